From an optimization exercise on the open Yosys and OpenROAD flow, aimed at small area; shortcuts taken in it are not production practice. RTL that was checked went through simulation tests only; none was proved equivalent to the original. Order is by start time. A run may have started before the one above it ended, and the first run may already hold edits. Not every run is shown, and edits may drop behaviour that the tests do not exercise. The RTL of runs 19 and 22 was laid out without a check of its function.

<file path="design/flow/config.mk">
export PLATFORM = sky130hd
export DESIGN_NAME = uart_transmitter
export DESIGN_NICKNAME = uart_transmitter
export VERILOG_FILES = /design/flow/design.v
export SDC_FILE = /design/flow/constraint.sdc
export NUM_CORES = 4
export LEC_CHECK = 0
export CAP_MARGIN = 20
export CORE_MARGIN = 2
export CORE_UTILIZATION = 40
export SLEW_MARGIN = 20
</file>
<file path="design/flow/constraint.sdc">
create_clock -name core_clock -period 10.0 [get_ports {clock_i}]
set_input_delay 2.0000 -clock core_clock [delete_from_list [all_inputs] [get_ports {clock_i}]]
set_output_delay 2.0000 -clock core_clock [all_outputs]
set_load 0.01 [all_outputs]
</file>
<file path="design/flow/run.sh">
#!/bin/bash
# synth_recipe.tcl (not shown) runs the flow's synth.tcl, then flattens the netlist and writes it again
# the make line also repeats each setting of config.mk as NAME=value (left out here)
make -C /OpenROAD-flow-scripts/flow DESIGN_CONFIG=/design/flow/config.mk WORK_HOME=/design/flow/orfs CLKGATE_MAP_FILE= SYNTH_SCRIPT=/design/flow/synth_recipe.tcl finish
</file>
<file path="design/flow/design.v">
module fifo_buffer
(
	input clock, reset_n,
	input write_enable, read_enable,
	input [7:0] data_in,
	input [5:0] full_thres,
	output [7:0] data_out,
	output empty, full
);
wire wr_en_mem, rd_en_mem;
reg [4:0] write_ptr, read_ptr;
reg [5:0] fifo_cnt;
reg [7:0] memory [0:31];
assign	wr_en_mem = write_enable & ~full;
assign	rd_en_mem = read_enable & ~empty;
assign	full = fifo_cnt == full_thres;
assign	empty = fifo_cnt == 0;
always@(posedge clock) begin
	if(reset_n == 0)
		fifo_cnt <= 0;
	else begin
		if((wr_en_mem == 0) & (rd_en_mem == 1))
			fifo_cnt <= fifo_cnt - 1;
		if((wr_en_mem == 1) & (rd_en_mem == 0))
			fifo_cnt <= fifo_cnt + 1;
	end
	if(reset_n == 0)
		write_ptr <= 0;
	else
		if(wr_en_mem == 1)
			write_ptr <= write_ptr + 1;
		else
			write_ptr <= write_ptr;
	if(reset_n == 0)
		read_ptr <= 0;
	else
		if(rd_en_mem == 1)
			read_ptr <= read_ptr + 1;
		else
			read_ptr <= read_ptr;
end
always@(posedge clock) begin
	if(wr_en_mem)
		memory[write_ptr] <= data_in;
end
assign data_out = memory[read_ptr];
endmodule
module tx_baud_gen
(
	input clock, reset_n,
	input[1:0] baudrate_select,
	output reg tx_baud
);
reg [6:0]num;
always@(posedge clock) begin
	if(reset_n == 0)
		num <= 0;
	else
		num <= num + 1;
end
always@(*) begin
	case(baudrate_select)
		0: tx_baud = (4'b1111 == num[3:0]) ? 1 : 0;
		1: tx_baud = (5'b11111 == num[4:0]) ? 1 : 0;
		2: tx_baud = (6'b111111 == num[5:0]) ? 1 : 0;
		3: tx_baud = (7'b1111111 == num[6:0]) ? 1 : 0;
		default: tx_baud = 0;
	endcase
end
endmodule
module uart_tx
(
	input clock, reset_n,
	input tx_start, tx_baud,
	input [7:0] data_in,
	output tx_done,
	output reg tx
);
localparam STATE_IDLE =	2'b00;
localparam STATE_START = 2'b01;
localparam STATE_DATA = 2'b10;
localparam STATE_STOP = 2'b11;
reg [8:0] buffer_in;
reg [1:0] state, state_next;
reg [3:0] bit_counter;
always@(posedge clock) begin
	if(reset_n == 0)
		state <= STATE_IDLE;
	else
		state <= state_next;
end
always@(*) begin
	state_next = state;
	case(state)
		STATE_IDLE: begin
			if(tx_start == 1 & tx_baud == 1)
				state_next = STATE_START;
		end
		STATE_START: begin
			if(tx_baud == 1)
				state_next = STATE_DATA;
		end
		STATE_DATA: begin
			if(bit_counter == 4'b1000 & tx_baud == 1)
				state_next = STATE_STOP;
		end
		STATE_STOP: begin
			if(tx_baud == 1 & tx_start == 1)
				state_next = STATE_IDLE;
			else if(tx_baud == 1)
				state_next = STATE_IDLE;
		end
		default: state_next = STATE_IDLE;
	endcase
end
always@(posedge clock) begin
	if(reset_n == 0)
		buffer_in <= 0;
	else
		if(state == STATE_IDLE & tx_start == 1)
			buffer_in <= {^data_in, data_in};
		else
			if(state == STATE_DATA & tx_baud == 1)
				buffer_in <= buffer_in >> 1;
			else
				buffer_in <= buffer_in;
end
always@(posedge clock)begin
	if(reset_n == 0)
		bit_counter <= 0;
	else begin
		if(tx_baud == 1)
			bit_counter <= bit_counter + 1;
		if(state != STATE_DATA & tx_baud == 1)
			bit_counter <= 0;
	end
end
always@(*) begin
	if(state == STATE_START)
		tx = 0;
	else
		if(state == STATE_IDLE || state == STATE_STOP)
			tx = 1;
		else
			tx = buffer_in[0];
end
assign tx_done = (state == STATE_STOP & tx_baud == 1);
endmodule
module uart_transmitter
(
	input [7:0] data_i,
	input data_write_i, clock_i, reset_n_i,
	input [5:0] data_buffer_full_thres_i,
	input [1:0] baudrate_select_i,
	output data_buffer_full_o,
	output uart_tx_o
);
wire empty;
wire fifo_read;
wire [7:0] data;
wire tx_baud;
fifo_buffer FIFO
(
	.clock(clock_i),
	.reset_n(reset_n_i),
	.full_thres(data_buffer_full_thres_i),
	.write_enable(data_write_i),
	.read_enable(fifo_read),
	.data_in(data_i),
	.data_out(data),
	.full(data_buffer_full_o),
	.empty(empty)
);
tx_baud_gen TX_BAUD_GEN
(
	.clock(clock_i),
	.reset_n(reset_n_i),
	.baudrate_select(baudrate_select_i),
	.tx_baud(tx_baud)
);
uart_tx UART_TX
(
	.clock(clock_i),
	.reset_n(reset_n_i),
	.tx_start(~empty),
	.tx_baud(tx_baud),
	.data_in(data),
	.tx_done(fifo_read),
	.tx(uart_tx_o)
);
endmodule
</file>
==> out/qor_table.md, run 1 <==
| Group | Parameter | Value |
|---|---|---|
| status | Run status | finished clean |
| timing | Max Clock Skew | 0.0154 ns |
| synthesis | Number of instances in the synthesized netlist | 731 |
| synthesis | Number of flip-flops and latches in the synthesized netlist | 299 |
| critical path | Class of the most critical setup path | in2out |
| synthesis | Synthesized area per cell | 16.8 sq um |
| critical path | Critical path startpoint category | input port |
| cts | H-tree levels | 2 |
| floorplan | DIE WIDTH | 179 um |
| cts | PostCTS Resize Cnt | 0 |
| layout | Relative area change from synthesis to final layout | 13.7% |
| synthesis | Number of enable-type register cells in the synthesized netlist | 256 |
| timing | Pin slew with the least headroom to its limit | 0.897 ns |
| detailed routing | Post-route DRC violation count | 0 |
| detailed routing | Vias post-DR | 6373 |
| global routing | All-layer global routing usage | 0.162 |
| global routing | Wire length of the first global-routing pass | 38.4 mm |
| placement | Final HPWL DP | 15.8 mm |
| cts | Total of hold buffers inserted after clock tree synthesis | 0 |
| synthesis | Most used flip-flop cell after synthesis | edfxtp_1 |
| floorplan | Num ports | 21 |
| layout | Commonest cells after routing, fill and taps aside | 256 x edfxtp_1, 73 x nor2_1, 56 x mux4_2 |
| floorplan | Effective utilization at floorplan | 0.404 |
| synthesis | Sequential fraction of the synthesis area | 0.695 |
| critical path | Kind of end point of the critical path | primary output |
| placement | IO Port Bufs | 20 |
| cts | TritonCTS Buffers | 34 |
| layout | Most common cell after layout, fill and taps aside | edfxtp_1 |
| cts | TritonCTS Sinks | 299 |
| synthesis | Synthesis warning total | 3 |
| hold path | Hold crit path type | reg2reg |
| run | Max Cap Viol | 0 |
| layout | Antenna diode count | 0 |
| timing | Max-slew headroom | 0.390 |
| detailed routing | Total Routed Length | 25.5 mm |
| layout | Net count of the finished layout | 795 |
| timing | Final setup vio count | 0 |
| cts | Post-CTS setup buffer count | 0 |
| detailed routing | Average routed wire per standard cell | 21.7 um |
| critical path | Endpoint required time on the critical path | 8.00 ns |
| cts | CTS tree | yes |
| timing | Hold violation total from the final report | 0 |
| floorplan | Placeable core region | 30400 sq um |
| detailed routing | Via-per-instance ratio | 5.42 |
| timing | Max frequency | 181 MHz |
| global routing | Global-route congestion overflow total | 0 |
| synthesis | Number of distinct library cells after synthesis | 54 |
| detailed routing | Antenna Violating Nets Remaining | 0 |
| critical path | Maximum fanout along the worst path | 2 |
| detailed routing | Detailed-router iteration count before antenna repair | 5 |
| cts | Clock input transition at the sequential cells of the worst setup and hold paths | 0.05 ns |
| detailed routing | First DRT Iteration DRCs | 470 |
| cts | Later-pin clock latency in the skew report | 0.51 ns |
| synthesis | Number of nets produced by synthesis | 770 |
| synthesis | Cell area after synthesis | 12300 sq um |
| timing | RSZ-0062 raised after global routing | no |
| placement | Post-DP Area | 12800 sq um |
| floorplan | Count of standard-cell rows | 64 |
| floorplan | Height of the die | 179 um |
| critical path | Data arrival, critical path | 3.53 ns |
| critical path | Crit. Startpoint | data_buffer_full_thres_i[3] |
| global routing | Antenna violations before repair | 0 |
| timing | Shortest clock period the worst path allows after layout | 5.53 ns |
| hold path | Start point of the worst hold path | TX_BAUD_GEN.num[0]$_SDFF_PN0_ |
| timing | Final Max Slew Viols | 0 |
| timing | Final clock period utilization by the worst path | 0.553 |
| cts | Max Root-Sink Buffers | 3 |
| timing | Setup TNS | 0 ns |
| global routing | Via count of the first global-routing pass | 6500 |
| layout | Share of post-route cells with drive strength above 1 | 0.182 |
| floorplan | Die footprint | 32200 sq um |
| global routing | Pin count of the biggest net entering global routing | 73 |
| cts | Root Buffer Master | clkbuf_16 |
| placement | Routability congestion estimate | 0.804 |
| critical path | Startpoint of the worst-slack reg-to-reg timing path | TX_BAUD_GEN.num[0]$_SDFF_PN0_ |
| layout | Design area | 14000 sq um |
| synthesis | Async set-reset flop share out of synthesis | 0 |
## layer usage
metal / wire length, um / vias to the layer above / GRT usage
li1: - / 2883 / -
met1: 11200 / 3257 / 0.217
met2: 12400 / 180 / 0.267
met3: 1270 / 53 / 0.0276
met4: 678 / 0 / 0.0575
met5: 0 / - / 0
## through the flow
step	utilization	hold WS, ns	worst slack, ns	cells
2_1_floorplan	-	0.418	5.31	731
3_3_place_gp	0.420	0.428	4.42	1114
3_5_place_dp	0.420	0.465	4.18	1115
4_1_cts	0.459	0.473	4.44	1174
5_1_grt	0.460	0.501	4.28	1175
6_report	0.460	0.467	4.47	1175
## synth_stat cells, drive strengths merged, types with 3 or more instances
| cell type | n | area, sq um |
|---|---|---|
| buf | 18 | 161 |
| and3 | 10 | 62.6 |
| o21ai | 3 | 15.0 |
| mux4 | 56 | 1260 |
| o21bai | 10 | 75.1 |
| mux2i | 19 | 194 |
| and2 | 11 | 68.8 |
| nand3 | 15 | 75.1 |
| a221oi | 9 | 129 |
| xor2 | 14 | 123 |
| ha | 19 | 238 |
| xnor2 | 14 | 123 |
| nand2 | 39 | 146 |
| edfxtp | 256 | 7690 |
| a21boi | 8 | 60.1 |
| inv | 17 | 63.8 |
| a22oi | 8 | 60.1 |
| nand4 | 4 | 25.0 |
| or3 | 3 | 18.8 |
| a21oi | 15 | 75.1 |
| nor2 | 74 | 285 |
| dfxtp | 43 | 861 |
| a311oi | 8 | 70.1 |
| clkbuf | 18 | 75.1 |
| a31oi | 16 | 150 |
## layout make-up
cell class                      instances  area (sq um)
Sequential cell                       299          8560
Clock buffer                           49          1000
Timing Repair Buffer                   25           243
Inverter                               18          67.6
Tap cell                              396           495
Multi-Input combinational cell        378          3450
Fill cell                            2572         16400
Clock inverter                         10           175
## kinds of logic (layout without fill, tap and decap cells)
kind of cell,count (synthesis),in the layout,synth area share
flops,299,299,0.695
simple gates,171,171,0.0647
compound gates,83,83,0.0556
mux,76,76,0.119
buf+inv,54,102,0.0247
xor+xnor,28,28,0.0199
fa+ha+maj,20,20,0.0210
## sequential cells by signal, indices dropped and copies added, names as in the netlist, named ones only
signal / count
UART_TX.buffer_in: 9
TX_BAUD_GEN.num: 7
FIFO.memory: 256
UART_TX.state: 2
FIFO.fifo_cnt: 6
FIFO.read_ptr: 5
FIFO.write_ptr: 5
UART_TX.bit_counter: 4
## worst max-delay path, cell delays in order
cell and delay (ns):
clkdlybuf4s50_1 0.42, xor2_1 0.15, nor4_1 0.26, nand3_1 0.12, inv_1 0.06, clkdlybuf4s50_1 0.52
## worst paths after layout
check | endpoint | slack, ns | depth (start not counted)
worst max-delay path | data_buffer_full_o | 4.47 | 6
worst min-delay path | TX_BAUD_GEN.num[0]$_SDFF_PN0_ | 0.47 | 1
worst max register to register | FIFO.fifo_cnt[5]$_SDFFE_PN0P_ | 5.69 | 17
worst min register to register | TX_BAUD_GEN.num[0]$_SDFF_PN0_ | 0.47 | 1
Power of run 1 is not shown: the default activity estimate is doubtful for this run.
==> inputs of run 2 (changes only) <==
==> design/flow/design.v (replaced) <==
module fifo_buffer
(
	input clock, reset_n,
	input write_enable, read_enable,
	input [7:0] data_in,
	input [5:0] full_thres,
	output [7:0] tap_data,
	output head_at_tap,
	output empty, full
);
reg [5:0] fifo_cnt;
reg [4:0] wpos, rpos;
reg [255:0] ring;
wire wr = write_enable & ~full;
wire rd = read_enable & ~empty;
assign full  = fifo_cnt == full_thres;
assign empty = fifo_cnt == 0;
wire [4:0] wpos_e = empty ? 5'd0 : wpos;
always @(posedge clock) begin
	if (reset_n == 0)
		fifo_cnt <= 0;
	else if (wr & ~rd)
		fifo_cnt <= fifo_cnt + 1;
	else if (rd & ~wr)
		fifo_cnt <= fifo_cnt - 1;
	wpos <= wpos_e + 5'd1 + {4'd0, wr};
	rpos <= empty ? 5'd0 : rpos + 5'd1 + {4'd0, rd};
end
genvar i;
generate
	for (i = 0; i < 32; i = i + 1) begin : g_ring
		wire sel = wr & (wpos_e == i);
		wire [7:0] din = (i % 2) ? data_in : ~data_in;
		always @(posedge clock)
			ring[8*i +: 8] <= ~(sel ? din : ring[8*((i+31)%32) +: 8]);
	end
endgenerate
assign tap_data = ring[7:0];
assign head_at_tap = rpos == 5'd0;
endmodule
module tx_baud_gen
(
	input clock, reset_n,
	input [1:0] baudrate_select,
	output tx_baud
);
reg [6:0] num;
always @(posedge clock) begin
	if (reset_n == 0)
		num <= 0;
	else
		num <= num + 1;
end
assign tx_baud = &num[3:0] &
                 (num[4] | (baudrate_select == 2'd0)) &
                 (num[5] | ~baudrate_select[1]) &
                 (num[6] | (baudrate_select != 2'd3));
endmodule
module uart_tx
(
	input clock, reset_n,
	input tx_start, tx_baud,
	input [7:0] data_in,
	input data_valid,
	output tx_done,
	output tx
);
localparam STATE_IDLE  = 2'b00;
localparam STATE_START = 2'b01;
localparam STATE_DATA  = 2'b10;
localparam STATE_STOP  = 2'b11;
reg [1:0] state;
reg [8:0] sh;
reg par;
wire in_data = state == STATE_DATA;
wire last = sh[8:1] == 0;
always @(posedge clock) begin
	if (reset_n == 0)
		state <= STATE_IDLE;
	else if (tx_baud)
		case (state)
			STATE_IDLE:  if (tx_start) state <= STATE_START;
			STATE_START: state <= STATE_DATA;
			STATE_DATA:  if (last) state <= STATE_STOP;
			STATE_STOP:  state <= STATE_IDLE;
		endcase
end
always @(posedge clock) begin
	if (~in_data) begin
		if (data_valid)
			sh <= {1'b1, data_in};
	end else if (tx_baud)
		sh <= {1'b0, sh[8:1]};
	if (~in_data)
		par <= 1'b0;
	else if (tx_baud)
		par <= par ^ sh[0];
end
assign tx = (state == STATE_START) ? 1'b0 :
            in_data ? (last ? par : sh[0]) : 1'b1;
assign tx_done = (state == STATE_STOP) & tx_baud;
endmodule
module uart_transmitter
(
	input [7:0] data_i,
	input data_write_i, clock_i, reset_n_i,
	input [5:0] data_buffer_full_thres_i,
	input [1:0] baudrate_select_i,
	output data_buffer_full_o,
	output uart_tx_o
);
wire empty;
wire fifo_read;
wire [7:0] data;
wire head_at_tap;
wire tx_baud;
fifo_buffer FIFO
(
	.clock(clock_i),
	.reset_n(reset_n_i),
	.full_thres(data_buffer_full_thres_i),
	.write_enable(data_write_i),
	.read_enable(fifo_read),
	.data_in(data_i),
	.tap_data(data),
	.head_at_tap(head_at_tap),
	.full(data_buffer_full_o),
	.empty(empty)
);
tx_baud_gen TX_BAUD_GEN
(
	.clock(clock_i),
	.reset_n(reset_n_i),
	.baudrate_select(baudrate_select_i),
	.tx_baud(tx_baud)
);
uart_tx UART_TX
(
	.clock(clock_i),
	.reset_n(reset_n_i),
	.tx_start(~empty),
	.tx_baud(tx_baud),
	.data_in(data),
	.data_valid(head_at_tap),
	.tx_done(fifo_read),
	.tx(uart_tx_o)
);
endmodule
==> out/qor_table.md, run 2 <==
| Group | Parameter | Value |
|---|---|---|
| cts | Root Buffer Master | clkbuf_16 |
| synthesis | Most repeated cell in the gate-level netlist after synthesis | dfxtp_1 |
| global routing | Global-route congestion overflow total | 0 |
| synthesis | Number of distinct library cells after synthesis | 47 |
| cts | Post-CTS setup buffer count | 0 |
| synthesis | Most used flip-flop cell after synthesis | dfxtp_1 |
| global routing | Wire length of the first global-routing pass | 33.6 mm |
| detailed routing | Total Routed Length | 20.6 mm |
| critical path | Kind of end point of the critical path | primary output |
| synthesis | Number of nets produced by synthesis | 841 |
| synthesis | Number of enable-type register cells in the synthesized netlist | 9 |
| synthesis | Sequential fraction of the synthesis area | 0.571 |
| synthesis | Number of instances in the synthesized netlist | 805 |
| layout | Antenna diode count | 0 |
| floorplan | Placeable core region | 25300 sq um |
| hold path | Number of cells traversed by the worst hold path | 1 |
| global routing | Met2 global-route usage | 0.261 |
| global routing | Pin count of the biggest net entering global routing | 22 |
| cts | PostCTS Resize Cnt | 0 |
| global routing | Most crowded layer after global routing | met2 |
| layout | Share of post-route cells with drive strength above 1 | 0.118 |
| synthesis | Number of flip-flops and latches in the synthesized netlist | 291 |
| floorplan | Die footprint | 27200 sq um |
| placement | IO Port Bufs | 20 |
| placement | Routability congestion estimate | 0.744 |
| timing | Pin slew with the least headroom to its limit | 1.10 ns |
| global routing | Antenna violations before repair | 0 |
| layout | Commonest cells after routing, fill and taps aside | 282 x dfxtp_1, 258 x mux2i_1, 30 x clkbuf_16 |
| hold path | Hold crit path type | reg2reg |
| layout | Register bank with the most flops | FIFO.ring |
| global routing | Via count of the first global-routing pass | 5789 |
| global routing | GR met3 Demand/Resource | 0.0269 |
| detailed routing | Vias post-DR | 5728 |
| synthesis | Synthesis warning total | 3 |
| detailed routing | Detailed-router iteration count before antenna repair | 4 |
| timing | Final setup vio count | 0 |
| timing | Shortest clock period the worst path allows after layout | 5.84 ns |
| cts | Later-pin clock latency in the skew report | 0.53 ns |
| timing | Max-slew headroom | 0.265 |
| synthesis | Cell area after synthesis | 10400 sq um |
| cts | TritonCTS Buffers | 29 |
| floorplan | Effective utilization at floorplan | 0.409 |
| global routing | Met1 usage in global routing | 0.222 |
| layout | Registers with the most flip-flops | FIFO.ring (256), UART_TX.sh (9), TX_BAUD_GEN.num (7) |
| critical path | Class of the most critical setup path | in2out |
| layout | Fillers | 2284 |
| detailed routing | Antenna Violating Nets Remaining | 0 |
| critical path | Length in cells of the worst reg-to-reg path | 13 |
| timing | Hold violation total from the final report | 0 |
| critical path | Reg2reg setup slack | 6.87 ns |
| hold path | Start point of the worst hold path | FIFO.ring[134]$_DFF_P_ |
| cts | Max Root-Sink Buffers | 3 |
| run | Max Cap Viol | 0 |
| timing | Final Max Slew Viols | 0 |
| layout | Most common cell after layout, fill and taps aside | dfxtp_1 |
| cts | H-tree levels | 1 |
| timing | RSZ-0062 raised after global routing | no |
| synthesis | Portion of synthesized cell area occupied by the leading cell type | 0.545 |
| layout | Largest register FFs | 256 |
| cts | TritonCTS Sinks | 291 |
| critical path | Maximum fanout along the worst path | 5 |
| detailed routing | First DRT Iteration DRCs | 214 |
| detailed routing | Via-per-instance ratio | 4.91 |
| layout | Net count of the finished layout | 853 |
| synthesis | Most area-consuming cells after synthesis | dfxtp_1 54%, mux2i_1 25%, nor3_4 3.0% |
| synthesis | Cell type with the highest aggregate area in the netlist | dfxtp_1 |
| timing | Setup TNS | 0 ns |
| floorplan | Num ports | 21 |
| timing | Max frequency | 171 MHz |
| critical path | Data arrival, critical path | 3.84 ns |
| cts | Total of hold buffers inserted after clock tree synthesis | 0 |
| cts | Clock input transition at the sequential cells of the worst setup and hold paths | 0.06 ns |
| critical path | Startpoint of the worst-slack reg-to-reg timing path | TX_BAUD_GEN.num[0]$_SDFF_PN0_ |
| detailed routing | Average routed wire per standard cell | 17.7 um |
| synthesis | Synthesized area per cell | 12.9 sq um |
| placement | Final HPWL DP | 12.4 mm |
| synthesis | Most numerous cell types in the synthesized netlist | 282 x dfxtp_1, 258 x mux2i_1, 32 x clkbuf_1 |
| critical path | Critical path startpoint category | input port |
| cts | CTS tree | yes |
| synthesis | Async set-reset flop share out of synthesis | 0 |
| layout | Relative area change from synthesis to final layout | 13.7% |
| critical path | Capture instance of the worst register-to-register path | FIFO.fifo_cnt[5]$_SDFFE_PN0P_ |
| critical path | Crit. Startpoint | data_buffer_full_thres_i[4] |
| status | Run status | finished clean |
| timing | Max Clock Skew | 0.0134 ns |
| detailed routing | Post-route DRC violation count | 0 |
| floorplan | Count of standard-cell rows | 58 |
| timing | Final clock period utilization by the worst path | 0.584 |
| floorplan | DIE WIDTH | 165 um |
| global routing | All-layer global routing usage | 0.160 |
| floorplan | Height of the die | 165 um |
| critical path | Endpoint required time on the critical path | 8.00 ns |
| hold path | Hold path endpoint | FIFO.ring[142]$_DFF_P_ |
==> run 2: per-layer routing <==
layer  part of all wire  vias up  wire, um
li1                   -     2837         -
met1               0.49     2793     10200
met2               0.46       71      9400
met3              0.037       27       768
met4              0.015        0       304
met5                  0        -         0
==> run 2: through the flow <==
stage	util	std cells	worst slack (ns)	area (sq um)	hold WS [ns]
after detailed placement	0.428	1116	4.16	10800	0.392
final	0.465	1166	4.16	11800	0.397
after floorplan	-	805	5.15	10400	0.387
after CTS	0.465	1166	4.15	11800	0.399
after global routing	0.465	1166	4.06	11800	0.405
after global placement	0.428	1116	4.19	10800	0.388
==> run 2: logic make-up (layout without fill, tap and decap cells) <==
logic type / after synthesis / count (layout) / share of synthesized area
flip-flops: 291 / 291 / 0.571
AND/OR/NAND/NOR: 119 / 119 / 0.0893
buffers and inverters: 70 / 101 / 0.0286
AO/OA/AOI/OAI: 23 / 23 / 0.0161
multiplexers: 266 / 266 / 0.258
adder cells (fa/ha/maj): 17 / 17 / 0.0212
XOR/XNOR: 19 / 19 / 0.0161
==> run 2: worst max-delay path by stage <==
stage               slack (ns)                 end  cells past startpoint
CTS                       4.15  data_buffer_full_o                      6
detailed placement        4.16  data_buffer_full_o                      6
finish                    4.16  data_buffer_full_o                      6
global route              4.06  data_buffer_full_o                      6
floorplan                 5.15  data_buffer_full_o                      5
global placement          4.19  data_buffer_full_o                      6
==> run 2: final cells by class <==
| class | instances | area, sq um | share of cell area |
|---|---|---|---|
| clock buffers | 38 | 841 | 0.0713 |
| clock inverters | 12 | 114 | 0.00966 |
| inverters | 23 | 86.3 | 0.00733 |
| multi-input cells | 444 | 4160 | 0.353 |
| flip-flops and latches | 291 | 5920 | 0.502 |
| well taps | 330 | 413 | 0.0350 |
| repair buffers | 28 | 260 | 0.0221 |
==> run 2: worst max-delay path, stage by stage <==
cell and delay (ns):
clkdlybuf4s50_1 0.48, xnor2_1 0.12, nand4_1 0.22, or2_2 0.41, inv_1 0.08, clkdlybuf4s50_1 0.53
Power of run 2 is not shown: the default activity estimate is doubtful for this run.
==> inputs of run 3 (changes only) <==
--- a/design/flow/design.v
+++ b/design/flow/design.v
@@ -12,4 +12,6 @@
 reg [4:0] wpos, rpos;
 reg [255:0] ring;
+reg [7:0] data_d;
+reg staged;
 wire wr = write_enable & ~full;
 wire rd = read_enable & ~empty;
@@ -17,4 +19,6 @@
 assign empty = fifo_cnt == 0;
 wire [4:0] wpos_e = empty ? 5'd0 : wpos;
+wire ins = wpos_e[0] ? staged : wr;
+wire [7:0] bus = wpos_e[0] ? data_d : data_in;
 always @(posedge clock) begin
 	if (reset_n == 0)
@@ -26,12 +30,19 @@
 	wpos <= wpos_e + 5'd1 + {4'd0, wr};
 	rpos <= empty ? 5'd0 : rpos + 5'd1 + {4'd0, rd};
+	data_d <= data_in;
+	staged <= wr & wpos_e[0];
 end
 genvar i;
 generate
 	for (i = 0; i < 32; i = i + 1) begin : g_ring
-		wire sel = wr & (wpos_e == i);
-		wire [7:0] din = (i % 2) ? data_in : ~data_in;
-		always @(posedge clock)
-			ring[8*i +: 8] <= ~(sel ? din : ring[8*((i+31)%32) +: 8]);
+		if (i % 2 == 0) begin : g_even
+			wire sel = ins & (wpos_e[4:1] == i / 2);
+			wire [7:0] din = ((i / 2) % 2) ? bus : ~bus;
+			always @(posedge clock)
+				ring[8*i +: 8] <= ~(sel ? din : ring[8*((i+31)%32) +: 8]);
+		end else begin : g_odd
+			always @(posedge clock)
+				ring[8*i +: 8] <= ring[8*(i-1) +: 8];
+		end
 	end
 endgenerate
==> out/qor_table.md, run 3 <==
| Group | Parameter | Value |
|---|---|---|
| status | Run status | finished clean |
| detailed routing | Total Routed Length | 16.7 mm |
| synthesis | Share of synthesized cell area in full adder, half adder and majority cells | 0.0245 |
| critical path | Critical path startpoint category | input port |
| layout | Most common cell after layout, fill and taps aside | dfxtp_1 |
| detailed routing | Via-per-instance ratio | 4.76 |
| synthesis | Most used flip-flop cell after synthesis | dfxtp_1 |
| critical path | Kind of end point of the critical path | primary output |
| global routing | Global-route congestion overflow total | 0 |
| synthesis | Number of distinct library cells after synthesis | 43 |
| layout | Commonest cells after routing, fill and taps aside | 291 x dfxtp_1, 139 x mux2i_1, 31 x nand2_1 |
| floorplan | Count of standard-cell rows | 54 |
| synthesis | Number of instances in the synthesized netlist | 649 |
| cts | Max Root-Sink Buffers | 3 |
| layout | Relative area change from synthesis to final layout | 17.3% |
| synthesis | Fraction of the mapped netlist area in compound gates | 0.0432 |
| floorplan | DIE WIDTH | 154 um |
| timing | Max frequency | 175 MHz |
| synthesis | Most area-consuming cells after synthesis | dfxtp_1 65%, mux2i_1 15%, edfxtp_1 3.0% |
| timing | Final setup vio count | 0 |
| critical path | Startpoint of the worst-slack reg-to-reg timing path | FIFO.fifo_cnt[1]$_SDFFE_PN0P_ |
| synthesis | Share of the synthesized netlist area taken by xor and xnor gates | 0.0195 |
| timing | Max-slew headroom | 0.274 |
| critical path | Capture instance of the worst register-to-register path | FIFO.fifo_cnt[5]$_SDFFE_PN0P_ |
| detailed routing | Detailed-router iteration count before antenna repair | 4 |
| global routing | All-layer global routing usage | 0.146 |
| critical path | Maximum fanout along the worst path | 2 |
| synthesis | Most numerous cell types in the synthesized netlist | 291 x dfxtp_1, 139 x mux2i_1, 31 x nand2_1 |
| placement | IO Port Bufs | 20 |
| run | Max Cap Viol | 0 |
| detailed routing | Vias post-DR | 4749 |
| timing | Pin slew with the least headroom to its limit | 1.09 ns |
| floorplan | Placeable core region | 22000 sq um |
| critical path | Length in cells of the worst reg-to-reg path | 10 |
| critical path | Endpoint required time on the critical path | 8.00 ns |
| critical path | Data arrival, critical path | 3.70 ns |
| synthesis | Most repeated cell in the gate-level netlist after synthesis | dfxtp_1 |
| synthesis | Portion of synthesized cell area occupied by the leading cell type | 0.649 |
| global routing | Wire length of the first global-routing pass | 27.1 mm |
| global routing | Pin count of the biggest net entering global routing | 19 |
| cts | TritonCTS Buffers | 29 |
| layout | Largest register FFs | 256 |
| detailed routing | Average routed wire per standard cell | 16.8 um |
| critical path | Crit. Startpoint | data_buffer_full_thres_i[0] |
| timing | Final clock period utilization by the worst path | 0.570 |
| placement | Final HPWL DP | 10.3 mm |
| layout | Register area | 6100 sq um |
| timing | RSZ-0062 raised after global routing | no |
| cts | PostCTS Resize Cnt | 0 |
| detailed routing | First DRT Iteration DRCs | 181 |
| cts | CTS tree | yes |
| synthesis | Number of nets produced by synthesis | 685 |
| detailed routing | Antenna Violating Nets Remaining | 0 |
| synthesis | Largest family of logic cells by synthesized area | multiplexers |
| synthesis | Synthesis warning total | 3 |
| timing | Setup TNS | 0 ns |
| timing | Hold violation total from the final report | 0 |
| cts | TritonCTS Sinks | 300 |
| hold path | Hold crit path type | reg2reg |
| timing | Max Clock Skew | 0.0159 ns |
| cts | H-tree levels | 1 |
| global routing | Via count of the first global-routing pass | 5009 |
| critical path | Critical path capture point | data_buffer_full_o |
| cts | Clock input transition at the sequential cells of the worst setup and hold paths | 0.06 ns |
| timing | Final Max Slew Viols | 0 |
| layout | Registers with the most flip-flops | FIFO.ring (256), UART_TX.sh (9), FIFO.data_d (8) |
| synthesis | Synthesized area per cell | 13.8 sq um |
| floorplan | Effective utilization at floorplan | 0.409 |
| layout | Antenna diode count | 0 |
| synthesis | Cell area after synthesis | 8980 sq um |
| critical path | Reg2reg setup slack | 6.27 ns |
| synthesis | Number of flip-flops and latches in the synthesized netlist | 300 |
| placement | Routability congestion estimate | 0.787 |
| cts | Root Buffer Master | clkbuf_16 |
| synthesis | Async set-reset flop share out of synthesis | 0 |
| synthesis | Cell type with the highest aggregate area in the netlist | dfxtp_1 |
| detailed routing | Post-route DRC violation count | 0 |
| synthesis | Area fraction in and, or, nand and nor cells after synthesis | 0.0464 |
| synthesis | Sequential fraction of the synthesis area | 0.679 |
| global routing | Antenna violations before repair | 0 |
| layout | Net count of the finished layout | 730 |
| cts | Post-CTS setup buffer count | 0 |
| layout | Area of combinational cells with multiple inputs | 2770 sq um |
| layout | Share of post-route cells with drive strength above 1 | 0.124 |
| synthesis | Portion of netlist area occupied by mux cells | 0.175 |
| floorplan | Height of the die | 154 um |
| cts | Later-pin clock latency in the skew report | 0.54 ns |
| timing | Shortest clock period the worst path allows after layout | 5.70 ns |
| floorplan | Die footprint | 23700 sq um |
| floorplan | Num ports | 21 |
| cts | Total of hold buffers inserted after clock tree synthesis | 0 |
| layout | Register bank with the most flops | FIFO.ring |
| layout | Fillers | 1821 |
| synthesis | Number of enable-type register cells in the synthesized netlist | 9 |
| critical path | Class of the most critical setup path | in2out |
run 3: cells by family (layout without fill, tap and decap cells):
family                     count (synthesis)  after routing
AOI/OAI and AO/OA                         45             45
muxes                                    155            155
xor gates and xnor gates                  20             20
buffers and inverters                     28             96
DFF                                      300            300
adders and majority gates                 17             17
and+or+nand+nor                           84             84
run 3: metal layers:
metal | vias up | global-route usage | part of all wire
li1 | 2345 | - | -
met1 | 2306 | 0.198 | 0.48
met2 | 64 | 0.238 | 0.46
met3 | 34 | 0.0276 | 0.038
met4 | 0 | 0.0423 | 0.020
met5 | - | 0 | 0
run 3: cell type report:
cell class              count  share of cell area
clock buffers              34              0.0717
clock inverters            20              0.0241
inverters                  18             0.00642
multi-input cells         321               0.263
well taps                 280              0.0333
repair buffers             24              0.0222
flip-flops and latches    300               0.579
run 3: worst min-delay path by stage:
stage | start | end | slack, ns | cells after the start
2_1_floorplan | FIFO.ring[96]$_DFF_P_ | FIFO.ring[104]$_DFF_P_ | 0.31 | 0
3_3_place_gp | FIFO.ring[134]$_DFF_P_ | FIFO.ring[142]$_DFF_P_ | 0.31 | 0
3_5_place_dp | FIFO.ring[197]$_DFF_P_ | FIFO.ring[205]$_DFF_P_ | 0.31 | 0
4_1_cts | FIFO.ring[20]$_DFF_P_ | FIFO.ring[28]$_DFF_P_ | 0.31 | 0
5_1_grt | FIFO.ring[20]$_DFF_P_ | FIFO.ring[28]$_DFF_P_ | 0.32 | 0
6_report | FIFO.ring[20]$_DFF_P_ | FIFO.ring[28]$_DFF_P_ | 0.31 | 0
run 3: per-stage QoR:
| step | util | cell area [sq um] | hold WS [ns] | setup WS, ns | std cells |
|---|---|---|---|---|---|
| floorplan | - | 8980 | 0.310 | 5.30 | 649 |
| global placement | 0.433 | 9510 | 0.311 | 4.32 | 942 |
| detailed placement | 0.433 | 9510 | 0.312 | 4.29 | 942 |
| CTS | 0.479 | 10500 | 0.312 | 4.29 | 996 |
| global route | 0.479 | 10500 | 0.323 | 4.21 | 997 |
| finish | 0.479 | 10500 | 0.311 | 4.30 | 997 |
run 3: worst max-delay path, stage by stage:
cell and delay, ns:
clkdlybuf4s50_1 0.47, xnor2_1 0.11, nand2_1 0.11, or3_1 0.41, inv_1 0.07, clkdlybuf4s50_1 0.54
Power of run 3 is not shown: the default activity estimate is doubtful for this run.
==> inputs of run 4 (changes only) <==
--- a/design/flow/config.mk
+++ b/design/flow/config.mk
@@ -9,3 +9,4 @@
 export CORE_MARGIN = 2
 export CORE_UTILIZATION = 40
+export CTS_BUF_LIST = sky130_fd_sc_hd__clkbuf_4
 export SLEW_MARGIN = 20
==> out/qor_table.md, run 4 <==
| Group | Parameter | Value |
|---|---|---|
| status | Run status | finished clean |
| synthesis | Number of distinct library cells after synthesis | 43 |
| placement | Setup slack after placement | 4.29 ns |
| run | Max Cap Viol | 0 |
| critical path | Number of buffer and inverter instances along the worst setup path | 3 |
| cts | CTS tree | yes |
| global routing | Via count of the first global-routing pass | 5393 |
| detailed routing | First DRT Iteration DRCs | 192 |
| cts | Total of hold buffers inserted after clock tree synthesis | 0 |
| synthesis | Async set-reset flop share out of synthesis | 0 |
| global routing | Wire length of the first global-routing pass | 28.0 mm |
| synthesis | Largest family of logic cells by synthesized area | multiplexers |
| detailed routing | Detailed-router iteration count before antenna repair | 4 |
| placement | IO Port Bufs | 20 |
| layout | Largest register FFs | 256 |
| global routing | Global-route congestion overflow total | 0 |
| placement | Cells after DPL | 942 |
| synthesis | Synthesized area per cell | 13.8 sq um |
| detailed routing | Antenna Violating Nets Remaining | 0 |
| critical path | Maximum fanout along the worst path | 2 |
| cts | PostCTS Resize Cnt | 0 |
| cts | Later-pin clock latency in the skew report | 0.66 ns |
| detailed routing | Total Routed Length | 17.4 mm |
| synthesis | Fraction of the mapped netlist area in compound gates | 0.0432 |
| synthesis | Cell area after synthesis | 8980 sq um |
| detailed routing | Vias post-DR | 5040 |
| timing | Final Max Slew Viols | 0 |
| floorplan | Effective utilization at floorplan | 0.409 |
| synthesis | Most numerous cell types in the synthesized netlist | 291 x dfxtp_1, 139 x mux2i_1, 31 x nand2_1 |
| critical path | Kind of end point of the critical path | primary output |
| timing | Final clock period utilization by the worst path | 0.570 |
| timing | Shortest clock period the worst path allows after layout | 5.70 ns |
| cts | Clock input transition at the sequential cells of the worst setup and hold paths | 0.06 ns |
| synthesis | Cell type with the highest aggregate area in the netlist | dfxtp_1 |
| timing | Hold violation total from the final report | 0 |
| synthesis | Number of instances in the synthesized netlist | 649 |
| timing | Setup ws final | 4.30 ns |
| synthesis | Share of synthesized cell area in full adder, half adder and majority cells | 0.0245 |
| synthesis | Area fraction in and, or, nand and nor cells after synthesis | 0.0464 |
| layout | Most common cell after layout, fill and taps aside | dfxtp_1 |
| detailed routing | Via-per-instance ratio | 4.71 |
| floorplan | DIE WIDTH | 154 um |
| timing | Max Clock Skew | 0.0304 ns |
| hold path | Hold crit path type | reg2reg |
| timing | Final setup vio count | 0 |
| layout | Registers with the most flip-flops | FIFO.ring (256), UART_TX.sh (9), FIFO.data_d (8) |
| cts | H-tree levels | 3 |
| synthesis | Number of enable-type register cells in the synthesized netlist | 9 |
| floorplan | Die footprint | 23700 sq um |
| synthesis | Sequential fraction of the synthesis area | 0.679 |
| cts | Root Buffer Master | clkbuf_4 |
| placement | Final HPWL DP | 10.3 mm |
| global routing | Antenna violations before repair | 1 |
| synthesis | Number of flip-flops and latches in the synthesized netlist | 300 |
| detailed routing | Average routed wire per standard cell | 16.2 um |
| floorplan | Count of standard-cell rows | 54 |
| cts | TritonCTS Sinks | 300 |
| synthesis | Portion of netlist area occupied by mux cells | 0.175 |
| cts | Post-CTS setup buffer count | 0 |
| critical path | Standard cell with the maximum stage delay on the critical path | clkdlybuf4s50_1 |
| cts | Max Root-Sink Buffers | 3 |
| layout | Register bank with the most flops | FIFO.ring |
| global routing | Pin count of the biggest net entering global routing | 19 |
| placement | Routability congestion estimate | 0.787 |
| critical path | List of cells traversed by the critical path | clkdlybuf4s50_1 -> xnor2_1 -> nand2_1 -> or3_1 -> inv_1 -> clkdlybuf4s50_1 |
| critical path | Largest incremental delay on the critical path | 0.54 ns |
| layout | Share of post-route cells with drive strength above 1 | 0.190 |
| layout | Commonest cells after routing, fill and taps aside | 291 x dfxtp_1, 139 x mux2i_1, 107 x clkbuf_4 |
| synthesis | Portion of synthesized cell area occupied by the leading cell type | 0.649 |
| global routing | All-layer global routing usage | 0.153 |
| critical path | Class of the most critical setup path | in2out |
| synthesis | Most repeated cell in the gate-level netlist after synthesis | dfxtp_1 |
| cts | TritonCTS Buffers | 74 |
| critical path | Cell mode on critical path | clkdlybuf4s50_1 |
| timing | Max-slew headroom | 0.265 |
| critical path | Data arrival, critical path | 3.70 ns |
| critical path | Cell family with most CP delay | buffers and inverters |
| synthesis | Most used flip-flop cell after synthesis | dfxtp_1 |
| timing | Pin slew with the least headroom to its limit | 1.10 ns |
| synthesis | Most area-consuming cells after synthesis | dfxtp_1 65%, mux2i_1 15%, edfxtp_1 3.0% |
| floorplan | Height of the die | 154 um |
| timing | RSZ-0062 raised after global routing | no |
| layout | Relative area change from synthesis to final layout | 16.5% |
| critical path | Endpoint required time on the critical path | 8.00 ns |
| floorplan | Placeable core region | 22000 sq um |
| floorplan | Num ports | 21 |
| synthesis | Synthesis warning total | 3 |
| layout | Fin cells | 1070 |
| layout | Net count of the finished layout | 775 |
| timing | Setup TNS | 0 ns |
| synthesis | Number of nets produced by synthesis | 685 |
| detailed routing | Post-route DRC violation count | 0 |
| synthesis | Share of the synthesized netlist area taken by xor and xnor gates | 0.0195 |
| critical path | Critical path startpoint category | input port |
| timing | Max frequency | 175 MHz |
==> run 4: cell counts after synthesis <==
Identical to the previous run, type by type.
==> run 4: worst paths after layout <==
kind | start | end | slack, ns | cells after the start
worst min register to register | FIFO.ring[128]$_DFF_P_ | FIFO.ring[136]$_DFF_P_ | 0.30 | 0
worst max-delay path | data_buffer_full_thres_i[0] | data_buffer_full_o | 4.30 | 6
worst max register to register | FIFO.fifo_cnt[1]$_SDFFE_PN0P_ | FIFO.fifo_cnt[5]$_SDFFE_PN0P_ | 6.21 | 10
worst min-delay path | FIFO.ring[128]$_DFF_P_ | FIFO.ring[136]$_DFF_P_ | 0.30 | 0
==> run 4: cell families (layout without fill, tap and decap cells) <==
kind of cell,Yosys count,count (layout)
flip-flops,300,300
multiplexers,155,155
AND/OR/NAND/NOR,84,84
AO/OA/AOI/OAI,45,45
buffers and inverters,28,167
XOR/XNOR,20,20
adder cells (fa/ha/maj),17,17
other,0,2
==> run 4: cell type report <==
type                       count  area (sq um)
antenna                        2          5.00
clock buffer                 107           803
clock inverter                18           128
fill                        1890         11500
inverter                      18          67.6
multi-input combinational    321          2770
sequential                   300          6100
tap                          280           350
timing repair buffer          24           234
==> run 4: routing by layer <==
metal | global-route usage | vias up | share of wire
met5 | 0 | - | 0
met4 | 0.0717 | 0 | 0.021
met3 | 0.0479 | 34 | 0.049
met2 | 0.239 | 91 | 0.46
met1 | 0.195 | 2443 | 0.47
li1 | - | 2472 | -
==> run 4: worst reg2reg max path, delay by kind of cell, from the launching register on <==
family	cells	cell delay (ns)
flops	1	0.37
simple gates	5	1.83
buf+inv	1	0.17
compound gates	1	0.40
fa+ha+maj	2	0.72
mux	1	0.22
==> run 4: metrics by stage <==
| step | hold WS (ns) | util | instance area (sq um) |
|---|---|---|---|
| after floorplan | 0.310 | - | 8980 |
| after global placement | 0.311 | 0.433 | 9510 |
| after detailed placement | 0.312 | 0.433 | 9510 |
| after CTS | 0.283 | 0.475 | 10400 |
| after global routing | 0.289 | 0.476 | 10500 |
| final | 0.303 | 0.476 | 10500 |
Power of run 4 is not shown: the default activity estimate is doubtful for this run.
==> inputs of run 5 (changes only) <==
--- a/design/flow/config.mk
+++ b/design/flow/config.mk
@@ -8,5 +8,6 @@
 export CAP_MARGIN = 20
 export CORE_MARGIN = 2
-export CORE_UTILIZATION = 40
-export CTS_BUF_LIST = sky130_fd_sc_hd__clkbuf_4
+export CORE_UTILIZATION = 65
+export CTS_BUF_LIST = sky130_fd_sc_hd__clkbuf_2
+export PLACE_DENSITY = 0.75
 export SLEW_MARGIN = 20
==> out/qor_table.md, run 5 <==
| Group | Parameter | Value |
|---|---|---|
| synthesis | Most used flip-flop cell after synthesis | dfxtp_1 |
| synthesis | Number of instances in the synthesized netlist | 649 |
| layout | Largest register FFs | 256 |
| cts | H-tree levels | 3 |
| timing | Final setup vio count | 0 |
| synthesis | Synthesis warning total | 3 |
| cts | Total of hold buffers inserted after clock tree synthesis | 0 |
| synthesis | Share of the synthesized netlist area taken by xor and xnor gates | 0.0195 |
| critical path | Critical path startpoint category | input port |
| layout | Register bank with the most flops | FIFO.ring |
| timing | Hold violation total from the final report | 0 |
| timing | Final Max Slew Viols | 0 |
| critical path | Crit. Startpoint | data_buffer_full_thres_i[5] |
| layout | Area of combinational cells with multiple inputs | 2770 sq um |
| timing | Max Clock Skew | 0.0426 ns |
| synthesis | Portion of synthesized cell area occupied by the leading cell type | 0.649 |
| timing | Max-slew headroom | 0.263 |
| detailed routing | Average routed wire per standard cell | 17.5 um |
| cts | Max Root-Sink Buffers | 3 |
| run | Max Cap Viol | 0 |
| timing | Final clock period utilization by the worst path | 0.570 |
| cts | PostCTS Resize Cnt | 0 |
| detailed routing | Total Routed Length | 16.8 mm |
| global routing | Via count of the first global-routing pass | 5152 |
| synthesis | Portion of netlist area occupied by mux cells | 0.175 |
| placement | Routability congestion estimate | 0.846 |
| cts | Post-CTS setup buffer count | 0 |
| floorplan | DIE WIDTH | 122 um |
| cts | CTS tree | yes |
| hold path | Hold crit path type | reg2reg |
| synthesis | Synthesized area per cell | 13.8 sq um |
| detailed routing | Antenna Violating Nets Remaining | 0 |
| cts | Root Buffer Master | clkbuf_2 |
| detailed routing | Post-route DRC violation count | 0 |
| critical path | Data arrival, critical path | 3.70 ns |
| layout | Net count of the finished layout | 771 |
| global routing | Pin count of the biggest net entering global routing | 20 |
| global routing | GR met3 Demand/Resource | 0.0625 |
| synthesis | Async set-reset flop share out of synthesis | 0 |
| synthesis | Share of synthesized cell area in full adder, half adder and majority cells | 0.0245 |
| layout | Commonest cells after routing, fill and taps aside | 291 x dfxtp_1, 139 x mux2i_1, 101 x clkbuf_2 |
| floorplan | Die footprint | 14800 sq um |
| critical path | Startpoint of the worst-slack reg-to-reg timing path | FIFO.fifo_cnt[0]$_SDFFE_PN0P_ |
| layout | Registers with the most flip-flops | FIFO.ring (256), UART_TX.sh (9), FIFO.data_d (8) |
| critical path | Endpoint required time on the critical path | 8.00 ns |
| floorplan | Placeable core region | 13300 sq um |
| placement | IO Port Bufs | 20 |
| floorplan | Height of the die | 122 um |
| placement | Final HPWL DP | 10.1 mm |
| synthesis | Cell area after synthesis | 8980 sq um |
| timing | Max frequency | 176 MHz |
| cts | Clock input transition at the sequential cells of the worst setup and hold paths | 0.11 ns |
| timing | Setup TNS | 0 ns |
| layout | Most common cell after layout, fill and taps aside | dfxtp_1 |
| critical path | Class of the most critical setup path | in2out |
| synthesis | Number of nets produced by synthesis | 685 |
| timing | Pin slew with the least headroom to its limit | 1.11 ns |
| global routing | Antenna violations before repair | 1 |
| global routing | Most crowded layer after global routing | met2 |
| layout | Fillers | 912 |
| layout | Share of post-route cells with drive strength above 1 | 0.184 |
| synthesis | Largest family of logic cells by synthesized area | multiplexers |
| synthesis | Fraction of the mapped netlist area in compound gates | 0.0432 |
| floorplan | Num ports | 21 |
| critical path | Maximum fanout along the worst path | 2 |
| cts | TritonCTS Buffers | 70 |
| cts | TritonCTS Sinks | 300 |
| detailed routing | First DRT Iteration DRCs | 272 |
| layout | Register area | 6100 sq um |
| status | Run status | finished clean |
| synthesis | Most area-consuming cells after synthesis | dfxtp_1 65%, mux2i_1 15%, edfxtp_1 3.0% |
| global routing | All-layer global routing usage | 0.245 |
| global routing | Global-route congestion overflow total | 0 |
| synthesis | Area fraction in and, or, nand and nor cells after synthesis | 0.0464 |
| global routing | Met1 usage in global routing | 0.331 |
| timing | RSZ-0062 raised after global routing | no |
| detailed routing | Detailed-router iteration count before antenna repair | 4 |
| synthesis | Sequential fraction of the synthesis area | 0.679 |
| synthesis | Most numerous cell types in the synthesized netlist | 291 x dfxtp_1, 139 x mux2i_1, 31 x nand2_1 |
| detailed routing | Via-per-instance ratio | 5.18 |
| global routing | Met2 global-route usage | 0.380 |
| synthesis | Number of distinct library cells after synthesis | 43 |
| floorplan | Effective utilization at floorplan | 0.673 |
| critical path | Kind of end point of the critical path | primary output |
| global routing | Wire length of the first global-routing pass | 27.0 mm |
| synthesis | Cell type with the highest aggregate area in the netlist | dfxtp_1 |
| timing | Shortest clock period the worst path allows after layout | 5.70 ns |
| synthesis | Number of enable-type register cells in the synthesized netlist | 9 |
| synthesis | Most repeated cell in the gate-level netlist after synthesis | dfxtp_1 |
| layout | Relative area change from synthesis to final layout | 11.5% |
| synthesis | Number of flip-flops and latches in the synthesized netlist | 300 |
| detailed routing | Vias post-DR | 4965 |
| hold path | Start point of the worst hold path | FIFO.ring[51]$_DFF_P_ |
| cts | Later-pin clock latency in the skew report | 0.79 ns |
| floorplan | Count of standard-cell rows | 42 |
-- run 5: cell count changes in the layout (fill, tap and decap cells not counted), sizes merged --
cell | before | now
diode | 2 | 1
clkbuf | 107 | 101
inv | 18 | 20
clkinvlp | 2 | 0
clkinv | 14 | 13
-- run 5: logic make-up (layout without fill, tap and decap cells) --
| kind of cell | count (synthesis) | in the layout |
|---|---|---|
| adder cells (fa/ha/maj) | 17 | 17 |
| AO/OA/AOI/OAI | 45 | 45 |
| other | 0 | 1 |
| AND/OR/NAND/NOR | 84 | 84 |
| multiplexers | 155 | 155 |
| buffers and inverters | 28 | 160 |
| XOR/XNOR | 20 | 20 |
| flip-flops | 300 | 300 |
-- run 5: worst max-delay path: stages --
cell             delay (ns)
clkdlybuf4s50_1        0.47
xnor2_1                0.12
nand2_1                0.12
or3_1                  0.40
inv_1                  0.06
clkdlybuf4s50_1        0.52
-- run 5: layer usage --
metal | vias up | routed length, um | share of wire
met4 | 0 | 314 | 0.019
met2 | 106 | 7660 | 0.46
met5 | - | 0 | 0
li1 | 2447 | - | -
met1 | 2383 | 7910 | 0.47
met3 | 29 | 922 | 0.055
-- run 5: final cells by class --
class | instances | share of cell area
tap | 176 | 0.0220
clock inverter | 17 | 0.0116
antenna | 1 | 0.000250
inverter | 18 | 0.00675
multi-input combinational | 321 | 0.277
clock buffer | 101 | 0.0505
timing repair buffer | 24 | 0.0230
sequential | 300 | 0.609
-- run 5: stage by stage --
stage	util	cell area (sq um)	setup WS [ns]	hold slack (ns)	instances
floorplan	-	8980	5.30	0.310	649
global placement	0.703	9390	4.33	0.311	839
detailed placement	0.703	9390	4.30	0.312	839
CTS	0.750	10000	4.29	0.288	957
global route	0.750	10000	4.20	0.297	958
finish	0.750	10000	4.30	0.300	958
-- run 5: path summary, 6_finish.rpt --
check	depth (start not counted)	to	slack [ns]
max	6	data_buffer_full_o	4.30
min	0	FIFO.ring[59]$_DFF_P_	0.30
max reg2reg	6	FIFO.ring[228]$_DFF_P_	6.50
min reg2reg	0	FIFO.ring[59]$_DFF_P_	0.30
Power of run 5 is not shown: the default activity estimate is doubtful for this run.
==> inputs of run 6 (changes only) <==
--- a/design/flow/config.mk
+++ b/design/flow/config.mk
@@ -9,5 +9,7 @@
 export CORE_MARGIN = 2
 export CORE_UTILIZATION = 65
-export CTS_BUF_LIST = sky130_fd_sc_hd__clkbuf_2
+export CTS_BUF_LIST = sky130_fd_sc_hd__clkbuf_16
+export CTS_CLUSTER_DIAMETER = 100
+export CTS_CLUSTER_SIZE = 30
 export PLACE_DENSITY = 0.75
 export SLEW_MARGIN = 20
==> out/qor_table.md, run 6 <==
| Group | Parameter | Value |
|---|---|---|
| detailed routing | Via-per-instance ratio | 5.37 |
| synthesis | Portion of synthesized cell area occupied by the leading cell type | 0.649 |
| critical path | Critical path startpoint category | input port |
| floorplan | Count of standard-cell rows | 42 |
| synthesis | Number of instances in the synthesized netlist | 649 |
| cts | Later-pin clock latency in the skew report | 0.48 ns |
| global routing | Pin count of the biggest net entering global routing | 32 |
| timing | Final Max Slew Viols | 0 |
| floorplan | Num ports | 21 |
| cts | Clock input transition at the sequential cells of the worst setup and hold paths | 0.10 ns |
| timing | RSZ-0062 raised after global routing | no |
| critical path | Kind of end point of the critical path | primary output |
| detailed routing | Detailed-router iteration count before antenna repair | 4 |
| detailed routing | Antenna Violating Nets Remaining | 0 |
| placement | Cells after DPL | 839 |
| synthesis | Async set-reset flop share out of synthesis | 0 |
| cts | Post-CTS setup buffer count | 0 |
| detailed routing | Total Routed Length | 16.0 mm |
| global routing | Antenna violations before repair | 0 |
| cts | H-tree levels | 1 |
| timing | Final setup vio count | 0 |
| global routing | All-layer global routing usage | 0.227 |
| critical path | Endpoint required time on the critical path | 8.00 ns |
| floorplan | Placeable core region | 13300 sq um |
| synthesis | Most area-consuming cells after synthesis | dfxtp_1 65%, mux2i_1 15%, edfxtp_1 3.0% |
| synthesis | Number of enable-type register cells in the synthesized netlist | 9 |
| layout | Fillers | 920 |
| synthesis | Most repeated cell in the gate-level netlist after synthesis | dfxtp_1 |
| floorplan | DIE WIDTH | 122 um |
| timing | Max frequency | 176 MHz |
| synthesis | Cell area after synthesis | 8980 sq um |
| synthesis | Synthesis warning total | 3 |
| layout | Net count of the finished layout | 714 |
| synthesis | Cell type with the highest aggregate area in the netlist | dfxtp_1 |
| critical path | Class of the most critical setup path | in2out |
| hold path | Hold crit path type | reg2reg |
| layout | Registers with the most flip-flops | FIFO.ring (256), UART_TX.sh (9), FIFO.data_d (8) |
| layout | Commonest cells after routing, fill and taps aside | 291 x dfxtp_1, 139 x mux2i_1, 31 x nand2_1 |
| layout | Register bank with the most flops | FIFO.ring |
| run | Max Cap Viol | 0 |
| cts | CTS tree | yes |
| placement | IO Port Bufs | 20 |
| critical path | Reg2reg setup slack | 6.50 ns |
| layout | Fin cells | 857 |
| synthesis | Most used flip-flop cell after synthesis | dfxtp_1 |
| critical path | Data arrival, critical path | 3.69 ns |
| cts | Total of hold buffers inserted after clock tree synthesis | 0 |
| timing | Pin slew with the least headroom to its limit | 1.11 ns |
| critical path | Maximum fanout along the worst path | 2 |
| detailed routing | First DRT Iteration DRCs | 242 |
| detailed routing | Average routed wire per standard cell | 18.7 um |
| timing | Hold violation total from the final report | 0 |
| layout | Largest register FFs | 256 |
| synthesis | Number of distinct library cells after synthesis | 43 |
| synthesis | Synthesized area per cell | 13.8 sq um |
| global routing | Wire length of the first global-routing pass | 25.5 mm |
| timing | Final clock period utilization by the worst path | 0.569 |
| cts | Max Root-Sink Buffers | 3 |
| floorplan | Die footprint | 14800 sq um |
| layout | Final core utilization | 0.729 |
| cts | Root Buffer Master | clkbuf_16 |
| synthesis | Sequential fraction of the synthesis area | 0.679 |
| cts | TritonCTS Buffers | 13 |
| floorplan | Height of the die | 122 um |
| placement | Final HPWL DP | 10.1 mm |
| timing | Setup TNS | 0 ns |
| synthesis | Number of nets produced by synthesis | 685 |
| global routing | Global-route congestion overflow total | 0 |
| timing | Fin Hold WS | 0.322 ns |
| synthesis | Number of flip-flops and latches in the synthesized netlist | 300 |
| cts | TritonCTS Sinks | 300 |
| placement | Routability congestion estimate | 0.846 |
| timing | Shortest clock period the worst path allows after layout | 5.69 ns |
| cts | PostCTS Resize Cnt | 0 |
| layout | Share of post-route cells with drive strength above 1 | 0.0778 |
| layout | Antenna diode count | 0 |
| global routing | Via count of the first global-routing pass | 4645 |
| timing | Max Clock Skew | 0.0241 ns |
| layout | Most common cell after layout, fill and taps aside | dfxtp_1 |
| timing | Max-slew headroom | 0.262 |
| status | Run status | finished clean |
| floorplan | Effective utilization at floorplan | 0.673 |
| detailed routing | Vias post-DR | 4599 |
| synthesis | Most numerous cell types in the synthesized netlist | 291 x dfxtp_1, 139 x mux2i_1, 31 x nand2_1 |
| layout | Relative area change from synthesis to final layout | 8.43% |
| detailed routing | Post-route DRC violation count | 0 |
==> run 6: cell types whose count changed in the layout (fill, tap and decap cells not counted), sizes merged <==
cell / change
inv: +3
clkinv: -13
diode: -1
bufinv: -2
clkbuf: -88
==> run 6: path summary, 6_finish.rpt <==
kind                                                     from                      to  cells after the start
worst max-delay path              data_buffer_full_thres_i[5]      data_buffer_full_o                      6
worst min-delay path                   FIFO.ring[177]$_DFF_P_  FIFO.ring[185]$_DFF_P_                      0
worst max register to register  FIFO.fifo_cnt[0]$_SDFFE_PN0P_  FIFO.ring[228]$_DFF_P_                      6
worst min register to register         FIFO.ring[177]$_DFF_P_  FIFO.ring[185]$_DFF_P_                      0
==> run 6: metal layers <==
layer / global-route usage / wire length, um / up-vias
met5: 0 / 0 / -
met4: 0.0374 / 223 / 0
li1: - / - / 2276
met1: 0.331 / 7670 / 2230
met2: 0.374 / 7360 / 76
met3: 0.0287 / 767 / 17
==> run 6: final cells by class <==
class | count | area, sq um | share of cell area
repair buffers | 24 | 230 | 0.0237
clock buffers | 13 | 325 | 0.0334
multi-input cells | 321 | 2770 | 0.285
well taps | 176 | 220 | 0.0226
inverters | 18 | 67.6 | 0.00694
clock inverters | 5 | 23.8 | 0.00244
flip-flops and latches | 300 | 6100 | 0.626
==> run 6: cells by family (layout without fill, tap and decap cells) <==
group / after synthesis / count (layout) / synth area share
multiplexers: 155 / 155 / 0.175
AO/OA/AOI/OAI: 45 / 45 / 0.0432
XOR/XNOR: 20 / 20 / 0.0195
buffers and inverters: 28 / 60 / 0.0123
flip-flops: 300 / 300 / 0.679
AND/OR/NAND/NOR: 84 / 84 / 0.0464
adder cells (fa/ha/maj): 17 / 17 / 0.0245
==> run 6: worst max-delay path, cell delays in order <==
cell and delay (ns):
clkdlybuf4s50_1 0.47, xnor2_1 0.12, nand2_1 0.12, or3_1 0.40
inv_1 0.06, clkdlybuf4s50_1 0.52
==> run 6: metrics by stage <==
step | setup WS (ns) | cell area [sq um]
after global routing | 4.20 | 9730
after floorplan | 5.30 | 8980
after detailed placement | 4.30 | 9390
after global placement | 4.33 | 9390
final | 4.31 | 9730
after CTS | 4.29 | 9730
Power of run 6 is not shown: the default activity estimate is doubtful for this run.
==> inputs of run 7 (changes only) <==
==> design/flow/flow/run.sh (new file) <==
#!/bin/bash
# The standard layout (standard.sh, with the standard synthesis) with three changes:
# port buffers are buf_1 cells, every cell is first given its smallest drive
# strength before repair_design, and clock-tree synthesis uses large clusters
# of clkbuf_16 leaves without dummy loads.
set -euo pipefail
here=$(pwd)
export BUFFER_PORTS_ARGS="-buffer_cell sky130_fd_sc_hd__buf_1"
export PRE_RESIZE_TCL="$here/flow/downsize.tcl"
export CTS_ARGS="-sink_clustering_enable -repair_clock_nets -dont_use_dummy_load -buf_list sky130_fd_sc_hd__clkbuf_16 -sink_clustering_size 30 -sink_clustering_max_diameter 100"
bash standard.sh > "$here/standard.log" 2>&1
==> design/flow/flow/downsize.tcl (new file) <==
# Run before repair_design (PRE_RESIZE_TCL): give every cell the smallest-area
# variant of its own function (same cell name, other drive strength).
# repair_design, which follows, sizes up or buffers wherever slew or
# capacitance needs it; timing repair after CTS handles setup and hold.
set db [ord::get_db]
set dont_use $::env(DONT_USE_CELLS)
set n 0
set saved 0.0
foreach inst [[ord::get_db_block] getInsts] {
  set m [$inst getMaster]
  if {[$m getType] ne "CORE"} { continue }
  set name [$m getName]
  if {![regexp {^(sky130_fd_sc_hd__[a-z0-9]+)_([0-9]+)$} $name -> base size]} { continue }
  set best $m
  set area [expr {[$m getWidth] * [$m getHeight]}]
  set best_area $area
  foreach s {0 1 2 3 4 6 8 12 16} {
    set c [$db findMaster ${base}_$s]
    if {$c eq "NULL"} { continue }
    if {[lsearch -exact $dont_use [$c getName]] >= 0} { continue }
    set a [expr {[$c getWidth] * [$c getHeight]}]
    if {$a < $best_area} { set best $c; set best_area $a }
  }
  if {$best ne $m} {
    if {[catch {replace_cell [sta::find_instance [$inst getName]] [$best getName]} err]} {
      puts "downsize: could not resize [$inst getName]: $err"
    } else {
      incr n
      set saved [expr {$saved + ($area - $best_area) / 1e6}]
    }
  }
}
puts [format "downsize: %d cells resized, %.1f um2 saved" $n $saved]
==> design/flow/standard.sh (new file) <==
#!/bin/bash
# synth_recipe.tcl (not shown) runs the flow's synth.tcl, then flattens the netlist and writes it again
# the make line also repeats each setting of config.mk as NAME=value (left out here)
make -C /OpenROAD-flow-scripts/flow DESIGN_CONFIG=/design/flow/config.mk WORK_HOME=/design/flow/orfs CLKGATE_MAP_FILE= SYNTH_SCRIPT=/design/flow/synth_recipe.tcl "${@:-finish}"
--- a/design/flow/config.mk
+++ b/design/flow/config.mk
@@ -9,7 +9,4 @@
 export CORE_MARGIN = 2
 export CORE_UTILIZATION = 65
-export CTS_BUF_LIST = sky130_fd_sc_hd__clkbuf_16
-export CTS_CLUSTER_DIAMETER = 100
-export CTS_CLUSTER_SIZE = 30
 export PLACE_DENSITY = 0.75
 export SLEW_MARGIN = 20
removed: design/flow/run.sh
==> out/qor_table.md, run 7 <==
| Group | Parameter | Value |
|---|---|---|
| global routing | All-layer global routing usage | 0.225 |
| detailed routing | Average routed wire per standard cell | 18.3 um |
| critical path | Largest incremental delay on the critical path | 0.39 ns |
| layout | Largest register FFs | 256 |
| layout | Registers with the most flip-flops | FIFO.ring (256), UART_TX.sh (9), FIFO.data_d (8) |
| floorplan | Height of the die | 122 um |
| synthesis | Portion of synthesized cell area occupied by the leading cell type | 0.649 |
| status | Run status | finished clean |
| floorplan | Placeable core region | 13300 sq um |
| floorplan | Count of standard-cell rows | 42 |
| synthesis | Sequential fraction of the synthesis area | 0.679 |
| detailed routing | Detailed-router iteration count before antenna repair | 4 |
| synthesis | Cell area after synthesis | 8980 sq um |
| cts | H-tree levels | 1 |
| critical path | Endpoint required time on the critical path | 8.00 ns |
| synthesis | Synthesized area per cell | 13.8 sq um |
| placement | IO Port Bufs | 20 |
| floorplan | DIE WIDTH | 122 um |
| layout | Fillers | 960 |
| layout | Most common cell after layout, fill and taps aside | dfxtp_1 |
| cts | Max Root-Sink Buffers | 3 |
| timing | Max-slew headroom | 0.394 |
| critical path | Kind of end point of the critical path | primary output |
| synthesis | Cell type with the highest aggregate area in the netlist | dfxtp_1 |
| critical path | List of cells traversed by the critical path | buf_1 -> xnor2_1 -> nand2_1 -> or3_1 -> inv_1 -> buf_1 |
| cts | CTS tree | yes |
| synthesis | Most numerous cell types in the synthesized netlist | 291 x dfxtp_1, 139 x mux2i_1, 31 x nand2_1 |
| layout | Register area | 6100 sq um |
| synthesis | Number of distinct library cells after synthesis | 43 |
| synthesis | Number of enable-type register cells in the synthesized netlist | 9 |
| placement | Final HPWL DP | 11.1 mm |
| synthesis | Most used flip-flop cell after synthesis | dfxtp_1 |
| detailed routing | Total length of routed met2 wires | 7.01 mm |
| synthesis | Synthesis warning total | 3 |
| layout | Relative area change from synthesis to final layout | 8.39% |
| detailed routing | Total Routed Length | 15.9 mm |
| critical path | Class of the most critical setup path | in2out |
| cts | Total of hold buffers inserted after clock tree synthesis | 0 |
| layout | Antenna diode count | 0 |
| synthesis | Async set-reset flop share out of synthesis | 0 |
| layout | Net count of the finished layout | 730 |
| cts | Root Buffer Master | clkbuf_16 |
| critical path | Critical path startpoint category | input port |
| cts | Later-pin clock latency in the skew report | 0.47 ns |
| detailed routing | Post-route DRC violation count | 0 |
| detailed routing | Highest routed layer | met4 |
| critical path | Standard cell with the maximum stage delay on the critical path | or3_1 |
| synthesis | Most area-consuming cells after synthesis | dfxtp_1 65%, mux2i_1 15%, edfxtp_1 3.0% |
| layout | Register bank with the most flops | FIFO.ring |
| layout | Share of post-route cells with drive strength above 1 | 0.0925 |
| floorplan | Effective utilization at floorplan | 0.673 |
| critical path | Cell family with most CP delay | simple AND/OR/NAND/NOR gates |
| timing | Pin slew with the least headroom to its limit | 0.907 ns |
| synthesis | Number of nets produced by synthesis | 685 |
| critical path | Cell mode on critical path | buf_1 |
| detailed routing | First DRT Iteration DRCs | 286 |
| timing | Final Max Slew Viols | 0 |
| placement | Routability congestion estimate | 0.814 |
| timing | Setup TNS | 0 ns |
| global routing | Via count of the first global-routing pass | 4702 |
| layout | Area of combinational cells with multiple inputs | 2740 sq um |
| detailed routing | Via-per-instance ratio | 5.24 |
| synthesis | Number of flip-flops and latches in the synthesized netlist | 300 |
| timing | Max Clock Skew | 0.0183 ns |
| detailed routing | Vias post-DR | 4548 |
| timing | Shortest clock period the worst path allows after layout | 4.91 ns |
| cts | PostCTS Resize Cnt | 0 |
| layout | Commonest cells after routing, fill and taps aside | 291 x dfxtp_1, 139 x mux2i_1, 31 x nand2_1 |
| timing | Final clock period utilization by the worst path | 0.491 |
| run | Max Cap Viol | 0 |
| detailed routing | Post-route met1 wirelength | 8.30 mm |
| cts | Clock input transition at the sequential cells of the worst setup and hold paths | 0.11 ns |
| hold path | Hold crit path type | reg2reg |
| critical path | Data arrival, critical path | 2.91 ns |
| detailed routing | Antenna Violating Nets Remaining | 0 |
| timing | Max frequency | 203 MHz |
| global routing | Global-route congestion overflow total | 0 |
| global routing | Wire length of the first global-routing pass | 25.5 mm |
| detailed routing | Sum of met3 wire segment lengths after detailed routing | 314 um |
| global routing | Antenna violations before repair | 0 |
| critical path | Maximum fanout along the worst path | 2 |
| cts | TritonCTS Buffers | 13 |
| floorplan | Num ports | 21 |
| global routing | Pin count of the biggest net entering global routing | 31 |
| cts | TritonCTS Sinks | 300 |
| critical path | Reg2reg setup slack | 6.55 ns |
| synthesis | Most repeated cell in the gate-level netlist after synthesis | dfxtp_1 |
| timing | Hold violation total from the final report | 0 |
| synthesis | Number of instances in the synthesized netlist | 649 |
| timing | Final setup vio count | 0 |
| cts | Post-CTS setup buffer count | 0 |
| floorplan | Die footprint | 14800 sq um |
| timing | RSZ-0062 raised after global routing | no |
| critical path | Number of buffer and inverter instances along the worst setup path | 3 |
[run 7: changes by cell type in the layout (fill, tap and decap cells not counted), moves of 2 or more]
cell / before / now
buf_6: 0 / 11
buf_4: 4 / 2
buf_1: 0 / 23
clkdlybuf4s50_1: 20 / 0
inv_1: 22 / 18
buf_2: 0 / 2
[run 7: worst paths after layout]
kind | start | to | cells past startpoint
setup / recovery | data_buffer_full_thres_i[0] | data_buffer_full_o | 6
hold / removal | FIFO.ring[208]$_DFF_P_ | FIFO.ring[216]$_DFF_P_ | 0
setup reg to reg | FIFO.fifo_cnt[0]$_SDFFE_PN0P_ | FIFO.ring[198]$_DFF_P_ | 8
hold reg to reg | FIFO.ring[208]$_DFF_P_ | FIFO.ring[216]$_DFF_P_ | 0
[run 7: logic make-up (layout without fill, tap and decap cells)]
kind of cell / after synthesis / after routing / share of synthesized area
xor+xnor: 20 / 20 / 0.0195
mux: 155 / 155 / 0.175
simple gates: 84 / 84 / 0.0464
buf+inv: 28 / 71 / 0.0123
compound gates: 45 / 45 / 0.0432
flops: 300 / 300 / 0.679
fa+ha+maj: 17 / 17 / 0.0245
[run 7: cell type report]
| class | count | share of cell area |
|---|---|---|
| repair buffers | 40 | 0.0285 |
| clock buffers | 13 | 0.0334 |
| inverters | 18 | 0.00694 |
| flip-flops and latches | 300 | 0.626 |
| well taps | 176 | 0.0226 |
| multi-input cells | 321 | 0.282 |
[run 7: per-stage QoR]
step / instances / hold slack, ns / setup WS, ns / area [sq um] / util
finish: 868 / 0.323 / 5.09 / 9730 / 0.729
global route: 868 / 0.336 / 4.94 / 9730 / 0.729
CTS: 868 / 0.334 / 5.06 / 9730 / 0.729
detailed placement: 855 / 0.312 / 5.06 / 9410 / 0.705
global placement: 838 / 0.310 / 5.08 / 9250 / 0.693
floorplan: 649 / 0.310 / 5.30 / 8980 / -
[run 7: metal layers]
layer | vias to the layer above | global-route usage
met5 | - | 0
li1 | 2295 | -
met1 | 2197 | 0.341
met4 | 0 | 0.0388
met2 | 41 | 0.358
met3 | 15 | 0.0254
Power of run 7 is not shown: the default activity estimate is doubtful for this run.
==> inputs of run 8 (changes only) <==
--- a/design/flow/flow/run.sh
+++ b/design/flow/flow/run.sh
@@ -7,5 +7,5 @@
 here=$(pwd)
 export BUFFER_PORTS_ARGS="-buffer_cell sky130_fd_sc_hd__buf_1"
-export PRE_RESIZE_TCL="$here/flow/downsize.tcl"
+
 export CTS_ARGS="-sink_clustering_enable -repair_clock_nets -dont_use_dummy_load -buf_list sky130_fd_sc_hd__clkbuf_16 -sink_clustering_size 30 -sink_clustering_max_diameter 100"
 bash standard.sh > "$here/standard.log" 2>&1
removed: design/flow/flow/downsize.tcl
==> out/qor_table.md, run 8 <==
| Group | Parameter | Value |
|---|---|---|
| timing | Final Max Slew Viols | 0 |
| critical path | Endpoint required time on the critical path | 8.00 ns |
| critical path | Critical path startpoint category | input port |
| floorplan | Count of standard-cell rows | 42 |
| hold path | Hold crit path type | reg2reg |
| layout | Antenna diode count | 0 |
| layout | Registers with the most flip-flops | FIFO.ring (256), UART_TX.sh (9), FIFO.data_d (8) |
| synthesis | Sequential fraction of the synthesis area | 0.679 |
| cts | TritonCTS Buffers | 13 |
| cts | TritonCTS Sinks | 300 |
| cts | Clock input transition at the sequential cells of the worst setup and hold paths | 0.10 ns |
| timing | Shortest clock period the worst path allows after layout | 4.97 ns |
| layout | Fillers | 959 |
| detailed routing | Total Routed Length | 15.8 mm |
| detailed routing | Antenna Violating Nets Remaining | 0 |
| synthesis | Cell area after synthesis | 8980 sq um |
| global routing | Global-route congestion overflow total | 0 |
| cts | Root Buffer Master | clkbuf_16 |
| cts | CTS tree | yes |
| layout | Most common cell after layout, fill and taps aside | dfxtp_1 |
| global routing | All-layer global routing usage | 0.226 |
| critical path | Class of the most critical setup path | in2out |
| cts | PostCTS Resize Cnt | 0 |
| layout | Commonest cells after routing, fill and taps aside | 291 x dfxtp_1, 139 x mux2i_1, 31 x nand2_1 |
| cts | Later-pin clock latency in the skew report | 0.47 ns |
| detailed routing | Detailed-router iteration count before antenna repair | 4 |
| synthesis | Async set-reset flop share out of synthesis | 0 |
| global routing | Antenna violations before repair | 0 |
| critical path | Kind of end point of the critical path | primary output |
| placement | Routability congestion estimate | 0.814 |
| detailed routing | Vias post-DR | 4588 |
| floorplan | DIE WIDTH | 122 um |
| timing | Final clock period utilization by the worst path | 0.497 |
| timing | Max Clock Skew | 0.0214 ns |
| critical path | Maximum fanout along the worst path | 2 |
| global routing | Wire length of the first global-routing pass | 25.4 mm |
| synthesis | Most area-consuming cells after synthesis | dfxtp_1 65%, mux2i_1 15%, edfxtp_1 3.0% |
| placement | Final HPWL DP | 9.83 mm |
| layout | Register bank with the most flops | FIFO.ring |
| synthesis | Number of flip-flops and latches in the synthesized netlist | 300 |
| synthesis | Most numerous cell types in the synthesized netlist | 291 x dfxtp_1, 139 x mux2i_1, 31 x nand2_1 |
| global routing | Pin count of the biggest net entering global routing | 31 |
| critical path | Largest incremental delay on the critical path | 0.40 ns |
| floorplan | Die footprint | 14800 sq um |
| detailed routing | Post-route DRC violation count | 0 |
| cts | H-tree levels | 1 |
| timing | Pin slew with the least headroom to its limit | 1.10 ns |
| timing | Setup TNS | 0 ns |
| cts | Post-CTS setup buffer count | 0 |
| layout | Share of post-route cells with drive strength above 1 | 0.0756 |
| critical path | Standard cell with the maximum stage delay on the critical path | or3_1 |
| synthesis | Number of distinct library cells after synthesis | 43 |
| floorplan | Num ports | 21 |
| layout | Net count of the finished layout | 713 |
| critical path | Data arrival, critical path | 2.97 ns |
| detailed routing | Via-per-instance ratio | 5.39 |
| global routing | Via count of the first global-routing pass | 4588 |
| synthesis | Most repeated cell in the gate-level netlist after synthesis | dfxtp_1 |
| run | Max Cap Viol | 0 |
| synthesis | Number of instances in the synthesized netlist | 649 |
| layout | Relative area change from synthesis to final layout | 6.69% |
| detailed routing | Average routed wire per standard cell | 18.6 um |
| cts | Total of hold buffers inserted after clock tree synthesis | 0 |
| placement | IO Port Bufs | 20 |
| cts | Max Root-Sink Buffers | 3 |
| layout | Largest register FFs | 256 |
| floorplan | Height of the die | 122 um |
| synthesis | Portion of synthesized cell area occupied by the leading cell type | 0.649 |
| floorplan | Placeable core region | 13300 sq um |
| critical path | List of cells traversed by the critical path | buf_1 -> xnor2_1 -> nand2_1 -> or3_1 -> inv_1 -> buf_1 |
| synthesis | Most used flip-flop cell after synthesis | dfxtp_1 |
| synthesis | Number of enable-type register cells in the synthesized netlist | 9 |
| timing | Final setup vio count | 0 |
| synthesis | Synthesis warning total | 3 |
| status | Run status | finished clean |
| floorplan | Effective utilization at floorplan | 0.673 |
| timing | Max frequency | 201 MHz |
| synthesis | Synthesized area per cell | 13.8 sq um |
| timing | Max-slew headroom | 0.263 |
| detailed routing | First DRT Iteration DRCs | 282 |
| critical path | Cell mode on critical path | buf_1 |
| synthesis | Cell type with the highest aggregate area in the netlist | dfxtp_1 |
| timing | RSZ-0062 raised after global routing | no |
| timing | Hold violation total from the final report | 0 |
| synthesis | Number of nets produced by synthesis | 685 |
run 8: logic make-up (layout without fill, tap and decap cells):
group                      Yosys count  count (layout)  synth area share
DFF                                300             300             0.679
muxes                              155             155             0.175
and+or+nand+nor                     84              84            0.0464
AOI/OAI and AO/OA                   45              45            0.0432
buffers and inverters               28              54            0.0123
xor gates and xnor gates            20              20            0.0195
adders and majority gates           17              17            0.0245
run 8: final timing paths:
check,start,endpoint,slack [ns],cells past startpoint
setup / recovery,data_buffer_full_thres_i[0],data_buffer_full_o,5.03,6
hold / removal,FIFO.ring[134]$_DFF_P_,FIFO.ring[142]$_DFF_P_,0.32,0
setup reg to reg,FIFO.fifo_cnt[0]$_SDFFE_PN0P_,FIFO.ring[228]$_DFF_P_,6.14,5
hold reg to reg,FIFO.ring[134]$_DFF_P_,FIFO.ring[142]$_DFF_P_,0.32,0
run 8: final cells by class:
type                       count  area, sq um  area share
inverter                      18         67.6     0.00705
sequential                   300         6100       0.636
multi-input combinational    321         2770       0.289
tap                          176          220      0.0230
clock buffer                  13          325      0.0340
timing repair buffer          23         97.6      0.0102
run 8: stage by stage:
stage / utilization / std cells / setup WS, ns / instance area (sq um) / hold slack [ns]
after floorplan: - / 649 / 5.30 / 8980 / 0.310
after global placement: 0.693 / 838 / 5.08 / 9250 / 0.310
after detailed placement: 0.693 / 838 / 5.02 / 9250 / 0.312
after CTS: 0.718 / 851 / 5.01 / 9580 / 0.322
after global routing: 0.718 / 851 / 4.95 / 9580 / 0.334
final: 0.718 / 851 / 5.03 / 9580 / 0.315
run 8: layer usage:
layer  global-route usage  vias to the layer above  share of wire
met5                    0                        -              0
met4               0.0352                        0         0.0094
met3               0.0282                       13          0.034
met2                0.363                       51           0.46
met1                0.337                     2252           0.50
li1                     -                     2272              -
run 8: critical path, delay by kind of cell:
family / cells / cell delay (ns)
buf+inv: 3 / 0.29
simple gates: 2 / 0.52
xor+xnor: 1 / 0.15
Power of run 8 is not shown: the default activity estimate is doubtful for this run.
==> inputs of run 9 (changes only) <==
--- a/design/flow/flow/run.sh
+++ b/design/flow/flow/run.sh
@@ -7,5 +7,5 @@
 here=$(pwd)
 export BUFFER_PORTS_ARGS="-buffer_cell sky130_fd_sc_hd__buf_1"
-
+export POST_RESIZE_TCL="$here/flow/recover.tcl"
 export CTS_ARGS="-sink_clustering_enable -repair_clock_nets -dont_use_dummy_load -buf_list sky130_fd_sc_hd__clkbuf_16 -sink_clustering_size 30 -sink_clustering_max_diameter 100"
 bash standard.sh > "$here/standard.log" 2>&1
==> design/flow/flow/recover.tcl (new file) <==
# Run after repair_design (POST_RESIZE_TCL): size down cells off the critical
# paths while setup timing, slew and capacitance limits still hold.
estimate_parasitics -placement
repair_timing -setup -recover_power 100 -verbose
==> out/qor_table.md, run 9 <==
| Group | Parameter | Value |
|---|---|---|
| status | Run status | finished clean |
| floorplan | Placeable core region | 13300 sq um |
| run | Max Cap Viol | 0 |
| layout | Share of post-route cells with drive strength above 1 | 0.0913 |
| cts | CTS tree | yes |
| synthesis | Synthesized area per cell | 13.8 sq um |
| synthesis | Portion of synthesized cell area occupied by the leading cell type | 0.649 |
| floorplan | Count of standard-cell rows | 42 |
| placement | Routability congestion estimate | 0.814 |
| timing | Shortest clock period the worst path allows after layout | 4.96 ns |
| detailed routing | Post-route DRC violation count | 0 |
| layout | Most common cell after layout, fill and taps aside | dfxtp_1 |
| timing | Final clock period utilization by the worst path | 0.496 |
| layout | Register bank with the most flops | FIFO.ring |
| global routing | Global-route congestion overflow total | 0 |
| critical path | Endpoint required time on the critical path | 8.00 ns |
| detailed routing | Antenna Violating Nets Remaining | 0 |
| detailed routing | Vias post-DR | 4631 |
| critical path | Class of the most critical setup path | in2out |
| timing | Max-slew headroom | 0.295 |
| floorplan | Height of the die | 122 um |
| detailed routing | Average routed wire per standard cell | 18.5 um |
| timing | Pin slew with the least headroom to its limit | 1.05 ns |
| synthesis | Cell type with the highest aggregate area in the netlist | dfxtp_1 |
| timing | Max frequency | 201 MHz |
| global routing | Pin count of the biggest net entering global routing | 31 |
| layout | Net count of the finished layout | 728 |
| floorplan | Num ports | 21 |
| synthesis | Most area-consuming cells after synthesis | dfxtp_1 65%, mux2i_1 15%, edfxtp_1 3.0% |
| cts | Total of hold buffers inserted after clock tree synthesis | 0 |
| cts | Clock input transition at the sequential cells of the worst setup and hold paths | 0.12 ns |
| hold path | Number of cells traversed by the worst hold path | 0 |
| critical path | Data arrival, critical path | 2.96 ns |
| global routing | Wire length of the first global-routing pass | 25.2 mm |
| detailed routing | First DRT Iteration DRCs | 278 |
| global routing | Via count of the first global-routing pass | 4605 |
| synthesis | Most numerous cell types in the synthesized netlist | 291 x dfxtp_1, 139 x mux2i_1, 31 x nand2_1 |
| global routing | All-layer global routing usage | 0.223 |
| cts | PostCTS Resize Cnt | 0 |
| synthesis | Number of flip-flops and latches in the synthesized netlist | 300 |
| timing | Hold violation total from the final report | 0 |
| placement | Final HPWL DP | 9.76 mm |
| placement | IO Port Bufs | 20 |
| layout | Largest register FFs | 256 |
| synthesis | Number of distinct library cells after synthesis | 43 |
| layout | Antenna diode count | 0 |
| timing | Final Max Slew Viols | 0 |
| cts | H-tree levels | 1 |
| timing | Final setup vio count | 0 |
| floorplan | DIE WIDTH | 122 um |
| layout | Relative area change from synthesis to final layout | 8.15% |
| cts | Post-CTS setup buffer count | 0 |
| synthesis | Number of nets produced by synthesis | 685 |
| detailed routing | Via-per-instance ratio | 5.35 |
| critical path | Kind of end point of the critical path | primary output |
| timing | Setup TNS | 0 ns |
| critical path | Critical path startpoint category | input port |
| timing | Max Clock Skew | 0.0203 ns |
| timing | RSZ-0062 raised after global routing | no |
| floorplan | Die footprint | 14800 sq um |
| synthesis | Async set-reset flop share out of synthesis | 0 |
| synthesis | Synthesis warning total | 3 |
| cts | Max Root-Sink Buffers | 3 |
| synthesis | Number of instances in the synthesized netlist | 649 |
| cts | TritonCTS Sinks | 300 |
| cts | TritonCTS Buffers | 13 |
| floorplan | Effective utilization at floorplan | 0.673 |
| hold path | Hold crit path type | reg2reg |
| synthesis | Sequential fraction of the synthesis area | 0.679 |
| synthesis | Most repeated cell in the gate-level netlist after synthesis | dfxtp_1 |
| detailed routing | Total Routed Length | 16.0 mm |
| global routing | Antenna violations before repair | 0 |
| synthesis | Number of enable-type register cells in the synthesized netlist | 9 |
| critical path | Length in cells of the worst reg-to-reg path | 6 |
| layout | Registers with the most flip-flops | FIFO.ring (256), UART_TX.sh (9), FIFO.data_d (8) |
| layout | Commonest cells after routing, fill and taps aside | 291 x dfxtp_1, 139 x mux2i_1, 31 x nand2_1 |
| cts | Later-pin clock latency in the skew report | 0.47 ns |
| cts | Root Buffer Master | clkbuf_16 |
| critical path | Maximum fanout along the worst path | 2 |
| synthesis | Most used flip-flop cell after synthesis | dfxtp_1 |
| detailed routing | Detailed-router iteration count before antenna repair | 4 |
| synthesis | Cell area after synthesis | 8980 sq um |
## run 9: cell counts after synthesis
No cell type changed its count.
## run 9: cell families after synthesis
group / share of synthesized area
fa+ha+maj: 0.0245
flops: 0.679
simple gates: 0.0464
mux: 0.175
xor+xnor: 0.0195
compound gates: 0.0432
buf+inv: 0.0123
## run 9: worst paths after layout
| path | slack, ns | start | end |
|---|---|---|---|
| setup / recovery | 5.04 | data_buffer_full_thres_i[0] | data_buffer_full_o |
| hold / removal | 0.32 | FIFO.ring[196]$_DFF_P_ | FIFO.ring[204]$_DFF_P_ |
| setup reg to reg | 6.23 | FIFO.fifo_cnt[0]$_SDFFE_PN0P_ | FIFO.ring[198]$_DFF_P_ |
| hold reg to reg | 0.32 | FIFO.ring[196]$_DFF_P_ | FIFO.ring[204]$_DFF_P_ |
## run 9: cell type report
| cell class | instances | area, sq um |
|---|---|---|
| multi-input combinational | 321 | 2750 |
| sequential | 300 | 6100 |
| fill | 941 | 3640 |
| timing repair buffer | 38 | 246 |
| tap | 176 | 220 |
| clock buffer | 13 | 325 |
| inverter | 18 | 67.6 |
## run 9: stage by stage
step	cell area, sq um	utilization	setup slack (ns)	hold WS (ns)	cells
floorplan	8980	-	5.30	0.310	649
global placement	9250	0.693	5.08	0.310	838
detailed placement	9170	0.687	3.20	0.312	838
CTS	9490	0.711	3.33	0.325	851
global route	9710	0.727	4.95	0.333	866
finish	9710	0.727	5.04	0.324	866
## run 9: critical path: stages
cell	delay, ns
buf_1	0.09
xnor2_1	0.15
nand2_1	0.12
or3_1	0.40
inv_1	0.06
buf_1	0.14
## run 9: layer usage
metal	GRT usage	part of all wire	up-vias
li1	-	-	2291
met1	0.335	0.51	2273
met2	0.358	0.45	52
met3	0.0226	0.022	15
met4	0.0431	0.014	0
met5	0	0	-
Power of run 9 is not shown: the default activity estimate is doubtful for this run.
==> inputs of run 10 (changes only) <==
==> design/flow/flow/run.sh (replaced) <==
#!/bin/bash
# The standard layout (standard.sh, with the standard synthesis) with two changes:
# port buffers are buf_1 cells, and clock-tree synthesis uses large clusters of
# clkbuf_16 leaves without dummy loads.
set -euo pipefail
here=$(pwd)
export BUFFER_PORTS_ARGS="-buffer_cell sky130_fd_sc_hd__buf_1"
export CTS_ARGS="-sink_clustering_enable -repair_clock_nets -dont_use_dummy_load -buf_list sky130_fd_sc_hd__clkbuf_16 -sink_clustering_size 30 -sink_clustering_max_diameter 100"
bash standard.sh > "$here/standard.log" 2>&1
removed: design/flow/flow/recover.tcl
==> out/qor_table.md, run 10 <==
| Group | Parameter | Value |
|---|---|---|
| run | Max Cap Viol | 0 |
| detailed routing | Via-per-instance ratio | 5.39 |
| timing | Final setup vio count | 0 |
| global routing | Pin count of the biggest net entering global routing | 31 |
| critical path | Startpoint of the worst-slack reg-to-reg timing path | FIFO.fifo_cnt[0]$_SDFFE_PN0P_ |
| critical path | Capture instance of the worst register-to-register path | FIFO.ring[228]$_DFF_P_ |
| floorplan | Effective utilization at floorplan | 0.673 |
| critical path | List of cells traversed by the critical path | buf_1 -> xnor2_1 -> nand2_1 -> or3_1 -> inv_1 -> buf_1 |
| critical path | Critical path capture point | data_buffer_full_o |
| global routing | Via count of the first global-routing pass | 4588 |
| placement | Routability congestion estimate | 0.814 |
| detailed routing | Antenna Violating Nets Remaining | 0 |
| timing | Max Clock Skew | 0.0214 ns |
| placement | Final HPWL DP | 9.83 mm |
| layout | Antenna diode count | 0 |
| global routing | Wire length of the first global-routing pass | 25.4 mm |
| critical path | Cell mode on critical path | buf_1 |
| hold path | Hold crit path type | reg2reg |
| floorplan | Die footprint | 14800 sq um |
| timing | Shortest clock period the worst path allows after layout | 4.97 ns |
| timing | Max frequency | 201 MHz |
| synthesis | Number of flip-flops and latches in the synthesized netlist | 300 |
| timing | Hold violation total from the final report | 0 |
| layout | Fin cells | 851 |
| synthesis | Most repeated cell in the gate-level netlist after synthesis | dfxtp_1 |
| synthesis | Cell area after synthesis | 8980 sq um |
| layout | Relative area change from synthesis to final layout | 6.69% |
| critical path | Class of the most critical setup path | in2out |
| synthesis | Most used flip-flop cell after synthesis | dfxtp_1 |
| cts | Root Buffer Master | clkbuf_16 |
| synthesis | Sequential fraction of the synthesis area | 0.679 |
| synthesis | Async set-reset flop share out of synthesis | 0 |
| layout | Fillers | 959 |
| cts | CTS tree | yes |
| critical path | Standard cell with the maximum stage delay on the critical path | or3_1 |
| detailed routing | Vias post-DR | 4588 |
| critical path | Kind of end point of the critical path | primary output |
| timing | Pin slew with the least headroom to its limit | 1.10 ns |
| status | Run status | finished clean |
| cts | Max Root-Sink Buffers | 3 |
| layout | Share of post-route cells with drive strength above 1 | 0.0756 |
| critical path | Maximum fanout along the worst path | 2 |
| cts | Clock input transition at the sequential cells of the worst setup and hold paths | 0.10 ns |
| layout | Registers with the most flip-flops | FIFO.ring (256), UART_TX.sh (9), FIFO.data_d (8) |
| synthesis | Number of enable-type register cells in the synthesized netlist | 9 |
| synthesis | Number of nets produced by synthesis | 685 |
| timing | RSZ-0062 raised after global routing | no |
| synthesis | Most area-consuming cells after synthesis | dfxtp_1 65%, mux2i_1 15%, edfxtp_1 3.0% |
| layout | Net count of the finished layout | 713 |
| critical path | Critical path startpoint category | input port |
| placement | IO Port Bufs | 20 |
| synthesis | Number of distinct library cells after synthesis | 43 |
| cts | Later-pin clock latency in the skew report | 0.47 ns |
| detailed routing | Detailed-router iteration count before antenna repair | 4 |
| layout | Commonest cells after routing, fill and taps aside | 291 x dfxtp_1, 139 x mux2i_1, 31 x nand2_1 |
| critical path | Length in cells of the worst reg-to-reg path | 5 |
| timing | Setup TNS | 0 ns |
| floorplan | Count of standard-cell rows | 42 |
| critical path | Cell family with most CP delay | simple AND/OR/NAND/NOR gates |
| critical path | Data arrival, critical path | 2.97 ns |
| global routing | All-layer global routing usage | 0.226 |
| critical path | Largest incremental delay on the critical path | 0.40 ns |
| placement | Setup slack after placement | 5.02 ns |
| critical path | Crit. Startpoint | data_buffer_full_thres_i[0] |
| timing | Setup ws final | 5.03 ns |
| placement | Cells after DPL | 838 |
| timing | Max-slew headroom | 0.263 |
| synthesis | Synthesized area per cell | 13.8 sq um |
| floorplan | Height of the die | 122 um |
| detailed routing | Average routed wire per standard cell | 18.6 um |
| timing | Final clock period utilization by the worst path | 0.497 |
| timing | Final Max Slew Viols | 0 |
| critical path | Number of cells on the critical path | 6 |
| cts | Post-CTS setup buffer count | 0 |
| floorplan | Num ports | 21 |
| floorplan | Placeable core region | 13300 sq um |
| synthesis | Synthesis warning total | 3 |
| global routing | Global-route congestion overflow total | 0 |
| synthesis | Number of instances in the synthesized netlist | 649 |
| layout | Register bank with the most flops | FIFO.ring |
| critical path | Number of buffer and inverter instances along the worst setup path | 3 |
| cts | PostCTS Resize Cnt | 0 |
| layout | Largest register FFs | 256 |
| cts | H-tree levels | 1 |
| layout | Most common cell after layout, fill and taps aside | dfxtp_1 |
| synthesis | Cell type with the highest aggregate area in the netlist | dfxtp_1 |
| floorplan | DIE WIDTH | 122 um |
| cts | Total of hold buffers inserted after clock tree synthesis | 0 |
| detailed routing | Total Routed Length | 15.8 mm |
| cts | TritonCTS Buffers | 13 |
| cts | TritonCTS Sinks | 300 |
| detailed routing | Post-route DRC violation count | 0 |
| global routing | Antenna violations before repair | 0 |
| critical path | Endpoint required time on the critical path | 8.00 ns |
| synthesis | Most numerous cell types in the synthesized netlist | 291 x dfxtp_1, 139 x mux2i_1, 31 x nand2_1 |
| critical path | Reg2reg setup slack | 6.14 ns |
| detailed routing | First DRT Iteration DRCs | 282 |
| synthesis | Portion of synthesized cell area occupied by the leading cell type | 0.649 |
## run 10: cell counts after synthesis
No cell type changed its count.
## run 10: cell families after synthesis
family	Yosys count	synth area share
fa+ha+maj	17	0.0245
buf+inv	28	0.0123
simple gates	84	0.0464
flops	300	0.679
compound gates	45	0.0432
xor+xnor	20	0.0195
mux	155	0.175
## run 10: metrics by stage
stage	cell area, sq um	utilization	hold slack, ns
3_3_place_gp	9250	0.693	0.310
5_1_grt	9580	0.718	0.334
6_report	9580	0.718	0.315
3_5_place_dp	9250	0.693	0.312
2_1_floorplan	8980	-	0.310
4_1_cts	9580	0.718	0.322
## run 10: worst reg2reg max path, cell delays in order, from the launching register on
cell	delay (ns)
dfxtp_1	0.39
or4_1	0.65
o21ai_4	0.75
o311ai_4	0.52
a2111oi_4	1.14
mux2i_1	0.32
## run 10: cell type report
| cell class | count | area [sq um] | share of cell area |
|---|---|---|---|
| Sequential cell | 300 | 6100 | 0.636 |
| Multi-Input combinational cell | 321 | 2770 | 0.289 |
| Clock buffer | 13 | 325 | 0.0340 |
| Tap cell | 176 | 220 | 0.0230 |
| Timing Repair Buffer | 23 | 97.6 | 0.0102 |
| Inverter | 18 | 67.6 | 0.00705 |
## run 10: routing by layer
layer | up-vias | track usage | part of all wire
met2 | 51 | 0.363 | 0.46
met5 | - | 0 | 0
met3 | 13 | 0.0282 | 0.034
met4 | 0 | 0.0352 | 0.0094
li1 | 2272 | - | -
met1 | 2252 | 0.337 | 0.50
## run 10: worst min path at each step
stage	start	endpoint	cells past startpoint
final	FIFO.ring[134]$_DFF_P_	FIFO.ring[142]$_DFF_P_	0
after CTS	FIFO.ring[134]$_DFF_P_	FIFO.ring[142]$_DFF_P_	0
after floorplan	FIFO.ring[96]$_DFF_P_	FIFO.ring[104]$_DFF_P_	0
after detailed placement	FIFO.ring[130]$_DFF_P_	FIFO.ring[138]$_DFF_P_	0
after global routing	FIFO.ring[134]$_DFF_P_	FIFO.ring[142]$_DFF_P_	0
after global placement	FIFO.ring[129]$_DFF_P_	FIFO.ring[137]$_DFF_P_	0
Power of run 10 is not shown: the default activity estimate is doubtful for this run.
==> inputs of run 11 (changes only) <==
==> design/flow/flow/run.sh (replaced) <==
#!/bin/bash
# The standard layout (standard.sh, with the standard synthesis) with two changes:
# port buffers are buf_1 cells, and clock-tree synthesis uses large clusters of
# clkbuf_16 leaves without dummy loads.
set -euo pipefail
here=$(pwd)
export BUFFER_PORTS_ARGS="-buffer_cell sky130_fd_sc_hd__buf_1"
export CTS_ARGS="-sink_clustering_enable -repair_clock_nets -dont_use_dummy_load -buf_list sky130_fd_sc_hd__clkbuf_8 -sink_clustering_size 16 -sink_clustering_max_diameter 60"
bash standard.sh > "$here/standard.log" 2>&1
==> out/qor_table.md, run 11 <==
| Group | Parameter | Value |
|---|---|---|
| status | Run status | finished clean |
| layout | Most common cell after layout, fill and taps aside | dfxtp_1 |
| floorplan | Placeable core region | 13300 sq um |
| placement | Setup slack after placement | 5.02 ns |
| timing | Final Max Slew Viols | 0 |
| detailed routing | Via-per-instance ratio | 5.33 |
| detailed routing | Total Routed Length | 16.0 mm |
| placement | Post-DP Area | 9250 sq um |
| cts | Root Buffer Master | clkbuf_8 |
| critical path | Standard cell with the maximum stage delay on the critical path | or3_1 |
| detailed routing | Average routed wire per standard cell | 18.5 um |
| synthesis | Number of distinct library cells after synthesis | 43 |
| cts | TritonCTS Buffers | 23 |
| synthesis | Synthesized area per cell | 13.8 sq um |
| global routing | Pin count of the biggest net entering global routing | 20 |
| timing | Hold violation total from the final report | 0 |
| critical path | Largest incremental delay on the critical path | 0.40 ns |
| floorplan | Height of the die | 122 um |
| detailed routing | Post-route DRC violation count | 0 |
| placement | Final HPWL DP | 9.83 mm |
| floorplan | Die footprint | 14800 sq um |
| cts | Max Root-Sink Buffers | 3 |
| layout | Antenna diode count | 0 |
| layout | Area of combinational cells with multiple inputs | 2770 sq um |
| timing | Final setup vio count | 0 |
| critical path | Number of buffer and inverter instances along the worst setup path | 3 |
| global routing | Global-route congestion overflow total | 0 |
| layout | Design area | 9570 sq um |
| layout | Registers with the most flip-flops | FIFO.ring (256), UART_TX.sh (9), FIFO.data_d (8) |
| global routing | Via count of the first global-routing pass | 4685 |
| detailed routing | Antenna Violating Nets Remaining | 0 |
| synthesis | Synthesis warning total | 3 |
| critical path | Class of the most critical setup path | in2out |
| hold path | Hold crit path type | reg2reg |
| layout | Net count of the finished layout | 723 |
| synthesis | Async set-reset flop share out of synthesis | 0 |
| cts | Post-CTS setup buffer count | 0 |
| layout | Largest register FFs | 256 |
| global routing | Antenna violations before repair | 0 |
| critical path | List of cells traversed by the critical path | buf_1 -> xnor2_1 -> nand2_1 -> or3_1 -> inv_1 -> buf_1 |
| timing | RSZ-0062 raised after global routing | no |
| layout | Final core utilization | 0.717 |
| synthesis | Number of instances in the synthesized netlist | 649 |
| timing | Max Clock Skew | 0.0370 ns |
| cts | Later-pin clock latency in the skew report | 0.52 ns |
| layout | Fillers | 969 |
| cts | PostCTS Resize Cnt | 0 |
| detailed routing | Vias post-DR | 4591 |
| floorplan | Count of standard-cell rows | 42 |
| cts | CTS tree | yes |
| global routing | All-layer global routing usage | 0.229 |
| critical path | Maximum fanout along the worst path | 2 |
| placement | Routability congestion estimate | 0.814 |
| floorplan | DIE WIDTH | 122 um |
| synthesis | Most numerous cell types in the synthesized netlist | 291 x dfxtp_1, 139 x mux2i_1, 31 x nand2_1 |
| layout | Register bank with the most flops | FIFO.ring |
| floorplan | Num ports | 21 |
| synthesis | Most used flip-flop cell after synthesis | dfxtp_1 |
| synthesis | Most repeated cell in the gate-level netlist after synthesis | dfxtp_1 |
| critical path | Cell family with most CP delay | simple AND/OR/NAND/NOR gates |
| synthesis | Number of nets produced by synthesis | 685 |
| critical path | Critical path startpoint category | input port |
| layout | Register area | 6100 sq um |
| cts | Clock input transition at the sequential cells of the worst setup and hold paths | 0.09 ns |
| critical path | Kind of end point of the critical path | primary output |
| floorplan | Effective utilization at floorplan | 0.673 |
| synthesis | Cell type with the highest aggregate area in the netlist | dfxtp_1 |
| detailed routing | First DRT Iteration DRCs | 240 |
| timing | Final clock period utilization by the worst path | 0.497 |
| synthesis | Most area-consuming cells after synthesis | dfxtp_1 65%, mux2i_1 15%, edfxtp_1 3.0% |
| detailed routing | Detailed-router iteration count before antenna repair | 4 |
| layout | Relative area change from synthesis to final layout | 6.59% |
| critical path | Endpoint required time on the critical path | 8.00 ns |
| layout | Share of post-route cells with drive strength above 1 | 0.0891 |
| timing | Setup TNS | 0 ns |
| global routing | Wire length of the first global-routing pass | 25.6 mm |
| timing | Shortest clock period the worst path allows after layout | 4.97 ns |
| synthesis | Number of enable-type register cells in the synthesized netlist | 9 |
| synthesis | Cell area after synthesis | 8980 sq um |
| run | Max Cap Viol | 0 |
| cts | Total of hold buffers inserted after clock tree synthesis | 0 |
| critical path | Data arrival, critical path | 2.97 ns |
| synthesis | Number of flip-flops and latches in the synthesized netlist | 300 |
| layout | Commonest cells after routing, fill and taps aside | 291 x dfxtp_1, 139 x mux2i_1, 31 x nand2_1 |
| cts | H-tree levels | 1 |
| timing | Setup ws final | 5.03 ns |
| critical path | Cell mode on critical path | buf_1 |
| timing | Pin slew with the least headroom to its limit | 1.07 ns |
| cts | TritonCTS Sinks | 300 |
| timing | Max-slew headroom | 0.285 |
| synthesis | Sequential fraction of the synthesis area | 0.679 |
| synthesis | Portion of synthesized cell area occupied by the leading cell type | 0.649 |
| placement | IO Port Bufs | 20 |
| timing | Max frequency | 201 MHz |
[run 11: cell counts after synthesis]
Identical to the previous run, type by type.
[run 11: final cells by class]
cell class,instances,share of cell area
Clock buffer,23,0.0331
Timing Repair Buffer,23,0.0102
Inverter,18,0.00706
Sequential cell,300,0.637
Multi-Input combinational cell,321,0.290
Tap cell,176,0.0230
[run 11: cells by family (layout without fill, tap and decap cells)]
group,after synthesis,count (layout),share of synthesized area
and+or+nand+nor,84,84,0.0464
muxes,155,155,0.175
buffers and inverters,28,64,0.0123
adders and majority gates,17,17,0.0245
DFF,300,300,0.679
AOI/OAI and AO/OA,45,45,0.0432
xor gates and xnor gates,20,20,0.0195
[run 11: routing by layer]
metal | GRT usage | up-vias | share of wire
li1 | - | 2281 | -
met1 | 0.341 | 2232 | 0.50
met2 | 0.355 | 59 | 0.44
met3 | 0.0376 | 19 | 0.039
met4 | 0.0503 | 0 | 0.017
met5 | 0 | - | 0
[run 11: worst reg2reg max path: stages (launching register included)]
cell and delay [ns]:
dfxtp_1 0.38, or4_1 0.66, o21ai_4 0.78, o311ai_4 0.53, a2111oi_4 1.11, mux2i_1 0.28
[run 11: per-stage QoR]
stage	hold WS [ns]	std cells
finish	0.304	861
global route	0.319	861
CTS	0.304	861
detailed placement	0.312	838
global placement	0.310	838
floorplan	0.310	649
[run 11: worst paths after layout]
kind / start / endpoint / slack [ns] / cells past startpoint
hold / removal: FIFO.ring[70]$_DFF_P_ / FIFO.ring[78]$_DFF_P_ / 0.30 / 0
hold reg to reg: FIFO.ring[70]$_DFF_P_ / FIFO.ring[78]$_DFF_P_ / 0.30 / 0
setup / recovery: data_buffer_full_thres_i[0] / data_buffer_full_o / 5.03 / 6
setup reg to reg: FIFO.fifo_cnt[0]$_SDFFE_PN0P_ / FIFO.ring[228]$_DFF_P_ / 6.19 / 5
Power of run 11 is not shown: the default activity estimate is doubtful for this run.
==> inputs of run 12 (changes only) <==
--- a/design/flow/design.v
+++ b/design/flow/design.v
@@ -10,5 +10,5 @@
 );
 reg [5:0] fifo_cnt;
-reg [4:0] wpos, rpos;
+reg [4:0] wpos;
 reg [255:0] ring;
 reg [7:0] data_d;
@@ -29,13 +29,27 @@
 		fifo_cnt <= fifo_cnt - 1;
 	wpos <= wpos_e + 5'd1 + {4'd0, wr};
-	rpos <= empty ? 5'd0 : rpos + 5'd1 + {4'd0, rd};
 	data_d <= data_in;
 	staged <= wr & wpos_e[0];
 end
+wire go = ~empty & ins;
+wire [3:0] pa = {wpos[2] & wpos[1], wpos[2] & ~wpos[1], ~wpos[2] & wpos[1], ~wpos[2] & ~wpos[1]};
+wire [3:0] pb = {wpos[4] & wpos[3], wpos[4] & ~wpos[3], ~wpos[4] & wpos[3], ~wpos[4] & ~wpos[3]};
+wire [3:0] pa_go = pa & {4{go}};
+wire [15:0] sel_all;
+genvar j;
+generate
+	for (j = 0; j < 16; j = j + 1) begin : g_dec
+		if (j == 0) begin : g_zero
+			assign sel_all[j] = (pa_go[0] & pb[0]) | (empty & wr);
+		end else begin : g_other
+			assign sel_all[j] = pa_go[j % 4] & pb[j / 4];
+		end
+	end
+endgenerate
 genvar i;
 generate
 	for (i = 0; i < 32; i = i + 1) begin : g_ring
 		if (i % 2 == 0) begin : g_even
-			wire sel = ins & (wpos_e[4:1] == i / 2);
+			wire sel = sel_all[i / 2];
 			wire [7:0] din = ((i / 2) % 2) ? bus : ~bus;
 			always @(posedge clock)
@@ -48,5 +62,5 @@
 endgenerate
 assign tap_data = ring[7:0];
-assign head_at_tap = rpos == 5'd0;
+assign head_at_tap = wpos == fifo_cnt[4:0] + 5'd1;
 endmodule
 module tx_baud_gen
==> design/flow/flow/run.sh (replaced) <==
#!/bin/bash
# The standard layout (standard.sh, with the standard synthesis) with two changes:
# port buffers are buf_1 cells, and clock-tree synthesis uses large clusters of
# clkbuf_16 leaves without dummy loads.
set -euo pipefail
here=$(pwd)
export BUFFER_PORTS_ARGS="-buffer_cell sky130_fd_sc_hd__buf_1"
export CTS_ARGS="-sink_clustering_enable -repair_clock_nets -dont_use_dummy_load -buf_list sky130_fd_sc_hd__clkbuf_16 -sink_clustering_size 30 -sink_clustering_max_diameter 100"
bash standard.sh > "$here/standard.log" 2>&1
==> out/qor_table.md, run 12 <==
| Group | Parameter | Value |
|---|---|---|
| floorplan | Count of standard-cell rows | 42 |
| synthesis | Share of the synthesized netlist area taken by xor and xnor gates | 0.0248 |
| detailed routing | Post-route DRC violation count | 0 |
| synthesis | Share of synthesized cell area in full adder, half adder and majority cells | 0.0250 |
| layout | Share of post-route cells with drive strength above 1 | 0.0750 |
| synthesis | Number of enable-type register cells in the synthesized netlist | 9 |
| cts | Post-CTS setup buffer count | 0 |
| synthesis | Number of nets produced by synthesis | 669 |
| layout | Net count of the finished layout | 691 |
| layout | Largest register FFs | 256 |
| cts | Total of hold buffers inserted after clock tree synthesis | 0 |
| floorplan | Placeable core region | 13200 sq um |
| detailed routing | Antenna Violating Nets Remaining | 0 |
| timing | Setup TNS | 0 ns |
| synthesis | Cell area after synthesis | 8820 sq um |
| critical path | Capture instance of the worst register-to-register path | FIFO.fifo_cnt[5]$_SDFFE_PN0P_ |
| critical path | Critical path capture point | data_buffer_full_o |
| synthesis | Portion of synthesized cell area occupied by the leading cell type | 0.649 |
| floorplan | Num ports | 21 |
| detailed routing | Total Routed Length | 15.0 mm |
| floorplan | Effective utilization at floorplan | 0.666 |
| layout | Register area | 6000 sq um |
| global routing | Via count of the first global-routing pass | 4490 |
| global routing | Global-route congestion overflow total | 0 |
| layout | Antenna diode count | 0 |
| critical path | Crit. Startpoint | data_buffer_full_thres_i[5] |
| detailed routing | Average routed wire per standard cell | 18.1 um |
| critical path | Data arrival, critical path | 2.74 ns |
| placement | Routability congestion estimate | 0.756 |
| synthesis | Largest family of logic cells by synthesized area | multiplexers |
| placement | Final HPWL DP | 9.49 mm |
| synthesis | Async set-reset flop share out of synthesis | 0 |
| timing | Final Max Slew Viols | 0 |
| cts | PostCTS Resize Cnt | 0 |
| layout | Commonest cells after routing, fill and taps aside | 286 x dfxtp_1, 139 x mux2i_1, 20 x buf_1 |
| detailed routing | Vias post-DR | 4424 |
| detailed routing | Detailed-router iteration count before antenna repair | 4 |
| critical path | Endpoint required time on the critical path | 8.00 ns |
| timing | RSZ-0062 raised after global routing | no |
| timing | Shortest clock period the worst path allows after layout | 4.74 ns |
| global routing | All-layer global routing usage | 0.217 |
| timing | Hold violation total from the final report | 0 |
| critical path | Class of the most critical setup path | in2out |
| critical path | Length in cells of the worst reg-to-reg path | 13 |
| cts | Clock input transition at the sequential cells of the worst setup and hold paths | 0.10 ns |
| layout | Relative area change from synthesis to final layout | 6.24% |
| synthesis | Fraction of the mapped netlist area in compound gates | 0.0200 |
| layout | Fillers | 954 |
| cts | TritonCTS Buffers | 13 |
| layout | Registers with the most flip-flops | FIFO.ring (256), UART_TX.sh (9), FIFO.data_d (8) |
| synthesis | Area fraction in and, or, nand and nor cells after synthesis | 0.0536 |
| hold path | Hold crit path type | reg2reg |
| cts | Max Root-Sink Buffers | 3 |
| detailed routing | First DRT Iteration DRCs | 241 |
| synthesis | Synthesized area per cell | 13.9 sq um |
| cts | Root Buffer Master | clkbuf_16 |
| critical path | Startpoint of the worst-slack reg-to-reg timing path | TX_BAUD_GEN.num[0]$_SDFF_PN0_ |
| global routing | Pin count of the biggest net entering global routing | 31 |
| timing | Pin slew with the least headroom to its limit | 1.03 ns |
| synthesis | Most repeated cell in the gate-level netlist after synthesis | dfxtp_1 |
| synthesis | Cell type with the highest aggregate area in the netlist | dfxtp_1 |
| floorplan | Die footprint | 14500 sq um |
| status | Run status | finished clean |
| cts | CTS tree | yes |
| global routing | Antenna violations before repair | 0 |
| synthesis | Number of instances in the synthesized netlist | 633 |
| timing | Final setup vio count | 0 |
| critical path | Maximum fanout along the worst path | 2 |
| cts | TritonCTS Sinks | 295 |
| placement | IO Port Bufs | 20 |
| critical path | Kind of end point of the critical path | primary output |
| critical path | Critical path startpoint category | input port |
| synthesis | Most numerous cell types in the synthesized netlist | 286 x dfxtp_1, 139 x mux2i_1, 19 x nand2_1 |
| timing | Max frequency | 211 MHz |
| timing | Final clock period utilization by the worst path | 0.474 |
| run | Max Cap Viol | 0 |
| synthesis | Most used flip-flop cell after synthesis | dfxtp_1 |
| timing | Max-slew headroom | 0.292 |
| synthesis | Number of distinct library cells after synthesis | 40 |
| synthesis | Synthesis warning total | 3 |
| synthesis | Most area-consuming cells after synthesis | dfxtp_1 65%, mux2i_1 16%, edfxtp_1 3.1% |
| timing | Max Clock Skew | 0.0156 ns |
| cts | H-tree levels | 1 |
| synthesis | Sequential fraction of the synthesis area | 0.680 |
| synthesis | Portion of netlist area occupied by mux cells | 0.178 |
| layout | Register bank with the most flops | FIFO.ring |
| layout | Area of combinational cells with multiple inputs | 2690 sq um |
| layout | Most common cell after layout, fill and taps aside | dfxtp_1 |
| global routing | Wire length of the first global-routing pass | 24.4 mm |
| hold path | Start point of the worst hold path | FIFO.ring[247]$_DFF_P_ |
| floorplan | DIE WIDTH | 120 um |
| floorplan | Height of the die | 120 um |
| critical path | Reg2reg setup slack | 6.71 ns |
| timing | Fin Hold WS | 0.322 ns |
| cts | Later-pin clock latency in the skew report | 0.47 ns |
| synthesis | Number of flip-flops and latches in the synthesized netlist | 295 |
| detailed routing | Via-per-instance ratio | 5.34 |
run 12: cell count changes after synthesis, sizes merged, moves of 4 or more:
cell	previous run	this run
inv	18	12
a21oi	18	7
dfxtp	291	286
nor3	1	7
a211oi	5	0
clkbuf	3	7
nor3b	1	5
run 12: metal layers:
layer	vias to the layer above	wire length, um	global-route usage
met2	53	6940	0.356
met5	-	0	0
met1	2174	7400	0.314
li1	2177	-	-
met4	0	276	0.0436
met3	20	380	0.0278
run 12: logic make-up (layout without fill, tap and decap cells):
family / Yosys count / in the layout
DFF: 295 / 295
AOI/OAI and AO/OA: 24 / 24
and+or+nand+nor: 89 / 89
xor gates and xnor gates: 25 / 25
adders and majority gates: 17 / 17
muxes: 155 / 155
buffers and inverters: 28 / 48
run 12: stage by stage:
| stage | cell area (sq um) | utilization | worst slack (ns) | instances |
|---|---|---|---|---|
| floorplan | 8820 | - | 5.54 | 633 |
| detailed placement | 9050 | 0.683 | 5.20 | 816 |
| global route | 9370 | 0.708 | 5.14 | 829 |
| global placement | 9030 | 0.682 | 5.33 | 816 |
| CTS | 9370 | 0.708 | 5.28 | 829 |
| finish | 9370 | 0.708 | 5.26 | 829 |
run 12: how the worst min path moves through the flow:
stage / endpoint / depth (start not counted)
after floorplan: FIFO.ring[104]$_DFF_P_ / 0
after global placement: FIFO.ring[41]$_DFF_P_ / 0
after detailed placement: FIFO.ring[153]$_DFF_P_ / 0
after CTS: FIFO.ring[255]$_DFF_P_ / 0
after global routing: FIFO.ring[120]$_DFF_P_ / 0
final: FIFO.ring[255]$_DFF_P_ / 0
run 12: layout make-up:
| cell class | count | area share |
|---|---|---|
| sequential | 295 | 0.640 |
| multi-input combinational | 310 | 0.287 |
| tap | 176 | 0.0235 |
| clock buffer | 13 | 0.0347 |
| inverter | 12 | 0.00481 |
| timing repair buffer | 23 | 0.0104 |
run 12: worst max-delay path, cell delays in order:
cell and delay, ns:
buf_1 0.09, xnor2_1 0.16, nand4_1 0.17, nor2_1 0.16
buf_1 0.16
Power of run 12 is not shown: the default activity estimate is doubtful for this run.
==> inputs of run 13 (changes only) <==
==> design/flow/flow/run.sh (replaced) <==
#!/bin/bash
# The standard layout (standard.sh, with the standard synthesis) with two changes:
# port buffers are buf_1 cells, and clock-tree synthesis uses large clusters of
# clkbuf_16 leaves without dummy loads.
set -euo pipefail
here=$(pwd)
export BUFFER_PORTS_ARGS="-buffer_cell sky130_fd_sc_hd__buf_1"
export CTS_ARGS="-sink_clustering_enable -repair_clock_nets -dont_use_dummy_load -buf_list sky130_fd_sc_hd__clkbuf_8 -sink_clustering_size 18 -sink_clustering_max_diameter 70"
bash standard.sh > "$here/standard.log" 2>&1
==> out/qor_table.md, run 13 <==
| Group | Parameter | Value |
|---|---|---|
| critical path | Class of the most critical setup path | in2out |
| critical path | Endpoint required time on the critical path | 8.00 ns |
| critical path | Cell mode on critical path | buf_1 |
| floorplan | Count of standard-cell rows | 42 |
| synthesis | Cell area after synthesis | 8820 sq um |
| layout | Register bank with the most flops | FIFO.ring |
| cts | Post-CTS setup buffer count | 0 |
| critical path | Data arrival, critical path | 2.74 ns |
| timing | Setup TNS | 0 ns |
| synthesis | Cell type with the highest aggregate area in the netlist | dfxtp_1 |
| timing | Pin slew with the least headroom to its limit | 1.02 ns |
| detailed routing | Detailed-router iteration count before antenna repair | 4 |
| global routing | Wire length of the first global-routing pass | 24.7 mm |
| critical path | Standard cell with the maximum stage delay on the critical path | nand4_1 |
| layout | Net count of the finished layout | 698 |
| cts | PostCTS Resize Cnt | 0 |
| timing | Final Max Slew Viols | 0 |
| detailed routing | Average routed wire per standard cell | 18.2 um |
| cts | CTS tree | yes |
| timing | Max Clock Skew | 0.0450 ns |
| synthesis | Number of flip-flops and latches in the synthesized netlist | 295 |
| synthesis | Most numerous cell types in the synthesized netlist | 286 x dfxtp_1, 139 x mux2i_1, 19 x nand2_1 |
| hold path | Hold crit path type | reg2reg |
| floorplan | DIE WIDTH | 120 um |
| placement | Final HPWL DP | 9.49 mm |
| critical path | Number of cells on the critical path | 5 |
| synthesis | Number of nets produced by synthesis | 669 |
| synthesis | Synthesized area per cell | 13.9 sq um |
| layout | Registers with the most flip-flops | FIFO.ring (256), UART_TX.sh (9), FIFO.data_d (8) |
| timing | Final setup vio count | 0 |
| timing | Max frequency | 211 MHz |
| cts | TritonCTS Buffers | 20 |
| critical path | Largest incremental delay on the critical path | 0.17 ns |
| critical path | Capture instance of the worst register-to-register path | FIFO.fifo_cnt[5]$_SDFFE_PN0P_ |
| cts | Max Root-Sink Buffers | 3 |
| critical path | Reg2reg setup slack | 6.72 ns |
| placement | Routability congestion estimate | 0.756 |
| detailed routing | Vias post-DR | 4473 |
| timing | RSZ-0062 raised after global routing | no |
| cts | Clock input transition at the sequential cells of the worst setup and hold paths | 0.10 ns |
| critical path | Kind of end point of the critical path | primary output |
| synthesis | Most area-consuming cells after synthesis | dfxtp_1 65%, mux2i_1 16%, edfxtp_1 3.1% |
| timing | Shortest clock period the worst path allows after layout | 4.74 ns |
| global routing | Antenna violations before repair | 0 |
| hold path | Number of cells traversed by the worst hold path | 0 |
| detailed routing | Via-per-instance ratio | 5.35 |
| timing | Hold violation total from the final report | 0 |
| synthesis | Sequential fraction of the synthesis area | 0.680 |
| layout | Largest register FFs | 256 |
| global routing | Via count of the first global-routing pass | 4583 |
| layout | Commonest cells after routing, fill and taps aside | 286 x dfxtp_1, 139 x mux2i_1, 20 x clkbuf_8, 20 x buf_1, 19 x nand2_1 |
| floorplan | Placeable core region | 13200 sq um |
| run | Max Cap Viol | 0 |
| floorplan | Die footprint | 14500 sq um |
| synthesis | Number of enable-type register cells in the synthesized netlist | 9 |
| detailed routing | First DRT Iteration DRCs | 309 |
| timing | Max-slew headroom | 0.300 |
| synthesis | Portion of synthesized cell area occupied by the leading cell type | 0.649 |
| global routing | Pin count of the biggest net entering global routing | 19 |
| critical path | Startpoint of the worst-slack reg-to-reg timing path | TX_BAUD_GEN.num[0]$_SDFF_PN0_ |
| critical path | Number of buffer and inverter instances along the worst setup path | 2 |
| cts | Root Buffer Master | clkbuf_8 |
| critical path | Critical path startpoint category | input port |
| synthesis | Most used flip-flop cell after synthesis | dfxtp_1 |
| layout | Most common cell after layout, fill and taps aside | dfxtp_1 |
| hold path | Hold path endpoint | FIFO.ring[255]$_DFF_P_ |
| critical path | Maximum fanout along the worst path | 2 |
| critical path | List of cells traversed by the critical path | buf_1 -> xnor2_1 -> nand4_1 -> nor2_1 -> buf_1 |
| layout | Antenna diode count | 0 |
| cts | Total of hold buffers inserted after clock tree synthesis | 0 |
| cts | H-tree levels | 1 |
| global routing | Global-route congestion overflow total | 0 |
| synthesis | Most repeated cell in the gate-level netlist after synthesis | dfxtp_1 |
| timing | Final clock period utilization by the worst path | 0.474 |
| synthesis | Synthesis warning total | 3 |
| cts | TritonCTS Sinks | 295 |
| placement | IO Port Bufs | 20 |
| detailed routing | Total Routed Length | 15.2 mm |
| hold path | Start point of the worst hold path | FIFO.ring[247]$_DFF_P_ |
| synthesis | Number of distinct library cells after synthesis | 40 |
| critical path | Length in cells of the worst reg-to-reg path | 12 |
| layout | Share of post-route cells with drive strength above 1 | 0.0848 |
| global routing | All-layer global routing usage | 0.219 |
| synthesis | Number of instances in the synthesized netlist | 633 |
| layout | Relative area change from synthesis to final layout | 5.67% |
| floorplan | Effective utilization at floorplan | 0.666 |
| detailed routing | Post-route DRC violation count | 0 |
| cts | Later-pin clock latency in the skew report | 0.52 ns |
| floorplan | Height of the die | 120 um |
| floorplan | Num ports | 21 |
| critical path | Cell family with most CP delay | simple AND/OR/NAND/NOR gates |
| detailed routing | Antenna Violating Nets Remaining | 0 |
| synthesis | Async set-reset flop share out of synthesis | 0 |
| status | Run status | finished clean |
| layout | Final core utilization | 0.704 |
-- run 13: metal layers --
metal	vias to the layer above	global-route usage	wire length, um
li1	2188	-	-
met1	2186	0.315	7570
met2	76	0.358	6890
met3	23	0.0274	438
met4	0	0.0487	291
met5	-	0	0
-- run 13: worst reg2reg max path, stage by stage (launching register included) --
cell      delay [ns]
dfxtp_1         0.36
ha_1            0.19
nand3_1         0.18
a221oi_1        0.60
nand3_1         0.16
ha_1            0.25
inv_1           0.21
ha_1            0.27
a21o_1          0.17
a21oi_1         0.23
o311ai_0        0.20
xor2_1          0.18
and2_1          0.17
-- run 13: area by class of cell --
type / count / area [sq um]
inverter: 12 / 45.0
multi-input combinational: 310 / 2690
tap: 176 / 220
clock buffer: 20 / 275
timing repair buffer: 23 / 97.6
sequential: 295 / 6000
fill: 949 / 3920
-- run 13: worst max path at each step --
stage	startpoint	end	slack, ns
global route	data_buffer_full_thres_i[5]	data_buffer_full_o	5.14
finish	data_buffer_full_thres_i[5]	data_buffer_full_o	5.26
CTS	data_buffer_full_thres_i[5]	data_buffer_full_o	5.28
floorplan	data_buffer_full_thres_i[0]	data_buffer_full_o	5.54
global placement	baudrate_select_i[1]	FIFO.fifo_cnt[5]$_SDFFE_PN0P_	5.33
detailed placement	baudrate_select_i[1]	FIFO.fifo_cnt[5]$_SDFFE_PN0P_	5.20
-- run 13: cell families (layout without fill, tap and decap cells) --
| family | count (synthesis) | in the layout | synth area share |
|---|---|---|---|
| fa+ha+maj | 17 | 17 | 0.0250 |
| mux | 155 | 155 | 0.178 |
| compound gates | 24 | 24 | 0.0200 |
| simple gates | 89 | 89 | 0.0536 |
| buf+inv | 28 | 55 | 0.0187 |
| flops | 295 | 295 | 0.680 |
| xor+xnor | 25 | 25 | 0.0248 |
-- run 13: metrics by stage --
| stage | cells | cell area (sq um) | hold slack (ns) | setup slack, ns |
|---|---|---|---|---|
| floorplan | 633 | 8820 | 0.310 | 5.54 |
| global placement | 816 | 9030 | 0.311 | 5.33 |
| detailed placement | 816 | 9050 | 0.312 | 5.20 |
| CTS | 836 | 9320 | 0.282 | 5.28 |
| global route | 836 | 9320 | 0.295 | 5.14 |
| finish | 836 | 9320 | 0.282 | 5.26 |
Power of run 13 is not shown: the default activity estimate is doubtful for this run.
==> inputs of run 14 (changes only) <==
==> design/flow/flow/run.sh (replaced) <==
#!/bin/bash
# The standard layout (standard.sh, with the standard synthesis) with two changes:
# port buffers are buf_1 cells, and clock-tree synthesis uses large clusters of
# clkbuf_16 leaves without dummy loads.
set -euo pipefail
here=$(pwd)
export BUFFER_PORTS_ARGS="-buffer_cell sky130_fd_sc_hd__buf_1"
export CTS_ARGS="-sink_clustering_enable -repair_clock_nets -dont_use_dummy_load -buf_list sky130_fd_sc_hd__clkbuf_8 -sink_clustering_size 20 -sink_clustering_max_diameter 70"
bash standard.sh > "$here/standard.log" 2>&1
==> out/qor_table.md, run 14 <==
| Group | Parameter | Value |
|---|---|---|
| critical path | Critical path startpoint category | input port |
| layout | Antenna diode count | 0 |
| synthesis | Most numerous cell types in the synthesized netlist | 286 x dfxtp_1, 139 x mux2i_1, 19 x nand2_1 |
| layout | Relative area change from synthesis to final layout | 5.36% |
| timing | Final setup vio count | 0 |
| synthesis | Async set-reset flop share out of synthesis | 0 |
| cts | PostCTS Resize Cnt | 0 |
| timing | Final clock period utilization by the worst path | 0.474 |
| global routing | Pin count of the biggest net entering global routing | 21 |
| layout | Registers with the most flip-flops | FIFO.ring (256), UART_TX.sh (9), FIFO.data_d (8) |
| timing | Max-slew headroom | 0.284 |
| critical path | List of cells traversed by the critical path | buf_1 -> xnor2_1 -> nand4_1 -> nor2_1 -> buf_1 |
| critical path | Cell mode on critical path | buf_1 |
| layout | Share of post-route cells with drive strength above 1 | 0.0821 |
| synthesis | Synthesized area per cell | 13.9 sq um |
| cts | Total of hold buffers inserted after clock tree synthesis | 0 |
| hold path | Hold crit path type | reg2reg |
| synthesis | Sequential fraction of the synthesis area | 0.680 |
| synthesis | Cell type with the highest aggregate area in the netlist | dfxtp_1 |
| synthesis | Most repeated cell in the gate-level netlist after synthesis | dfxtp_1 |
| layout | Register bank with the most flops | FIFO.ring |
| timing | Max Clock Skew | 0.0343 ns |
| detailed routing | Total Routed Length | 15.0 mm |
| synthesis | Number of distinct library cells after synthesis | 40 |
| synthesis | Number of flip-flops and latches in the synthesized netlist | 295 |
| timing | Pin slew with the least headroom to its limit | 1.04 ns |
| critical path | Largest incremental delay on the critical path | 0.17 ns |
| timing | Fin Hold WS | 0.321 ns |
| critical path | Class of the most critical setup path | in2out |
| detailed routing | Post-route DRC violation count | 0 |
| layout | Largest register FFs | 256 |
| floorplan | Die footprint | 14500 sq um |
| cts | Max Root-Sink Buffers | 3 |
| synthesis | Most area-consuming cells after synthesis | dfxtp_1 65%, mux2i_1 16%, edfxtp_1 3.1% |
| detailed routing | Detailed-router iteration count before antenna repair | 4 |
| timing | RSZ-0062 raised after global routing | no |
| timing | Hold violation total from the final report | 0 |
| synthesis | Number of instances in the synthesized netlist | 633 |
| floorplan | Height of the die | 120 um |
| critical path | Kind of end point of the critical path | primary output |
| cts | TritonCTS Sinks | 295 |
| critical path | Standard cell with the maximum stage delay on the critical path | nand4_1 |
| global routing | Wire length of the first global-routing pass | 24.5 mm |
| detailed routing | Vias post-DR | 4432 |
| floorplan | Placeable core region | 13200 sq um |
| placement | Post-DP Area | 9050 sq um |
| critical path | Endpoint required time on the critical path | 8.00 ns |
| cts | Later-pin clock latency in the skew report | 0.51 ns |
| global routing | Antenna violations before repair | 0 |
| layout | Commonest cells after routing, fill and taps aside | 286 x dfxtp_1, 139 x mux2i_1, 20 x buf_1 |
| global routing | Global-route congestion overflow total | 0 |
| global routing | All-layer global routing usage | 0.217 |
| critical path | Cell family with most CP delay | simple AND/OR/NAND/NOR gates |
| floorplan | Num ports | 21 |
| layout | Most common cell after layout, fill and taps aside | dfxtp_1 |
| placement | Final HPWL DP | 9.49 mm |
| detailed routing | Antenna Violating Nets Remaining | 0 |
| critical path | Maximum fanout along the worst path | 2 |
| critical path | Number of buffer and inverter instances along the worst setup path | 2 |
| cts | TritonCTS Buffers | 18 |
| cts | H-tree levels | 1 |
| timing | Setup TNS | 0 ns |
| placement | IO Port Bufs | 20 |
| detailed routing | First DRT Iteration DRCs | 310 |
| detailed routing | Via-per-instance ratio | 5.31 |
| timing | Final Max Slew Viols | 0 |
| layout | Net count of the finished layout | 696 |
| synthesis | Number of nets produced by synthesis | 669 |
| synthesis | Cell area after synthesis | 8820 sq um |
| floorplan | Count of standard-cell rows | 42 |
| synthesis | Most used flip-flop cell after synthesis | dfxtp_1 |
| synthesis | Portion of synthesized cell area occupied by the leading cell type | 0.649 |
| timing | Shortest clock period the worst path allows after layout | 4.74 ns |
| run | Max Cap Viol | 0 |
| synthesis | Synthesis warning total | 3 |
| floorplan | DIE WIDTH | 120 um |
| cts | Post-CTS setup buffer count | 0 |
| floorplan | Effective utilization at floorplan | 0.666 |
| cts | Clock input transition at the sequential cells of the worst setup and hold paths | 0.12 ns |
| layout | Design area | 9290 sq um |
| cts | CTS tree | yes |
| timing | Max frequency | 211 MHz |
| synthesis | Number of enable-type register cells in the synthesized netlist | 9 |
| critical path | Data arrival, critical path | 2.74 ns |
| placement | Routability congestion estimate | 0.756 |
| detailed routing | Average routed wire per standard cell | 18.0 um |
| status | Run status | finished clean |
| cts | Root Buffer Master | clkbuf_8 |
| global routing | Via count of the first global-routing pass | 4530 |
## run 14: worst paths after layout
check	start	depth (start not counted)	to	slack [ns]
worst max register to register	TX_BAUD_GEN.num[0]$_SDFF_PN0_	12	FIFO.fifo_cnt[5]$_SDFFE_PN0P_	6.70
worst max-delay path	data_buffer_full_thres_i[5]	5	data_buffer_full_o	5.26
worst min-delay path	FIFO.ring[21]$_DFF_P_	0	FIFO.ring[29]$_DFF_P_	0.32
worst min register to register	FIFO.ring[21]$_DFF_P_	0	FIFO.ring[29]$_DFF_P_	0.32
## run 14: per-stage QoR
stage          utilization  instances  setup slack [ns]
6_report             0.702        834              5.26
5_1_grt              0.702        834              5.14
4_1_cts              0.702        834              5.28
3_5_place_dp         0.683        816              5.20
3_3_place_gp         0.682        816              5.33
2_1_floorplan            -        633              5.54
## run 14: cells by family (layout without fill, tap and decap cells)
| family | after synthesis | in the layout | synth area share |
|---|---|---|---|
| adder cells (fa/ha/maj) | 17 | 17 | 0.0250 |
| XOR/XNOR | 25 | 25 | 0.0248 |
| AND/OR/NAND/NOR | 89 | 89 | 0.0536 |
| multiplexers | 155 | 155 | 0.178 |
| AO/OA/AOI/OAI | 24 | 24 | 0.0200 |
| buffers and inverters | 28 | 53 | 0.0187 |
| flip-flops | 295 | 295 | 0.680 |
## run 14: worst register-to-register path: stages, from the launching register on
cell and delay, ns:
dfxtp_1 0.36, ha_1 0.19, nand3_1 0.18, a221oi_1 0.61
nand3_1 0.16, ha_1 0.25, inv_1 0.21, ha_1 0.27
a21o_1 0.17, a21oi_1 0.23, o311ai_0 0.20, xor2_1 0.18
and2_1 0.17
## run 14: final cells by class
| cell class | count | area, sq um |
|---|---|---|
| Sequential cell | 295 | 6000 |
| Clock buffer | 18 | 248 |
| Inverter | 12 | 45.0 |
| Multi-Input combinational cell | 310 | 2690 |
| Timing Repair Buffer | 23 | 97.6 |
| Tap cell | 176 | 220 |
| Fill cell | 960 | 3950 |
## run 14: layer usage
layer | track usage | up-vias | share of wire
met5 | 0 | - | 0
met4 | 0.0509 | 0 | 0.022
met3 | 0.0231 | 21 | 0.025
met2 | 0.352 | 66 | 0.45
met1 | 0.318 | 2166 | 0.50
li1 | - | 2179 | -
Power of run 14 is not shown: the default activity estimate is doubtful for this run.
==> inputs of run 15 (changes only) <==
--- a/design/flow/design.v
+++ b/design/flow/design.v
@@ -11,5 +11,4 @@
 reg [5:0] fifo_cnt;
 reg [4:0] wpos;
-reg [255:0] ring;
 reg [7:0] data_d;
 reg staged;
@@ -21,4 +20,5 @@
 wire ins = wpos_e[0] ? staged : wr;
 wire [7:0] bus = wpos_e[0] ? data_d : data_in;
+wire may_clear = ins | (~wpos_e[0] & ~fifo_cnt[5]);
 always @(posedge clock) begin
 	if (reset_n == 0)
@@ -32,27 +32,38 @@
 	staged <= wr & wpos_e[0];
 end
-wire go = ~empty & ins;
-wire [3:0] pa = {wpos[2] & wpos[1], wpos[2] & ~wpos[1], ~wpos[2] & wpos[1], ~wpos[2] & ~wpos[1]};
-wire [3:0] pb = {wpos[4] & wpos[3], wpos[4] & ~wpos[3], ~wpos[4] & wpos[3], ~wpos[4] & ~wpos[3]};
-wire [3:0] pa_go = pa & {4{go}};
-wire [15:0] sel_all;
+wire [15:0] keep_n, load_n;
 genvar j;
 generate
-	for (j = 0; j < 16; j = j + 1) begin : g_dec
-		if (j == 0) begin : g_zero
-			assign sel_all[j] = (pa_go[0] & pb[0]) | (empty & wr);
-		end else begin : g_other
-			assign sel_all[j] = pa_go[j % 4] & pb[j / 4];
-		end
+	for (j = 0; j < 16; j = j + 1) begin : g_sel
+		wire here = wpos_e[4:1] == j;
+		assign keep_n[j] = here & may_clear;
+		assign load_n[j] = ~(here & ins);
 	end
 endgenerate
+fifo_ring RING
+(
+	.clock(clock),
+	.keep_n(keep_n),
+	.load_n(load_n),
+	.bus(bus),
+	.tap(tap_data)
+);
+assign head_at_tap = wpos == fifo_cnt[4:0] + 5'd1;
+endmodule
+module fifo_ring
+(
+	input clock,
+	input [15:0] keep_n, load_n,
+	input [7:0] bus,
+	output [7:0] tap
+);
+reg [255:0] ring;
 genvar i;
 generate
 	for (i = 0; i < 32; i = i + 1) begin : g_ring
 		if (i % 2 == 0) begin : g_even
-			wire sel = sel_all[i / 2];
 			wire [7:0] din = ((i / 2) % 2) ? bus : ~bus;
 			always @(posedge clock)
-				ring[8*i +: 8] <= ~(sel ? din : ring[8*((i+31)%32) +: 8]);
+				ring[8*i +: 8] <= ~(({8{load_n[i/2]}} | din) & ({8{keep_n[i/2]}} | ring[8*((i+31)%32) +: 8]));
 		end else begin : g_odd
 			always @(posedge clock)
@@ -61,6 +72,5 @@
 	end
 endgenerate
-assign tap_data = ring[7:0];
-assign head_at_tap = wpos == fifo_cnt[4:0] + 5'd1;
+assign tap = ring[7:0];
 endmodule
 module tx_baud_gen
==> design/flow/flow/run.sh (replaced) <==
#!/bin/bash
# The standard layout (standard.sh, with the standard synthesis) with three changes:
# port buffers are buf_1 cells; before repair_design, each cell that drives a
# single pin gets its smallest drive strength (flow/downsize.tcl); and
# clock-tree synthesis uses clusters of up to 18 sinks on clkbuf_8 leaves
# without dummy loads.
set -euo pipefail
here=$(pwd)
export BUFFER_PORTS_ARGS="-buffer_cell sky130_fd_sc_hd__buf_1"
export PRE_RESIZE_TCL="$here/flow/downsize.tcl"
export CTS_ARGS="-sink_clustering_enable -repair_clock_nets -dont_use_dummy_load -buf_list sky130_fd_sc_hd__clkbuf_8 -sink_clustering_size 18 -sink_clustering_max_diameter 70"
bash standard.sh > "$here/standard.log" 2>&1
==> design/flow/flow/downsize.tcl (new file) <==
# Run before repair_design (PRE_RESIZE_TCL): a cell whose output drives a
# single input pin gets the smallest-area variant of its own function (same
# cell name, other drive strength). repair_design, which follows, sizes up
# or buffers wherever slew or capacitance still needs it.
set db [ord::get_db]
set dont_use $::env(DONT_USE_CELLS)
set n 0
set saved 0.0
foreach inst [[ord::get_db_block] getInsts] {
  set m [$inst getMaster]
  if {[$m getType] ne "CORE" || [$m isSequential]} { continue }
  set name [$m getName]
  if {![regexp {^(sky130_fd_sc_hd__[a-z0-9]+)_([0-9]+)$} $name -> base size]} { continue }
  set fanout -1
  foreach it [$inst getITerms] {
    if {[$it isOutputSignal] && [$it getNet] ne "NULL"} {
      set fanout [expr {[llength [[$it getNet] getITerms]] + [llength [[$it getNet] getBTerms]] - 1}]
    }
  }
  if {$fanout != 1} { continue }
  set best $m
  set area [expr {[$m getWidth] * [$m getHeight]}]
  set best_area $area
  foreach s {0 1 2 3 4 6 8 12 16} {
    set c [$db findMaster ${base}_$s]
    if {$c eq "NULL"} { continue }
    if {[lsearch -exact $dont_use [$c getName]] >= 0} { continue }
    set a [expr {[$c getWidth] * [$c getHeight]}]
    if {$a < $best_area} { set best $c; set best_area $a }
  }
  if {$best ne $m} {
    if {[catch {replace_cell [sta::find_instance [$inst getName]] [$best getName]} err]} {
      puts "downsize: could not resize [$inst getName]: $err"
    } else {
      incr n
      set saved [expr {$saved + ($area - $best_area) / 1e6}]
    }
  }
}
puts [format "downsize: %d cells resized, %.1f um2 saved" $n $saved]
--- a/design/flow/config.mk
+++ b/design/flow/config.mk
@@ -11,2 +11,4 @@
 export PLACE_DENSITY = 0.75
 export SLEW_MARGIN = 20
+export SYNTH_HIERARCHICAL = 1
+export SYNTH_MINIMUM_KEEP_SIZE = 600
==> out/qor_table.md, run 15 <==
| Group | Parameter | Value |
|---|---|---|
| synthesis | Most area-consuming cells after synthesis | dfxtp_1 63%, o22ai_2 8.8%, o22ai_1 4.5% |
| floorplan | Num ports | 21 |
| detailed routing | Via-per-instance ratio | 5.86 |
| synthesis | Share of synthesized cell area in full adder, half adder and majority cells | 0.0241 |
| global routing | Pin count of the biggest net entering global routing | 19 |
| floorplan | Height of the die | 123 um |
| synthesis | Largest family of logic cells by synthesized area | compound AO/OA/AOI/OAI gates |
| synthesis | Fraction of the mapped netlist area in compound gates | 0.159 |
| hold path | Hold crit path type | reg2reg |
| global routing | Global-route congestion overflow total | 0 |
| cts | Max Root-Sink Buffers | 3 |
| synthesis | Area fraction in and, or, nand and nor cells after synthesis | 0.0608 |
| timing | RSZ-0062 raised after global routing | no |
| placement | Post-DP Area | 8710 sq um |
| critical path | Class of the most critical setup path | in2out |
| synthesis | Number of distinct library cells after synthesis | 53 |
| detailed routing | Average routed wire per standard cell | 20.1 um |
| global routing | Antenna violations before repair | 1 |
| synthesis | Most used flip-flop cell after synthesis | dfxtp_1 |
| layout | Antenna diode count | 0 |
| synthesis | Number of nets produced by synthesis | 731 |
| layout | Design area | 8980 sq um |
| layout | Commonest cells after routing, fill and taps aside | 286 x dfxtp_1, 129 x o22ai_1, 20 x clkbuf_8, 20 x buf_1, 18 x nor3_1 |
| cts | Clock input transition at the sequential cells of the worst setup and hold paths | 0.10 ns |
| cts | PostCTS Resize Cnt | 0 |
| floorplan | Die footprint | 15000 sq um |
| global routing | All-layer global routing usage | 0.238 |
| floorplan | DIE WIDTH | 123 um |
| layout | Register area | 6000 sq um |
| timing | Max-slew headroom | 0.372 |
| global routing | Via count of the first global-routing pass | 4937 |
| synthesis | Most repeated cell in the gate-level netlist after synthesis | dfxtp_1 |
| critical path | Critical path startpoint category | input port |
| synthesis | Cell area after synthesis | 9130 sq um |
| synthesis | Portion of netlist area occupied by mux cells | 0.0219 |
| synthesis | Portion of synthesized cell area occupied by the leading cell type | 0.627 |
| detailed routing | Vias post-DR | 5045 |
| run | Max Cap Viol | 0 |
| critical path | Data arrival, critical path | 2.81 ns |
| synthesis | Cell type with the highest aggregate area in the netlist | dfxtp_1 |
| floorplan | Count of standard-cell rows | 43 |
| placement | IO Port Bufs | 20 |
| floorplan | Effective utilization at floorplan | 0.661 |
| synthesis | Number of enable-type register cells in the synthesized netlist | 9 |
| layout | Share of post-route cells with drive strength above 1 | 0.109 |
| critical path | Standard cell with the maximum stage delay on the critical path | nor2_1 |
| synthesis | Sequential fraction of the synthesis area | 0.656 |
| cts | Root Buffer Master | clkbuf_8 |
| layout | Relative area change from synthesis to final layout | -1.66% |
| timing | Final setup vio count | 0 |
| cts | Post-CTS setup buffer count | 0 |
| timing | Setup TNS | 0 ns |
| synthesis | Synthesized area per cell | 13.1 sq um |
| timing | Hold violation total from the final report | 0 |
| layout | Net count of the finished layout | 719 |
| critical path | Kind of end point of the critical path | primary output |
| status | Run status | finished clean |
| timing | Pin slew with the least headroom to its limit | 0.936 ns |
| cts | Total of hold buffers inserted after clock tree synthesis | 0 |
| timing | Fin Hold WS | 0.309 ns |
| critical path | Cell mode on critical path | buf_1 |
| critical path | Maximum fanout along the worst path | 2 |
| timing | Final Max Slew Viols | 0 |
| critical path | Endpoint required time on the critical path | 8.00 ns |
| layout | Registers with the most flip-flops | FIFO.RING.ring (256), UART_TX.sh (9), FIFO.data_d (8) |
| cts | H-tree levels | 1 |
| cts | Later-pin clock latency in the skew report | 0.54 ns |
| layout | Fillers | 1047 |
| detailed routing | Total Routed Length | 17.3 mm |
| layout | Register bank with the most flops | FIFO.RING.ring |
| synthesis | Number of flip-flops and latches in the synthesized netlist | 295 |
| synthesis | Number of instances in the synthesized netlist | 695 |
| critical path | List of cells traversed by the critical path | buf_1 -> xor2_1 -> nor2_1 -> and3_1 -> buf_1 |
| placement | Final HPWL DP | 11.2 mm |
| detailed routing | Antenna Violating Nets Remaining | 0 |
| synthesis | Async set-reset flop share out of synthesis | 0 |
| placement | Routability congestion estimate | 0.841 |
| timing | Final clock period utilization by the worst path | 0.481 |
| timing | Shortest clock period the worst path allows after layout | 4.81 ns |
| timing | Max Clock Skew | 0.0753 ns |
| cts | TritonCTS Buffers | 20 |
| synthesis | Synthesis warning total | 10 |
| detailed routing | First DRT Iteration DRCs | 390 |
| layout | Most common cell after layout, fill and taps aside | dfxtp_1 |
| synthesis | Most numerous cell types in the synthesized netlist | 286 x dfxtp_1, 65 x o22ai_1, 64 x o22ai_2 |
| critical path | Largest incremental delay on the critical path | 0.22 ns |
| synthesis | Share of the synthesized netlist area taken by xor and xnor gates | 0.0240 |
| floorplan | Placeable core region | 13800 sq um |
| cts | CTS tree | yes |
| detailed routing | Post-route DRC violation count | 0 |
| detailed routing | Detailed-router iteration count before antenna repair | 5 |
| layout | Area of combinational cells with multiple inputs | 2240 sq um |
| layout | Largest register FFs | 256 |
| timing | Max frequency | 208 MHz |
| global routing | Wire length of the first global-routing pass | 26.9 mm |
| cts | TritonCTS Sinks | 295 |
run 15: cell count changes after synthesis, moves of 6 or more:
cell     delta
mux2i_1   -137
o22ai_1    +64
o22ai_2    +64
buf_2      +34
or2_2      +16
nand2_2    -10
nor3_1     +10
nand2_1     -9
buf_4       +7
inv_6       +7
nor2_1      -6
run 15: worst max-delay path, delay by kind of cell:
family        cells  cell delay [ns]
simple gates      2             0.42
buf+inv           2             0.24
xor+xnor          1             0.14
run 15: final cells by class:
| cell class | instances | area share |
|---|---|---|
| clock buffers | 20 | 0.0306 |
| inverters | 23 | 0.0138 |
| multi-input cells | 317 | 0.250 |
| flip-flops and latches | 295 | 0.668 |
| well taps | 180 | 0.0251 |
| repair buffers | 26 | 0.0134 |
run 15: worst paths after layout:
path,slack (ns),depth (start not counted),endpoint,startpoint
setup / recovery,5.19,5,data_buffer_full_o,data_buffer_full_thres_i[5]
hold / removal,0.31,0,FIFO.RING.ring[157]$_DFF_P_,FIFO.RING.ring[149]$_DFF_P_
setup reg to reg,6.51,12,FIFO.fifo_cnt[5]$_SDFFE_PN0P_,TX_BAUD_GEN.num[0]$_SDFF_PN0_
hold reg to reg,0.31,0,FIFO.RING.ring[157]$_DFF_P_,FIFO.RING.ring[149]$_DFF_P_
run 15: cells by family after synthesis:
kind of cell,after synthesis
mux,18
fa+ha+maj,17
compound gates,162
flops,295
simple gates,95
buf+inv,83
xor+xnor,25
run 15: layer usage:
metal | part of all wire | track usage | up-vias
li1 | - | - | 2403
met1 | 0.47 | 0.341 | 2475
met2 | 0.46 | 0.372 | 141
met3 | 0.057 | 0.0460 | 26
met4 | 0.019 | 0.0632 | 0
met5 | 0 | 0 | -
run 15: per-module statistics from Yosys, one instance, submodules excluded:
module	area (sq um)	flip-flops and latches
uart_transmitter	2430	39
fifo_ring	6700	256
run 15: through the flow:
| stage | setup slack (ns) | util | instances |
|---|---|---|---|
| finish | 5.19 | 0.650 | 861 |
| detailed placement | 5.10 | 0.630 | 841 |
| CTS | 5.21 | 0.650 | 861 |
| global placement | 5.23 | 0.659 | 841 |
| global route | 5.14 | 0.650 | 861 |
| floorplan | 5.44 | - | 695 |
Power of run 15 is not shown: the default activity estimate is doubtful for this run.
==> inputs of run 16 (changes only) <==
==> design/flow/flow/run.sh (replaced) <==
#!/bin/bash
# The standard layout (standard.sh, with the standard synthesis) with three changes:
# port buffers are buf_1 cells; before repair_design, each cell that drives at
# most 8 pins gets its smallest drive strength (flow/downsize.tcl); and
# clock-tree synthesis uses clusters of up to 20 sinks on clkbuf_8 leaves
# without dummy loads.
set -euo pipefail
here=$(pwd)
export BUFFER_PORTS_ARGS="-buffer_cell sky130_fd_sc_hd__buf_1"
export PRE_RESIZE_TCL="$here/flow/downsize.tcl"
export CTS_ARGS="-sink_clustering_enable -repair_clock_nets -dont_use_dummy_load -buf_list sky130_fd_sc_hd__clkbuf_8 -sink_clustering_size 20 -sink_clustering_max_diameter 70"
bash standard.sh > "$here/standard.log" 2>&1
--- a/design/flow/flow/downsize.tcl
+++ b/design/flow/flow/downsize.tcl
@@ -1,4 +1,4 @@
-# Run before repair_design (PRE_RESIZE_TCL): a cell whose output drives a
-# single input pin gets the smallest-area variant of its own function (same
+# Run before repair_design (PRE_RESIZE_TCL): a cell whose output drives at
+# most 8 input pins gets the smallest-area variant of its own function (same
 # cell name, other drive strength). repair_design, which follows, sizes up
 # or buffers wherever slew or capacitance still needs it.
@@ -18,5 +18,5 @@
     }
   }
-  if {$fanout != 1} { continue }
+  if {$fanout < 1 || $fanout > 8} { continue }
   set best $m
   set area [expr {[$m getWidth] * [$m getHeight]}]
==> out/qor_table.md, run 16 <==
| Group | Parameter | Value |
|---|---|---|
| cts | Root Buffer Master | clkbuf_8 |
| global routing | Global-route congestion overflow total | 0 |
| cts | PostCTS Resize Cnt | 0 |
| synthesis | Most area-consuming cells after synthesis | dfxtp_1 63%, o22ai_2 8.8%, o22ai_1 4.5% |
| floorplan | Placeable core region | 13800 sq um |
| timing | Max-slew headroom | 0.328 |
| layout | Share of post-route cells with drive strength above 1 | 0.0825 |
| timing | Shortest clock period the worst path allows after layout | 4.71 ns |
| layout | Largest register FFs | 256 |
| layout | Most common cell after layout, fill and taps aside | dfxtp_1 |
| timing | RSZ-0062 raised after global routing | no |
| floorplan | Height of the die | 123 um |
| cts | TritonCTS Sinks | 295 |
| critical path | Startpoint of the worst-slack reg-to-reg timing path | FIFO.fifo_cnt[2]$_SDFFE_PN0P_ |
| detailed routing | Vias post-DR | 5044 |
| synthesis | Most used flip-flop cell after synthesis | dfxtp_1 |
| floorplan | Num ports | 21 |
| placement | IO Port Bufs | 20 |
| floorplan | DIE WIDTH | 123 um |
| detailed routing | Post-route DRC violation count | 0 |
| detailed routing | First DRT Iteration DRCs | 431 |
| hold path | Start point of the worst hold path | FIFO.RING.ring[35]$_DFF_P_ |
| placement | Routability congestion estimate | 0.841 |
| detailed routing | Average routed wire per standard cell | 20.1 um |
| synthesis | Number of distinct library cells after synthesis | 53 |
| synthesis | Cell area after synthesis | 9130 sq um |
| floorplan | Effective utilization at floorplan | 0.661 |
| timing | Max frequency | 212 MHz |
| global routing | Wire length of the first global-routing pass | 26.7 mm |
| global routing | All-layer global routing usage | 0.233 |
| detailed routing | Detailed-router iteration count before antenna repair | 5 |
| layout | Commonest cells after routing, fill and taps aside | 286 x dfxtp_1, 129 x o22ai_1, 25 x buf_1 |
| timing | Hold violation total from the final report | 0 |
| cts | TritonCTS Buffers | 18 |
| critical path | Critical path startpoint category | input port |
| cts | Later-pin clock latency in the skew report | 0.52 ns |
| placement | Final HPWL DP | 11.2 mm |
| critical path | Class of the most critical setup path | in2out |
| critical path | Endpoint required time on the critical path | 8.00 ns |
| synthesis | Cell type with the highest aggregate area in the netlist | dfxtp_1 |
| timing | Final clock period utilization by the worst path | 0.471 |
| synthesis | Async set-reset flop share out of synthesis | 0 |
| cts | CTS tree | yes |
| timing | Pin slew with the least headroom to its limit | 1.00 ns |
| synthesis | Number of instances in the synthesized netlist | 695 |
| critical path | Maximum fanout along the worst path | 2 |
| timing | Max Clock Skew | 0.0337 ns |
| run | Max Cap Viol | 0 |
| global routing | Pin count of the biggest net entering global routing | 21 |
| synthesis | Most numerous cell types in the synthesized netlist | 286 x dfxtp_1, 65 x o22ai_1, 64 x o22ai_2 |
| status | Run status | finished clean |
| layout | Net count of the finished layout | 717 |
| critical path | Crit. Startpoint | data_buffer_full_thres_i[3] |
| cts | Total of hold buffers inserted after clock tree synthesis | 0 |
| cts | H-tree levels | 1 |
| hold path | Hold crit path type | reg2reg |
| synthesis | Sequential fraction of the synthesis area | 0.656 |
| layout | Register bank with the most flops | FIFO.RING.ring |
| global routing | Via count of the first global-routing pass | 4874 |
| detailed routing | Total Routed Length | 17.2 mm |
| layout | Relative area change from synthesis to final layout | -2.96% |
| cts | Max Root-Sink Buffers | 3 |
| synthesis | Synthesized area per cell | 13.1 sq um |
| timing | Final Max Slew Viols | 0 |
| detailed routing | Via-per-instance ratio | 5.87 |
| detailed routing | Antenna Violating Nets Remaining | 0 |
| cts | Clock input transition at the sequential cells of the worst setup and hold paths | 0.12 ns |
| synthesis | Synthesis warning total | 10 |
| layout | Antenna diode count | 0 |
| layout | Registers with the most flip-flops | FIFO.RING.ring (256), UART_TX.sh (9), FIFO.data_d (8) |
| floorplan | Die footprint | 15000 sq um |
| critical path | Kind of end point of the critical path | primary output |
| timing | Setup TNS | 0 ns |
| synthesis | Number of flip-flops and latches in the synthesized netlist | 295 |
| synthesis | Number of enable-type register cells in the synthesized netlist | 9 |
| floorplan | Count of standard-cell rows | 43 |
| synthesis | Number of nets produced by synthesis | 731 |
| cts | Post-CTS setup buffer count | 0 |
| synthesis | Portion of synthesized cell area occupied by the leading cell type | 0.627 |
| critical path | Data arrival, critical path | 2.71 ns |
| synthesis | Most repeated cell in the gate-level netlist after synthesis | dfxtp_1 |
| timing | Final setup vio count | 0 |
| global routing | Antenna violations before repair | 0 |
[run 16: worst max-delay path, stage by stage]
cell,delay [ns]
buf_1,0.08
xor2_1,0.13
nor2_1,0.16
and3_1,0.19
buf_1,0.15
[run 16: stage by stage]
stage	utilization	hold WS (ns)	instances	instance area [sq um]	setup WS, ns
floorplan	-	0.310	695	9130	5.44
global placement	0.659	0.310	841	9110	5.23
detailed placement	0.623	0.312	841	8620	5.11
CTS	0.641	0.324	859	8860	5.30
global route	0.641	0.326	859	8860	5.25
finish	0.641	0.321	859	8860	5.29
[run 16: final timing paths]
kind / depth (start not counted) / to / slack, ns
worst max-delay path: 5 / data_buffer_full_o / 5.29
worst min-delay path: 0 / FIFO.RING.ring[43]$_DFF_P_ / 0.32
worst max register to register: 9 / FIFO.RING.ring[227]$_DFF_P_ / 6.23
worst min register to register: 0 / FIFO.RING.ring[43]$_DFF_P_ / 0.32
[run 16: per-layer routing]
| layer | vias up | routed length (um) | GRT usage |
|---|---|---|---|
| met5 | - | 0 | 0 |
| li1 | 2392 | - | - |
| met3 | 22 | 905 | 0.0437 |
| met1 | 2490 | 8180 | 0.336 |
| met4 | 0 | 246 | 0.0381 |
| met2 | 140 | 7910 | 0.376 |
[run 16: cells by family (layout without fill, tap and decap cells)]
kind of cell,count (synthesis),after routing,share of synthesized area
DFF,295,295,0.656
AOI/OAI and AO/OA,162,162,0.159
and+or+nand+nor,95,95,0.0608
buffers and inverters,83,67,0.0537
xor gates and xnor gates,25,25,0.0240
muxes,18,18,0.0219
adders and majority gates,17,17,0.0241
[run 16: per-module statistics from Yosys (local to each module, per instance)]
module | flip-flops and latches | cell area, sq um | cells | times used
uart_transmitter | 39 | 2430 | 255 | 1
fifo_ring | 256 | 6700 | 440 | 1
[run 16: layout make-up]
type                    count  area, sq um
inverters                  23         86.3
flip-flops and latches    295         6000
fillers                  1057         4960
multi-input cells         317         2210
repair buffers             26          101
well taps                 180          225
clock buffers              18          248
Power of run 16 is not shown: the default activity estimate is doubtful for this run.
==> inputs of run 17 (changes only) <==
--- a/design/flow/flow/downsize.tcl
+++ b/design/flow/flow/downsize.tcl
@@ -18,5 +18,5 @@
     }
   }
-  if {$fanout < 1 || $fanout > 8} { continue }
+  if {$fanout < 1} { continue }
   set best $m
   set area [expr {[$m getWidth] * [$m getHeight]}]
==> out/qor_table.md, run 17 <==
| Group | Parameter | Value |
|---|---|---|
| layout | Registers with the most flip-flops | FIFO.RING.ring (256), UART_TX.sh (9), FIFO.data_d (8) |
| detailed routing | Post-route DRC violation count | 0 |
| layout | Relative area change from synthesis to final layout | -3.00% |
| run | Max Cap Viol | 0 |
| detailed routing | Detailed-router iteration count before antenna repair | 5 |
| timing | Max-slew headroom | 0.346 |
| global routing | Via count of the first global-routing pass | 4879 |
| critical path | Cell family with most CP delay | simple AND/OR/NAND/NOR gates |
| synthesis | Sequential fraction of the synthesis area | 0.656 |
| placement | IO Port Bufs | 20 |
| critical path | Number of buffer and inverter instances along the worst setup path | 2 |
| floorplan | Placeable core region | 13800 sq um |
| critical path | Class of the most critical setup path | in2out |
| synthesis | Most area-consuming cells after synthesis | dfxtp_1 63%, o22ai_2 8.8%, o22ai_1 4.5% |
| critical path | Endpoint required time on the critical path | 8.00 ns |
| layout | Share of post-route cells with drive strength above 1 | 0.0810 |
| timing | Max Clock Skew | 0.0314 ns |
| cts | Total of hold buffers inserted after clock tree synthesis | 0 |
| detailed routing | Average routed wire per standard cell | 19.9 um |
| critical path | List of cells traversed by the critical path | buf_1 -> xor2_1 -> nor2_1 -> and3_1 -> buf_1 |
| timing | RSZ-0062 raised after global routing | no |
| detailed routing | Via-per-instance ratio | 5.84 |
| global routing | Pin count of the biggest net entering global routing | 21 |
| cts | H-tree levels | 1 |
| detailed routing | First DRT Iteration DRCs | 416 |
| cts | Post-CTS setup buffer count | 0 |
| synthesis | Most repeated cell in the gate-level netlist after synthesis | dfxtp_1 |
| synthesis | Number of enable-type register cells in the synthesized netlist | 9 |
| critical path | Cell mode on critical path | buf_1 |
| timing | Hold violation total from the final report | 0 |
| critical path | Maximum fanout along the worst path | 2 |
| critical path | Kind of end point of the critical path | primary output |
| cts | Clock input transition at the sequential cells of the worst setup and hold paths | 0.11 ns |
| global routing | All-layer global routing usage | 0.234 |
| critical path | Largest incremental delay on the critical path | 0.18 ns |
| timing | Final clock period utilization by the worst path | 0.471 |
| timing | Pin slew with the least headroom to its limit | 0.973 ns |
| synthesis | Cell area after synthesis | 9130 sq um |
| global routing | GR met3 Demand/Resource | 0.0367 |
| global routing | Antenna violations before repair | 0 |
| layout | Most common cell after layout, fill and taps aside | dfxtp_1 |
| synthesis | Async set-reset flop share out of synthesis | 0 |
| cts | Max Root-Sink Buffers | 3 |
| cts | Root Buffer Master | clkbuf_8 |
| detailed routing | Vias post-DR | 5014 |
| layout | Net count of the finished layout | 717 |
| synthesis | Number of nets produced by synthesis | 731 |
| critical path | Critical path startpoint category | input port |
| timing | Max frequency | 213 MHz |
| cts | CTS tree | yes |
| placement | Post-DP Area | 8610 sq um |
| synthesis | Number of distinct library cells after synthesis | 53 |
| synthesis | Synthesized area per cell | 13.1 sq um |
| hold path | Hold crit path type | reg2reg |
| floorplan | Count of standard-cell rows | 43 |
| synthesis | Cell type with the highest aggregate area in the netlist | dfxtp_1 |
| floorplan | Die footprint | 15000 sq um |
| global routing | Wire length of the first global-routing pass | 26.6 mm |
| timing | Final Max Slew Viols | 0 |
| timing | Shortest clock period the worst path allows after layout | 4.71 ns |
| layout | Commonest cells after routing, fill and taps aside | 286 x dfxtp_1, 129 x o22ai_1, 26 x buf_1 |
| global routing | Global-route congestion overflow total | 0 |
| synthesis | Most numerous cell types in the synthesized netlist | 286 x dfxtp_1, 65 x o22ai_1, 64 x o22ai_2 |
| synthesis | Number of instances in the synthesized netlist | 695 |
| global routing | Met2 global-route usage | 0.377 |
| floorplan | Num ports | 21 |
| synthesis | Most used flip-flop cell after synthesis | dfxtp_1 |
| floorplan | Height of the die | 123 um |
| cts | TritonCTS Buffers | 18 |
| layout | Antenna diode count | 0 |
| detailed routing | Total Routed Length | 17.1 mm |
| synthesis | Portion of synthesized cell area occupied by the leading cell type | 0.627 |
| synthesis | Number of flip-flops and latches in the synthesized netlist | 295 |
| placement | Final HPWL DP | 11.2 mm |
| floorplan | DIE WIDTH | 123 um |
| cts | PostCTS Resize Cnt | 0 |
| critical path | Standard cell with the maximum stage delay on the critical path | and3_1 |
| timing | Final setup vio count | 0 |
| synthesis | Synthesis warning total | 10 |
| status | Run status | finished clean |
| layout | Largest register FFs | 256 |
| critical path | Data arrival, critical path | 2.71 ns |
| layout | Design area | 8860 sq um |
| cts | Later-pin clock latency in the skew report | 0.51 ns |
| cts | TritonCTS Sinks | 295 |
| layout | Register bank with the most flops | FIFO.RING.ring |
| placement | Routability congestion estimate | 0.841 |
| detailed routing | Antenna Violating Nets Remaining | 0 |
| timing | Setup TNS | 0 ns |
| global routing | Met1 usage in global routing | 0.338 |
| floorplan | Effective utilization at floorplan | 0.661 |
| global routing | Most crowded layer after global routing | met2 |
[run 17: cell type report]
class                           count  area (sq um)
Timing Repair Buffer               26          97.6
Inverter                           23          86.3
Clock buffer                       18           248
Sequential cell                   295          6000
Tap cell                          180           225
Fill cell                        1054          4970
Multi-Input combinational cell    317          2210
[run 17: logic make-up after synthesis]
family          Yosys count  share of synthesized area
fa+ha+maj                17                     0.0241
xor+xnor                 25                     0.0240
simple gates             95                     0.0608
buf+inv                  83                     0.0537
mux                      18                     0.0219
compound gates          162                      0.159
flops                   295                      0.656
[run 17: per-module statistics from Yosys (local to each module, per instance)]
module,times used,cells
uart_transmitter,1,255
fifo_ring,1,440
[run 17: final timing paths]
check | from | slack, ns | endpoint | depth (start not counted)
hold / removal | FIFO.RING.ring[35]$_DFF_P_ | 0.33 | FIFO.RING.ring[43]$_DFF_P_ | 0
setup / recovery | data_buffer_full_thres_i[1] | 5.29 | data_buffer_full_o | 5
setup reg to reg | FIFO.fifo_cnt[2]$_SDFFE_PN0P_ | 6.02 | FIFO.RING.ring[212]$_DFF_P_ | 9
hold reg to reg | FIFO.RING.ring[35]$_DFF_P_ | 0.33 | FIFO.RING.ring[43]$_DFF_P_ | 0
[run 17: routing by layer]
layer / wire length, um / up-vias
li1: - / 2385
met1: 8080 / 2473
met2: 7780 / 131
met3: 931 / 25
met4: 306 / 0
met5: 0 / -
[run 17: per-stage QoR]
stage / utilization / setup WS (ns) / cells / hold WS [ns]
after CTS: 0.641 / 5.31 / 859 / 0.331
final: 0.641 / 5.29 / 859 / 0.326
after global routing: 0.641 / 5.24 / 859 / 0.330
after detailed placement: 0.623 / 5.10 / 841 / 0.312
after global placement: 0.659 / 5.23 / 841 / 0.310
after floorplan: - / 5.44 / 695 / 0.310
[run 17: worst reg2reg max path: stages, from the launching register on]
cell and delay [ns]:
dfxtp_1 0.42, nor4_1 0.38, nand2_1 0.35, nand2_1 0.22
inv_2 0.15, a311oi_1 0.72, nor3_1 0.14, buf_1 0.37
nor3_1 0.88, o22ai_1 0.23
Power of run 17 is not shown: the default activity estimate is doubtful for this run.
==> inputs of run 18 (changes only) <==
--- a/design/flow/design.v
+++ b/design/flow/design.v
@@ -21,9 +21,10 @@
 wire [7:0] bus = wpos_e[0] ? data_d : data_in;
 wire may_clear = ins | (~wpos_e[0] & ~fifo_cnt[5]);
+wire [5:0] cnt_inc = fifo_cnt + 6'd1;
 always @(posedge clock) begin
 	if (reset_n == 0)
 		fifo_cnt <= 0;
 	else if (wr & ~rd)
-		fifo_cnt <= fifo_cnt + 1;
+		fifo_cnt <= cnt_inc;
 	else if (rd & ~wr)
 		fifo_cnt <= fifo_cnt - 1;
@@ -49,5 +50,5 @@
 	.tap(tap_data)
 );
-assign head_at_tap = wpos == fifo_cnt[4:0] + 5'd1;
+assign head_at_tap = wpos == cnt_inc[4:0];
 endmodule
 module fifo_ring
--- a/design/flow/flow/downsize.tcl
+++ b/design/flow/flow/downsize.tcl
@@ -18,5 +18,5 @@
     }
   }
-  if {$fanout < 1} { continue }
+  if {$fanout < 1 || $fanout > 8} { continue }
   set best $m
   set area [expr {[$m getWidth] * [$m getHeight]}]
==> out/qor_table.md, run 18 <==
| Group | Parameter | Value |
|---|---|---|
| layout | Relative area change from synthesis to final layout | -3.05% |
| critical path | Startpoint of the worst-slack reg-to-reg timing path | FIFO.fifo_cnt[0]$_SDFFE_PN0P_ |
| detailed routing | Vias post-DR | 4887 |
| timing | Pin slew with the least headroom to its limit | 0.927 ns |
| layout | Share of post-route cells with drive strength above 1 | 0.0617 |
| layout | Antenna diode count | 0 |
| floorplan | Placeable core region | 13400 sq um |
| critical path | Cell mode on critical path | buf_1 |
| synthesis | Number of flip-flops and latches in the synthesized netlist | 295 |
| global routing | Via count of the first global-routing pass | 4804 |
| critical path | Kind of end point of the critical path | primary output |
| critical path | Capture instance of the worst register-to-register path | FIFO.RING.ring[211]$_DFF_P_ |
| critical path | Data arrival, critical path | 3.02 ns |
| detailed routing | Detailed-router iteration count before antenna repair | 4 |
| global routing | Antenna violations before repair | 0 |
| layout | Largest register FFs | 256 |
| global routing | All-layer global routing usage | 0.234 |
| global routing | Global-route congestion overflow total | 0 |
| synthesis | Most numerous cell types in the synthesized netlist | 286 x dfxtp_1, 65 x o22ai_1, 64 x o22ai_2 |
| critical path | Number of cells on the critical path | 5 |
| layout | Register bank with the most flops | FIFO.RING.ring |
| critical path | Standard cell with the maximum stage delay on the critical path | nor4_1 |
| timing | Max frequency | 199 MHz |
| synthesis | Async set-reset flop share out of synthesis | 0 |
| floorplan | Die footprint | 14800 sq um |
| cts | Clock input transition at the sequential cells of the worst setup and hold paths | 0.11 ns |
| synthesis | Sequential fraction of the synthesis area | 0.667 |
| layout | Register area | 6000 sq um |
| detailed routing | Via-per-instance ratio | 5.82 |
| critical path | Cell family with most CP delay | simple AND/OR/NAND/NOR gates |
| floorplan | Count of standard-cell rows | 42 |
| layout | Registers with the most flip-flops | FIFO.RING.ring (256), UART_TX.sh (9), FIFO.data_d (8) |
| hold path | Hold crit path type | reg2reg |
| synthesis | Synthesis warning total | 10 |
| floorplan | DIE WIDTH | 122 um |
| detailed routing | Antenna Violating Nets Remaining | 0 |
| detailed routing | Total Routed Length | 16.8 mm |
| synthesis | Synthesized area per cell | 13.1 sq um |
| critical path | Maximum fanout along the worst path | 2 |
| critical path | Crit. Startpoint | data_buffer_full_thres_i[4] |
| critical path | Reg2reg setup slack | 6.77 ns |
| floorplan | Effective utilization at floorplan | 0.671 |
| cts | PostCTS Resize Cnt | 0 |
| layout | Commonest cells after routing, fill and taps aside | 286 x dfxtp_1, 129 x o22ai_1, 23 x buf_1 |
| synthesis | Most repeated cell in the gate-level netlist after synthesis | dfxtp_1 |
| floorplan | Num ports | 21 |
| floorplan | Height of the die | 122 um |
| timing | Max-slew headroom | 0.382 |
| run | Max Cap Viol | 0 |
| layout | Fillers | 1047 |
| cts | TritonCTS Sinks | 295 |
| critical path | Number of buffer and inverter instances along the worst setup path | 2 |
| critical path | Class of the most critical setup path | in2out |
| layout | Area of combinational cells with multiple inputs | 2100 sq um |
| cts | Max Root-Sink Buffers | 3 |
| synthesis | Cell type with the highest aggregate area in the netlist | dfxtp_1 |
| synthesis | Number of enable-type register cells in the synthesized netlist | 9 |
| synthesis | Number of nets produced by synthesis | 716 |
| cts | CTS tree | yes |
| status | Run status | finished clean |
| synthesis | Cell area after synthesis | 8990 sq um |
| synthesis | Most area-consuming cells after synthesis | dfxtp_1 64%, o22ai_2 8.9%, o22ai_1 4.5% |
| timing | RSZ-0062 raised after global routing | no |
| layout | Net count of the finished layout | 698 |
| detailed routing | First DRT Iteration DRCs | 402 |
| timing | Final Max Slew Viols | 0 |
| detailed routing | Post-route DRC violation count | 0 |
| cts | Later-pin clock latency in the skew report | 0.52 ns |
| layout | Most common cell after layout, fill and taps aside | dfxtp_1 |
| critical path | Endpoint required time on the critical path | 8.00 ns |
| timing | Max Clock Skew | 0.0357 ns |
| placement | IO Port Bufs | 20 |
| synthesis | Number of distinct library cells after synthesis | 44 |
| critical path | Largest incremental delay on the critical path | 0.44 ns |
| placement | Final HPWL DP | 10.8 mm |
| synthesis | Number of instances in the synthesized netlist | 684 |
| timing | Hold violation total from the final report | 0 |
| critical path | Critical path capture point | data_buffer_full_o |
| global routing | Pin count of the biggest net entering global routing | 21 |
| cts | H-tree levels | 1 |
| cts | Root Buffer Master | clkbuf_8 |
| timing | Final setup vio count | 0 |
| global routing | Wire length of the first global-routing pass | 26.3 mm |
| cts | TritonCTS Buffers | 18 |
| synthesis | Portion of synthesized cell area occupied by the leading cell type | 0.637 |
| detailed routing | Average routed wire per standard cell | 20.0 um |
| timing | Shortest clock period the worst path allows after layout | 5.02 ns |
| critical path | List of cells traversed by the critical path | buf_1 -> xor2_1 -> nor4_1 -> and2_1 -> buf_1 |
| timing | Setup TNS | 0 ns |
| synthesis | Most used flip-flop cell after synthesis | dfxtp_1 |
| critical path | Length in cells of the worst reg-to-reg path | 8 |
| cts | Post-CTS setup buffer count | 0 |
| placement | Routability congestion estimate | 0.887 |
| timing | Final clock period utilization by the worst path | 0.502 |
| cts | Total of hold buffers inserted after clock tree synthesis | 0 |
| critical path | Critical path startpoint category | input port |
## run 18: cell count changes in the layout (fill, tap and decap cells not counted), sizes merged, moves of 3 or more
cell,before,now
ha,16,13
nand4,0,3
nor2,5,9
buf,26,23
o21bai,4,0
xnor2,13,9
inv,23,19
or2,16,2
or3,1,19
xor2,12,16
## run 18: how the worst min path moves through the flow
stage                                           start                     endpoint  depth (start not counted)
final                     FIFO.RING.ring[117]$_DFF_P_  FIFO.RING.ring[125]$_DFF_P_                          0
after CTS                 FIFO.RING.ring[117]$_DFF_P_  FIFO.RING.ring[125]$_DFF_P_                          0
after detailed placement   FIFO.RING.ring[99]$_DFF_P_  FIFO.RING.ring[107]$_DFF_P_                          0
after global placement     FIFO.RING.ring[99]$_DFF_P_  FIFO.RING.ring[107]$_DFF_P_                          0
after global routing      FIFO.RING.ring[117]$_DFF_P_  FIFO.RING.ring[125]$_DFF_P_                          0
after floorplan            FIFO.RING.ring[96]$_DFF_P_  FIFO.RING.ring[104]$_DFF_P_                          0
## run 18: per-layer routing
layer / part of all wire / vias up / GRT usage
met2: 0.44 / 147 / 0.356
met1: 0.46 / 2370 / 0.342
met4: 0.024 / 0 / 0.0596
li1: - / 2334 / -
met3: 0.069 / 36 / 0.0524
met5: 0 / - / 0
## run 18: cells by family (layout without fill, tap and decap cells)
| family | after synthesis | after routing | share of synthesized area |
|---|---|---|---|
| DFF | 295 | 295 | 0.667 |
| AOI/OAI and AO/OA | 151 | 151 | 0.149 |
| and+or+nand+nor | 100 | 100 | 0.0627 |
| buffers and inverters | 80 | 60 | 0.0544 |
| xor gates and xnor gates | 25 | 25 | 0.0243 |
| muxes | 20 | 20 | 0.0245 |
| adders and majority gates | 13 | 13 | 0.0181 |
## run 18: per-module statistics from Yosys, one instance, submodules excluded
| module | cells inside | flops+latches | times used | cell area (sq um) |
|---|---|---|---|---|
| fifo_ring | 440 | 256 | 1 | 6700 |
| uart_transmitter | 244 | 39 | 1 | 2290 |
## run 18: area by class of cell
| type | instances | share of cell area |
|---|---|---|
| Multi-Input combinational cell | 309 | 0.241 |
| Sequential cell | 295 | 0.688 |
| Tap cell | 176 | 0.0253 |
| Timing Repair Buffer | 23 | 0.00990 |
| Inverter | 19 | 0.00818 |
| Clock buffer | 18 | 0.0284 |
## run 18: through the flow
step	cells	hold WS [ns]	worst slack [ns]	util	instance area, sq um
finish	840	0.318	4.98	0.651	8720
global route	840	0.334	4.94	0.651	8720
CTS	840	0.326	5.01	0.651	8720
detailed placement	822	0.312	5.02	0.632	8470
global placement	822	0.310	5.01	0.666	8930
floorplan	684	0.310	5.35	-	8990
## run 18: worst register-to-register path, stage by stage, from the launching register on
cell      delay, ns
dfxtp_1        0.42
inv_1          0.12
ha_1           0.15
nand2b_1       0.08
or4_4          0.50
a221o_1        0.35
o211a_1        0.37
nor3_1         0.84
o22ai_1        0.24
Power of run 18 is not shown: the default activity estimate is doubtful for this run.
==> inputs of run 19 (changes only) <==
--- a/design/flow/design.v
+++ b/design/flow/design.v
@@ -122,10 +122,9 @@
 		endcase
 end
+wire load = ~in_data & data_valid;
+wire shift = in_data & tx_baud;
 always @(posedge clock) begin
-	if (~in_data) begin
-		if (data_valid)
-			sh <= {1'b1, data_in};
-	end else if (tx_baud)
-		sh <= {1'b0, sh[8:1]};
+	if (load | shift)
+		sh <= ({9{in_data}} | {1'b1, data_in}) & ({9{load}} | {1'b0, sh[8:1]});
 	if (~in_data)
 		par <= 1'b0;
==> out/qor_table.md, run 19 <==
| Group | Parameter | Value |
|---|---|---|
| cts | H-tree levels | 1 |
| detailed routing | Antenna Violating Nets Remaining | 0 |
| critical path | Class of the most critical setup path | in2out |
| critical path | Critical path startpoint category | input port |
| detailed routing | Average routed wire per standard cell | 19.8 um |
| critical path | Maximum fanout along the worst path | 2 |
| hold path | Hold crit path type | reg2reg |
| placement | Final HPWL DP | 10.5 mm |
| layout | Register bank with the most flops | FIFO.RING.ring |
| synthesis | Synthesized area per cell | 13.3 sq um |
| critical path | Cell mode on critical path | buf_1 |
| placement | IO Port Bufs | 20 |
| cts | TritonCTS Sinks | 295 |
| floorplan | Num ports | 21 |
| layout | Net count of the finished layout | 692 |
| timing | Final Max Slew Viols | 0 |
| synthesis | Portion of synthesized cell area occupied by the leading cell type | 0.638 |
| cts | Clock input transition at the sequential cells of the worst setup and hold paths | 0.11 ns |
| critical path | Crit. Startpoint | data_buffer_full_thres_i[2] |
| detailed routing | Total Routed Length | 16.6 mm |
| floorplan | Die footprint | 14800 sq um |
| critical path | Standard cell with the maximum stage delay on the critical path | nor4_1 |
| run | Max Cap Viol | 0 |
| global routing | Via count of the first global-routing pass | 4725 |
| synthesis | Number of flip-flops and latches in the synthesized netlist | 295 |
| timing | Hold violation total from the final report | 0 |
| layout | Most common cell after layout, fill and taps aside | dfxtp_1 |
| critical path | Largest incremental delay on the critical path | 0.39 ns |
| cts | TritonCTS Buffers | 18 |
| layout | Commonest cells after routing, fill and taps aside | 286 x dfxtp_1, 128 x o22ai_1, 23 x buf_1 |
| synthesis | Most used flip-flop cell after synthesis | dfxtp_1 |
| global routing | All-layer global routing usage | 0.227 |
| critical path | Kind of end point of the critical path | primary output |
| synthesis | Number of nets produced by synthesis | 708 |
| detailed routing | Post-route DRC violation count | 0 |
| floorplan | Count of standard-cell rows | 42 |
| timing | Max-slew headroom | 0.347 |
| cts | Max Root-Sink Buffers | 3 |
| timing | Max Clock Skew | 0.0296 ns |
| layout | Largest register FFs | 256 |
| floorplan | Height of the die | 122 um |
| cts | Total of hold buffers inserted after clock tree synthesis | 0 |
| global routing | Pin count of the biggest net entering global routing | 21 |
| global routing | Wire length of the first global-routing pass | 25.5 mm |
| global routing | Antenna violations before repair | 0 |
| detailed routing | Detailed-router iteration count before antenna repair | 7 |
| hold path | Start point of the worst hold path | FIFO.RING.ring[103]$_DFF_P_ |
| timing | RSZ-0062 raised after global routing | no |
| timing | Final setup vio count | 0 |
| global routing | Global-route congestion overflow total | 0 |
| critical path | Data arrival, critical path | 2.98 ns |
| layout | Registers with the most flip-flops | FIFO.RING.ring (256), UART_TX.sh (9), FIFO.data_d (8) |
| layout | Fillers | 1031 |
| synthesis | Number of distinct library cells after synthesis | 50 |
| timing | Shortest clock period the worst path allows after layout | 4.98 ns |
| timing | Final clock period utilization by the worst path | 0.498 |
| detailed routing | Vias post-DR | 4858 |
| status | Run status | finished clean |
| synthesis | Synthesis warning total | 10 |
| cts | CTS tree | yes |
| synthesis | Number of enable-type register cells in the synthesized netlist | 9 |
| placement | Routability congestion estimate | 0.848 |
| floorplan | Placeable core region | 13300 sq um |
| layout | Antenna diode count | 0 |
| timing | Max frequency | 201 MHz |
| cts | PostCTS Resize Cnt | 0 |
| critical path | Cell family with most CP delay | simple AND/OR/NAND/NOR gates |
| layout | Relative area change from synthesis to final layout | -3.00% |
| layout | Share of post-route cells with drive strength above 1 | 0.0501 |
| cts | Post-CTS setup buffer count | 0 |
| synthesis | Cell type with the highest aggregate area in the netlist | dfxtp_1 |
| critical path | List of cells traversed by the critical path | buf_1 -> xor2_1 -> nor4_1 -> and2_1 -> buf_1 |
| floorplan | DIE WIDTH | 122 um |
| cts | Later-pin clock latency in the skew report | 0.52 ns |
| timing | Setup TNS | 0 ns |
| synthesis | Cell area after synthesis | 8980 sq um |
| detailed routing | First DRT Iteration DRCs | 386 |
| timing | Pin slew with the least headroom to its limit | 0.971 ns |
| cts | Root Buffer Master | clkbuf_8 |
| synthesis | Most repeated cell in the gate-level netlist after synthesis | dfxtp_1 |
| synthesis | Number of instances in the synthesized netlist | 677 |
| synthesis | Most numerous cell types in the synthesized netlist | 286 x dfxtp_1, 64 x o22ai_1, 64 x o22ai_2 |
| critical path | Number of buffer and inverter instances along the worst setup path | 2 |
| critical path | Startpoint of the worst-slack reg-to-reg timing path | FIFO.fifo_cnt[3]$_SDFFE_PN0P_ |
| floorplan | Effective utilization at floorplan | 0.673 |
| synthesis | Sequential fraction of the synthesis area | 0.668 |
| synthesis | Async set-reset flop share out of synthesis | 0 |
| critical path | Endpoint required time on the critical path | 8.00 ns |
| detailed routing | Via-per-instance ratio | 5.82 |
| synthesis | Most area-consuming cells after synthesis | dfxtp_1 64%, o22ai_2 8.9%, o22ai_1 4.5% |
## run 19: per-stage QoR
stage	util	hold WS, ns	cell area, sq um	setup WS, ns	cells
6_report	0.653	0.332	8710	5.02	835
5_1_grt	0.653	0.345	8710	4.98	835
4_1_cts	0.653	0.335	8710	5.06	835
3_5_place_dp	0.634	0.312	8460	5.06	817
3_3_place_gp	0.669	0.310	8920	5.10	817
2_1_floorplan	-	0.310	8980	5.35	677
## run 19: layout make-up
type	count	area, sq um	share of cell area
Inverter	19	71.3	0.00819
Sequential cell	295	6000	0.688
Multi-Input combinational cell	304	2090	0.240
Clock buffer	18	248	0.0284
Tap cell	176	220	0.0253
Timing Repair Buffer	23	86.3	0.00991
## run 19: per-layer routing
layer  share of wire  global-route usage  vias up
met1            0.47               0.329     2363
met2            0.45               0.364      126
met3           0.059              0.0375       26
met4           0.018              0.0489        0
li1                -                   -     2343
met5               0                   0        -
## run 19: kinds of logic (layout without fill, tap and decap cells)
| group | after synthesis | in the layout | synth area share |
|---|---|---|---|
| flops | 295 | 295 | 0.668 |
| simple gates | 98 | 98 | 0.0649 |
| buf+inv | 78 | 60 | 0.0538 |
| xor+xnor | 24 | 24 | 0.0234 |
| mux | 11 | 11 | 0.0134 |
| compound gates | 159 | 159 | 0.160 |
| fa+ha+maj | 12 | 12 | 0.0167 |
## run 19: worst register-to-register path, cell delays in order, from the launching register on
cell and delay [ns]:
dfxtp_1 0.45, nor3_1 0.39, nand3b_4 0.19, a221o_1 0.36, o211a_1 0.37, nor3_1 0.89, o22ai_1 0.21
## run 19: modules after synthesis, one instance, submodules excluded
module            flops+latches  times used
fifo_ring                   256           1
uart_transmitter             39           1
## run 19: final timing paths
kind,slack [ns],cells after the start,endpoint
hold / removal,0.33,0,FIFO.RING.ring[111]$_DFF_P_
hold reg to reg,0.33,0,FIFO.RING.ring[111]$_DFF_P_
setup reg to reg,6.98,6,FIFO.RING.ring[180]$_DFF_P_
setup / recovery,5.02,5,data_buffer_full_o
Power of run 19 is not shown: the default activity estimate is doubtful for this run.
==> inputs of run 20 (changes only) <==
--- a/design/flow/design.v
+++ b/design/flow/design.v
@@ -122,9 +122,10 @@
 		endcase
 end
-wire load = ~in_data & data_valid;
-wire shift = in_data & tx_baud;
 always @(posedge clock) begin
-	if (load | shift)
-		sh <= ({9{in_data}} | {1'b1, data_in}) & ({9{load}} | {1'b0, sh[8:1]});
+	if (~in_data) begin
+		if (data_valid)
+			sh <= {1'b1, data_in};
+	end else if (tx_baud)
+		sh <= {1'b0, sh[8:1]};
 	if (~in_data)
 		par <= 1'b0;
--- a/design/flow/flow/run.sh
+++ b/design/flow/flow/run.sh
@@ -9,4 +9,4 @@
 export BUFFER_PORTS_ARGS="-buffer_cell sky130_fd_sc_hd__buf_1"
 export PRE_RESIZE_TCL="$here/flow/downsize.tcl"
-export CTS_ARGS="-sink_clustering_enable -repair_clock_nets -dont_use_dummy_load -buf_list sky130_fd_sc_hd__clkbuf_8 -sink_clustering_size 20 -sink_clustering_max_diameter 70"
+export CTS_ARGS="-sink_clustering_enable -repair_clock_nets -dont_use_dummy_load -buf_list sky130_fd_sc_hd__clkbuf_8 -root_buf sky130_fd_sc_hd__clkbuf_4 -sink_clustering_size 20 -sink_clustering_max_diameter 70"
 bash standard.sh > "$here/standard.log" 2>&1
==> out/qor_table.md, run 20 <==
| Group | Parameter | Value |
|---|---|---|
| status | Run status | finished clean |
| layout | Net count of the finished layout | 698 |
| timing | Setup TNS | 0 ns |
| cts | Total of hold buffers inserted after clock tree synthesis | 0 |
| critical path | Length in cells of the worst reg-to-reg path | 8 |
| cts | Clock input transition at the sequential cells of the worst setup and hold paths | 0.11 ns |
| hold path | Hold path endpoint | FIFO.RING.ring[125]$_DFF_P_ |
| floorplan | DIE WIDTH | 122 um |
| synthesis | Number of instances in the synthesized netlist | 684 |
| critical path | Maximum fanout along the worst path | 2 |
| cts | TritonCTS Sinks | 295 |
| floorplan | Num ports | 21 |
| synthesis | Synthesized area per cell | 13.1 sq um |
| critical path | Endpoint required time on the critical path | 8.00 ns |
| floorplan | Height of the die | 122 um |
| hold path | Hold crit path type | reg2reg |
| timing | Final Max Slew Viols | 0 |
| cts | Root Buffer Master | clkbuf_4 |
| cts | PostCTS Resize Cnt | 0 |
| cts | Later-pin clock latency in the skew report | 0.62 ns |
| cts | CTS tree | yes |
| global routing | All-layer global routing usage | 0.234 |
| hold path | Number of cells traversed by the worst hold path | 0 |
| synthesis | Most repeated cell in the gate-level netlist after synthesis | dfxtp_1 |
| layout | Largest register FFs | 256 |
| global routing | Global-route congestion overflow total | 0 |
| layout | Commonest cells after routing, fill and taps aside | 286 x dfxtp_1, 129 x o22ai_1, 23 x buf_1 |
| synthesis | Synthesis warning total | 10 |
| placement | Post-DP Area | 8470 sq um |
| synthesis | Number of nets produced by synthesis | 716 |
| critical path | Critical path startpoint category | input port |
| cts | H-tree levels | 1 |
| placement | IO Port Bufs | 20 |
| synthesis | Most used flip-flop cell after synthesis | dfxtp_1 |
| critical path | Kind of end point of the critical path | primary output |
| synthesis | Number of distinct library cells after synthesis | 44 |
| detailed routing | Via-per-instance ratio | 5.85 |
| critical path | Data arrival, critical path | 3.01 ns |
| critical path | Reg2reg setup slack | 6.72 ns |
| layout | Register bank with the most flops | FIFO.RING.ring |
| detailed routing | Antenna Violating Nets Remaining | 0 |
| cts | Post-CTS setup buffer count | 0 |
| detailed routing | Detailed-router iteration count before antenna repair | 5 |
| layout | Design area | 8700 sq um |
| synthesis | Portion of synthesized cell area occupied by the leading cell type | 0.637 |
| hold path | Start point of the worst hold path | FIFO.RING.ring[117]$_DFF_P_ |
| critical path | Class of the most critical setup path | in2out |
| layout | Most common cell after layout, fill and taps aside | dfxtp_1 |
| timing | RSZ-0062 raised after global routing | no |
| floorplan | Placeable core region | 13400 sq um |
| timing | Shortest clock period the worst path allows after layout | 5.01 ns |
| synthesis | Number of flip-flops and latches in the synthesized netlist | 295 |
| layout | Share of post-route cells with drive strength above 1 | 0.0617 |
| timing | Final clock period utilization by the worst path | 0.501 |
| layout | Final core utilization | 0.649 |
| layout | Antenna diode count | 0 |
| critical path | Capture instance of the worst register-to-register path | FIFO.RING.ring[211]$_DFF_P_ |
| floorplan | Effective utilization at floorplan | 0.671 |
| timing | Max-slew headroom | 0.359 |
| synthesis | Most numerous cell types in the synthesized netlist | 286 x dfxtp_1, 65 x o22ai_1, 64 x o22ai_2 |
| synthesis | Cell area after synthesis | 8990 sq um |
| critical path | Startpoint of the worst-slack reg-to-reg timing path | FIFO.fifo_cnt[0]$_SDFFE_PN0P_ |
| placement | Final HPWL DP | 10.8 mm |
| detailed routing | Average routed wire per standard cell | 20.0 um |
| floorplan | Die footprint | 14800 sq um |
| global routing | Pin count of the biggest net entering global routing | 21 |
| cts | Max Root-Sink Buffers | 3 |
| global routing | Wire length of the first global-routing pass | 26.3 mm |
| global routing | Antenna violations before repair | 0 |
| synthesis | Cell type with the highest aggregate area in the netlist | dfxtp_1 |
| detailed routing | First DRT Iteration DRCs | 402 |
| detailed routing | Vias post-DR | 4914 |
| timing | Max frequency | 199 MHz |
| detailed routing | Total Routed Length | 16.8 mm |
| timing | Final setup vio count | 0 |
| run | Max Cap Viol | 0 |
| floorplan | Count of standard-cell rows | 42 |
| cts | TritonCTS Buffers | 18 |
| layout | Relative area change from synthesis to final layout | -3.26% |
| global routing | Via count of the first global-routing pass | 4809 |
| synthesis | Async set-reset flop share out of synthesis | 0 |
| synthesis | Number of enable-type register cells in the synthesized netlist | 9 |
| timing | Hold violation total from the final report | 0 |
| placement | Routability congestion estimate | 0.887 |
| detailed routing | Post-route DRC violation count | 0 |
| synthesis | Most area-consuming cells after synthesis | dfxtp_1 64%, o22ai_2 8.9%, o22ai_1 4.5% |
| synthesis | Sequential fraction of the synthesis area | 0.667 |
| layout | Registers with the most flip-flops | FIFO.RING.ring (256), UART_TX.sh (9), FIFO.data_d (8) |
| timing | Max Clock Skew | 0.0495 ns |
| timing | Pin slew with the least headroom to its limit | 0.954 ns |
==> run 20: Yosys stat by module (local to each module, per instance) <==
module | times used | cells | flip-flops and latches | area [sq um]
fifo_ring | 1 | 440 | 256 | 6700
uart_transmitter | 1 | 244 | 39 | 2290
==> run 20: worst max path at each step <==
stage / startpoint / to / cells past startpoint
6_report: data_buffer_full_thres_i[4] / data_buffer_full_o / 5
5_1_grt: data_buffer_full_thres_i[3] / data_buffer_full_o / 5
4_1_cts: data_buffer_full_thres_i[4] / data_buffer_full_o / 5
3_5_place_dp: data_buffer_full_thres_i[4] / data_buffer_full_o / 5
3_3_place_gp: data_buffer_full_thres_i[4] / data_buffer_full_o / 5
2_1_floorplan: data_buffer_full_thres_i[4] / data_buffer_full_o / 3
==> run 20: layer usage <==
layer,track usage,vias to the layer above,part of all wire
met3,0.0529,32,0.067
met2,0.358,166,0.44
met4,0.0546,0,0.024
li1,-,2335,-
met1,0.342,2381,0.47
met5,0,-,0
==> run 20: cell type report <==
type | instances | area, sq um
timing repair buffer | 23 | 86.3
inverter | 19 | 71.3
clock buffer | 18 | 229
tap | 176 | 220
fill | 1054 | 4700
sequential | 295 | 6000
multi-input combinational | 309 | 2100
==> run 20: worst max-delay path: stages <==
cell    delay (ns)
buf_1         0.08
xor2_1        0.13
nor4_1        0.43
and2_1        0.21
buf_1         0.15
==> run 20: per-stage QoR <==
stage                     instances  hold WS, ns  setup WS (ns)
after floorplan                 684        0.310           5.35
after global placement          822        0.310           5.01
after detailed placement        822        0.312           5.02
after CTS                       840        0.313           5.01
after global routing            840        0.323           4.94
final                           840        0.311           4.99
==> run 20: logic make-up after synthesis <==
| family | after synthesis | share of synthesized area |
|---|---|---|
| flip-flops | 295 | 0.667 |
| AO/OA/AOI/OAI | 151 | 0.149 |
| AND/OR/NAND/NOR | 100 | 0.0627 |
| buffers and inverters | 80 | 0.0544 |
| XOR/XNOR | 25 | 0.0243 |
| multiplexers | 20 | 0.0245 |
| adder cells (fa/ha/maj) | 13 | 0.0181 |
Power of run 20 is not shown: the default activity estimate is doubtful for this run.
==> inputs of run 21 (changes only) <==
--- a/design/flow/flow/run.sh
+++ b/design/flow/flow/run.sh
@@ -9,4 +9,4 @@
 export BUFFER_PORTS_ARGS="-buffer_cell sky130_fd_sc_hd__buf_1"
 export PRE_RESIZE_TCL="$here/flow/downsize.tcl"
-export CTS_ARGS="-sink_clustering_enable -repair_clock_nets -dont_use_dummy_load -buf_list sky130_fd_sc_hd__clkbuf_8 -root_buf sky130_fd_sc_hd__clkbuf_4 -sink_clustering_size 20 -sink_clustering_max_diameter 70"
+export CTS_ARGS="-sink_clustering_enable -repair_clock_nets -dont_use_dummy_load -buf_list sky130_fd_sc_hd__clkbuf_8 -sink_clustering_size 20 -sink_clustering_max_diameter 70"
 bash standard.sh > "$here/standard.log" 2>&1
--- a/design/flow/config.mk
+++ b/design/flow/config.mk
@@ -8,6 +8,6 @@
 export CAP_MARGIN = 20
 export CORE_MARGIN = 2
-export CORE_UTILIZATION = 65
-export PLACE_DENSITY = 0.75
+export CORE_UTILIZATION = 55
+export PLACE_DENSITY = 0.65
 export SLEW_MARGIN = 20
 export SYNTH_HIERARCHICAL = 1
==> out/qor_table.md, run 21 <==
| Group | Parameter | Value |
|---|---|---|
| status | Run status | finished clean |
| critical path | Critical path startpoint category | input port |
| layout | Fillers | 1340 |
| global routing | Wire length of the first global-routing pass | 27.7 mm |
| synthesis | Number of distinct library cells after synthesis | 44 |
| global routing | All-layer global routing usage | 0.203 |
| critical path | Kind of end point of the critical path | primary output |
| floorplan | Height of the die | 132 um |
| cts | Post-CTS setup buffer count | 0 |
| layout | Registers with the most flip-flops | FIFO.RING.ring (256), UART_TX.sh (9), FIFO.data_d (8) |
| detailed routing | Highest routed layer | met4 |
| layout | Antenna diode count | 0 |
| floorplan | Placeable core region | 15900 sq um |
| layout | Register area | 6000 sq um |
| synthesis | Number of enable-type register cells in the synthesized netlist | 9 |
| detailed routing | Via-per-instance ratio | 5.52 |
| hold path | Hold crit path type | reg2reg |
| critical path | Data arrival, critical path | 2.92 ns |
| layout | Relative area change from synthesis to final layout | -2.30% |
| layout | Most common cell after layout, fill and taps aside | dfxtp_1 |
| layout | Register bank with the most flops | FIFO.RING.ring |
| timing | RSZ-0062 raised after global routing | no |
| synthesis | Synthesized area per cell | 13.1 sq um |
| run | Max Cap Viol | 0 |
| cts | PostCTS Resize Cnt | 0 |
| placement | IO Port Bufs | 20 |
| cts | TritonCTS Sinks | 295 |
| synthesis | Most numerous cell types in the synthesized netlist | 286 x dfxtp_1, 65 x o22ai_1, 64 x o22ai_2 |
| cts | Max Root-Sink Buffers | 3 |
| synthesis | Most used flip-flop cell after synthesis | dfxtp_1 |
| global routing | Via count of the first global-routing pass | 4892 |
| placement | Routability congestion estimate | 0.805 |
| floorplan | Num ports | 21 |
| timing | Shortest clock period the worst path allows after layout | 4.92 ns |
| detailed routing | Vias post-DR | 4872 |
| synthesis | Async set-reset flop share out of synthesis | 0 |
| synthesis | Most area-consuming cells after synthesis | dfxtp_1 64%, o22ai_2 8.9%, o22ai_1 4.5% |
| detailed routing | Total Routed Length | 17.3 mm |
| cts | Later-pin clock latency in the skew report | 0.51 ns |
| synthesis | Cell area after synthesis | 8990 sq um |
| floorplan | Effective utilization at floorplan | 0.564 |
| synthesis | Synthesis warning total | 10 |
| detailed routing | Average routed wire per standard cell | 19.6 um |
| synthesis | Portion of synthesized cell area occupied by the leading cell type | 0.637 |
| placement | Final HPWL DP | 10.9 mm |
| layout | Largest register FFs | 256 |
| synthesis | Number of flip-flops and latches in the synthesized netlist | 295 |
| floorplan | Die footprint | 17400 sq um |
| detailed routing | Total length of routed met2 wires | 7.88 mm |
| timing | Final Max Slew Viols | 0 |
| detailed routing | Post-route met1 wirelength | 8.38 mm |
| cts | Root Buffer Master | clkbuf_8 |
| cts | H-tree levels | 1 |
| critical path | Class of the most critical setup path | in2out |
| detailed routing | Antenna Violating Nets Remaining | 0 |
| global routing | Pin count of the biggest net entering global routing | 21 |
| cts | TritonCTS Buffers | 19 |
| timing | Final clock period utilization by the worst path | 0.492 |
| synthesis | Sequential fraction of the synthesis area | 0.667 |
| synthesis | Number of instances in the synthesized netlist | 684 |
| layout | Share of post-route cells with drive strength above 1 | 0.0631 |
| layout | Area of combinational cells with multiple inputs | 2100 sq um |
| detailed routing | Sum of met3 wire segment lengths after detailed routing | 720 um |
| layout | Commonest cells after routing, fill and taps aside | 286 x dfxtp_1, 129 x o22ai_1, 24 x buf_1 |
| synthesis | Cell type with the highest aggregate area in the netlist | dfxtp_1 |
| timing | Max-slew headroom | 0.335 |
| timing | Final setup vio count | 0 |
| cts | Total of hold buffers inserted after clock tree synthesis | 0 |
| floorplan | DIE WIDTH | 132 um |
| synthesis | Number of nets produced by synthesis | 716 |
| critical path | Endpoint required time on the critical path | 8.00 ns |
| critical path | Maximum fanout along the worst path | 2 |
| timing | Pin slew with the least headroom to its limit | 0.990 ns |
| cts | CTS tree | yes |
| synthesis | Most repeated cell in the gate-level netlist after synthesis | dfxtp_1 |
| floorplan | Count of standard-cell rows | 46 |
| detailed routing | Detailed-router iteration count before antenna repair | 4 |
| cts | Clock input transition at the sequential cells of the worst setup and hold paths | 0.11 ns |
| layout | Net count of the finished layout | 700 |
| timing | Hold violation total from the final report | 0 |
| timing | Max Clock Skew | 0.0712 ns |
| global routing | Antenna violations before repair | 0 |
| timing | Setup TNS | 0 ns |
| timing | Max frequency | 203 MHz |
| detailed routing | First DRT Iteration DRCs | 310 |
| global routing | Global-route congestion overflow total | 0 |
| detailed routing | Post-route DRC violation count | 0 |
run 21: cell counts after synthesis:
No cell type changed its count.
run 21: layout make-up:
class                           instances  area share
Sequential cell                       295       0.682
Multi-Input combinational cell        309       0.239
Tap cell                              216      0.0308
Clock buffer                           19      0.0298
Timing Repair Buffer                   24      0.0103
Inverter                               19     0.00812
run 21: routing by layer:
layer,track usage,up-vias
li1,-,2348
met1,0.295,2385
met2,0.321,112
met3,0.0319,27
met4,0.0471,0
met5,0,-
run 21: cell families after synthesis:
kind of cell | Yosys count | share of synthesized area
compound gates | 151 | 0.149
xor+xnor | 25 | 0.0243
fa+ha+maj | 13 | 0.0181
buf+inv | 80 | 0.0544
flops | 295 | 0.667
mux | 20 | 0.0245
simple gates | 100 | 0.0627
run 21: per-module statistics from Yosys, one instance, submodules excluded:
module	cells inside	copies in the design
uart_transmitter	244	1
fifo_ring	440	1
run 21: final timing paths:
path | depth (start not counted) | from | slack, ns | endpoint
hold / removal | 0 | FIFO.RING.ring[243]$_DFF_P_ | 0.30 | FIFO.RING.ring[251]$_DFF_P_
setup / recovery | 5 | data_buffer_full_thres_i[4] | 5.08 | data_buffer_full_o
hold reg to reg | 0 | FIFO.RING.ring[243]$_DFF_P_ | 0.30 | FIFO.RING.ring[251]$_DFF_P_
setup reg to reg | 8 | FIFO.fifo_cnt[0]$_SDFFE_PN0P_ | 6.75 | FIFO.RING.ring[18]$_DFF_P_
run 21: stage by stage:
step	instance area [sq um]	setup slack, ns	instances	utilization	hold WS [ns]
after floorplan	8990	5.35	684	-	0.310
after global placement	8990	5.13	863	0.564	0.310
after detailed placement	8530	5.08	863	0.535	0.312
after CTS	8790	5.08	882	0.551	0.297
after global routing	8790	4.99	882	0.551	0.293
final	8790	5.08	882	0.551	0.298
run 21: critical path: stages:
cell	delay (ns)
buf_1	0.08
xor2_1	0.14
nor4_1	0.35
and2_1	0.19
buf_1	0.16
Power of run 21 is not shown: the default activity estimate is doubtful for this run.
==> inputs of run 22 (changes only) <==
--- a/design/flow/design.v
+++ b/design/flow/design.v
@@ -5,5 +5,6 @@
 	input [7:0] data_in,
 	input [5:0] full_thres,
-	output [7:0] tap_data,
+	input sh_load, sh_shift, sh_hold,
+	output [8:0] sh,
 	output head_at_tap,
 	output empty, full
@@ -17,5 +18,5 @@
 assign full  = fifo_cnt == full_thres;
 assign empty = fifo_cnt == 0;
-wire [4:0] wpos_e = empty ? 5'd0 : wpos;
+wire [4:0] wpos_e = empty ? 5'd30 : wpos;
 wire ins = wpos_e[0] ? staged : wr;
 wire [7:0] bus = wpos_e[0] ? data_d : data_in;
@@ -42,5 +43,5 @@
 	end
 endgenerate
-fifo_ring RING
+fifo_store STORE
 (
 	.clock(clock),
@@ -48,14 +49,18 @@
 	.load_n(load_n),
 	.bus(bus),
-	.tap(tap_data)
+	.sh_load(sh_load),
+	.sh_shift(sh_shift),
+	.sh_hold(sh_hold),
+	.sh(sh)
 );
-assign head_at_tap = wpos == cnt_inc[4:0];
+assign head_at_tap = wpos == fifo_cnt[4:0];
 endmodule
-module fifo_ring
+module fifo_store
 (
 	input clock,
 	input [15:0] keep_n, load_n,
 	input [7:0] bus,
-	output [7:0] tap
+	input sh_load, sh_shift, sh_hold,
+	output reg [8:0] sh
 );
 reg [255:0] ring;
@@ -73,5 +78,8 @@
 	end
 endgenerate
-assign tap = ring[7:0];
+wire [8:0] new_n = {1'b0, ring[255:248]};
+wire [8:0] above_n = {1'b1, ~sh[8:1]};
+always @(posedge clock)
+	sh <= ~(({9{sh_load}} & new_n) | ({9{sh_shift}} & above_n) | ({9{sh_hold}} & ~sh));
 endmodule
 module tx_baud_gen
@@ -97,6 +105,7 @@
 	input clock, reset_n,
 	input tx_start, tx_baud,
-	input [7:0] data_in,
 	input data_valid,
+	input [8:0] sh,
+	output sh_load, sh_shift, sh_hold,
 	output tx_done,
 	output tx
@@ -107,5 +116,4 @@
 localparam STATE_STOP  = 2'b11;
 reg [1:0] state;
-reg [8:0] sh;
 reg par;
 wire in_data = state == STATE_DATA;
@@ -122,10 +130,8 @@
 		endcase
 end
+assign sh_load  = ~in_data & data_valid;
+assign sh_shift = in_data & tx_baud;
+assign sh_hold  = ~(sh_load | sh_shift);
 always @(posedge clock) begin
-	if (~in_data) begin
-		if (data_valid)
-			sh <= {1'b1, data_in};
-	end else if (tx_baud)
-		sh <= {1'b0, sh[8:1]};
 	if (~in_data)
 		par <= 1'b0;
@@ -148,7 +154,8 @@
 wire empty;
 wire fifo_read;
-wire [7:0] data;
 wire head_at_tap;
 wire tx_baud;
+wire sh_load, sh_shift, sh_hold;
+wire [8:0] sh;
 fifo_buffer FIFO
 (
@@ -159,5 +166,8 @@
 	.read_enable(fifo_read),
 	.data_in(data_i),
-	.tap_data(data),
+	.sh_load(sh_load),
+	.sh_shift(sh_shift),
+	.sh_hold(sh_hold),
+	.sh(sh),
 	.head_at_tap(head_at_tap),
 	.full(data_buffer_full_o),
@@ -177,6 +187,9 @@
 	.tx_start(~empty),
 	.tx_baud(tx_baud),
-	.data_in(data),
 	.data_valid(head_at_tap),
+	.sh(sh),
+	.sh_load(sh_load),
+	.sh_shift(sh_shift),
+	.sh_hold(sh_hold),
 	.tx_done(fifo_read),
 	.tx(uart_tx_o)
--- a/design/flow/config.mk
+++ b/design/flow/config.mk
@@ -8,6 +8,6 @@
 export CAP_MARGIN = 20
 export CORE_MARGIN = 2
-export CORE_UTILIZATION = 55
-export PLACE_DENSITY = 0.65
+export CORE_UTILIZATION = 65
+export PLACE_DENSITY = 0.75
 export SLEW_MARGIN = 20
 export SYNTH_HIERARCHICAL = 1
==> out/qor_table.md, run 22 <==
| Group | Parameter | Value |
|---|---|---|
| global routing | Global-route congestion overflow total | 0 |
| layout | Largest register FFs | 256 |
| synthesis | Synthesized area per cell | 12.2 sq um |
| detailed routing | First DRT Iteration DRCs | 474 |
| layout | Most common cell after layout, fill and taps aside | dfxtp_1 |
| cts | Clock input transition at the sequential cells of the worst setup and hold paths | 0.10 ns |
| global routing | Antenna violations before repair | 0 |
| detailed routing | Average routed wire per standard cell | 20.1 um |
| critical path | List of cells traversed by the critical path | buf_1 -> xor2_1 -> nor4_1 -> nand3_1 -> inv_1 -> buf_1 |
| layout | Net count of the finished layout | 721 |
| cts | Max Root-Sink Buffers | 3 |
| run | Max Cap Viol | 0 |
| cts | Root Buffer Master | clkbuf_8 |
| timing | Final Max Slew Viols | 0 |
| timing | Final clock period utilization by the worst path | 0.538 |
| synthesis | Cell area after synthesis | 8540 sq um |
| critical path | Reg2reg setup slack | 6.41 ns |
| synthesis | Portion of synthesized cell area occupied by the leading cell type | 0.692 |
| critical path | Cell mode on critical path | buf_1 |
| layout | Antenna diode count | 0 |
| critical path | Number of buffer and inverter instances along the worst setup path | 3 |
| synthesis | Most repeated cell in the gate-level netlist after synthesis | dfxtp_1 |
| critical path | Capture instance of the worst register-to-register path | FIFO.fifo_cnt[5]$_SDFFE_PN0P_ |
| synthesis | Most numerous cell types in the synthesized netlist | 295 x dfxtp_1, 128 x o22ai_1, 38 x clkbuf_1 |
| placement | Routability congestion estimate | 0.998 |
| critical path | Maximum fanout along the worst path | 4 |
| floorplan | DIE WIDTH | 119 um |
| global routing | Wire length of the first global-routing pass | 27.2 mm |
| critical path | Startpoint of the worst-slack reg-to-reg timing path | FIFO.fifo_cnt[1]$_SDFFE_PN0P_ |
| cts | H-tree levels | 1 |
| cts | TritonCTS Buffers | 18 |
| cts | Total of hold buffers inserted after clock tree synthesis | 0 |
| hold path | Number of cells traversed by the worst hold path | 0 |
| synthesis | Synthesis warning total | 10 |
| critical path | Endpoint required time on the critical path | 8.00 ns |
| floorplan | Placeable core region | 12700 sq um |
| cts | Post-CTS setup buffer count | 0 |
| timing | Max frequency | 186 MHz |
| synthesis | Most area-consuming cells after synthesis | dfxtp_1 69%, o22ai_1 9.4%, ha_1 2.1% |
| floorplan | Height of the die | 119 um |
| timing | Pin slew with the least headroom to its limit | 0.987 ns |
| global routing | All-layer global routing usage | 0.244 |
| timing | RSZ-0062 raised after global routing | no |
| placement | Final HPWL DP | 11.4 mm |
| layout | Register bank with the most flops | FIFO.STORE.ring |
| critical path | Critical path startpoint category | input port |
| placement | IO Port Bufs | 20 |
| cts | CTS tree | yes |
| timing | Hold violation total from the final report | 0 |
| floorplan | Count of standard-cell rows | 41 |
| synthesis | Number of instances in the synthesized netlist | 701 |
| synthesis | Sequential fraction of the synthesis area | 0.692 |
| detailed routing | Post-route DRC violation count | 0 |
| synthesis | Number of flip-flops and latches in the synthesized netlist | 295 |
| critical path | Cell family with most CP delay | simple AND/OR/NAND/NOR gates |
| status | Run status | finished clean |
| layout | Commonest cells after routing, fill and taps aside | 295 x dfxtp_1, 128 x o22ai_1, 21 x inv_1, 21 x buf_1, 20 x nand2_1 |
| critical path | Class of the most critical setup path | in2out |
| timing | Final setup vio count | 0 |
| floorplan | Effective utilization at floorplan | 0.671 |
| timing | Setup TNS | 0 ns |
| detailed routing | Via-per-instance ratio | 6.06 |
| timing | Max Clock Skew | 0.0191 ns |
| global routing | Via count of the first global-routing pass | 5063 |
| floorplan | Die footprint | 14100 sq um |
| synthesis | Async set-reset flop share out of synthesis | 0 |
| global routing | Pin count of the biggest net entering global routing | 21 |
| synthesis | Number of nets produced by synthesis | 735 |
| layout | Relative area change from synthesis to final layout | 3.62% |
| synthesis | Most used flip-flop cell after synthesis | dfxtp_1 |
| layout | Registers with the most flip-flops | FIFO.STORE.ring (256), FIFO.STORE.sh (9), FIFO.data_d (8) |
| hold path | Hold crit path type | reg2reg |
| synthesis | Cell type with the highest aggregate area in the netlist | dfxtp_1 |
| cts | TritonCTS Sinks | 295 |
| critical path | Length in cells of the worst reg-to-reg path | 10 |
| timing | Shortest clock period the worst path allows after layout | 5.38 ns |
| critical path | Data arrival, critical path | 3.38 ns |
| synthesis | Number of enable-type register cells in the synthesized netlist | 0 |
| hold path | Start point of the worst hold path | FIFO.STORE.ring[146]$_DFF_P_ |
| cts | Later-pin clock latency in the skew report | 0.51 ns |
| hold path | Hold path endpoint | FIFO.STORE.ring[154]$_DFF_P_ |
| cts | PostCTS Resize Cnt | 0 |
| detailed routing | Antenna Violating Nets Remaining | 0 |
| critical path | Largest incremental delay on the critical path | 0.79 ns |
| layout | Share of post-route cells with drive strength above 1 | 0.0628 |
| critical path | Kind of end point of the critical path | primary output |
| detailed routing | Total Routed Length | 17.2 mm |
| detailed routing | Detailed-router iteration count before antenna repair | 5 |
| floorplan | Num ports | 21 |
| critical path | Standard cell with the maximum stage delay on the critical path | nor4_1 |
| timing | Max-slew headroom | 0.338 |
| detailed routing | Vias post-DR | 5197 |
| synthesis | Number of distinct library cells after synthesis | 49 |
==> run 22: cell types whose count changed after synthesis, sizes merged, moves of 9 or more <==
cell,previous run,this run
buf,52,18
clkbuf,9,38
a211oi,0,19
nor3,18,1
or3,19,2
o211ai,0,15
inv,19,30
xor2,16,6
dfxtp,286,295
edfxtp,9,0
==> run 22: kinds of logic after synthesis <==
family	count (synthesis)	synth area share
muxes	12	0.0152
AOI/OAI and AO/OA	205	0.164
adders and majority gates	15	0.0229
xor gates and xnor gates	20	0.0205
buffers and inverters	86	0.0422
and+or+nand+nor	68	0.0432
DFF	295	0.692
==> run 22: how the worst max path moves through the flow <==
stage / start / endpoint / slack [ns] / cells past startpoint
final: data_buffer_full_thres_i[2] / data_buffer_full_o / 4.62 / 6
after global routing: data_buffer_full_thres_i[1] / data_buffer_full_o / 4.50 / 6
after CTS: data_buffer_full_thres_i[2] / data_buffer_full_o / 4.75 / 6
after detailed placement: data_buffer_full_thres_i[2] / data_buffer_full_o / 4.76 / 6
after global placement: data_buffer_full_thres_i[2] / data_buffer_full_o / 4.83 / 6
after floorplan: data_buffer_full_thres_i[2] / data_buffer_full_o / 5.06 / 4
==> run 22: worst register-to-register path, cell delays in order, from the launching register on <==
cell and delay, ns:
dfxtp_1 0.55, xor2_1 0.13, nor4_1 0.77, a31oi_1 0.31, ha_1 0.34, inv_1 0.19
ha_1 0.29, a211oi_1 0.33, nor2_1 0.13, o211ai_1 0.29, mux2i_1 0.21
==> run 22: final cells by class <==
type	count	area, sq um
Sequential cell	295	5910
Multi-Input combinational cell	320	2280
Clock buffer	18	248
Timing Repair Buffer	22	83.8
Inverter	30	113
Fill cell	944	3880
Tap cell	172	215
==> run 22: layer usage <==
| layer | vias up | routed length [um] | global-route usage |
|---|---|---|---|
| met3 | 58 | 897 | 0.0338 |
| li1 | 2484 | - | - |
| met4 | 0 | 789 | 0.0982 |
| met5 | - | 0 | 0 |
| met2 | 159 | 7670 | 0.383 |
| met1 | 2496 | 7830 | 0.342 |
==> run 22: Yosys stat by module (local to each module, per instance) <==
module            cells  flops+latches  area [sq um]
fifo_store          462            265          6440
uart_transmitter    239             30          2100
==> run 22: through the flow <==
stage               area [sq um]  std cells  hold WS, ns  utilization  setup slack [ns]
floorplan                   8540        701        0.310            -              5.06
global placement            8590        838        0.310        0.675              4.83
detailed placement          8570        838        0.312        0.673              4.76
CTS                         8810        856        0.330        0.693              4.75
global route                8840        857        0.340        0.695              4.50
finish                      8840        857        0.329        0.695              4.62
Power of run 22 is not shown: the default activity estimate is doubtful for this run.
==> inputs of run 23 (changes only) <==
--- a/design/flow/design.v
+++ b/design/flow/design.v
@@ -35,12 +35,12 @@
 end
 wire [15:0] keep_n, load_n;
-genvar j;
-generate
-	for (j = 0; j < 16; j = j + 1) begin : g_sel
-		wire here = wpos_e[4:1] == j;
-		assign keep_n[j] = here & may_clear;
-		assign load_n[j] = ~(here & ins);
-	end
-endgenerate
+fifo_select SELECT
+(
+	.pos(wpos_e[4:1]),
+	.may_clear(may_clear),
+	.ins(ins),
+	.keep_n(keep_n),
+	.load_n(load_n)
+);
 fifo_store STORE
 (
@@ -55,4 +55,22 @@
 );
 assign head_at_tap = wpos == fifo_cnt[4:0];
+endmodule
+module fifo_select
+(
+	input [3:0] pos,
+	input may_clear, ins,
+	output [15:0] keep_n, load_n
+);
+wire [3:0] lo = 4'b0001 << pos[1:0];
+wire [3:0] hi = 4'b0001 << pos[3:2];
+wire [3:0] lo_clear = lo & {4{may_clear}};
+wire [3:0] lo_ins = lo & {4{ins}};
+genvar j;
+generate
+	for (j = 0; j < 16; j = j + 1) begin : g_sel
+		assign keep_n[j] = lo_clear[j % 4] & hi[j / 4];
+		assign load_n[j] = ~(lo_ins[j % 4] & hi[j / 4]);
+	end
+endgenerate
 endmodule
 module fifo_store
--- a/design/flow/config.mk
+++ b/design/flow/config.mk
@@ -12,3 +12,3 @@
 export SLEW_MARGIN = 20
 export SYNTH_HIERARCHICAL = 1
-export SYNTH_MINIMUM_KEEP_SIZE = 600
+export SYNTH_MINIMUM_KEEP_SIZE = 5
==> out/qor_table.md, run 23 <==
| Group | Parameter | Value |
|---|---|---|
| cts | TritonCTS Buffers | 18 |
| synthesis | Number of flip-flops and latches in the synthesized netlist | 295 |
| detailed routing | Antenna Violating Nets Remaining | 0 |
| floorplan | Count of standard-cell rows | 41 |
| floorplan | Effective utilization at floorplan | 0.668 |
| synthesis | Synthesized area per cell | 12.3 sq um |
| synthesis | Most numerous cell types in the synthesized netlist | 295 x dfxtp_1, 128 x o22ai_1, 31 x clkbuf_1 |
| layout | Commonest cells after routing, fill and taps aside | 295 x dfxtp_1, 128 x o22ai_1, 26 x nand2_1 |
| floorplan | Height of the die | 118 um |
| detailed routing | Total Routed Length | 16.7 mm |
| detailed routing | Average routed wire per standard cell | 19.7 um |
| synthesis | Number of nets produced by synthesis | 723 |
| synthesis | Most used flip-flop cell after synthesis | dfxtp_1 |
| timing | Max-slew headroom | 0.358 |
| detailed routing | First DRT Iteration DRCs | 454 |
| layout | Share of post-route cells with drive strength above 1 | 0.0545 |
| cts | Clock input transition at the sequential cells of the worst setup and hold paths | 0.11 ns |
| placement | Routability congestion estimate | 0.794 |
| hold path | Hold crit path type | reg2reg |
| cts | Later-pin clock latency in the skew report | 0.51 ns |
| global routing | Wire length of the first global-routing pass | 27.0 mm |
| layout | Relative area change from synthesis to final layout | 2.76% |
| timing | Max Clock Skew | 0.0189 ns |
| critical path | Data arrival, critical path | 2.71 ns |
| synthesis | Number of distinct library cells after synthesis | 58 |
| timing | Final clock period utilization by the worst path | 0.471 |
| synthesis | Portion of synthesized cell area occupied by the leading cell type | 0.698 |
| critical path | Kind of end point of the critical path | primary output |
| timing | Final Max Slew Viols | 0 |
| detailed routing | Via-per-instance ratio | 5.86 |
| synthesis | Most repeated cell in the gate-level netlist after synthesis | dfxtp_1 |
| cts | Max Root-Sink Buffers | 3 |
| layout | Net count of the finished layout | 715 |
| floorplan | DIE WIDTH | 118 um |
| detailed routing | Post-route DRC violation count | 0 |
| global routing | Antenna violations before repair | 0 |
| timing | Shortest clock period the worst path allows after layout | 4.71 ns |
| global routing | Via count of the first global-routing pass | 5054 |
| cts | CTS tree | yes |
| critical path | Class of the most critical setup path | in2out |
| critical path | Maximum fanout along the worst path | 2 |
| global routing | All-layer global routing usage | 0.243 |
| layout | Largest register FFs | 256 |
| timing | Hold violation total from the final report | 0 |
| placement | Final HPWL DP | 11.0 mm |
| timing | Max frequency | 212 MHz |
| floorplan | Num ports | 21 |
| layout | Most common cell after layout, fill and taps aside | dfxtp_1 |
| global routing | Pin count of the biggest net entering global routing | 21 |
| critical path | Critical path startpoint category | input port |
| synthesis | Async set-reset flop share out of synthesis | 0 |
| synthesis | Number of enable-type register cells in the synthesized netlist | 0 |
| timing | Pin slew with the least headroom to its limit | 0.955 ns |
| timing | Setup TNS | 0 ns |
| cts | PostCTS Resize Cnt | 0 |
| floorplan | Placeable core region | 12700 sq um |
| detailed routing | Detailed-router iteration count before antenna repair | 7 |
| cts | Post-CTS setup buffer count | 0 |
| synthesis | Sequential fraction of the synthesis area | 0.698 |
| global routing | Global-route congestion overflow total | 0 |
| cts | Total of hold buffers inserted after clock tree synthesis | 0 |
| timing | Final setup vio count | 0 |
| cts | TritonCTS Sinks | 295 |
| layout | Antenna diode count | 0 |
| floorplan | Die footprint | 14000 sq um |
| cts | Root Buffer Master | clkbuf_8 |
| synthesis | Most area-consuming cells after synthesis | dfxtp_1 70%, o22ai_1 9.5%, ha_1 2.1% |
| layout | Registers with the most flip-flops | FIFO.STORE.ring (256), FIFO.STORE.sh (9), FIFO.data_d (8) |
| critical path | Endpoint required time on the critical path | 8.00 ns |
| cts | H-tree levels | 1 |
| placement | IO Port Bufs | 20 |
| synthesis | Cell type with the highest aggregate area in the netlist | dfxtp_1 |
| timing | RSZ-0062 raised after global routing | no |
| detailed routing | Vias post-DR | 4986 |
| synthesis | Cell area after synthesis | 8470 sq um |
| synthesis | Synthesis warning total | 10 |
| layout | Register bank with the most flops | FIFO.STORE.ring |
| run | Max Cap Viol | 0 |
| synthesis | Number of instances in the synthesized netlist | 689 |
| status | Run status | finished clean |
## run 23: kinds of logic after synthesis
| logic type | synth area share |
|---|---|
| xor+xnor | 0.0217 |
| fa+ha+maj | 0.0231 |
| mux | 0.0192 |
| simple gates | 0.0690 |
| compound gates | 0.128 |
| flops | 0.698 |
| buf+inv | 0.0411 |
## run 23: Yosys stat by module (local to each module, per instance)
module | flip-flops and latches | cells
fifo_store | 265 | 462
fifo_buffer | 20 | 116
tx_baud_gen | 7 | 32
uart_tx | 3 | 30
fifo_select | 0 | 48
uart_transmitter | 0 | 1
## run 23: worst max-delay path, stage by stage
cell	delay [ns]
buf_1	0.10
xnor2_1	0.17
nand2_1	0.09
nor3_1	0.17
buf_1	0.17
## run 23: path summary, 6_finish.rpt
check                                start                            to  slack (ns)  cells past startpoint
max            data_buffer_full_thres_i[4]            data_buffer_full_o        5.29                      5
min           FIFO.STORE.ring[165]$_DFF_P_  FIFO.STORE.ring[173]$_DFF_P_        0.33                      0
max reg2reg  FIFO.fifo_cnt[0]$_SDFFE_PN0P_    FIFO.STORE.ring[1]$_DFF_P_        6.47                      7
min reg2reg   FIFO.STORE.ring[165]$_DFF_P_  FIFO.STORE.ring[173]$_DFF_P_        0.33                      0
## run 23: area by class of cell
cell class / instances / area, sq um
sequential: 295 / 5910
fill: 911 / 3970
multi-input combinational: 314 / 2140
clock buffer: 18 / 248
tap: 172 / 215
inverter: 32 / 120
timing repair buffer: 20 / 75.1
## run 23: per-layer routing
layer,part of all wire,global-route usage,up-vias
met2,0.47,0.402,126
met4,0.026,0.0776,0
li1,-,-,2379
met1,0.46,0.332,2444
met3,0.044,0.0347,37
met5,0,0,-
## run 23: through the flow
stage / cells / cell area, sq um / util / setup WS (ns) / hold WS (ns)
final: 851 / 8700 / 0.687 / 5.29 / 0.325
after global routing: 851 / 8700 / 0.687 / 5.19 / 0.337
after CTS: 851 / 8700 / 0.687 / 5.31 / 0.328
after detailed placement: 833 / 8450 / 0.667 / 5.28 / 0.312
after global placement: 833 / 8530 / 0.673 / 5.36 / 0.310
after floorplan: 689 / 8470 / - / 5.50 / 0.310
Power of run 23 is not shown: the default activity estimate is doubtful for this run.
==> inputs of run 24 (changes only) <==
--- a/design/flow/config.mk
+++ b/design/flow/config.mk
@@ -12,3 +12,3 @@
 export SLEW_MARGIN = 20
 export SYNTH_HIERARCHICAL = 1
-export SYNTH_MINIMUM_KEEP_SIZE = 5
+export SYNTH_MINIMUM_KEEP_SIZE = 600
==> out/qor_table.md, run 24 <==
| Group | Parameter | Value |
|---|---|---|
| status | Run status | finished clean |
| global routing | All-layer global routing usage | 0.240 |
| timing | Pin slew with the least headroom to its limit | 1.01 ns |
| detailed routing | Total Routed Length | 16.6 mm |
| critical path | Endpoint required time on the critical path | 8.00 ns |
| cts | PostCTS Resize Cnt | 0 |
| cts | Clock input transition at the sequential cells of the worst setup and hold paths | 0.11 ns |
| synthesis | Cell area after synthesis | 8460 sq um |
| floorplan | DIE WIDTH | 118 um |
| timing | Shortest clock period the worst path allows after layout | 4.88 ns |
| floorplan | Effective utilization at floorplan | 0.668 |
| detailed routing | First DRT Iteration DRCs | 335 |
| synthesis | Most repeated cell in the gate-level netlist after synthesis | dfxtp_1 |
| layout | Fin cells | 853 |
| placement | Routability congestion estimate | 0.863 |
| critical path | Data arrival, critical path | 2.88 ns |
| global routing | Global-route congestion overflow total | 0 |
| timing | Max-slew headroom | 0.324 |
| placement | Final HPWL DP | 10.8 mm |
| floorplan | Die footprint | 13900 sq um |
| synthesis | Number of instances in the synthesized netlist | 698 |
| layout | Registers with the most flip-flops | FIFO.STORE.ring (256), FIFO.STORE.sh (9), FIFO.data_d (8) |
| layout | Largest register FFs | 256 |
| layout | Antenna diode count | 0 |
| synthesis | Most used flip-flop cell after synthesis | dfxtp_1 |
| timing | Final setup vio count | 0 |
| floorplan | Num ports | 21 |
| cts | CTS tree | yes |
| global routing | Most crowded layer after global routing | met2 |
| layout | Register bank with the most flops | FIFO.STORE.ring |
| floorplan | Count of standard-cell rows | 41 |
| synthesis | Number of flip-flops and latches in the synthesized netlist | 295 |
| critical path | Class of the most critical setup path | in2out |
| timing | Hold violation total from the final report | 0 |
| cts | Post-CTS setup buffer count | 0 |
| global routing | Met2 global-route usage | 0.394 |
| floorplan | Placeable core region | 12700 sq um |
| global routing | Wire length of the first global-routing pass | 26.5 mm |
| synthesis | Async set-reset flop share out of synthesis | 0 |
| cts | H-tree levels | 1 |
| global routing | Via count of the first global-routing pass | 5025 |
| global routing | Met1 usage in global routing | 0.323 |
| global routing | GR met3 Demand/Resource | 0.0392 |
| synthesis | Number of enable-type register cells in the synthesized netlist | 0 |
| cts | Total of hold buffers inserted after clock tree synthesis | 0 |
| global routing | Antenna violations before repair | 0 |
| layout | Commonest cells after routing, fill and taps aside | 295 x dfxtp_1, 128 x o22ai_1, 22 x inv_1 |
| cts | Later-pin clock latency in the skew report | 0.51 ns |
| layout | Fillers | 950 |
| cts | Max Root-Sink Buffers | 3 |
| layout | Most common cell after layout, fill and taps aside | dfxtp_1 |
| timing | Setup TNS | 0 ns |
| detailed routing | Average routed wire per standard cell | 19.4 um |
| timing | Max Clock Skew | 0.0270 ns |
| detailed routing | Antenna Violating Nets Remaining | 0 |
| synthesis | Most area-consuming cells after synthesis | dfxtp_1 70%, o22ai_1 9.5%, ha_1 2.1% |
| synthesis | Most numerous cell types in the synthesized netlist | 295 x dfxtp_1, 128 x o22ai_1, 38 x clkbuf_1 |
| synthesis | Cell type with the highest aggregate area in the netlist | dfxtp_1 |
| synthesis | Synthesized area per cell | 12.1 sq um |
| cts | TritonCTS Buffers | 18 |
| detailed routing | Post-route DRC violation count | 0 |
| global routing | Pin count of the biggest net entering global routing | 21 |
| hold path | Hold crit path type | reg2reg |
| critical path | Kind of end point of the critical path | primary output |
| run | Max Cap Viol | 0 |
| placement | Cells after DPL | 835 |
| timing | Final Max Slew Viols | 0 |
| synthesis | Number of nets produced by synthesis | 732 |
| floorplan | Height of the die | 118 um |
| timing | Final clock period utilization by the worst path | 0.488 |
| critical path | Critical path startpoint category | input port |
| placement | IO Port Bufs | 20 |
| layout | Share of post-route cells with drive strength above 1 | 0.0602 |
| timing | RSZ-0062 raised after global routing | no |
| layout | Register area | 5910 sq um |
| detailed routing | Detailed-router iteration count before antenna repair | 5 |
| synthesis | Sequential fraction of the synthesis area | 0.698 |
| detailed routing | Vias post-DR | 5032 |
| timing | Max frequency | 205 MHz |
| layout | Relative area change from synthesis to final layout | 2.71% |
| synthesis | Portion of synthesized cell area occupied by the leading cell type | 0.698 |
| detailed routing | Via-per-instance ratio | 5.90 |
| synthesis | Synthesis warning total | 10 |
| synthesis | Number of distinct library cells after synthesis | 41 |
| layout | Area of combinational cells with multiple inputs | 2130 sq um |
| cts | TritonCTS Sinks | 295 |
| layout | Net count of the finished layout | 717 |
| cts | Root Buffer Master | clkbuf_8 |
| critical path | Maximum fanout along the worst path | 2 |
[run 24: cell count changes after synthesis, sizes merged, moves of 4 or more]
cell / change
nor3: +12
nand2: -9
and2: +7
clkbuf: +7
nor2: -7
xor2: +7
nand3: +6
xnor2: -5
nand2b: -4
[run 24: logic make-up after synthesis]
| group | Yosys count | synth area share |
|---|---|---|
| AO/OA/AOI/OAI | 168 | 0.129 |
| XOR/XNOR | 23 | 0.0238 |
| adder cells (fa/ha/maj) | 15 | 0.0231 |
| buffers and inverters | 86 | 0.0435 |
| flip-flops | 295 | 0.698 |
| multiplexers | 11 | 0.0148 |
| AND/OR/NAND/NOR | 100 | 0.0674 |
[run 24: metrics by stage]
| step | utilization | cell area (sq um) | hold slack (ns) | setup slack, ns |
|---|---|---|---|---|
| floorplan | - | 8460 | 0.310 | 5.39 |
| global placement | 0.671 | 8500 | 0.310 | 5.17 |
| detailed placement | 0.666 | 8440 | 0.312 | 5.11 |
| CTS | 0.686 | 8690 | 0.331 | 5.11 |
| global route | 0.686 | 8690 | 0.339 | 4.99 |
| finish | 0.686 | 8690 | 0.329 | 5.12 |
[run 24: layout make-up]
| class | instances | area share |
|---|---|---|
| Clock buffer | 18 | 0.0285 |
| Sequential cell | 295 | 0.680 |
| Inverter | 31 | 0.0134 |
| Timing Repair Buffer | 20 | 0.00864 |
| Tap cell | 172 | 0.0248 |
| Multi-Input combinational cell | 317 | 0.245 |
[run 24: worst paths after layout]
kind	from	to	slack, ns	cells after the start
worst min register to register	FIFO.STORE.ring[49]$_DFF_P_	FIFO.STORE.ring[57]$_DFF_P_	0.33	0
worst max-delay path	data_buffer_full_thres_i[3]	data_buffer_full_o	5.12	5
worst max register to register	FIFO.fifo_cnt[0]$_SDFFE_PN0P_	FIFO.fifo_cnt[5]$_SDFFE_PN0P_	6.63	11
worst min-delay path	FIFO.STORE.ring[49]$_DFF_P_	FIFO.STORE.ring[57]$_DFF_P_	0.33	0
[run 24: worst max-delay path, stage by stage]
cell and delay, ns:
buf_1 0.09, xor2_1 0.14, nor4_1 0.34, and2_1 0.17, buf_1 0.14
[run 24: modules after synthesis (local to each module, per instance)]
module / cell area, sq um / copies in the design / flip-flops and latches
uart_transmitter: 2020 / 1 / 30
fifo_store: 6440 / 1 / 265
[run 24: routing by layer]
| layer | vias up | routed length, um |
|---|---|---|
| met5 | - | 0 |
| met4 | 0 | 600 |
| met3 | 46 | 784 |
| met2 | 155 | 7680 |
| met1 | 2422 | 7500 |
| li1 | 2409 | - |
Power of run 24 is not shown: the default activity estimate is doubtful for this run.

afterwards: timing with drivers on the ports:
The results above use ideal ports. As a check the final layouts listed here were re-extracted and re-timed, cells and wires unchanged.
Step 1: set_driving_cell puts a clkbuf_16 on clock_i and a buf_2 on each other input, an assumption about the parent block.
Step 2, shift: input delay + t, output delay - t, t = (earliest + latest rising clock arrival at the registers) / 2. This alone moves slack from input paths to output paths.
Three values: no drivers, after step 1, after step 2; two values: the first two.
run	shift t [ns]	setup slack, ns	hold WS [ns]	worst setup path after step 2	slew at the worst register clock pin (ns)
run 1	0.552	4.467 / 4.439 / 4.102	0.467 / 0.467 / 0.467	input to register	0.06 / 0.06
run 2	0.575	4.160 / 4.123 / 4.123	0.397 / 0.397 / 0.397	input to output	0.06 / 0.06
run 3	0.577	4.299 / 4.271 / 4.271	0.311 / 0.311 / 0.311	input to output	0.07 / 0.07
run 4	0.677	4.299 / 4.271 / 4.271	0.303 / 0.303 / 0.303	input to output	0.08 / 0.08
run 5	0.796	4.304 / 4.273 / 4.273	0.300 / 0.300 / 0.300	input to output	0.12 / 0.12
run 6	0.507	4.306 / 4.274 / 4.274	0.322 / 0.322 / 0.322	input to output	0.12 / 0.12
run 7	0.506	5.086 / 5.065 / 5.065	0.323 / 0.323 / 0.323	input to output	0.12 / 0.12
run 8	0.504	5.029 / 5.009 / 5.009	0.315 / 0.315 / 0.315	input to output	0.11 / 0.11
run 9	0.504	5.037 / 5.017 / 5.017	0.324 / 0.324 / 0.324	input to output	0.12 / 0.12
run 10	0.504	5.029 / 5.009 / 5.009	0.315 / 0.315 / 0.315	input to output	0.11 / 0.11
run 11	0.544	5.030 / 5.010 / 5.010	0.304 / 0.304 / 0.304	input to output	0.10 / 0.10
run 12	0.498	5.259 / 5.239 / 5.187	0.322 / 0.322 / 0.322	input to register	0.11 / 0.11
run 13	0.528	5.261 / 5.240 / 5.211	0.282 / 0.282 / 0.282	input to register	0.11 / 0.11
run 14	0.528	5.262 / 5.242 / 5.178	0.321 / 0.321 / 0.321	input to register	0.12 / 0.12
run 15	0.544	5.193 / 5.172 / 5.070	0.309 / 0.309 / 0.309	input to register	0.12 / 0.12
run 16	0.538	5.288 / 5.268 / 5.013	0.321 / 0.321 / 0.321	input to register	0.12 / 0.12
run 17	0.536	5.294 / 5.263 / 5.095	0.326 / 0.326 / 0.326	input to register	0.12 / 0.12
run 18	0.538	4.977 / 4.950 / 4.950	0.318 / 0.318 / 0.318	input to output	0.12 / 0.12
run 19	0.542	5.024 / 5.004 / 5.004	0.332 / 0.332 / 0.332	input to output	0.12 / 0.12
run 20	0.633	4.985 / 4.958 / 4.958	0.311 / 0.311 / 0.311	input to output	0.12 / 0.12
run 21	0.530	5.081 / 5.057 / 5.057	0.298 / 0.298 / 0.298	input to output	0.11 / 0.11
run 22	0.536	4.618 / 4.593 / 4.593	0.329 / 0.329 / 0.329	input to output	0.12 / 0.12
run 23	0.536	5.293 / 5.274 / 5.172	0.325 / 0.325 / 0.325	input to register	0.12 / 0.12
run 24	0.532	5.119 / 5.097 / 5.097	0.329 / 0.329 / 0.329	input to output	0.11 / 0.11
After both steps setup and hold are still met in every run listed. The setup slack of run 1, which loses most, moves by -0.028 ns with the drivers and by -0.365 ns with both steps.
